Context: an optimization exercise on an open-source flow, tuned for small area. The choices shown serve that exercise and are no tape-out recipe.
RTL that was checked went through simulation tests only; none was proved equivalent to the original.
The runs stand in the order in which they began. Some may have run side by side, so a run need not build on the results above it, and the first need not be the original design.
Some runs may be left out. An edit can pass the tests and still lose a function that they never use.
For runs 1, 2, 10 and 15, only the layout was checked, not whether the RTL still works.
The clock cells of runs 7 to 21 come from the design's own scripts or RTL, not from TritonCTS.
The flow treats the clock pin as an ideal source. Dropping or thinning the clock tree relies on that and would not hold on a real chip.
No activity file was given, so power comes from the tool's default toggle rates.

===== design/flow/run.sh =====
#!/bin/bash
# synth_recipe.tcl (not shown) runs the flow's synth.tcl, then flattens the netlist and writes it again
# the make line also repeats each setting of config.mk as NAME=value (left out here)
make -C /OpenROAD-flow-scripts/flow DESIGN_CONFIG=/design/flow/config.mk WORK_HOME=/design/flow/orfs CLKGATE_MAP_FILE= SYNTH_SCRIPT=/design/flow/synth_recipe.tcl finish

===== design/flow/config.mk =====
export PLATFORM = sky130hd
export DESIGN_NAME = top2
export DESIGN_NICKNAME = top2
export VERILOG_FILES = /design/flow/design.v
export SDC_FILE = /design/flow/constraint.sdc
export NUM_CORES = 4
export LEC_CHECK = 0
export CAP_MARGIN = 20
export CORE_MARGIN = 2
export CORE_UTILIZATION = 40
export SLEW_MARGIN = 20

===== design/flow/constraint.sdc =====
create_clock -name core_clock -period 10.0 [get_ports {clk}]
set_input_delay 2.0000 -clock core_clock [delete_from_list [all_inputs] [get_ports {clk}]]
set_output_delay 2.0000 -clock core_clock [all_outputs]
set_load 0.01 [all_outputs]

===== design/flow/design.v =====
module hc_sr042(input clk,
	input rst_n,
	input en,
	input echo2	,
	output reg trig2,
	output [8:0] dis
    );
reg [23:0]cnt;
reg [31:0] cnt_t;
parameter T=24'd15000000; 
parameter C=10'd600;
always@(posedge clk or negedge rst_n)
begin
	if(!rst_n)
		cnt<=0;
	else if(cnt==T-1)
		cnt<=0;
	else 
		cnt<=cnt+1;
end
always@(posedge clk or negedge rst_n)
begin
	if(!rst_n)
		trig2<=0;
	else if(cnt>=1&&cnt<=C)
		trig2<=1;
	else
		trig2<=0;
end
always@(posedge clk or negedge rst_n)
begin
	if(!rst_n)
		cnt_t<=0;	
	else if(echo2==1)
		cnt_t<=cnt_t+1;
	else if(cnt==T-1)
		cnt_t<=0;
	else 
		cnt_t<=cnt_t;
end
reg [31:0]distance ;
always@(posedge clk or negedge rst_n)
begin
	if(!rst_n)
		distance<=0;
	else if(cnt==T-2'd2)
		distance<=(cnt_t*11)>>15;
end
assign dis=distance;	
endmodule
module bcd2(input               clk,
     input               rst_n,
     input               tran_en,
     input       [15:0]  data_in,
     output   reg        tran_done,
     output      [15:0]  bcd
 );
 parameter       DATA_WIDTH  =   16;
 parameter       SHIFT_WIDTH =   5;
 parameter       SHIFT_DEPTH =   16;
 localparam  IDLE    =   3'b001;
 localparam   SHIFT   =   3'b010;
 localparam   DONE    =   3'b100;
 reg     [2:0]   pre_state;
 reg     [2:0]   next_state;
 reg     [SHIFT_DEPTH-1:0]   shift_cnt;
 reg     [DATA_WIDTH:0]  data_reg;
 reg     [3:0]   thou_reg;
 reg        [3:0]    hund_reg;
 reg        [3:0]    tens_reg;
 reg        [3:0]    unit_reg; 
 reg     [3:0]   thou_out;
 reg        [3:0]    hund_out;
 reg        [3:0]    tens_out;
 reg        [3:0]    unit_out; 
 wire    [3:0]   thou_tmp;
 wire    [3:0]    hund_tmp;
 wire    [3:0]    tens_tmp;
 wire    [3:0]    unit_tmp;
 always  @(posedge clk or negedge rst_n)begin
     if(rst_n == 1'b0)begin
         pre_state <= IDLE;
     end
     else begin
         pre_state <= next_state;
     end
 end
 always  @(*)begin
     case(pre_state)
     IDLE:begin
         if(tran_en == 1'b1)
             next_state = SHIFT;
         else 
             next_state = IDLE;
     end
     SHIFT:begin
         if(shift_cnt == SHIFT_DEPTH + 1)
             next_state = DONE;
         else 
             next_state = SHIFT;
     end
     DONE:begin
         next_state = IDLE;
     end
     default:next_state = IDLE;
     endcase
 end
 always  @(posedge clk or negedge rst_n)begin
     if(rst_n == 1'b0)begin
         thou_reg <= 4'b0; 
         hund_reg <= 4'b0; 
         tens_reg <= 4'b0; 
         unit_reg <= 4'b0; 
         tran_done <= 1'b0;
         shift_cnt <= 'd0; 
         data_reg <= 'd0;
     end
     else begin
         case(next_state)
         IDLE:begin
             thou_reg <= 4'b0; 
             hund_reg <= 4'b0; 
             tens_reg <= 4'b0; 
             unit_reg <= 4'b0; 
             tran_done <= 1'b0;
             shift_cnt <= 'd0; 
             data_reg <= data_in;
         end
         SHIFT:begin
             if(shift_cnt == SHIFT_DEPTH + 1)
                 shift_cnt <= 'd0;
             else begin
                 shift_cnt <= shift_cnt + 1'b1;
                 data_reg <= data_reg << 1;
                 unit_reg <= {unit_tmp[2:0], data_reg[16]};
                 tens_reg <= {tens_tmp[2:0], unit_tmp[3]};
                 hund_reg <= {hund_tmp[2:0], tens_tmp[3]};
                 thou_reg <= {thou_tmp[2:0], hund_tmp[3]};
             end
         end
         DONE:begin
             tran_done <= 1'b1;
         end
         default:begin
             thou_reg <= thou_reg; 
             hund_reg <= hund_reg; 
             tens_reg <= tens_reg; 
             unit_reg <= unit_reg; 
             tran_done <= tran_done;
             shift_cnt <= shift_cnt; 
         end
         endcase
     end
 end
 always  @(posedge clk or negedge rst_n)begin
     if(rst_n == 1'b0)begin
         thou_out <= 'd0;
         hund_out <= 'd0;
         tens_out <= 'd0;
         unit_out <= 'd0; 
     end
     else if(tran_done == 1'b1)begin
         thou_out <= thou_reg;
         hund_out <= hund_reg;
         tens_out <= tens_reg;
         unit_out <= unit_reg;
     end
     else begin
         thou_out <= thou_out;
         hund_out <= hund_out;
         tens_out <= tens_out;
         unit_out <= unit_out;
     end
 end
 assign  thou_tmp = (thou_reg > 4'd4)?  (thou_reg + 2'd3) : thou_reg;
 assign  hund_tmp = (hund_reg > 4'd4)?  (hund_reg + 2'd3) : hund_reg;
 assign  tens_tmp = (tens_reg > 4'd4)?  (tens_reg + 2'd3) : tens_reg; 
 assign  unit_tmp = (unit_reg > 4'd4)?  (unit_reg + 2'd3) : unit_reg; 
 assign bcd = {thou_out,hund_out,tens_out,unit_out};
endmodule
module smg2(input [9:0] x,
	  input clk,
	  input rst_n,
	  output reg led0,
	  output  [9:0]hz
    );
	 assign hz = x[3:0]*1 + x[7:4]*10 + x[9:8]*100;
	 always@(posedge clk or negedge  rst_n)
	 if(!rst_n)
	   led0 <= 0;
	 else if(hz <=40)
	   led0 <= 1;
	  else 
	   led0 <= 0;
endmodule
module top2(
input          clk     ,
		 input          rst_n   ,
		 input          echo2    ,
		 output         trig2,
		 output         led0,
		 output      [9:0]hz
    );   
	wire [8:0]  dis    ;
	wire        tran_en;
    hc_sr042 #(.T(24'd2500000)) HC_SR04_inst(
	          .clk    (clk   ),
	          .rst_n  (rst_n ),
	          .en     (1'b1  ),
	          .echo2	  (echo2	 ),
	          .trig2   (trig2  ),
	          .dis    (dis   )
    );
	reg  [ 8:0] dis_reg;
	wire [ 8:0] dis_wire;
	wire [15:0] bcd;
	always @(posedge clk or negedge rst_n) begin
	   if (!rst_n)
	      dis_reg <= 0;
	   else 
	      dis_reg <= dis;
	end
	assign dis_wire = dis_reg;
	assign tran_en = (dis_reg != dis)? 1'd1:1'd0;
	bcd2 bin_bcd_inst(
              .clk         (clk       ),
              .rst_n       (rst_n     ),
              .tran_en     (1'd1   ),
              .data_in     ({7'd0,dis_wire}),
              .tran_done   (          ),
              .bcd         (bcd       )
 );
    smg2 x7seg_msg_inst(
              .x         (bcd     ),
	          .clk       (clk     ),
	          .rst_n       (rst_n  ),
			  .led0 (led0),
			  .hz(hz)
    );
endmodule

==> results of run 1 <==
-- final cells by class --
cell class	count	area (um^2)	area share, %
repair buffers	17	163.9	1.802
flip-flops and latches	127	3179	34.96
multi-input cells	616	4392	48.29
inverters	110	412.9	4.540
clock buffers	17	425.4	4.677
clock inverters	15	183.9	2.022
well taps	270	337.8	3.714
-- power by group through the flow --
stage / sequential, uW / clock, uW / combinational (uW)
final: 529 / 645 / 66.6
after global routing: 530 / 683 / 80.0
after CTS: 529 / 657 / 68.8
after detailed placement: 538 / 0 / 68.3
after global placement: 538 / 0 / 67.1
after floorplan: 536 / 0 / 45.2
-- critical path: stages, from the launching register on --
cell and delay (ps):
dfrtp_1 420, ha_1 310, ha_1 230, fa_1 380, xor2_1 170, ha_1 310, ha_1 340, a31o_2 240
a21oi_1 170, xnor2_1 160, clkdlybuf4s50_1 570
-- metal layers --
layer  track usage [%]  up-vias  routed length [um]
li1                  -     3021                   -
met1             19.92     2811                7440
met2             25.38       63                7120
met3             3.375       23                 359
met4             5.388        0                 270
met5                 0        -                   0
-- Yosys cell counts, drive strengths merged, types with 9 or more instances --
| cell | instances | share of area (%) |
|---|---|---|
| o21ai | 52 | 3.2 |
| a21oi | 52 | 3.2 |
| nand2 | 94 | 4.4 |
| xnor2 | 25 | 2.7 |
| a21o | 13 | 1.2 |
| nand3 | 43 | 2.7 |
| xor2 | 25 | 2.7 |
| dfrtp | 126 | 39 |
| fa | 23 | 5.7 |
| inv | 110 | 5.1 |
| nor2 | 63 | 2.9 |
| clkbuf | 18 | 0.83 |
| a211oi | 9 | 0.83 |
| mux2i | 18 | 2.2 |
| nand4 | 18 | 1.4 |
| nor3 | 20 | 1.2 |
| ha | 69 | 11 |
-- worst paths after layout --
kind	slack, ps	to	depth (start not counted)
max	4260	hz[8]	10
min	370	dis_reg[3]$_DFF_PN0_	0
max reg2reg	6610	HC_SR04_inst.distance[8]$_DFFE_PN0N_	11
min reg2reg	370	dis_reg[3]$_DFF_PN0_	0
max in group asynchronous	7310	HC_SR04_inst.cnt_t[11]$_DFFE_PN0P_	2
min in group asynchronous	1600	bin_bcd_inst.shift_cnt[12]$_DFFE_PN0P_	1
-- logic make-up (layout without fill, tap and decap cells) --
| group | after synthesis | count (layout) | synth area share (%) |
|---|---|---|---|
| mux | 25 | 25 | 3.195 |
| buf+inv | 136 | 159 | 6.592 |
| fa+ha+maj | 92 | 92 | 16.33 |
| flops | 127 | 127 | 39.23 |
| compound gates | 159 | 159 | 11.78 |
| simple gates | 290 | 290 | 17.47 |
| xor+xnor | 50 | 50 | 5.403 |
-- through the flow --
stage / std cells / hold slack [ps] / power (uW)
final: 1172 / 373.4 / 1241
after global routing: 1172 / 381.1 / 1292
after CTS: 1172 / 377.7 / 1254
after detailed placement: 1140 / 364.5 / 606.6
after global placement: 1140 / 357.9 / 605.5
after floorplan: 879 / 353.5 / 580.9
==> notes.md, run 1 <==
CTS resizes -> 0
Status -> timing/DRC/antenna clean
Initial antenna violation count -> 0
ANT nets after route -> 0
Combinational power share -> 5.4%
Synthesized area -> 8105 um^2
Power Dens Cells -> 136.4 nW/um^2
Cell Area, Placed -> 8486 um^2
CP arrival -> 3740 ps
HP Class -> register to register
Post-Syn Instances -> 879
Hpwl dp -> 10,740 um
Die area -> 21,420 um^2
Layout cell share with drive strength beyond 1 -> 6.098%
Sequential fraction of the synthesis area -> 39.23%
Commonest cells after routing, fill and taps aside -> dfrtp_1 (126), inv_1 (110), nand2_1 (94)
Synth unique cells -> 56
Antenna diodes -> 0
Clk pin slew, worst setup/hold paths -> 60 ps
Initial DRC count -> 257
Placer Congestion -> 0.7681
Placement Setup Slack -> 4710 ps
Setup Viol. Count Final -> 0
Number of global-route vias before repair -> 5,792
Ports -> 15
Yosys Warn Count -> 5
Predominant post-synthesis flop cell -> dfrtp_1
Avg WL per Cell -> 12.96 um
Syn avg cell area -> 9.221 um^2
Final WS setup -> 4264 ps
Commonest non-fill, non-tap cell in the layout -> dfrtp_1
Layout area overhead -> 12.21%
Initial Util -> 40.45%
Worst VDD drop -> 0.0001043 V
Switching Power -> 298.5 uW
Setup TNS -> 0 ps
Drt pass-1 iters -> 5
Sink Count -> 127
Slew Limit Fails -> 0
Least-Margin Pin Slew -> 916.6 ps
P_leak -> 0.004469 uW
Share of synthesized registers carrying an async set or reset -> 100.0%
Critical path endpoint category -> primary output
Clk pwr share -> 52.0%
Min Clock Period, post-route -> 5736 ps
CP startpoint -> bin_bcd_inst.tens_out[1]$_DFFE_PN0P_
RSZ-0062 raised after global routing -> false
Post-synth EDFFs -> 0
Final Skew -> 10.07 ps
Die H -> 146.4 um
Final Net Count -> 984
Final hold viol count -> 0
Area of the core -> 20,040 um^2
Clk Latency, worst-skew pair -> 430 ps
Pin count of the biggest net entering global routing -> 81
Fillers -> 1,971
Setup CP Type -> register to primary output
Via count -> 5,918
CTS tree -> yes
Fmax -> 0.1743 GHz
DRC -> 0
Critical path launch point type -> register
Worst R2R Start -> HC_SR04_inst.cnt_t[6]$_DFFE_PN0P_
GRT Overall Usage -> 15.33%
Synth Register Bits -> 127
Max-cap violation count -> 0
Reg power frac -> 42.6%
Worst slew margin -> 38.67%
Worst Path Max Fanout -> 3
Finished layout cell area -> 9095 um^2
Max Root-Sink Buffers -> 2
CTS H-tree lvls -> 4
Post-CTS setup buffers -> 0
Drt via density -> 5.049
CTS Buf Count -> 17
Cell-internal power -> 942.3 uW
Data required, critical path -> 8000 ps
Global-route wire length before repair -> 27,210 um
Site Rows -> 52
Start point of the worst min-delay path -> HC_SR04_inst.distance[3]$_DFFE_PN0N_
IO buf count -> 14
Die Span X -> 146.4 um
Total wire length -> 15,190 um
Switch share -> 24.06%
Hold_buf cts -> 0
Total grt overflow -> 0
Clock root cell -> clkbuf_16
Post-layout util -> 45.39%
Period utilization -> 57.36%
==> run 2, diff against run 1 <==
==> design/flow/design.v (replaced) <==
module hc_sr042 #(parameter T = 2500000, parameter C = 600) (
    input            clk,
    input            rst_n,
    input            echo2,
    output           trig2,
    output           upd_win,    
    output reg [8:0] dis
);
    reg [21:0] cnt;
    reg [23:0] acc;
    wire last = (cnt == T - 1);
    always @(posedge clk or negedge rst_n)
        if (!rst_n)    cnt <= 22'd0;
        else if (last) cnt <= 22'd0;
        else           cnt <= cnt + 22'd1;
    assign trig2   = (cnt >= 2) && (cnt <= C + 1);
    assign upd_win = (cnt >= 19) && (cnt <= 37);
    always @(posedge clk or negedge rst_n)
        if (!rst_n)     acc <= 24'd0;
        else if (echo2) acc <= acc + 24'd11;
        else if (last)  acc <= 24'd0;
    wire [8:0] d    = acc[23:15];
    wire       ge   = d[8] & d[7] & (d[6] | d[5] | d[4]);    
    wire [8:0] fold = ge ? {2'b00, d[6:4] - 3'd1, d[3:0]} : d;
    always @(posedge clk or negedge rst_n)
        if (!rst_n)              dis <= 9'd0;
        else if (cnt == T - 2)   dis <= fold;
endmodule
module bcd2(
    input  clk,
    input  rst_n,
    output phase_end
);
    reg [4:0] ph;
    assign phase_end = (ph == 5'd18);
    always @(posedge clk or negedge rst_n)
        if (!rst_n)         ph <= 5'd0;
        else if (phase_end) ph <= 5'd0;
        else                ph <= ph + 5'd1;
endmodule
module smg2(
    input            clk,
    input            rst_n,
    input      [8:0] dis,
    input            load,
    output reg [8:0] disp,
    output reg       led0
);
    always @(posedge clk or negedge rst_n)
        if (!rst_n)    disp <= 9'd0;
        else if (load) disp <= dis;
    always @(posedge clk or negedge rst_n)
        if (!rst_n) led0 <= 1'b0;
        else        led0 <= (disp <= 9'd40);
endmodule
module top2(
    input        clk,
    input        rst_n,
    input        echo2,
    output       trig2,
    output       led0,
    output [9:0] hz
);
    wire       cap, upd_win, phase_end;
    wire [8:0] dis;
    wire [8:0] disp;
    hc_sr042 #(.T(2500000)) HC_SR04_inst(
        .clk(clk), .rst_n(rst_n), .echo2(echo2),
        .trig2(trig2), .upd_win(upd_win), .dis(dis));
    bcd2 bin_bcd_inst(
        .clk(clk), .rst_n(rst_n), .phase_end(phase_end));
    smg2 x7seg_msg_inst(
        .clk(clk), .rst_n(rst_n), .dis(dis), .load(upd_win & phase_end),
        .disp(disp), .led0(led0));
    assign hz = {1'b0, disp};
endmodule
==> run 2 against run 1 <==
  * Critical path depth is 5 lower
  * Routed wire length is 50% lower
  * Count of clock-buffer cells in the layout is 8 lower
  * Hold slack better by 84 ps
  * Critical endpoint is now trig2
  * Clock power is about 60% lower
  * Sequential cell count is 57 lower
  * Maximum frequency is 27% higher
  * Utilization hardly changed
  * Power is 49% lower
  * Area after synthesis is 54% lower
  * Register-to-register slack better by 890 ps
  * Via count is 53% lower
==> notes.md, run 2 <==
Status -> timing/DRC/antenna clean
Share of synthesized registers carrying an async set or reset -> 100.0% (unchanged)
Max-cap violation count -> 0 (unchanged)
Final hold viol count -> 0 (unchanged)
Global-route wire length before repair -> 13,070 um (-52%)
Total wire length -> 7547 um (-50%)
HP Class -> register to register
Predominant post-synthesis flop cell -> dfrtp_1
Fmax -> 0.2206 GHz (+27%)
Post-synth EDFFs -> 0 (unchanged)
Post-Syn Instances -> 363 (-59%)
Slowest-stage cell, CP -> nor3_1
Max Root-Sink Buffers -> 2 (unchanged)
RSZ-0062 raised after global routing -> false
Max FFs per register -> 24
Critical path launch point type -> register
Die H -> 100.2 um (-32%)
Layout area overhead -> 11.63%
Fillers -> 857 (-57%)
Antenna diodes -> 0 (unchanged)
ANT nets after route -> 0 (unchanged)
CTS tree -> yes
Drt via density -> 5.637 (+12%)
CTS resizes -> 0 (unchanged)
CP bufs+invs -> 1 (unchanged)
Cell Area, Placed -> 3909 um^2 (-54%)
Drt pass-1 iters -> 4 (-1)
Top cell type's share of synthesized area -> 47.35% (+8.4 points)
Number of global-route vias before repair -> 2,640 (-54%)
Worst VDD drop -> 0.00006120 V (-41%)
Pin count of the biggest net entering global routing -> 71 (-12%)
Biggest register -> HC_SR04_inst.acc
Yosys Warn Count -> 3 (-2)
Cell type with the highest aggregate area in the netlist -> dfrtp_1
Crit path cell chain -> nor3_1 > and4b_1 > o41ai_1 > a21oi_1 > clkdlybuf4s50_1
Via count -> 2,768 (-53%)
GRT Overall Usage -> 16.41% (+1.1 points)
Synthesized area -> 3700 um^2 (-54%)
WHS -> 457.8 ps (+84.34 ps)
Least-Margin Pin Slew -> 887.8 ps (-28.80 ps)
Family with the most delay on the worst path -> simple AND/OR/NAND/NOR gates
Clock root cell -> clkbuf_8
CTS H-tree lvls -> 3 (-1)
Die area -> 10,040 um^2 (-53%)
Worst slew margin -> 40.81% (+2.1 points)
Hold_buf cts -> 0 (unchanged)
Period utilization -> 45.34% (-12 points)
Area of the core -> 9109 um^2 (-55%)
Critical path endpoint category -> primary output
Synth top cells by count -> dfrtp_1 (70), inv_1 (21), nand2_1 (20), nor2_1 (19)
Initial DRC count -> 111 (-57%)
Placer Congestion -> 0.8217 (+7.0%)
Min Clock Period, post-route -> 4534 ps (-1202 ps)
Initial antenna violation count -> 0 (unchanged)
Avg WL per Cell -> 15.37 um (+19%)
Count leader, synth -> dfrtp_1
Setup Viol. Count Final -> 0 (unchanged)
Die Span X -> 100.2 um (-32%)
Finished layout cell area -> 4130 um^2 (-55%)
Clk pin slew, worst setup/hold paths -> 80 ps (+20 ps)
Sink Count -> 70 (-45%)
Post-CTS setup buffers -> 0 (unchanged)
Slew Limit Fails -> 0 (unchanged)
Ports -> 15 (unchanged)
Syn avg cell area -> 10.19 um^2 (+11%)
Commonest non-fill, non-tap cell in the layout -> dfrtp_1
Power Dens Cells -> 154.5 nW/um^2 (+13%)
Synth top area cells -> dfrtp_1 (47%), mux2_2 (4.9%), xnor2_1 (3.1%)
CP arrival -> 2530 ps (-1210 ps)
Final Net Count -> 387 (-61%)
Setup TNS -> 0 ps (unchanged)
DRC -> 0 (unchanged)
Data required, critical path -> 8000 ps (about the same)
Synth unique cells -> 58 (+3.6%)
Setup CP Type -> register to primary output
Synth Register Bits -> 70 (-45%)
Initial Util -> 40.62% (+0.17 points)
Worst Path Max Fanout -> 6 (+3)
Final Skew -> 8.555 ps (-1.514 ps)
Total grt overflow -> 0 (unchanged)
Clk Latency, worst-skew pair -> 350 ps (-80 ps)
Commonest cells after routing, fill and taps aside -> dfrtp_1 (70), inv_1 (21), nand2_1 (20)
P_leak -> 0.001714 uW (-62%)
Site Rows -> 35 (-33%)
Hpwl dp -> 5033 um (-53%)
Max stage delay on crit path -> 600 ps (+30 ps)
CTS Buf Count -> 9 (-8)
Layout cell share with drive strength beyond 1 -> 11.05% (+5.0 points)
IO buf count -> 13 (-1)
Sequential fraction of the synthesis area -> 47.35% (+8.1 points)
run 2: cell count changes in the layout (fill, tap and decap cells not counted), moves of 17 or more:
cell / delta
nand2_1: -74
clkbuf_16: -17
inv_1: -89
a21oi_1: -44
o21ai_0: -35
nor2_1: -44
fa_1: -23
ha_1: -60
xor2_1: -17
dfrtp_1: -56
nand3_1: -25
run 2: worst paths after layout:
kind,start,depth (start not counted),end,slack [ps]
setup reg to reg,bin_bcd_inst.ph[0]$_DFF_PN0_,6,x7seg_msg_inst.disp[2]$_DFFE_PN0P_,7500
hold reg to reg,x7seg_msg_inst.disp[8]$_DFFE_PN0P_,1,x7seg_msg_inst.led0$_DFF_PN0_,460
hold / removal,x7seg_msg_inst.disp[8]$_DFFE_PN0P_,1,x7seg_msg_inst.led0$_DFF_PN0_,460
max in group asynchronous,rst_n,2,HC_SR04_inst.cnt[18]$_DFF_PN0_,7580
setup / recovery,HC_SR04_inst.cnt[11]$_DFF_PN0_,5,trig2,5470
min in group asynchronous,rst_n,2,HC_SR04_inst.acc[7]$_DFFE_PN0P_,1850
run 2: where the power goes:
group	total [uW]	switching (uW)	leakage, uW	internal, uW
Combinational	57.2	36.8	0.000698	20.4
Clock	256	115	0.000106	141
Sequential	325	25.0	0.000910	300
Total	638	177	0.00171	461
run 2: routing by layer:
layer / share of wire (%) / vias to the layer above / track usage (%)
met5: 0 / - / 0
met3: 3.5 / 9 / 4.666
li1: - / 1362 / -
met4: 1.2 / 0 / 5.374
met2: 47 / 51 / 25.81
met1: 48 / 1346 / 21.92
run 2: kinds of logic after synthesis:
family	synth area share, %
AOI/OAI and AO/OA	13.46
xor gates and xnor gates	4.971
adders and majority gates	3.044
buffers and inverters	3.923
DFF	47.35
muxes	7.034
other	0.1014
and+or+nand+nor	20.12
run 2: layout make-up:
class                   instances  area [um^2]  area share, %
repair buffers                 14        132.6          3.211
well taps                     111        138.9          3.363
clock inverters                 7        97.59          2.363
clock buffers                   9        123.9          2.999
multi-input cells             258         1803          43.65
inverters                      22        82.58          1.999
flip-flops and latches         70         1752          42.41
run 2: stage by stage:
step	power (uW)	utilization [%]	worst slack, ps	instances
global placement	385.0	42.91	5861	475
finish	638.2	45.34	5466	491
CTS	647.5	45.34	5481	491
detailed placement	386.9	42.91	5881	475
floorplan	365.2	-	6669	363
global route	672.6	45.34	5347	491
==> run 3, diff against run 2 <==
==> design/flow/design.v (replaced) <==
module hc_sr042 #(
    parameter [21:0] S0   = 22'h337507,
    parameter [21:0] S1   = 22'h26ea0e,
    parameter [21:0] S601 = 22'h2431c5,
    parameter [21:0] STM2 = 22'h1cdd41
) (
    input            clk,
    input            rst_n,
    input            echo2,
    output reg       trig2,
    output reg       last,       
    output reg [8:0] dis
);
    reg [21:0] s;
    reg [23:0] acc;
    always @(posedge clk or negedge rst_n)
        if (!rst_n) s <= S0;
        else        s <= {s[20:0], s[21] ^ s[20] ^ last};
    always @(posedge clk or negedge rst_n)
        if (!rst_n) begin
            last  <= 1'b0;
            trig2 <= 1'b0;
        end else begin
            last  <= (s == STM2);
            trig2 <= (s == S1) | (trig2 & (s != S601));
        end
    wire [24:0] cy;
    wire [23:0] sum;
    assign sum[0] = acc[0] ^ echo2;
    assign cy[1]  = acc[0] & echo2;
    assign sum[1] = acc[1] ^ echo2 ^ cy[1];
    assign cy[2]  = (acc[1] & echo2) | (cy[1] & (acc[1] ^ echo2));
    assign sum[2] = acc[2] ^ cy[2];
    assign cy[3]  = acc[2] & cy[2];
    assign sum[3] = acc[3] ^ echo2 ^ cy[3];
    assign cy[4]  = (acc[3] & echo2) | (cy[3] & (acc[3] ^ echo2));
    genvar i;
    generate for (i = 4; i < 24; i = i + 1) begin : inc
        assign sum[i]  = acc[i] ^ cy[i];
        assign cy[i+1] = acc[i] & cy[i];
    end endgenerate
    always @(posedge clk or negedge rst_n)
        if (!rst_n)              acc <= 24'd0;
        else if (!echo2 && last) acc <= 24'd0;
        else                     acc <= sum;
    wire [8:0] d    = acc[23:15];
    wire       ge   = d[8] & d[7] & (d[6] | d[5] | d[4]);    
    wire [8:0] fold = ge ? {2'b00, d[6:4] - 3'd1, d[3:0]} : d;
    always @(posedge clk or negedge rst_n)
        if (!rst_n)           dis <= 9'd0;
        else if (s == STM2)   dis <= fold;
endmodule
module bcd2(
    input  clk,
    input  rst_n,
    output phase_end
);
    reg [4:0] p;
    assign phase_end = (p == 5'b10110);
    always @(posedge clk or negedge rst_n)
        if (!rst_n) p <= 5'b01101;
        else        p <= {p[3:0], p[4] ^ p[2] ^ phase_end};
endmodule
module smg2(
    input            clk,
    input            rst_n,
    input      [8:0] dis,
    input            load,
    output reg [8:0] disp,
    output reg       led0
);
    always @(posedge clk or negedge rst_n)
        if (!rst_n)    disp <= 9'd0;
        else if (load) disp <= dis;
    always @(posedge clk or negedge rst_n)
        if (!rst_n) led0 <= 1'b0;
        else        led0 <= (disp <= 9'd40);
endmodule
module top2(
    input        clk,
    input        rst_n,
    input        echo2,
    output       trig2,
    output       led0,
    output [9:0] hz
);
    wire       last, phase_end;
    wire [8:0] dis;
    wire [8:0] disp;
    reg        wait1, wait2;
    hc_sr042 HC_SR04_inst(
        .clk(clk), .rst_n(rst_n), .echo2(echo2),
        .trig2(trig2), .last(last), .dis(dis));
    bcd2 bin_bcd_inst(
        .clk(clk), .rst_n(rst_n), .phase_end(phase_end));
    always @(posedge clk or negedge rst_n)
        if (!rst_n) begin
            wait1 <= 1'b0;
            wait2 <= 1'b0;
        end else begin
            if (last)           wait1 <= 1'b1;
            else if (phase_end) wait1 <= 1'b0;
            if (phase_end)      wait2 <= wait1;
        end
    smg2 x7seg_msg_inst(
        .clk(clk), .rst_n(rst_n), .dis(dis), .load(phase_end & wait2),
        .disp(disp), .led0(led0));
    assign hz = {1'b0, disp};
endmodule
==> run 3 against run 2 <==
  * Final cell count shrank 34%
  * Synthesized cell count shrank 46%
  * First-iteration DRC count shrank 50%
  * Global-route usage shrank 4.3 points
  * Maximum frequency shrank 37%
  * Power shrank 4.3%
  * Largest cell class is now registers
  * Highest routed layer unchanged
==> notes.md, run 3 <==
Data required, critical path -> 10,240 ps (+2240 ps)
Critical path launch point type -> input pin
Setup CP Type -> input pin to register
Hpwl dp -> 2590 um (-49%)
Die Span X -> 89.59 um (-11%)
Routed length on met2 -> 1691 um (-53%)
Clock root cell -> clkbuf_8
Slowest-stage cell, CP -> clkdlybuf4s50_1
Worst slew margin -> 40.28% (-0.53 points)
Clk pwr share -> 39.1% (-1.1 points)
Initial DRC count -> 56 (-50%)
Drt pass-1 iters -> 4 (unchanged)
Die area -> 8026 um^2 (-20%)
Die H -> 89.59 um (-11%)
Sequential fraction of the synthesis area -> 63.83% (+16 points)
HP Class -> register to register
Worst Path Max Fanout -> 4 (-2)
Syn avg cell area -> 14.87 um^2 (+46%)
Hold path cells -> 0 (-1)
Worst R2R Start -> HC_SR04_inst.acc[0]$_DFF_PN0_
Min Clock Period, post-route -> 7193 ps (+2659 ps)
Cell type with the highest aggregate area in the netlist -> dfrtp_1
Synth top cells by count -> dfrtp_1 (59), and2_1 (24), ha_1 (24), dfstp_2 (15), mux2_2 (10)
Post-Syn Instances -> 197 (-46%)
Reg2reg path depth -> 25 (+19)
Reg2reg setup slack -> 4670 ps (-2830 ps)
Least-Margin Pin Slew -> 895.8 ps (+7.975 ps)
Setup TNS -> 0 ps (unchanged)
Status -> timing/DRC/antenna clean
P_leak -> 0.001665 uW (-2.9%)
Reg-to-Reg End -> HC_SR04_inst.acc[23]$_DFF_PN0_
CTS resizes -> 0 (unchanged)
Area of the core -> 7176 um^2 (-21%)
Global-route wire length before repair -> 7134 um (-45%)
Share of synthesized registers carrying an async set or reset -> 100.0% (unchanged)
Cell-internal power -> 464.8 uW (+0.81%)
Start point of the worst min-delay path -> HC_SR04_inst.s[16]$_DFF_PN1_
Clk Latency, worst-skew pair -> 350 ps (about the same)
Layout cell share with drive strength beyond 1 -> 23.32% (+12 points)
Finished layout cell area -> 3368 um^2 (-18%)
CTS Buf Count -> 9 (unchanged)
Final Net Count -> 247 (-36%)
ANT nets after route -> 0 (unchanged)
Switch share -> 23.91% (-3.8 points)
Initial antenna violation count -> 0 (unchanged)
Final hold viol count -> 0 (unchanged)
Slew Limit Fails -> 0 (unchanged)
Setup Viol. Count Final -> 0 (unchanged)
Commonest non-fill, non-tap cell in the layout -> dfrtp_1
Reg power frac -> 53.6% (+2.7 points)
Clk pin slew, worst setup/hold paths -> 80 ps (about the same)
Avg WL per Cell -> 12.51 um (-19%)
Commonest cells after routing, fill and taps aside -> dfrtp_1 (59), and2_1 (24), ha_1 (24)
Multi-input logic area -> 1007 um^2 (-44%)
Sink Count -> 74 (+5.7%)
Max FFs per register -> 24 (unchanged)
Count leader, synth -> dfrtp_1
Final Skew -> 6.465 ps (-2.090 ps)
Post-CTS setup buffers -> 0 (unchanged)
Max stage delay on crit path -> 510 ps (-90 ps)
Synth Register Bits -> 74 (+5.7%)
Yosys Warn Count -> 4 (+1)
Total wire length -> 4028 um (-47%)
Worst VDD drop -> 0.0001328 V (+120%)
Max Root-Sink Buffers -> 2 (unchanged)
Ports -> 15 (unchanged)
Combinational power share -> 7.3% (-1.7 points)
CTS tree -> yes
Fmax -> 0.1390 GHz (-37%)
Drt via density -> 4.593 (-19%)
Fillers -> 628 (-27%)
Cell Area, Placed -> 3161 um^2 (-19%)
Family with the most delay on the worst path -> adder cells
Biggest register -> HC_SR04_inst.acc
Antenna diodes -> 0 (unchanged)
Layout area overhead -> 14.94%
Post-synth EDFFs -> 0 (unchanged)
Placer Congestion -> 0.7290 (-11%)
Synthesized area -> 2930 um^2 (-21%)
CP arrival -> 7430 ps (+4900 ps)
Period utilization -> 71.93% (+27 points)
FF+latch area -> 1871 um^2 (+6.8%)
Predominant post-synthesis flop cell -> dfrtp_1
RSZ-0062 raised after global routing -> false
Via count -> 1,479 (-47%)
Number of global-route vias before repair -> 1,501 (-43%)
Max-cap violation count -> 0 (unchanged)
Total grt overflow -> 0 (unchanged)
Hold_buf cts -> 0 (unchanged)
GRT Overall Usage -> 12.14% (-4.3 points)
IO buf count -> 13 (unchanged)
Site Rows -> 31 (-11%)
Top Layer Used -> met4
CP bufs+invs -> 1 (unchanged)
Wire length on met3 -> 200 um (-25%)
DRC -> 0 (unchanged)
Power Dens Cells -> 181.4 nW/um^2 (+17%)
Switching Power -> 146.1 uW (-18%)
Synth unique cells -> 37 (-36%)
Pin count of the biggest net entering global routing -> 75 (+5.6%)
Initial Util -> 40.84% (+0.22 points)
CTS H-tree lvls -> 3 (unchanged)
Routed length on met1 -> 2059 um (-43%)
Top cell type's share of synthesized area -> 50.38% (+3.0 points)
Most frequent CP cell -> ha_1
WHS Endpoint -> HC_SR04_inst.s[17]$_DFF_PN1_
Synth top area cells -> dfrtp_1 (50%), dfstp_2 (13%), ha_1 (10%)
Critical path endpoint category -> register
==> run 3: changes by cell type in the layout (fill, tap and decap cells not counted), moves of 15 or more <==
cell	change
and2_1	+19
ha_1	+15
nor2_1	-18
dfstp_2	+15
==> run 3: power by group through the flow <==
stage                     combinational (uW)  sequential (uW)  clock (uW)
final                                   44.4              327         239
after CTS                               46.5              328         250
after detailed placement                46.0              333           0
after global routing                    57.4              329         264
after global placement                  44.5              333           0
after floorplan                         33.2              332           0
==> run 3: layout make-up <==
type / count / area share [%]
clock buffer: 9 / 3.678
tap: 99 / 3.678
timing repair buffer: 14 / 3.938
inverter: 7 / 0.7801
sequential: 74 / 55.53
clock inverter: 7 / 2.489
multi-input combinational: 112 / 29.90
==> run 3: how the worst max path moves through the flow <==
stage / startpoint / to / slack [ps] / cells after the start
4_1_cts: echo2 / HC_SR04_inst.acc[23]$_DFF_PN0_ / 2770 / 26
6_report: echo2 / HC_SR04_inst.acc[23]$_DFF_PN0_ / 2810 / 26
3_3_place_gp: echo2 / HC_SR04_inst.acc[23]$_DFF_PN0_ / 2410 / 26
2_1_floorplan: echo2 / HC_SR04_inst.acc[23]$_DFF_PN0_ / 3230 / 25
5_1_grt: echo2 / HC_SR04_inst.acc[23]$_DFF_PN0_ / 2550 / 26
3_5_place_dp: echo2 / HC_SR04_inst.acc[23]$_DFF_PN0_ / 2390 / 26
==> run 3: through the flow <==
step | hold WS (ps) | total power, uW | instances | util, % | setup slack, ps
after floorplan | 347.7 | 365.3 | 197 | - | 3226
after global placement | 351.2 | 377.7 | 306 | 44.05 | 2413
after detailed placement | 355.5 | 379.4 | 306 | 44.05 | 2389
after CTS | 375.8 | 624.3 | 322 | 46.94 | 2770
after global routing | 380.2 | 651.2 | 322 | 46.94 | 2547
final | 373.4 | 610.9 | 322 | 46.94 | 2807
==> run 3: cells by family (layout without fill, tap and decap cells) <==
family	count (synthesis)	count (layout)	synth area share [%]
xor+xnor	2	2	0.5979
other cells	1	1	0.1280
compound gates	11	11	2.520
simple gates	53	53	11.40
flops	74	74	63.83
buf+inv	11	37	1.794
fa+ha+maj	26	26	11.61
mux	19	19	8.113
==> run 3: per-layer routing <==
| metal | up-vias | GRT usage [%] |
|---|---|---|
| met5 | - | 0 |
| met4 | 0 | 4.478 |
| met3 | 7 | 6.033 |
| met2 | 26 | 16.78 |
| met1 | 727 | 16.45 |
| li1 | 719 | - |
==> run 4, diff against run 3 <==
--- a/design/flow/config.mk
+++ b/design/flow/config.mk
@@ -10,2 +10,4 @@
 export CORE_UTILIZATION = 40
+export CTS_CLUSTER_DIAMETER = 500
+export CTS_CLUSTER_SIZE = 100
 export SLEW_MARGIN = 20
==> run 4 against run 3 <==
  * Still clean on timing, DRC and antenna
  * Synthesized cell count stayed put
  * Die area unchanged
  * Critical path depth unchanged
  * Hold slack is the same
  * Area after synthesis stayed put
  * Power did not move
  * Global-route usage is the same
  * Worst setup slack unchanged
  * Final cell count stayed put
  * Maximum frequency is the same
  * Cell area stayed put
  * Critical endpoint unchanged
  * Largest power group unchanged
==> notes.md, run 4 <==
Sequential fraction of the synthesis area -> 63.83% (unchanged)
Predominant post-synthesis flop cell -> dfrtp_1
Layout cell share with drive strength beyond 1 -> 23.32% (unchanged)
Post-synthesis compound-gate area fraction -> 2.519% (unchanged)
Cell-internal power -> 464.8 uW (unchanged)
Reg power frac -> 53.6% (about the same)
Worst VDD drop -> 0.0001328 V (unchanged)
Status -> timing/DRC/antenna clean
Post-Synth Simple-Gate Area -> 11.40% (unchanged)
Layout area overhead -> 14.94% (unchanged)
Initial antenna violation count -> 0 (unchanged)
CTS tree -> yes
Slew Limit Fails -> 0 (unchanged)
Clk pin slew, worst setup/hold paths -> 80 ps (about the same)
Share of synthesized registers carrying an async set or reset -> 100.0% (unchanged)
CTS resizes -> 0 (unchanged)
Hold_buf cts -> 0 (unchanged)
P_leak -> 0.001665 uW (unchanged)
Drt pass-1 iters -> 4 (unchanged)
Cell type with the highest aggregate area in the netlist -> dfrtp_1
Largest family of logic cells by synthesized area -> adder cells
Power Dens Cells -> 181.4 nW/um^2 (unchanged)
Global-route wire length before repair -> 7134 um (unchanged)
Critical path launch point type -> input pin
Critical path endpoint category -> register
Initial Util -> 40.84% (unchanged)
Worst R2R Start -> HC_SR04_inst.acc[0]$_DFF_PN0_
Total grt overflow -> 0 (unchanged)
Synth top area cells -> dfrtp_1 (50%), dfstp_2 (13%), ha_1 (10%)
CP arrival -> 7430 ps (about the same)
Area of the core -> 7176 um^2 (unchanged)
Final Skew -> 6.465 ps (unchanged)
Start point of the worst min-delay path -> HC_SR04_inst.s[16]$_DFF_PN1_
Fillers -> 628 (unchanged)
Least-Margin Pin Slew -> 895.8 ps (unchanged)
GRT Overall Usage -> 12.14% (unchanged)
FF+latch area -> 1871 um^2 (unchanged)
Antenna diodes -> 0 (unchanged)
Synth unique cells -> 37 (unchanged)
Max Root-Sink Buffers -> 2 (unchanged)
Period utilization -> 71.93% (unchanged)
Total wire length -> 4028 um (unchanged)
Final Net Count -> 247 (unchanged)
Switching Power -> 146.1 uW (unchanged)
HP Class -> register to register
Min Clock Period, post-route -> 7193 ps (unchanged)
Commonest cells after routing, fill and taps aside -> dfrtp_1 (59), and2_1 (24), ha_1 (24)
Fmax -> 0.1390 GHz (unchanged)
Drt via density -> 4.593 (unchanged)
Site Rows -> 31 (unchanged)
Initial DRC count -> 56 (unchanged)
Biggest register -> HC_SR04_inst.acc
Post-CTS setup buffers -> 0 (unchanged)
Die Span X -> 89.59 um (unchanged)
Sink Count -> 74 (unchanged)
Clk pwr share -> 39.1% (about the same)
Worst Path Max Fanout -> 4 (unchanged)
Number of global-route vias before repair -> 1,501 (unchanged)
RSZ-0062 raised after global routing -> false
Count leader, synth -> dfrtp_1
Finished layout cell area -> 3368 um^2 (unchanged)
Setup Viol. Count Final -> 0 (unchanged)
CTS H-tree lvls -> 3 (unchanged)
Clk Latency, worst-skew pair -> 350 ps (about the same)
Setup TNS -> 0 ps (unchanged)
Ports -> 15 (unchanged)
Yosys Warn Count -> 4 (unchanged)
Commonest non-fill, non-tap cell in the layout -> dfrtp_1
Final hold viol count -> 0 (unchanged)
Clock root cell -> clkbuf_8
Worst slew margin -> 40.28% (unchanged)
Die area -> 8026 um^2 (unchanged)
Cell Area, Placed -> 3161 um^2 (unchanged)
Synth Register Bits -> 74 (unchanged)
IO buf count -> 13 (unchanged)
Hpwl dp -> 2590 um (unchanged)
Post-Syn Instances -> 197 (unchanged)
Multi-input logic area -> 1007 um^2 (unchanged)
Synth top cells by count -> dfrtp_1 (59), and2_1 (24), ha_1 (24), dfstp_2 (15), mux2_2 (10)
Placer Congestion -> 0.7290 (unchanged)
DRC -> 0 (unchanged)
Top cell type's share of synthesized area -> 50.38% (unchanged)
Syn avg cell area -> 14.87 um^2 (unchanged)
XOR/XNOR Fraction of Synth Area -> 0.5978% (unchanged)
CTS Buf Count -> 9 (unchanged)
Synthesized area -> 2930 um^2 (unchanged)
Pin count of the biggest net entering global routing -> 75 (unchanged)
Data required, critical path -> 10,240 ps (about the same)
Combinational power share -> 7.3% (about the same)
Synth Area in Adders -> 11.61% (unchanged)
Setup CP Type -> input pin to register
Max-cap violation count -> 0 (unchanged)
Max FFs per register -> 24 (unchanged)
CP startpoint -> echo2
Avg WL per Cell -> 12.51 um (unchanged)
Via count -> 1,479 (unchanged)
ANT nets after route -> 0 (unchanged)
Post-synthesis mux area share -> 8.113% (unchanged)
Switch share -> 23.91% (unchanged)
Post-synth EDFFs -> 0 (unchanged)
Die H -> 89.59 um (unchanged)
## run 4: cell counts in the layout (fill, tap and decap cells not counted)
Identical to the previous run, type by type.
## run 4: per-layer routing
metal | GRT usage [%] | wire length, um | share of wire [%]
met2 | 16.78 | 1691 | 42
met4 | 4.478 | 77 | 1.9
met1 | 16.45 | 2059 | 51
met5 | 0 | 0 | 0
met3 | 6.033 | 200 | 5.0
## run 4: power groups by stage
stage               Clock, uW  Combinational (uW)  Sequential [uW]
floorplan                   0                33.2              332
detailed placement          0                46.0              333
finish                    239                44.4              327
global route              264                57.4              329
global placement            0                44.5              333
CTS                       250                46.5              328
## run 4: final timing paths
kind                       cells past startpoint  slack (ps)                              to
hold / removal                                 0         370    HC_SR04_inst.s[17]$_DFF_PN1_
hold reg to reg                                0         370    HC_SR04_inst.s[17]$_DFF_PN1_
max in group asynchronous                      2        7560  HC_SR04_inst.acc[11]$_DFF_PN0_
setup reg to reg                              25        4670  HC_SR04_inst.acc[23]$_DFF_PN0_
setup / recovery                              26        2810  HC_SR04_inst.acc[23]$_DFF_PN0_
min in group asynchronous                      2        1860   x7seg_msg_inst.led0$_DFF_PN0_
## run 4: through the flow
stage | std cells | utilization, % | hold slack, ps | power (uW) | worst slack (ps)
final | 322 | 46.94 | 373.4 | 610.9 | 2807
after global routing | 322 | 46.94 | 380.2 | 651.2 | 2547
after CTS | 322 | 46.94 | 375.8 | 624.3 | 2770
after detailed placement | 306 | 44.05 | 355.5 | 379.4 | 2389
after global placement | 306 | 44.05 | 351.2 | 377.7 | 2413
after floorplan | 197 | - | 347.7 | 365.3 | 3226
## run 4: cell families after synthesis
group | count (synthesis)
XOR/XNOR | 2
AO/OA/AOI/OAI | 11
AND/OR/NAND/NOR | 53
flip-flops | 74
multiplexers | 19
other | 1
buffers and inverters | 11
adder cells (fa/ha/maj) | 26
## run 4: layout make-up
type	count	area share (%)
clock buffers	9	3.678
clock inverters	7	2.489
repair buffers	14	3.938
well taps	99	3.678
inverters	7	0.7801
flip-flops and latches	74	55.53
multi-input cells	112	29.90
## run 4: critical path, stage by stage
cell	delay, ps
clkdlybuf4s50_1	510
ha_1	260
fa_1	360
ha_1	200
fa_1	360
ha_1	190
ha_1	180
ha_1	180
ha_1	180
ha_1	180
ha_1	180
ha_1	180
ha_1	180
ha_1	180
ha_1	180
ha_1	180
ha_1	180
ha_1	180
ha_1	180
ha_1	190
ha_1	180
ha_1	180
ha_1	170
ha_1	180
xor2_1	150
and2_1	150
==> run 5, diff against run 4 <==
--- a/design/flow/config.mk
+++ b/design/flow/config.mk
@@ -10,2 +10,3 @@
 export CORE_UTILIZATION = 40
+export CTS_BUF_LIST = sky130_fd_sc_hd__clkbuf_16
 export CTS_CLUSTER_DIAMETER = 500
==> run 5 against run 4 <==
  * Critical path type unchanged
  * Routed wire length increased by 1.1%
  * Largest power group unchanged
  * Area after synthesis unchanged
  * Sequential share of layout area decreased by 1.6 points
  * Non-clock buffer count unchanged
==> notes.md, run 5 <==
CTS resizes -> 0 (unchanged)
Drt via density -> 4.643 (+1.1%)
Top cell type's share of synthesized area -> 50.38% (unchanged)
Total grt overflow -> 0 (unchanged)
Ports -> 15 (unchanged)
Hold_buf cts -> 0 (unchanged)
Cell Area, Placed -> 3161 um^2 (unchanged)
Share of synthesized registers carrying an async set or reset -> 100.0% (unchanged)
Post-CTS setup buffers -> 0 (unchanged)
Post-synth EDFFs -> 0 (unchanged)
Cell type with the highest aggregate area in the netlist -> dfrtp_1
Synth top area cells -> dfrtp_1 (50%), dfstp_2 (13%), ha_1 (10%)
Worst R2R Start -> HC_SR04_inst.acc[0]$_DFF_PN0_
Worst VDD drop -> 0.0001436 V (+8.1%)
Fillers -> 609 (-3.0%)
Layout area overhead -> 18.40%
Non-filler cells, final -> 322 (unchanged)
Synth unique cells -> 37 (unchanged)
Most frequent CP cell -> ha_1
Die H -> 89.59 um (unchanged)
Critical path launch point type -> input pin
Data required, critical path -> 10,220 ps (-20 ps)
Crit path to -> HC_SR04_inst.acc[23]$_DFF_PN0_
Global-route wire length before repair -> 7196 um (+0.87%)
Site Rows -> 31 (unchanged)
Synthesized area -> 2930 um^2 (unchanged)
CTS tree -> yes
Yosys Warn Count -> 4 (unchanged)
CTS Buf Count -> 9 (unchanged)
Setup CP Type -> input pin to register
Sequential fraction of the synthesis area -> 63.83% (unchanged)
Status -> timing/DRC/antenna clean
Via count -> 1,495 (+1.1%)
Max stage delay on crit path -> 510 ps (about the same)
IO buf count -> 13 (unchanged)
Post-Syn Instances -> 197 (unchanged)
Total wire length -> 4074 um (+1.1%)
WP depth -> 26 (unchanged)
Fmax -> 0.1386 GHz (-0.29%)
Slew Limit Fails -> 0 (unchanged)
Final Net Count -> 247 (unchanged)
Max Root-Sink Buffers -> 2 (unchanged)
Max FFs per register -> 24 (unchanged)
CP bufs+invs -> 1 (unchanged)
Avg WL per Cell -> 12.65 um (+1.1%)
GRT Overall Usage -> 12.12% (-0.015 points)
Clock root cell -> clkbuf_16
Die Span X -> 89.59 um (unchanged)
CTS H-tree lvls -> 3 (unchanged)
Worst Path Max Fanout -> 4 (unchanged)
Predominant post-synthesis flop cell -> dfrtp_1
Layout cell share with drive strength beyond 1 -> 23.32% (unchanged)
Commonest cells after routing, fill and taps aside -> dfrtp_1 (59), and2_1 (24), ha_1 (24)
Hpwl dp -> 2590 um (unchanged)
Final Skew -> 5.522 ps (-0.9426 ps)
Commonest non-fill, non-tap cell in the layout -> dfrtp_1
Min Clock Period, post-route -> 7214 ps (+20.95 ps)
Final WS setup -> 2786 ps (-20.95 ps)
Placement Setup Slack -> 2389 ps (unchanged)
Finished layout cell area -> 3470 um^2 (+3.0%)
Least-Margin Pin Slew -> 893.1 ps (-2.699 ps)
Antenna diodes -> 0 (unchanged)
Setup TNS -> 0 ps (unchanged)
Syn avg cell area -> 14.87 um^2 (unchanged)
Reg2reg path depth -> 25 (unchanged)
Count leader, synth -> dfrtp_1
HP Class -> register to register
Number of global-route vias before repair -> 1,518 (+1.1%)
Family with the most delay on the worst path -> adder cells
Area of the core -> 7176 um^2 (unchanged)
ANT nets after route -> 0 (unchanged)
WHS -> 370.1 ps (-3.323 ps)
Critical path endpoint category -> register
Post-Place Cells -> 306 (unchanged)
Power Dens Cells -> 201.7 nW/um^2 (+11%)
Slowest-stage cell, CP -> clkdlybuf4s50_1
CP startpoint -> echo2
Synth top cells by count -> dfrtp_1 (59), and2_1 (24), ha_1 (24), dfstp_2 (15), mux2_2 (10)
Setup Viol. Count Final -> 0 (unchanged)
Biggest register -> HC_SR04_inst.acc
Drt pass-1 iters -> 4 (unchanged)
P_leak -> 0.001711 uW (+2.8%)
Sink Count -> 74 (unchanged)
Worst slew margin -> 40.46% (+0.18 points)
CP arrival -> 7430 ps (about the same)
DRC -> 0 (unchanged)
Initial antenna violation count -> 0 (unchanged)
Pin count of the biggest net entering global routing -> 75 (unchanged)
Initial DRC count -> 47 (-16%)
Reg2reg setup slack -> 4680 ps (about the same)
Period utilization -> 72.14% (+0.21 points)
Clk Latency, worst-skew pair -> 330 ps (-20 ps)
Clk pin slew, worst setup/hold paths -> 60 ps (-20 ps)
RSZ-0062 raised after global routing -> false
Final hold viol count -> 0 (unchanged)
Max-cap violation count -> 0 (unchanged)
Die area -> 8026 um^2 (unchanged)
Reg-to-Reg End -> HC_SR04_inst.acc[23]$_DFF_PN0_
Synth Register Bits -> 74 (unchanged)
Initial Util -> 40.84% (unchanged)
Placer Congestion -> 0.7290 (unchanged)
[run 5: cell counts after synthesis]
No cell type changed its count.
[run 5: layout make-up]
type                    count  area, um^2  share of cell area, %
well taps                  99       123.9                  3.570
flip-flops and latches     74        1871                  53.91
repair buffers             14       132.6                  3.823
multi-input cells         112        1007                  29.03
clock buffers               9       225.2                  6.491
inverters                   7       26.28                 0.7573
clock inverters             7       83.83                  2.416
[run 5: power breakdown]
part	switching [uW]	internal (uW)
Combinational	20.3	24.1
Clock	129	198
Sequential	7.19	321
[run 5: cell families after synthesis]
kind of cell,share of synthesized area [%]
XOR/XNOR,0.5979
other,0.1280
AO/OA/AOI/OAI,2.520
multiplexers,8.113
buffers and inverters,1.794
adder cells (fa/ha/maj),11.61
AND/OR/NAND/NOR,11.40
flip-flops,63.83
[run 5: worst reg2reg max path, stage by stage (launching register included)]
cell     delay [ps]
dfrtp_1         360
ha_1            190
fa_1            360
ha_1            200
fa_1            360
ha_1            190
ha_1            180
ha_1            180
ha_1            180
ha_1            180
ha_1            180
ha_1            180
ha_1            180
ha_1            180
ha_1            180
ha_1            180
ha_1            180
ha_1            180
ha_1            180
ha_1            190
ha_1            180
ha_1            180
ha_1            170
ha_1            180
xor2_1          150
and2_1          150
[run 5: worst min-delay path by stage]
stage | start | to | slack, ps | cells after the start
floorplan | bin_bcd_inst.p[1]$_DFF_PN0_ | bin_bcd_inst.p[2]$_DFF_PN1_ | 350 | 0
global placement | bin_bcd_inst.p[1]$_DFF_PN0_ | bin_bcd_inst.p[2]$_DFF_PN1_ | 350 | 0
detailed placement | bin_bcd_inst.p[1]$_DFF_PN0_ | bin_bcd_inst.p[2]$_DFF_PN1_ | 360 | 0
CTS | bin_bcd_inst.p[1]$_DFF_PN0_ | bin_bcd_inst.p[2]$_DFF_PN1_ | 370 | 0
global route | bin_bcd_inst.p[1]$_DFF_PN0_ | bin_bcd_inst.p[2]$_DFF_PN1_ | 380 | 0
finish | bin_bcd_inst.p[1]$_DFF_PN0_ | bin_bcd_inst.p[2]$_DFF_PN1_ | 370 | 0
[run 5: through the flow]
stage / power (uW) / utilization (%)
after detailed placement: 379.4 / 44.05
final: 699.7 / 48.35
after floorplan: 365.3 / -
after global routing: 740.1 / 48.35
after global placement: 377.7 / 44.05
after CTS: 711.7 / 48.35
[run 5: routing by layer]
| metal | part of all wire [%] | GRT usage [%] | up-vias |
|---|---|---|---|
| met4 | 2.2 | 6.106 | 0 |
| met1 | 51 | 16.65 | 741 |
| met2 | 43 | 17.11 | 21 |
| met5 | 0 | 0 | - |
| li1 | - | - | 723 |
| met3 | 3.4 | 4.113 | 10 |
==> run 6, diff against run 5 <==
==> design/flow/flow/run.sh (new file) <==
#!/bin/bash
# Standard ORFS layout with a lighter clock tree (one level of large clock
# buffers, no dummy loads), minimum-size port buffers and a power-recovery
# pass that downsizes cells off the critical paths.
set -uo pipefail
bash standard.sh \
  "CTS_ARGS=-sink_clustering_enable -sink_clustering_size 100 -sink_clustering_max_diameter 500 -dont_use_dummy_load -root_buf sky130_fd_sc_hd__clkbuf_16 -buf_list sky130_fd_sc_hd__clkbuf_16 -repair_clock_nets" \
  "BUFFER_PORTS_ARGS=-buffer_cell sky130_fd_sc_hd__buf_1" \
  RECOVER_POWER=100 \
  finish > standard.log 2>&1
==> design/flow/standard.sh (new file) <==
#!/bin/bash
# synth_recipe.tcl (not shown) runs the flow's synth.tcl, then flattens the netlist and writes it again
# the make line also repeats each setting of config.mk as NAME=value (left out here)
make -C /OpenROAD-flow-scripts/flow DESIGN_CONFIG=/design/flow/config.mk WORK_HOME=/design/flow/orfs CLKGATE_MAP_FILE= SYNTH_SCRIPT=/design/flow/synth_recipe.tcl "${@:-finish}"
--- a/design/flow/config.mk
+++ b/design/flow/config.mk
@@ -10,5 +10,2 @@
 export CORE_UTILIZATION = 40
-export CTS_BUF_LIST = sky130_fd_sc_hd__clkbuf_16
-export CTS_CLUSTER_DIAMETER = 500
-export CTS_CLUSTER_SIZE = 100
 export SLEW_MARGIN = 20
removed: design/flow/run.sh
==> run 6 against run 5 <==
  * The layout now fails its checks (capacitance limit, slew limit)
  * Die area is the same
  * Routed wire length shrank 2.1%
  * Clock power shrank 21%
  * Critical path type unchanged
==> notes.md, run 6 <==
Status -> complete, but fails checks
Layout Check Fails -> capacitance limit, slew limit
Clock root cell -> clkbuf_16
Max-cap violation count -> 1 (+1)
Pin count of the biggest net entering global routing -> 75 (unchanged)
Site Rows -> 31 (unchanged)
Antenna diodes -> 0 (unchanged)
Total wire length -> 3989 um (-2.1%)
Initial antenna violation count -> 0 (unchanged)
Largest family of logic cells by synthesized area -> adder cells
Least-Margin Pin Slew -> 3777 ps (+2884 ps)
Placer Congestion -> 0.7170 (-1.6%)
IO buf count -> 13 (unchanged)
Worst Path Max Fanout -> 4 (unchanged)
Total grt overflow -> 0 (unchanged)
Max Root-Sink Buffers -> 2 (unchanged)
Worst slew margin -> -151.8% (-190 points)
Area of the core -> 7176 um^2 (unchanged)
Power Dens Cells -> 191.8 nW/um^2 (-4.9%)
Share of synthesized registers carrying an async set or reset -> 100.0% (unchanged)
Critical path launch point type -> input pin
Layout area overhead -> 11.83%
Drt pass-1 iters -> 4 (unchanged)
Data required, critical path -> 10,200 ps (-20 ps)
Synth unique cells -> 37 (unchanged)
Final Net Count -> 247 (unchanged)
Critical path endpoint category -> register
DRC -> 0 (unchanged)
Sequential fraction of the synthesis area -> 63.83% (unchanged)
Reg power frac -> 52.3% (+5.4 points)
Reg2reg setup slack -> 4710 ps (+30 ps)
Die H -> 89.59 um (unchanged)
Clk Latency, worst-skew pair -> 330 ps (about the same)
Post-Synth Simple-Gate Area -> 11.40% (unchanged)
RSZ-0062 raised after global routing -> false
Post-Syn Instances -> 197 (unchanged)
Initial Util -> 40.84% (unchanged)
Post-CTS setup buffers -> 0 (unchanged)
Sink Count -> 74 (unchanged)
Post-synthesis mux area share -> 8.113% (unchanged)
Switch share -> 20.41% (-1.9 points)
Fmax -> 0.1467 GHz (+5.8%)
GRT Overall Usage -> 12.07% (-0.056 points)
Synthesized area -> 2930 um^2 (unchanged)
Synth Register Bits -> 74 (unchanged)
Fillers -> 642 (+5.4%)
Drt via density -> 4.581 (-1.3%)
Setup CP Type -> input pin to register
P_leak -> 0.001611 uW (-5.8%)
Period utilization -> 68.17% (-4.0 points)
Hold_buf cts -> 0 (unchanged)
Max FFs per register -> 24 (unchanged)
Number of global-route vias before repair -> 1,486 (-2.1%)
XOR/XNOR Fraction of Synth Area -> 0.5978% (unchanged)
Die area -> 8026 um^2 (unchanged)
CTS tree -> yes
Hpwl dp -> 2500 um (-3.5%)
Clk pin slew, worst setup/hold paths -> 50 ps (about the same)
Cell-internal power -> 500.2 uW (-7.9%)
CP arrival -> 7020 ps (-410 ps)
Synth Area in Adders -> 11.61% (unchanged)
Setup Viol. Count Final -> 0 (unchanged)
Via count -> 1,443 (-3.5%)
Switching Power -> 128.3 uW (-18%)
Predominant post-synthesis flop cell -> dfrtp_1
ANT nets after route -> 0 (unchanged)
Initial DRC count -> 46 (-2.1%)
Min Clock Period, post-route -> 6817 ps (-397.5 ps)
Commonest cells after routing, fill and taps aside -> dfrtp_1 (59), ha_1 (24), and2_0 (16)
Avg WL per Cell -> 12.66 um (about the same)
Layout cell share with drive strength beyond 1 -> 10.19% (-13 points)
Worst VDD drop -> 0.0001154 V (-20%)
Cell type with the highest aggregate area in the netlist -> dfrtp_1
Post-synth EDFFs -> 0 (unchanged)
Setup TNS -> 0 ps (unchanged)
Final Skew -> 16.07 ps (+10.55 ps)
Global-route wire length before repair -> 7113 um (-1.2%)
CTS resizes -> 0 (unchanged)
Yosys Warn Count -> 4 (unchanged)
Slew Limit Fails -> 75 (+75)
Die Span X -> 89.59 um (unchanged)
Combinational power share -> 6.8% (+0.5 points)
Clk pwr share -> 40.9% (-5.9 points)
Syn avg cell area -> 14.87 um^2 (unchanged)
CTS H-tree lvls -> 3 (unchanged)
Count leader, synth -> dfrtp_1
Biggest register -> HC_SR04_inst.acc
Synth top cells by count -> dfrtp_1 (59), and2_1 (24), ha_1 (24), dfstp_2 (15), mux2_2 (10)
Final hold viol count -> 0 (unchanged)
Post-Place Cells -> 306 (unchanged)
Post-synthesis compound-gate area fraction -> 2.519% (unchanged)
Synth top area cells -> dfrtp_1 (50%), dfstp_2 (13%), ha_1 (10%)
Non-filler cells, final -> 315 (-2.2%)
HP Class -> register to register
Top cell type's share of synthesized area -> 50.38% (unchanged)
CTS Buf Count -> 9 (unchanged)
Commonest non-fill, non-tap cell in the layout -> dfrtp_1
Ports -> 15 (unchanged)
-- run 6: cell counts after synthesis --
No cell type changed its count.
-- run 6: cell families after synthesis --
kind of cell,Yosys count
buffers and inverters,11
DFF,74
other,1
xor gates and xnor gates,2
muxes,19
and+or+nand+nor,53
AOI/OAI and AO/OA,11
adders and majority gates,26
-- run 6: final timing paths --
path,to,cells after the start,startpoint
worst max-delay path,HC_SR04_inst.acc[23]$_DFF_PN0_,26,echo2
max in group asynchronous,HC_SR04_inst.acc[8]$_DFF_PN0_,2,rst_n
min in group asynchronous,x7seg_msg_inst.led0$_DFF_PN0_,2,rst_n
worst max register to register,HC_SR04_inst.acc[23]$_DFF_PN0_,25,HC_SR04_inst.acc[0]$_DFF_PN0_
worst min register to register,bin_bcd_inst.p[2]$_DFF_PN1_,0,bin_bcd_inst.p[1]$_DFF_PN0_
worst min-delay path,bin_bcd_inst.p[2]$_DFF_PN1_,0,bin_bcd_inst.p[1]$_DFF_PN0_
-- run 6: metal layers --
| layer | wire (um) | track usage, % | up-vias | part of all wire (%) |
|---|---|---|---|---|
| met2 | 1632 | 15.71 | 21 | 41 |
| met4 | 46 | 5.292 | 0 | 1.2 |
| met5 | 0 | 0 | - | 0 |
| met3 | 171 | 5.484 | 5 | 4.3 |
| li1 | - | - | 713 | - |
| met1 | 2139 | 17.19 | 704 | 54 |
-- run 6: critical path, stage by stage --
cell and delay (ps):
clkbuf_1 150, ha_1 240, fa_1 360, ha_1 200, fa_1 360, ha_1 190, ha_1 180, ha_1 180
ha_1 170, ha_1 170, ha_1 180, ha_1 180, ha_1 180, ha_1 180, ha_1 180, ha_1 180
ha_1 180, ha_1 180, ha_1 180, ha_1 190, ha_1 190, ha_1 180, ha_1 170, ha_1 180
xor2_1 150, and2_1 150
-- run 6: final cells by class --
cell class | count | area (um^2) | area share (%)
Timing Repair Buffer | 14 | 53.80 | 1.642
Sequential cell | 74 | 1871 | 57.08
Clock buffer | 9 | 225.2 | 6.873
Tap cell | 99 | 123.9 | 3.780
Inverter | 7 | 26.28 | 0.8018
Multi-Input combinational cell | 112 | 977.2 | 29.82
-- run 6: power by group through the flow --
stage | Clock (uW) | Sequential, uW | Combinational (uW)
global route | 279 | 330 | 55.7
global placement | 0 | 334 | 44.9
floorplan | 0 | 332 | 33.2
detailed placement | 0 | 333 | 45.8
CTS | 267 | 329 | 46.9
finish | 257 | 328 | 43.0
-- run 6: per-stage QoR --
step	utilization, %	hold slack (ps)	total power [uW]	setup WS, ps	instance area (um^2)
6_report	45.67	365.8	628.5	3183	3277
5_1_grt	45.67	370.8	665.0	2947	3277
4_1_cts	46.14	364.2	642.9	3137	3311
3_5_place_dp	43.00	353.0	379.3	2807	3085
3_3_place_gp	43.00	352.1	378.6	2851	3085
2_1_floorplan	-	347.7	365.3	3226	2930
==> run 7, diff against run 6 <==
==> design/flow/flow/run.sh (replaced) <==
#!/bin/bash
# Standard ORFS layout with: combinational cells downsized after synthesis
# (the flow's repair sizes up what timing needs), synthesis buffers removed,
# minimum-size port buffers, and a single clock buffer in place of the CTS
# H-tree. Logs: standard.log here and ORFS's per-step logs under orfs/logs.
set -uo pipefail
F=$(pwd)/flow
bash standard.sh \
  "PRE_FLOORPLAN_TCL=$F/pre_floorplan.tcl" \
  REMOVE_ABC_BUFFERS=1 \
  "BUFFER_PORTS_ARGS=-buffer_cell sky130_fd_sc_hd__buf_1" \
  "PRE_CTS_TCL=$F/pre_cts.tcl" \
  CLK_LEAF_BUF=${CLK_LEAF_BUF:-sky130_fd_sc_hd__clkbuf_8} CLK_NCLUSTERS=${CLK_NCLUSTERS:-4} \
  finish > standard.log 2>&1
==> design/flow/flow/pre_cts.tcl (new file) <==
# Clock distribution: the flip-flops are split into CLK_NCLUSTERS groups of equal
# size by position (balanced k-means); the clock port drives one clock buffer per group,
# placed at the group's centre, which drives the group's clock pins. This
# replaces TritonCTS's H-tree, which for this small design builds nine
# buffers and dummy loads.
set db [ord::get_db]
set block [ord::get_db_block]
set clknet [$block findNet clk]
set master [$db findMaster $::env(CLK_LEAF_BUF)]
set K $::env(CLK_NCLUSTERS)
set sinks {}
foreach it [$clknet getITerms] {
  set b [[$it getInst] getBBox]
  lappend sinks [list $it [expr {([$b xMin] + [$b xMax]) / 2.0}] [expr {([$b yMin] + [$b yMax]) / 2.0}]]
}
set ns [llength $sinks]
# k-means, seeded with sinks spread along x then y
set sorted [lsort -real -index 1 $sinks]
set cx {}; set cy {}
for {set k 0} {$k < $K} {incr k} {
  set s [lindex $sorted [expr {int(($k + 0.5) * $ns / $K)}]]
  lappend cx [lindex $s 1]; lappend cy [lindex $s 2]
}
# balanced k-means: each group holds at most ceil(ns/K) sinks
set cap [expr {($ns + $K - 1) / $K}]
for {set iter 0} {$iter < 30} {incr iter} {
  set pairs {}
  set i 0
  foreach s $sinks {
    for {set k 0} {$k < $K} {incr k} {
      lappend pairs [list [expr {abs([lindex $s 1] - [lindex $cx $k]) + abs([lindex $s 2] - [lindex $cy $k])}] $i $k]
    }
    incr i
  }
  set assign [lrepeat $ns -1]
  set cnt [lrepeat $K 0]
  foreach p [lsort -real -index 0 $pairs] {
    lassign $p d i k
    if {[lindex $assign $i] >= 0 || [lindex $cnt $k] >= $cap} { continue }
    lset assign $i $k
    lset cnt $k [expr {[lindex $cnt $k] + 1}]
  }
  set sumx [lrepeat $K 0.0]; set sumy [lrepeat $K 0.0]
  foreach s $sinks a $assign {
    lset sumx $a [expr {[lindex $sumx $a] + [lindex $s 1]}]
    lset sumy $a [expr {[lindex $sumy $a] + [lindex $s 2]}]
  }
  for {set k 0} {$k < $K} {incr k} {
    if {[lindex $cnt $k] > 0} {
      lset cx $k [expr {[lindex $sumx $k] / [lindex $cnt $k]}]
      lset cy $k [expr {[lindex $sumy $k] / [lindex $cnt $k]}]
    }
  }
}
for {set k 0} {$k < $K} {incr k} {
  if {[lindex $cnt $k] == 0} { continue }
  set inst [odb::dbInst_create $block $master clkbuf_leaf_$k]
  set net [odb::dbNet_create $block clknet_leaf_$k]
  $net setSigType CLOCK
  set i 0
  foreach s $sinks a $assign {
    if {$a == $k} { set it [lindex $s 0]; $it disconnect; $it connect $net }
  }
  [$inst findITerm A] connect $clknet
  [$inst findITerm X] connect $net
  $inst setLocation [expr {int([lindex $cx $k])}] [expr {int([lindex $cy $k])}]
  $inst setPlacementStatus PLACED
  puts "pre_cts: clock buffer $k ($::env(CLK_LEAF_BUF)) drives [lindex $cnt $k] sinks"
}
set_propagated_clock [all_clocks]
# TritonCTS is not run.
rename clock_tree_synthesis {}
proc clock_tree_synthesis {args} { puts "clock_tree_synthesis skipped" }
==> design/flow/flow/pre_floorplan.tcl (new file) <==
# Downsize every combinational cell that synthesis upsized to the smallest
# cell of the same family (same function and pins), and remove the buffers
# synthesis inserted. Timing is repaired afterwards by the standard flow,
# which sizes cells up again where a path needs it.
set db [ord::get_db]
set block [ord::get_db_block]
set n 0
foreach inst [$block getInsts] {
  set m [$inst getMaster]
  set name [$m getName]
  if {![regexp {^(sky130_fd_sc_hd__[a-z0-9]+)_([0-9]+)$} $name -> base drive]} { continue }
  # keep sequential cells as synthesis gave them
  if {[regexp {__(df|edf|sdf|dl|sedf|sdl)} $name]} { continue }
  if {[regexp {__(conb|tap|fill|decap|diode)} $name]} { continue }
  foreach d {0 1} {
    if {$d >= $drive} { break }
    set cand [$db findMaster ${base}_$d]
    if {$cand ne "NULL" && $cand ne ""} {
      if {[catch {replace_cell [$inst getName] ${base}_$d}] == 0} { incr n }
      break
    }
  }
}
puts "pre_floorplan: downsized $n cells"
--- a/design/flow/config.mk
+++ b/design/flow/config.mk
@@ -9,3 +9,3 @@
 export CORE_MARGIN = 2
-export CORE_UTILIZATION = 40
+export CORE_UTILIZATION = 65
 export SLEW_MARGIN = 20
==> run 7 against run 6 <==
  * Now clean on timing, DRC and antenna
  * Hold slack improved by 11 ps
  * Worst setup slack got worse by 140 ps
  * Final cell count decreased by 17%
  * Register-to-register slack got worse by 30 ps
  * Routed wire length decreased by 7.2%
  * Sequential cell count unchanged
  * Global-route usage increased by 3.7 points
  * Critical path depth unchanged
  * Die area decreased by 38%
  * Synthesized cell count unchanged
  * Via count decreased by 0.55%
  * Maximum frequency decreased by 2.1%
  * Largest power group unchanged
==> notes.md, run 7 <==
Die Span X -> 70.67 um (-21%)
Slowest-stage cell, CP -> fa_1
Drt pass-1 iters -> 4 (unchanged)
Total grt overflow -> 0 (unchanged)
Post-CTS setup buffers -> 0 (unchanged)
Final Net Count -> 242 (-2.0%)
Number of global-route vias before repair -> 1,448 (-2.6%)
Commonest non-fill, non-tap cell in the layout -> dfrtp_1
Worst slew margin -> 41.74% (+190 points)
CTS resizes -> 0 (unchanged)
Initial antenna violation count -> 0 (unchanged)
Commonest cells after routing, fill and taps aside -> dfrtp_1 (59), and2_0 (24), ha_1 (24)
Placer Congestion -> 0.7629 (+6.4%)
Power Dens Cells -> 156.4 nW/um^2 (-18%)
Area of the core -> 4324 um^2 (-40%)
Least-Margin Pin Slew -> 873.9 ps (-2903 ps)
Drt via density -> 5.456 (+19%)
Die H -> 70.67 um (-21%)
Final hold viol count -> 0 (unchanged)
RSZ-0062 raised after global routing -> false
Fmax -> 0.1437 GHz (-2.1%)
Setup TNS -> 0 ps (unchanged)
Avg WL per Cell -> 14.07 um (+11%)
Clk Latency, worst-skew pair -> 160 ps (-170 ps)
Layout cell share with drive strength beyond 1 -> 9.953% (-0.23 points)
Initial DRC count -> 33 (-28%)
Min Clock Period, post-route -> 6961 ps (+144.4 ps)
Setup Viol. Count Final -> 0 (unchanged)
Critical path launch point type -> input pin
Reg power frac -> 68.8% (+16 points)
Family with the most delay on the worst path -> adder cells
Data required, critical path -> 10,060 ps (-140 ps)
Post-Syn Instances -> 197 (unchanged)
Final WS setup -> 3039 ps (-144.4 ps)
Pin count of the biggest net entering global routing -> 75 (unchanged)
Max-cap violation count -> 0 (-1)
Hpwl dp -> 2598 um (+3.9%)
WHS -> 376.5 ps (+10.67 ps)
Hold path cells -> 0 (unchanged)
Clk pwr share -> 22.1% (-19 points)
Period utilization -> 69.61% (+1.4 points)
CP bufs+invs -> 1 (unchanged)
Slew Limit Fails -> 0 (-100%)
Global-route wire length before repair -> 6534 um (-8.1%)
Setup CP Type -> input pin to register
Switching Power -> 98.02 uW (-24%)
Cell-internal power -> 379.3 uW (-24%)
GRT Overall Usage -> 15.76% (+3.7 points)
CP arrival -> 7020 ps (about the same)
Via count -> 1,435 (-0.55%)
Max stage delay on crit path -> 360 ps (about the same)
Hold_buf cts -> 0 (unchanged)
Worst Path Max Fanout -> 4 (unchanged)
IO buf count -> 13 (unchanged)
Biggest register -> HC_SR04_inst.acc
Combinational power share -> 9.1% (+2.3 points)
Initial Util -> 66.81% (+26 points)
Ports -> 15 (unchanged)
Yosys Warn Count -> 4 (unchanged)
HP Class -> register to register
Die area -> 4994 um^2 (-38%)
Antenna diodes -> 0 (unchanged)
Site Rows -> 24 (-23%)
Clk pin slew, worst setup/hold paths -> 100 ps (+50 ps)
Worst VDD drop -> 0.0001214 V (+5.1%)
Total wire length -> 3701 um (-7.2%)
ANT nets after route -> 0 (unchanged)
Switch share -> 20.54% (+0.12 points)
P_leak -> 0.001530 uW (-5.0%)
DRC -> 0 (unchanged)
Tot Pwr -> 477.3 uW (-24%)
Critical path endpoint category -> register
Placement Setup Slack -> 2793 ps (-14.72 ps)
Most frequent CP cell -> ha_1
Max FFs per register -> 24 (unchanged)
Final Skew -> 4.579 ps (-11.49 ps)
Reg2reg path depth -> 25 (unchanged)
WP depth -> 26 (unchanged)
Status -> timing/DRC/antenna clean
## run 7: cell count changes in the layout (fill, tap and decap cells not counted), moves of 8 or more
cell	change
mux2_2	-10
and2_0	+8
dfstp_2	+14
mux2_1	+10
clkbuf_16	-9
and2_1	-8
dfstp_1	-14
## run 7: metrics by stage
stage                     utilization [%]  cells  cell area, um^2
after floorplan                         -    193             2874
after global placement              69.30    259             2997
after detailed placement            69.30    259             2997
after CTS                           70.57    263             3052
after global routing                70.57    263             3052
final                               70.57    263             3052
## run 7: cell type report
| type | count | area (um^2) |
|---|---|---|
| sequential | 74 | 1871 |
| tap | 52 | 65.06 |
| inverter | 7 | 26.28 |
| fill | 312 | 1272 |
| multi-input combinational | 112 | 977.2 |
| timing repair buffer | 14 | 57.56 |
| buffer | 4 | 55.05 |
## run 7: worst register-to-register path, stage by stage, from the launching register on
cell and delay (ps):
dfrtp_1 380, ha_1 190, fa_1 360, ha_1 200, fa_1 360, ha_1 190, ha_1 180, ha_1 180
ha_1 190, ha_1 180, ha_1 180, ha_1 180, ha_1 180, ha_1 180, ha_1 180, ha_1 180
ha_1 180, ha_1 170, ha_1 170, ha_1 180, ha_1 180, ha_1 180, ha_1 180, ha_1 180
xor2_1 150, and2_0 150
## run 7: path summary, 6_finish.rpt
check / start / endpoint / slack (ps)
setup / recovery: echo2 / HC_SR04_inst.acc[23]$_DFF_PN0_ / 3040
hold / removal: HC_SR04_inst.s[16]$_DFF_PN1_ / HC_SR04_inst.s[17]$_DFF_PN1_ / 380
setup reg to reg: HC_SR04_inst.acc[0]$_DFF_PN0_ / HC_SR04_inst.acc[23]$_DFF_PN0_ / 4680
hold reg to reg: HC_SR04_inst.s[16]$_DFF_PN1_ / HC_SR04_inst.s[17]$_DFF_PN1_ / 380
max in group asynchronous: rst_n / bin_bcd_inst.p[4]$_DFF_PN0_ / 7410
min in group asynchronous: rst_n / HC_SR04_inst.dis[7]$_DFFE_PN0P_ / 2030
## run 7: power groups by stage
stage / sequential, uW / combinational [uW] / clock [uW]
after floorplan: 332 / 31.0 / 0
after global placement: 333 / 40.9 / 0
after detailed placement: 334 / 44.6 / 0
after CTS: 329 / 45.1 / 109
after global routing: 331 / 58.2 / 119
final: 328 / 43.4 / 105
## run 7: per-layer routing
layer | vias up | track usage, % | wire [um]
li1 | 700 | - | -
met1 | 710 | 24.27 | 1885
met2 | 22 | 26.42 | 1675
met3 | 3 | 0.9972 | 107
met4 | 0 | 1.677 | 32
met5 | - | 0 | 0
==> run 8, diff against run 7 <==
--- a/design/flow/config.mk
+++ b/design/flow/config.mk
@@ -9,3 +9,3 @@
 export CORE_MARGIN = 2
-export CORE_UTILIZATION = 65
+export CORE_UTILIZATION = 40
 export SLEW_MARGIN = 20
==> run 8 against run 7 <==
  * Clock skew rose by 11 ps
  * Register-to-register slack improved by 20 ps
  * Sequential cell count did not move
  * Worst setup slack got worse by 3.1 ps
  * First-iteration DRC count fell by 3.0%
  * Utilization fell by 26 points
  * Sequential share of layout area fell by 1.1 points
  * Via count fell by 1.3%
  * Critical path type unchanged
==> notes.md, run 8 <==
Multi-input logic area -> 977.2 um^2 (unchanged)
Reg2reg path depth -> 25 (unchanged)
Clk Latency, worst-skew pair -> 170 ps (about the same)
FF+latch area -> 1871 um^2 (unchanged)
Hold_buf cts -> 0 (unchanged)
Reg2reg setup slack -> 4700 ps (+20 ps)
Setup TNS -> 0 ps (unchanged)
ANT nets after route -> 0 (unchanged)
CP arrival -> 7030 ps (about the same)
Start point of the worst min-delay path -> HC_SR04_inst.s[1]$_DFF_PN1_
Setup Viol. Count Final -> 0 (unchanged)
Initial Util -> 41.83% (-25 points)
Drt pass-1 iters -> 4 (unchanged)
Max FFs per register -> 24 (unchanged)
Slew Limit Fails -> 0 (unchanged)
WHS Endpoint -> HC_SR04_inst.s[2]$_DFF_PN1_
Tot Pwr -> 477.7 uW (about the same)
Pin count of the biggest net entering global routing -> 75 (unchanged)
Post-Syn Instances -> 197 (unchanged)
Initial DRC count -> 32 (-3.0%)
Post-CTS setup buffers -> 0 (unchanged)
DRC -> 0 (unchanged)
Min Clock Period, post-route -> 6964 ps (+3.120 ps)
Max-cap violation count -> 0 (unchanged)
Worst slew margin -> 41.22% (-0.52 points)
Layout cell share with drive strength beyond 1 -> 9.953% (unchanged)
Critical path endpoint category -> register
Fmax -> 0.1436 GHz (about the same)
Least-Margin Pin Slew -> 881.6 ps (+7.777 ps)
Die H -> 88.99 um (+26%)
Area of the core -> 6907 um^2 (+60%)
Biggest register -> HC_SR04_inst.acc
Critical path launch point type -> input pin
Commonest cells after routing, fill and taps aside -> dfrtp_1 (59), and2_0 (24), ha_1 (24)
Status -> timing/DRC/antenna clean
Total wire length -> 3802 um (+2.7%)
Yosys Warn Count -> 4 (unchanged)
Data required, critical path -> 10,070 ps (about the same)
Final Skew -> 15.54 ps (+10.96 ps)
Worst Path Max Fanout -> 4 (unchanged)
Avg WL per Cell -> 12.38 um (-12%)
Clk pin slew, worst setup/hold paths -> 110 ps (about the same)
Commonest non-fill, non-tap cell in the layout -> dfrtp_1
HP Class -> register to register
Non-filler cells, final -> 307 (+17%)
Final hold viol count -> 0 (unchanged)
Global-route wire length before repair -> 6561 um (+0.41%)
Die area -> 7918 um^2 (+59%)
Setup CP Type -> input pin to register
Hpwl dp -> 2537 um (-2.4%)
Die Span X -> 88.99 um (+26%)
Power Dens Cells -> 153.8 nW/um^2 (-1.7%)
Antenna diodes -> 0 (unchanged)
RSZ-0062 raised after global routing -> false
Site Rows -> 30 (+25%)
Fillers -> 641 (+110%)
GRT Overall Usage -> 10.12% (-5.6 points)
Drt via density -> 4.612 (-15%)
Reg-to-Reg End -> HC_SR04_inst.acc[23]$_DFF_PN0_
Initial antenna violation count -> 0 (unchanged)
Via count -> 1,416 (-1.3%)
Total grt overflow -> 0 (unchanged)
Post-Place Cells -> 303 (+17%)
CTS resizes -> 0 (unchanged)
Placer Congestion -> 0.7441 (-2.5%)
Ports -> 15 (unchanged)
IO buf count -> 13 (unchanged)
WHS -> 377.6 ps (+1.170 ps)
P_leak -> 0.001530 uW (unchanged)
Worst R2R Start -> HC_SR04_inst.acc[0]$_DFF_PN0_
Number of global-route vias before repair -> 1,360 (-6.1%)
Hold path cells -> 0 (unchanged)
Final Net Count -> 242 (unchanged)
Worst VDD drop -> 0.0001202 V (-0.94%)
Period utilization -> 69.64% (about the same)
[run 8: cell counts in the layout (fill, tap and decap cells not counted)]
Identical to the previous run, type by type.
[run 8: worst max-delay path by stage]
stage          start                              to  depth (start not counted)
2_1_floorplan  echo2  HC_SR04_inst.acc[23]$_DFF_PN0_                         25
3_3_place_gp   echo2  HC_SR04_inst.acc[23]$_DFF_PN0_                         26
3_5_place_dp   echo2  HC_SR04_inst.acc[23]$_DFF_PN0_                         26
4_1_cts        echo2  HC_SR04_inst.acc[23]$_DFF_PN0_                         26
5_1_grt        echo2  HC_SR04_inst.acc[23]$_DFF_PN0_                         26
6_report       echo2  HC_SR04_inst.acc[23]$_DFF_PN0_                         26
[run 8: per-stage QoR]
| step | area (um^2) | utilization [%] | setup WS, ps |
|---|---|---|---|
| 6_report | 3107 | 44.98 | 3036 |
| 3_5_place_dp | 3052 | 44.18 | 2785 |
| 4_1_cts | 3107 | 44.98 | 2984 |
| 5_1_grt | 3107 | 44.98 | 2773 |
| 2_1_floorplan | 2874 | - | 3227 |
| 3_3_place_gp | 3052 | 44.18 | 2826 |
[run 8: cell type report]
class,instances,area share [%]
Buffer,4,1.772
Inverter,7,0.8458
Multi-Input combinational cell,112,31.45
Sequential cell,74,60.21
Tap cell,96,3.866
Timing Repair Buffer,14,1.853
[run 8: where the power goes]
group          internal, uW  leakage (uW)  switching (uW)
Sequential              320      0.000954            7.30
Clock                  37.3     0.0000288            70.3
Combinational          21.5      0.000547            21.0
[run 8: worst max-delay path, cell delays in order]
cell and delay, ps:
buf_1 150, ha_1 240, fa_1 360, ha_1 200, fa_1 370, ha_1 190, ha_1 180, ha_1 180
ha_1 180, ha_1 180, ha_1 180, ha_1 180, ha_1 180, ha_1 180, ha_1 180, ha_1 180
ha_1 180, ha_1 170, ha_1 180, ha_1 180, ha_1 180, ha_1 180, ha_1 180, ha_1 180
xor2_1 150, and2_0 150
[run 8: per-layer routing]
layer	vias up	GRT usage [%]	share of wire (%)
met5	-	0	0
met4	0	0.8141	0.87
li1	699	-	-
met1	685	15.73	53
met2	28	15.74	42
met3	4	1.570	4.9
==> run 9, diff against run 8 <==
--- a/design/flow/flow/run.sh
+++ b/design/flow/flow/run.sh
@@ -3,3 +3,3 @@
 # (the flow's repair sizes up what timing needs), synthesis buffers removed,
-# minimum-size port buffers, and a single clock buffer in place of the CTS
+# minimum-size port buffers, and a few clock buffers (flow/pre_cts.tcl) in place of the CTS
 # H-tree. Logs: standard.log here and ORFS's per-step logs under orfs/logs.
--- a/design/flow/config.mk
+++ b/design/flow/config.mk
@@ -9,3 +9,3 @@
 export CORE_MARGIN = 2
-export CORE_UTILIZATION = 40
+export CORE_UTILIZATION = 65
 export SLEW_MARGIN = 20
==> run 9 against run 8 <==
  * Still clean
  * Final cell count down 14%
  * First-iteration DRC count rose by 3.1%
  * Die area decreased by 37%
  * Hold slack worse by 1.2 ps
  * Critical endpoint unchanged
  * Highest routed layer unchanged
==> notes.md, run 9 <==
Setup CP Type -> input pin to register
Final hold viol count -> 0 (unchanged)
Total grt overflow -> 0 (unchanged)
Yosys Warn Count -> 4 (unchanged)
Commonest cells after routing, fill and taps aside -> dfrtp_1 (59), and2_0 (24), ha_1 (24)
CTS resizes -> 0 (unchanged)
Power Dens Cells -> 156.4 nW/um^2 (+1.7%)
Avg WL per Cell -> 14.07 um (+14%)
Biggest register -> HC_SR04_inst.acc
Critical path launch point type -> input pin
Ports -> 15 (unchanged)
Final Net Count -> 242 (unchanged)
Initial Util -> 66.81% (+25 points)
WP depth -> 26 (unchanged)
HP Class -> register to register
DRC -> 0 (unchanged)
IO buf count -> 13 (unchanged)
Die Span X -> 70.67 um (-21%)
Drt via density -> 5.456 (+18%)
Pin count of the biggest net entering global routing -> 75 (unchanged)
Area of the core -> 4324 um^2 (-37%)
Fmax -> 0.1437 GHz (about the same)
Reg2reg path depth -> 25 (unchanged)
M3 GR Usage -> 0.9972% (-0.57 points)
GRT Overall Usage -> 15.76% (+5.6 points)
P_leak -> 0.001530 uW (unchanged)
Commonest non-fill, non-tap cell in the layout -> dfrtp_1
Number of global-route vias before repair -> 1,448 (+6.5%)
Post-CTS setup buffers -> 0 (unchanged)
Site Rows -> 24 (-20%)
Family with the most delay on the worst path -> adder cells
Max stage delay on crit path -> 360 ps (about the same)
Setup TNS -> 0 ps (unchanged)
Grt peak-use layer -> met2
Antenna diodes -> 0 (unchanged)
Final Skew -> 4.579 ps (-10.96 ps)
Met2 Use GR -> 26.42% (+11 points)
CP bufs+invs -> 1 (unchanged)
Layout cell share with drive strength beyond 1 -> 9.953% (unchanged)
Drt pass-1 iters -> 4 (unchanged)
Total wire length -> 3701 um (-2.7%)
Clk pin slew, worst setup/hold paths -> 100 ps (about the same)
Critical path endpoint category -> register
Hold path cells -> 0 (unchanged)
Max-cap violation count -> 0 (unchanged)
Clk Latency, worst-skew pair -> 160 ps (about the same)
Hold_buf cts -> 0 (unchanged)
Initial DRC count -> 33 (+3.1%)
Initial antenna violation count -> 0 (unchanged)
Die area -> 4994 um^2 (-37%)
Slowest-stage cell, CP -> fa_1
Global-route wire length before repair -> 6534 um (-0.41%)
CP arrival -> 7020 ps (about the same)
Most frequent CP cell -> ha_1
Min Clock Period, post-route -> 6961 ps (-3.120 ps)
Via count -> 1,435 (+1.3%)
Status -> timing/DRC/antenna clean
ANT nets after route -> 0 (unchanged)
Met1 Resource Use GR -> 24.27% (+8.5 points)
Max FFs per register -> 24 (unchanged)
Post-layout util -> 70.57% (+26 points)
Post-Syn Instances -> 197 (unchanged)
RSZ-0062 raised after global routing -> false
Least-Margin Pin Slew -> 873.9 ps (-7.777 ps)
Hpwl dp -> 2598 um (+2.4%)
Setup Viol. Count Final -> 0 (unchanged)
Data required, critical path -> 10,060 ps (about the same)
Placer Congestion -> 0.7629 (+2.5%)
Die H -> 70.67 um (-21%)
Worst slew margin -> 41.74% (+0.52 points)
Period utilization -> 69.61% (about the same)
Worst Path Max Fanout -> 4 (unchanged)
Worst VDD drop -> 0.0001214 V (+0.95%)
Slew Limit Fails -> 0 (unchanged)
[run 9: report_power, final]
group          internal (uW)  switching (uW)
Clock                   37.2            68.3
Combinational           21.6            21.7
Sequential               320            8.03
Total                    379            98.0
[run 9: through the flow]
step	setup slack, ps	power (uW)	cell area (um^2)	hold slack (ps)	cells
detailed placement	2793	378.6	2997	360.9	259
global placement	2901	374.2	2997	353.7	259
global route	2794	508.3	3052	382.3	263
floorplan	3227	363.0	2874	346.2	193
finish	3039	477.3	3052	376.5	263
CTS	2977	482.9	3052	376.0	263
[run 9: final cells by class]
type / instances / area (um^2)
buffer: 4 / 55.05
fill: 312 / 1272
inverter: 7 / 26.28
multi-input combinational: 112 / 977.2
sequential: 74 / 1871
tap: 52 / 65.06
timing repair buffer: 14 / 57.56
[run 9: path summary, 6_finish.rpt]
path | startpoint | to | slack [ps]
setup / recovery | echo2 | HC_SR04_inst.acc[23]$_DFF_PN0_ | 3040
hold / removal | HC_SR04_inst.s[16]$_DFF_PN1_ | HC_SR04_inst.s[17]$_DFF_PN1_ | 380
setup reg to reg | HC_SR04_inst.acc[0]$_DFF_PN0_ | HC_SR04_inst.acc[23]$_DFF_PN0_ | 4680
hold reg to reg | HC_SR04_inst.s[16]$_DFF_PN1_ | HC_SR04_inst.s[17]$_DFF_PN1_ | 380
max in group asynchronous | rst_n | bin_bcd_inst.p[4]$_DFF_PN0_ | 7410
min in group asynchronous | rst_n | HC_SR04_inst.dis[7]$_DFFE_PN0P_ | 2030
[run 9: routing by layer]
layer	wire length (um)	vias to the layer above	share of wire, %
li1	-	700	-
met1	1885	710	51
met2	1675	22	45
met3	107	3	2.9
met4	32	0	0.86
met5	0	-	0
==> run 10, diff against run 9 <==
--- a/design/flow/design.v
+++ b/design/flow/design.v
@@ -48,5 +48,4 @@
     wire [8:0] fold = ge ? {2'b00, d[6:4] - 3'd1, d[3:0]} : d;
-    always @(posedge clk or negedge rst_n)
-        if (!rst_n)           dis <= 9'd0;
-        else if (s == STM2)   dis <= fold;
+    always @(posedge clk)
+        if (s == STM2) dis <= fold;
 endmodule
==> run 10 against run 9 <==
  * Critical path depth did not move
  * Clock power barely moved
  * Utilization fell by 0.23 points
  * Sequential cell count did not move
  * Still clean on timing, DRC and antenna
  * Largest cell class unchanged
  * Critical path type unchanged
==> notes.md, run 10 <==
Period utilization -> 70.67% (+1.1 points)
Least-Margin Pin Slew -> 775.6 ps (-98.31 ps)
DRC -> 0 (unchanged)
Clk Latency, worst-skew pair -> 170 ps (about the same)
Cell Area, Placed -> 2965 um^2 (-1.0%)
Post-CTS setup buffers -> 0 (unchanged)
Critical path endpoint category -> register
Fmax -> 0.1415 GHz (-1.5%)
Via count -> 1,459 (+1.7%)
Placer Congestion -> 0.7888 (+3.4%)
Clk pin slew, worst setup/hold paths -> 100 ps (about the same)
Power Dens Cells -> 160.3 nW/um^2 (+2.5%)
Hold_buf cts -> 0 (unchanged)
Total grt overflow -> 0 (unchanged)
Worst slew margin -> 48.30% (+6.6 points)
Worst R2R Start -> HC_SR04_inst.acc[0]$_DFF_PN0_
Number of global-route vias before repair -> 1,544 (+6.6%)
Fillers -> 285 (-8.7%)
Setup Viol. Count Final -> 0 (unchanged)
ANT nets after route -> 0 (unchanged)
Max FFs per register -> 24 (unchanged)
CTS resizes -> 0 (unchanged)
RSZ-0062 raised after global routing -> false
Critical path launch point type -> input pin
Die H -> 70.26 um (-0.58%)
Min Clock Period, post-route -> 7067 ps (+106.3 ps)
Setup CP Type -> input pin to register
Area of the core -> 4294 um^2 (-0.69%)
Status -> timing/DRC/antenna clean
Global-route wire length before repair -> 7286 um (+12%)
Data required, critical path -> 10,050 ps (about the same)
Total wire length -> 3983 um (+7.6%)
Antenna diodes -> 0 (unchanged)
Post-Syn Instances -> 190 (-3.6%)
Final hold viol count -> 0 (unchanged)
Initial antenna violation count -> 0 (unchanged)
Initial Util -> 66.46% (-0.35 points)
HP Class -> register to register
Worst Path Max Fanout -> 4 (unchanged)
CP startpoint -> echo2
Pin count of the biggest net entering global routing -> 66 (-12%)
Hpwl dp -> 2781 um (+7.0%)
Initial DRC count -> 72 (+120%)
Biggest register -> HC_SR04_inst.acc
Yosys Warn Count -> 4 (unchanged)
Drt pass-1 iters -> 4 (unchanged)
Site Rows -> 24 (unchanged)
Commonest non-fill, non-tap cell in the layout -> dfrtp_1
Die area -> 4936 um^2 (-1.2%)
Commonest cells after routing, fill and taps aside -> dfrtp_1 (50), and2_0 (25), ha_1 (24)
Start point of the worst min-delay path -> HC_SR04_inst.s[0]$_DFF_PN1_
Finished layout cell area -> 3020 um^2 (-1.0%)
Slew Limit Fails -> 0 (unchanged)
Ports -> 15 (unchanged)
Post-layout util -> 70.34% (-0.23 points)
Worst VDD drop -> 0.0001112 V (-8.3%)
P_leak -> 0.001419 uW (-7.2%)
IO buf count -> 13 (unchanged)
Drt via density -> 5.699 (+4.5%)
Avg WL per Cell -> 15.56 um (+11%)
Max-cap violation count -> 0 (unchanged)
Final Skew -> 18.23 ps (+13.65 ps)
Die Span X -> 70.26 um (-0.58%)
CP arrival -> 7120 ps (+100 ps)
Final Net Count -> 235 (-2.9%)
Layout cell share with drive strength beyond 1 -> 10.78% (+0.83 points)
GRT Overall Usage -> 17.90% (+2.1 points)
Setup TNS -> 0 ps (unchanged)
==> run 10: area by class of cell <==
type / count / area, um^2 / share of cell area [%]
Tap cell: 52 / 65.06 / 2.154
Buffer: 4 / 55.05 / 1.823
Inverter: 4 / 15.01 / 0.4971
Multi-Input combinational cell: 107 / 904.6 / 29.95
Timing Repair Buffer: 15 / 65.06 / 2.154
Sequential cell: 74 / 1916 / 63.42
==> run 10: worst paths after layout <==
| kind | endpoint | slack [ps] | cells after the start |
|---|---|---|---|
| min in group asynchronous | x7seg_msg_inst.disp[7]$_DFFE_PN0P_ | 1950 | 2 |
| min | HC_SR04_inst.s[1]$_DFF_PN1_ | 380 | 0 |
| max | HC_SR04_inst.acc[23]$_DFF_PN0_ | 2930 | 26 |
| max in group asynchronous | HC_SR04_inst.acc[2]$_DFF_PN0_ | 7500 | 2 |
| min reg2reg | HC_SR04_inst.s[1]$_DFF_PN1_ | 380 | 0 |
| max reg2reg | HC_SR04_inst.acc[23]$_DFF_PN0_ | 4580 | 25 |
==> run 10: where the power goes <==
group	switching, uW	internal [uW]	leakage, uW	total [uW]
Sequential	7.82	325	0.000890	333
Clock	71.0	37.3	0.0000288	108
Combinational	21.4	21.7	0.000500	43.0
==> run 10: metrics by stage <==
step / setup WS [ps] / power (uW) / hold WS (ps) / instances
after detailed placement: 2715 / 382.7 / 365.4 / 252
after floorplan: 3223 / 367.6 / 354.4 / 185
after global routing: 2715 / 515.4 / 384.1 / 256
after CTS: 2893 / 490.4 / 379.7 / 256
final: 2933 / 484.1 / 380.6 / 256
after global placement: 2863 / 378.5 / 364.0 / 252
==> run 10: critical path: stages <==
cell,delay [ps]
buf_1,140
ha_1,230
fa_1,370
ha_1,200
fa_1,360
ha_1,190
ha_1,180
ha_1,180
ha_1,180
ha_1,180
ha_1,180
ha_1,190
ha_1,190
ha_1,180
ha_1,180
ha_1,180
ha_1,180
ha_1,190
ha_1,180
ha_1,200
ha_1,190
ha_1,180
ha_1,180
ha_1,190
xor2_1,150
and2_0,150
==> run 10: routing by layer <==
metal	vias to the layer above	wire length (um)	GRT usage, %
met1	732	1908	26.05
met2	35	1841	29.66
met5	-	0	0
li1	683	-	-
met3	9	143	1.443
met4	0	90	4.701
==> run 11, diff against run 10 <==
--- a/design/flow/design.v
+++ b/design/flow/design.v
@@ -13,15 +13,15 @@
 );
-    reg [21:0] s;
-    reg [23:0] acc;
+    localparam [21:0] INV = 22'h155555;
+    reg  [21:0] y;
+    wire [21:0] s = y ^ INV;
+    reg  [23:0] acc;
+    always @(posedge clk)
+        if (!rst_n) y <= S0 ^ INV;
+        else        y <= {s[20:0], s[21] ^ s[20] ^ last} ^ INV;
+    always @(posedge clk)
+        if (!rst_n) last <= 1'b0;
+        else        last <= (s == STM2);
     always @(posedge clk or negedge rst_n)
-        if (!rst_n) s <= S0;
-        else        s <= {s[20:0], s[21] ^ s[20] ^ last};
-    always @(posedge clk or negedge rst_n)
-        if (!rst_n) begin
-            last  <= 1'b0;
-            trig2 <= 1'b0;
-        end else begin
-            last  <= (s == STM2);
-            trig2 <= (s == S1) | (trig2 & (s != S601));
-        end
+        if (!rst_n) trig2 <= 1'b0;
+        else        trig2 <= (s == S1) | (trig2 & (s != S601));
     wire [24:0] cy;
@@ -41,6 +41,5 @@
     end endgenerate
-    always @(posedge clk or negedge rst_n)
-        if (!rst_n)              acc <= 24'd0;
-        else if (!echo2 && last) acc <= 24'd0;
-        else                     acc <= sum;
+    always @(posedge clk)
+        if (!rst_n || (!echo2 && last)) acc <= 24'd0;
+        else                            acc <= sum;
     wire [8:0] d    = acc[23:15];
@@ -56,7 +55,9 @@
 );
-    reg [4:0] p;
+    localparam [4:0] INV = 5'b10101;
+    reg  [4:0] q;
+    wire [4:0] p = q ^ INV;
     assign phase_end = (p == 5'b10110);
-    always @(posedge clk or negedge rst_n)
-        if (!rst_n) p <= 5'b01101;
-        else        p <= {p[3:0], p[4] ^ p[2] ^ phase_end};
+    always @(posedge clk)
+        if (!rst_n) q <= 5'b01101 ^ INV;
+        else        q <= {p[3:0], p[4] ^ p[2] ^ phase_end} ^ INV;
 endmodule
@@ -94,3 +95,3 @@
         .clk(clk), .rst_n(rst_n), .phase_end(phase_end));
-    always @(posedge clk or negedge rst_n)
+    always @(posedge clk)
         if (!rst_n) begin
==> run 11 against run 10 <==
  * Critical endpoint is now HC_SR04_inst.acc[23]$_SDFF_PP0_
  * Via count is 0.89% higher
  * Critical path depth stayed put
  * Still clean on timing, DRC and antenna
  * Hold slack better by 12 ps
==> notes.md, run 11 <==
Die H -> 68.39 um (-2.7%)
Max-cap violation count -> 0 (unchanged)
CTS resizes -> 0 (unchanged)
Cell-internal power -> 355.2 uW (-7.5%)
Drt via density -> 5.220 (-8.4%)
Max stage delay on crit path -> 360 ps (about the same)
Family with the most delay on the worst path -> adder cells
Power Dens Cells -> 154.2 nW/um^2 (-3.8%)
Worst Path Max Fanout -> 4 (unchanged)
Die area -> 4677 um^2 (-5.3%)
Setup CP Type -> input pin to register
Period utilization -> 69.40% (-1.3 points)
Commonest cells after routing, fill and taps aside -> dfxtp_1 (54), and2_0 (28), ha_1 (24)
Fillers -> 293 (+2.8%)
Area of the core -> 4000 um^2 (-6.8%)
WHS -> 392.2 ps (+11.64 ps)
Antenna diodes -> 0 (unchanged)
Biggest register -> HC_SR04_inst.acc
Data required, critical path -> 10,080 ps (+30 ps)
HP Class -> register to register
Pin count of the biggest net entering global routing -> 43 (-35%)
Commonest non-fill, non-tap cell in the layout -> dfxtp_1
Initial antenna violation count -> 0 (unchanged)
Die Span X -> 68.39 um (-2.7%)
Initial Util -> 67.38% (+0.91 points)
Via count -> 1,472 (+0.89%)
Switching Power -> 85.49 uW (-15%)
Worst VDD drop -> 0.00008537 V (-23%)
Final hold viol count -> 0 (unchanged)
Fmax -> 0.1441 GHz (+1.8%)
Post-layout util -> 71.44% (+1.1 points)
Drt pass-1 iters -> 4 (unchanged)
P_leak -> 0.001264 uW (-11%)
Hpwl dp -> 2777 um (-0.13%)
Total wire length -> 3673 um (-7.8%)
IO buf count -> 13 (unchanged)
Avg WL per Cell -> 13.02 um (-16%)
Placer Congestion -> 0.7120 (-9.7%)
Cell Area, Placed -> 2799 um^2 (-5.6%)
Reg power frac -> 71.9% (+3.2 points)
Total grt overflow -> 0 (unchanged)
Layout cell share with drive strength beyond 1 -> 3.017% (-7.8 points)
Ports -> 15 (unchanged)
Met1 Resource Use GR -> 24.71% (-1.3 points)
Least-Margin Pin Slew -> 853.3 ps (+77.75 ps)
Critical path launch point type -> input pin
Setup TNS -> 0 ps (unchanged)
ANT nets after route -> 0 (unchanged)
Final Skew -> 13.75 ps (-4.487 ps)
Worst slew margin -> 42.39% (-5.9 points)
Hold_buf cts -> 0 (unchanged)
Setup Viol. Count Final -> 0 (unchanged)
Yosys Warn Count -> 4 (unchanged)
Combinational power share -> 3.7% (-5.2 points)
Most frequent CP cell -> ha_1
Global-route wire length before repair -> 6437 um (-12%)
CP arrival -> 7020 ps (-100 ps)
CP bufs+invs -> 1 (unchanged)
Clk pin slew, worst setup/hold paths -> 120 ps (+20 ps)
Slowest-stage cell, CP -> fa_1
Max FFs per register -> 24 (unchanged)
Post-CTS setup buffers -> 0 (unchanged)
Status -> timing/DRC/antenna clean
Post-Syn Instances -> 219 (+15%)
Clk Latency, worst-skew pair -> 170 ps (about the same)
Grt peak-use layer -> met2
Switch share -> 19.40% (-1.3 points)
Critical path endpoint category -> register
Site Rows -> 23 (-4.2%)
DRC -> 0 (unchanged)
M3 GR Usage -> 1.809% (+0.37 points)
Initial DRC count -> 62 (-14%)
RSZ-0062 raised after global routing -> false
Tot Pwr -> 440.7 uW (-9.0%)
Min Clock Period, post-route -> 6940 ps (-127.3 ps)
Slew Limit Fails -> 0 (unchanged)
GRT Overall Usage -> 17.51% (-0.39 points)
Number of global-route vias before repair -> 1,433 (-7.2%)
Clk pwr share -> 24.4% (+2.0 points)
Finished layout cell area -> 2858 um^2 (-5.4%)
Final Net Count -> 263 (+12%)
Met2 Use GR -> 30.29% (+0.62 points)
run 11: path summary, 6_finish.rpt:
check	cells after the start	slack, ps	from	to
setup reg to reg	25	4790	HC_SR04_inst.acc[0]$_SDFF_PP0_	HC_SR04_inst.acc[23]$_SDFF_PP0_
min in group asynchronous	2	1810	rst_n	x7seg_msg_inst.disp[3]$_DFFE_PN0P_
max in group asynchronous	2	7910	rst_n	HC_SR04_inst.trig2$_DFF_PN0_
setup / recovery	26	3060	echo2	HC_SR04_inst.acc[23]$_SDFF_PP0_
hold / removal	1	390	HC_SR04_inst.y[16]$_SDFF_PN0_	HC_SR04_inst.y[17]$_SDFF_PN1_
hold reg to reg	1	390	HC_SR04_inst.y[16]$_SDFF_PN0_	HC_SR04_inst.y[17]$_SDFF_PN1_
run 11: power by group through the flow:
stage / clock, uW / sequential (uW) / combinational, uW
3_3_place_gp: 0 / 323 / 15.8
5_1_grt: 121 / 318 / 20.6
4_1_cts: 110 / 317 / 16.9
2_1_floorplan: 0 / 321 / 11.0
3_5_place_dp: 0 / 324 / 16.8
6_report: 108 / 317 / 16.4
run 11: layout make-up:
| class | instances | area, um^2 | share of cell area, % |
|---|---|---|---|
| plain buffers | 4 | 55.05 | 1.926 |
| inverters | 7 | 26.28 | 0.9194 |
| multi-input cells | 132 | 1023 | 35.81 |
| flip-flops and latches | 74 | 1627 | 56.92 |
| well taps | 50 | 62.56 | 2.189 |
| repair buffers | 15 | 63.81 | 2.233 |
run 11: worst reg2reg max path, delay by kind of cell, from the launching register on:
family | cells | cell delay (ps)
flops | 1 | 320
fa+ha+maj | 23 | 4540
simple gates | 1 | 140
xor+xnor | 1 | 140
run 11: per-layer routing:
metal  share of wire [%]  vias to the layer above
met5                   0                        -
met4                0.90                        0
met3                 3.2                        4
met2                  47                       18
met1                  49                      693
li1                    -                      757
run 11: per-stage QoR:
step,instances,setup slack [ps]
floorplan,213,3252
global placement,278,2928
detailed placement,278,2801
CTS,282,2987
global route,282,2757
finish,282,3060
==> run 12, diff against run 11 <==
==> design/flow/flow/run.sh (replaced) <==
#!/bin/bash
# Standard ORFS layout (standard.sh) with these changes:
# - synthesis maps logic with an area-oriented ABC script (flow/synth_area.tcl,
#   flow/area.abc); registers are the standard synthesis's;
# - combinational cells are downsized after synthesis and synthesis buffers
#   removed (flow/pre_floorplan.tcl); the flow's repair sizes up what timing
#   needs;
# - port buffers are minimum-size buffers;
# - the clock tree is a few clock buffers, each driving an equal share of
#   the flip-flops (flow/pre_cts.tcl), in place of TritonCTS's H-tree.
# Logs: standard.log here, and ORFS's per-step logs under orfs/logs.
set -uo pipefail
W=$(pwd)
F=$W/flow
bash standard.sh \
  "SYNTH_SCRIPT=$F/synth_area.tcl" \
  "FLOW_SYNTH_TCL=$W/synth_recipe.tcl" \
  "AREA_ABC_SCRIPT=$F/area.abc" \
  "PRE_FLOORPLAN_TCL=$F/pre_floorplan.tcl" \
  REMOVE_ABC_BUFFERS=1 \
  "BUFFER_PORTS_ARGS=-buffer_cell sky130_fd_sc_hd__buf_1" \
  "PRE_CTS_TCL=$F/pre_cts.tcl" \
  CLK_LEAF_BUF=${CLK_LEAF_BUF:-sky130_fd_sc_hd__clkbuf_8} CLK_NCLUSTERS=${CLK_NCLUSTERS:-4} \
  finish > standard.log 2>&1
==> design/flow/flow/area.abc (new file) <==
strash
dch
amap
topo
==> design/flow/flow/synth_area.tcl (new file) <==
# The standard flow's synthesis (synth_recipe.tcl, sourced below unchanged), with ABC's
# technology mapping run with an area-oriented script (AREA_ABC_SCRIPT) in
# place of ORFS's delay-oriented one, which with its 10 ps delay target
# upsizes most cells. Everything before ABC (and so every register, its
# name and its cell) is the standard synthesis; ABC maps only the logic
# between registers.
proc abc {args} {
  set i [lsearch -exact $args -script]
  if {$i >= 0} { lset args [expr {$i + 1}] $::env(AREA_ABC_SCRIPT) }
  set j [lsearch -exact $args -D]
  if {$j >= 0} { set args [lreplace $args $j [expr {$j + 1}]] }
  yosys abc {*}$args
}
source $::env(FLOW_SYNTH_TCL)
==> run 12 against run 11 <==
  * Largest cell class unchanged
  * Clock skew decreased by 1.2 ps
  * Clock power barely moved
  * Critical endpoint is now HC_SR04_inst.acc[22]$_SDFF_PP0_
  * Utilization fell by 0.16 points
  * Highest routed layer unchanged
  * Largest power group unchanged
  * Synthesized cell count is 4.1% higher
  * Register-to-register slack better by 30 ps
==> notes.md, run 12 <==
Status -> timing/DRC/antenna clean
Worst R2R Start -> HC_SR04_inst.acc[0]$_SDFF_PP0_
Power Dens Cells -> 157.1 nW/um^2 (+1.9%)
Non-filler cells, final -> 296 (+5.0%)
Via count -> 1,569 (+6.6%)
Share of synthesized registers carrying an async set or reset -> 14.86%
Data required, critical path -> 10,050 ps (-30 ps)
Synth top area cells -> dfxtp_1 (41%), ha_1 (11%), dfrtp_1 (10%)
Top cell type's share of synthesized area -> 41.01%
Synth Register Bits -> 74
Synthesized area -> 2633 um^2
GRT Overall Usage -> 17.50% (about the same)
Total wire length -> 3638 um (-0.95%)
HP Class -> register to register
Die H -> 67.64 um (-1.1%)
Reg-to-Reg End -> HC_SR04_inst.acc[22]$_SDFF_PP0_
Reg2reg setup slack -> 4820 ps (+30 ps)
Final hold viol count -> 0 (unchanged)
Hold_buf cts -> 0 (unchanged)
Syn avg cell area -> 11.55 um^2
Synth unique cells -> 30
Pin count of the biggest net entering global routing -> 25 (-42%)
WHS -> 397.6 ps (+5.380 ps)
Worst VDD drop -> 0.0001192 V (+40%)
Yosys Warn Count -> 4 (unchanged)
Ports -> 15 (unchanged)
Layout cell share with drive strength beyond 1 -> 2.439% (-0.58 points)
Clk pin slew, worst setup/hold paths -> 110 ps (about the same)
Setup CP Type -> input pin to register
Cell Area, Placed -> 2755 um^2 (-1.6%)
Post-Place Cells -> 292 (+5.0%)
Post-synth EDFFs -> 9
Area of the core -> 3943 um^2 (-1.4%)
Yosys Chip Area -> 2636 um^2
RSZ-0062 raised after global routing -> false
Cell type with the highest aggregate area in the netlist -> dfxtp_1
Predominant post-synthesis flop cell -> dfxtp_1
Fmax -> 0.1450 GHz (+0.60%)
Final Skew -> 12.57 ps (-1.174 ps)
Period utilization -> 68.98% (-0.42 points)
Least-Margin Pin Slew -> 636.1 ps (-217.3 ps)
CTS resizes -> 0 (unchanged)
Count leader, synth -> dfxtp_1
Final Net Count -> 277 (+5.3%)
P_leak -> 0.001205 uW (-4.7%)
CP arrival -> 6950 ps (-70 ps)
Commonest cells after routing, fill and taps aside -> dfxtp_1 (54), nor2_1 (26), nor2b_1 (25)
Max FFs per register -> 24 (unchanged)
IO buf count -> 13 (unchanged)
Min Clock Period, post-route -> 6898 ps (-41.68 ps)
Biggest register -> HC_SR04_inst.acc
Die area -> 4575 um^2 (-2.2%)
Hpwl dp -> 2673 um (-3.8%)
Setup Viol. Count Final -> 0 (unchanged)
ANT nets after route -> 0 (unchanged)
Reg2reg path depth -> 24 (-4.0%)
Layout area overhead -> 6.749%
Worst Path Max Fanout -> 4 (unchanged)
Global-route wire length before repair -> 6396 um (-0.64%)
Max-cap violation count -> 0 (unchanged)
Post-CTS setup buffers -> 0 (unchanged)
Post-Syn Instances -> 228 (+4.1%)
Initial Util -> 66.77% (-0.60 points)
Sequential fraction of the synthesis area -> 61.70%
Initial antenna violation count -> 0 (unchanged)
Finished layout cell area -> 2810 um^2 (-1.7%)
Antenna diodes -> 0 (unchanged)
Drt pass-1 iters -> 4 (unchanged)
Initial DRC count -> 112 (+81%)
Commonest non-fill, non-tap cell in the layout -> dfxtp_1
Critical path endpoint category -> register
Synth top cells by count -> dfxtp_1 (54), nor2_1 (26), nor2b_1 (25), ha_1 (24), nand2_1 (17)
CP startpoint -> echo2
Setup TNS -> 0 ps (unchanged)
DRC -> 0 (unchanged)
Crit path to -> HC_SR04_inst.acc[22]$_SDFF_PP0_
Placer Congestion -> 0.7982 (+12%)
Clk Latency, worst-skew pair -> 170 ps (about the same)
Number of global-route vias before repair -> 1,490 (+4.0%)
Die Span X -> 67.64 um (-1.1%)
Site Rows -> 23 (unchanged)
Total grt overflow -> 0 (unchanged)
Worst slew margin -> 57.06% (+15 points)
Slew Limit Fails -> 0 (unchanged)
Critical path launch point type -> input pin
Drt via density -> 5.301 (+1.5%)
Avg WL per Cell -> 12.29 um (-5.6%)
[run 12: cell types whose count changed in the layout (fill, tap and decap cells not counted), sizes merged, moves of 9 or more]
cell / before / now
nor2: 2 / 26
clkinv: 0 / 16
nor2b: 16 / 25
mux2: 9 / 0
and2: 28 / 0
[run 12: metal layers]
layer	track usage, %	part of all wire [%]	wire, um
met3	1.333	3.5	127
met4	3.316	1.9	69
met5	0	0	0
met1	23.88	47	1726
met2	30.76	47	1715
[run 12: report_power, final]
group          switching (uW)  total, uW  internal, uW
Clock                    69.8        107          37.3
Sequential               6.22        316           310
Combinational            10.5       18.2          7.63
Total                    86.6        441           355
[run 12: per-stage QoR]
step | power, uW | worst slack, ps | utilization (%)
6_report | 441.4 | 3102 | 71.28
2_1_floorplan | 333.4 | 3262 | -
4_1_cts | 445.4 | 3063 | 71.28
3_5_place_dp | 341.2 | 2882 | 69.88
5_1_grt | 459.4 | 2851 | 71.28
3_3_place_gp | 339.4 | 3005 | 69.88
[run 12: cell families after synthesis]
family	share of synthesized area (%)
other cells	0.1422
compound gates	5.695
simple gates	16.99
flops	61.70
buf+inv	2.563
fa+ha+maj	12.91
[run 12: worst min-delay path by stage]
stage	cells past startpoint	slack, ps	start	end
finish	1	400	HC_SR04_inst.y[16]$_SDFF_PN0_	HC_SR04_inst.y[17]$_SDFF_PN1_
global route	1	410	HC_SR04_inst.y[16]$_SDFF_PN0_	HC_SR04_inst.y[17]$_SDFF_PN1_
CTS	1	400	HC_SR04_inst.y[5]$_SDFF_PN0_	HC_SR04_inst.y[6]$_SDFF_PN1_
detailed placement	1	370	HC_SR04_inst.y[16]$_SDFF_PN0_	HC_SR04_inst.y[17]$_SDFF_PN1_
global placement	1	370	bin_bcd_inst.q[3]$_SDFF_PN1_	bin_bcd_inst.q[4]$_SDFF_PN1_
floorplan	1	360	bin_bcd_inst.q[3]$_SDFF_PN1_	bin_bcd_inst.q[4]$_SDFF_PN1_
[run 12: critical path, stage by stage]
cell and delay, ps:
buf_1 150, ha_1 240, fa_1 370, ha_1 200
fa_1 370, ha_1 190, ha_1 180, ha_1 180
ha_1 180, ha_1 180, ha_1 180, ha_1 180
ha_1 180, ha_1 180, ha_1 180, ha_1 180
ha_1 180, ha_1 180, ha_1 180, ha_1 180
ha_1 180, ha_1 180, ha_1 180, ha_1 260
nor2b_1 120
[run 12: layout make-up]
cell class / instances / area [um^2]
flip-flops and latches: 74 / 1627
fillers: 300 / 1132
multi-input cells: 137 / 942.2
repair buffers: 15 / 63.81
well taps: 50 / 62.56
inverters: 16 / 60.06
plain buffers: 4 / 55.05
==> run 13, diff against run 12 <==
--- a/design/flow/flow/run.sh
+++ b/design/flow/flow/run.sh
@@ -22,3 +22,3 @@
   "PRE_CTS_TCL=$F/pre_cts.tcl" \
-  CLK_LEAF_BUF=${CLK_LEAF_BUF:-sky130_fd_sc_hd__clkbuf_8} CLK_NCLUSTERS=${CLK_NCLUSTERS:-4} \
+  CLK_LEAF_BUF=${CLK_LEAF_BUF:-sky130_fd_sc_hd__clkbuf_16} CLK_NCLUSTERS=${CLK_NCLUSTERS:-2} \
   finish > standard.log 2>&1
==> run 13 against run 12 <==
  * Still clean on timing, DRC and antenna
  * Sequential cell count unchanged
  * First-iteration DRC count is 36% higher
  * Critical path depth unchanged
  * Via count decreased by 0.64%
  * Combinational power barely moved
  * Routed wire length increased by 0.14%
  * Sequential share of layout area is 0.10 points higher
  * Clock power barely moved
  * Critical path type unchanged
  * Largest cell class unchanged
==> notes.md, run 13 <==
Fmax -> 0.1457 GHz (+0.52%)
CP arrival -> 6950 ps (about the same)
Worst Path Max Fanout -> 4 (unchanged)
GRT Overall Usage -> 17.65% (+0.14 points)
Final WS setup -> 3137 ps (+35.71 ps)
Period utilization -> 68.63% (-0.36 points)
Top cell type's share of synthesized area -> 41.01% (unchanged)
Post-synth EDFFs -> 9 (unchanged)
CTS resizes -> 0 (unchanged)
Worst VDD drop -> 0.0001212 V (+1.7%)
Slew Limit Fails -> 0 (unchanged)
Total grt overflow -> 0 (unchanged)
Final hold viol count -> 0 (unchanged)
Syn avg cell area -> 11.55 um^2 (unchanged)
Area of the core -> 3943 um^2 (unchanged)
Cell type with the highest aggregate area in the netlist -> dfxtp_1
Die area -> 4575 um^2 (unchanged)
Biggest register -> HC_SR04_inst.acc
Setup Viol. Count Final -> 0 (unchanged)
DRC -> 0 (unchanged)
Least-Margin Pin Slew -> 628.9 ps (-7.130 ps)
Share of synthesized registers carrying an async set or reset -> 14.86% (unchanged)
Yosys Chip Area -> 2636 um^2 (unchanged)
Hpwl dp -> 2673 um (unchanged)
Synth top area cells -> dfxtp_1 (41%), ha_1 (11%), dfrtp_1 (10%)
Global-route wire length before repair -> 6465 um (+1.1%)
Hold_buf cts -> 0 (unchanged)
Count leader, synth -> dfxtp_1
Placement Setup Slack -> 2882 ps (unchanged)
Setup CP Type -> input pin to register
Synth top cells by count -> dfxtp_1 (54), nor2_1 (26), nor2b_1 (25), ha_1 (24), nand2_1 (17)
Final Net Count -> 275 (-0.72%)
Initial DRC count -> 152 (+36%)
Critical path endpoint category -> register
Data required, critical path -> 10,090 ps (+40 ps)
Number of global-route vias before repair -> 1,488 (-0.13%)
Min Clock Period, post-route -> 6863 ps (-35.71 ps)
Power Dens Cells -> 157.6 nW/um^2 (+0.33%)
Sequential fraction of the synthesis area -> 61.70% (unchanged)
Layout area overhead -> 6.559%
Synth Register Bits -> 74 (unchanged)
Commonest cells after routing, fill and taps aside -> dfxtp_1 (54), nor2_1 (26), nor2b_1 (25)
Tot Pwr -> 442.1 uW (+0.15%)
Worst slew margin -> 57.54% (+0.48 points)
Drt via density -> 5.303 (about the same)
Initial antenna violation count -> 0 (unchanged)
Commonest non-fill, non-tap cell in the layout -> dfxtp_1
HP Class -> register to register
Die H -> 67.64 um (unchanged)
Via count -> 1,559 (-0.64%)
Reg2reg setup slack -> 4830 ps (about the same)
Synthesized area -> 2633 um^2 (unchanged)
Antenna diodes -> 0 (unchanged)
Final Skew -> 11.75 ps (-0.8248 ps)
Ports -> 15 (unchanged)
Status -> timing/DRC/antenna clean
RSZ-0062 raised after global routing -> false
Drt pass-1 iters -> 4 (unchanged)
ANT nets after route -> 0 (unchanged)
Clk Latency, worst-skew pair -> 180 ps (about the same)
Predominant post-synthesis flop cell -> dfxtp_1
Post-Syn Instances -> 228 (unchanged)
Initial Util -> 66.77% (unchanged)
Total wire length -> 3643 um (+0.14%)
Site Rows -> 23 (unchanged)
Clk pin slew, worst setup/hold paths -> 130 ps (+20 ps)
Finished layout cell area -> 2805 um^2 (-0.18%)
Critical path launch point type -> input pin
Max-cap violation count -> 0 (unchanged)
P_leak -> 0.001200 uW (-0.34%)
Pin count of the biggest net entering global routing -> 38 (+52%)
Avg WL per Cell -> 12.39 um (+0.82%)
Synth unique cells -> 30 (unchanged)
Die Span X -> 67.64 um (unchanged)
Placer Congestion -> 0.7982 (unchanged)
IO buf count -> 13 (unchanged)
Max FFs per register -> 24 (unchanged)
Post-CTS setup buffers -> 0 (unchanged)
Layout cell share with drive strength beyond 1 -> 1.639% (-0.80 points)
Setup TNS -> 0 ps (unchanged)
Yosys Warn Count -> 4 (unchanged)
Cell Area, Placed -> 2755 um^2 (unchanged)
==> run 13: cell counts after synthesis <==
No cell type changed its count.
==> run 13: layout make-up <==
class	count	area [um^2]
Fill cell	296	1137
Tap cell	50	62.56
Sequential cell	74	1627
Multi-Input combinational cell	137	942.2
Buffer	2	50.05
Inverter	16	60.06
Timing Repair Buffer	15	63.81
==> run 13: cell families after synthesis <==
family | synth area share (%)
AOI/OAI and AO/OA | 5.695
adders and majority gates | 12.91
buffers and inverters | 2.563
DFF | 61.70
other | 0.1422
and+or+nand+nor | 16.99
==> run 13: metrics by stage <==
step | hold slack (ps) | cells | utilization, %
6_report | 401.9 | 294 | 71.15
5_1_grt | 411.4 | 294 | 71.15
4_1_cts | 402.8 | 294 | 71.15
3_5_place_dp | 373.7 | 292 | 69.88
3_3_place_gp | 368.7 | 292 | 69.88
2_1_floorplan | 359.7 | 227 | -
==> run 13: final timing paths <==
kind / start / end / depth (start not counted)
max: echo2 / HC_SR04_inst.acc[22]$_SDFF_PP0_ / 25
max reg2reg: HC_SR04_inst.acc[0]$_SDFF_PP0_ / HC_SR04_inst.acc[22]$_SDFF_PP0_ / 24
min in group asynchronous: rst_n / x7seg_msg_inst.led0$_DFF_PN0_ / 2
min: HC_SR04_inst.y[16]$_SDFF_PN0_ / HC_SR04_inst.y[17]$_SDFF_PN1_ / 1
min reg2reg: HC_SR04_inst.y[16]$_SDFF_PN0_ / HC_SR04_inst.y[17]$_SDFF_PN1_ / 1
max in group asynchronous: rst_n / x7seg_msg_inst.disp[5]$_DFFE_PN0P_ / 2
==> run 13: worst max-delay path: stages <==
cell and delay [ps]:
buf_1 150, ha_1 240, fa_1 370, ha_1 200
fa_1 370, ha_1 190, ha_1 180, ha_1 180
ha_1 180, ha_1 180, ha_1 180, ha_1 180
ha_1 180, ha_1 180, ha_1 180, ha_1 180
ha_1 180, ha_1 180, ha_1 180, ha_1 180
ha_1 180, ha_1 180, ha_1 180, ha_1 260
nor2b_1 120
==> run 13: power breakdown <==
part           leakage [uW]  internal (uW)  switching [uW]
Sequential         0.000654            310            6.22
Combinational      0.000522           7.67            10.6
Clock             0.0000246           37.6            69.9
==> run 13: metal layers <==
layer	GRT usage, %	wire length [um]
met1	24.97	1792
met2	30.76	1725
met3	1.000	85
met4	2.296	38
met5	0	0
==> run 14, diff against run 13 <==
--- a/design/flow/flow/run.sh
+++ b/design/flow/flow/run.sh
@@ -22,3 +22,3 @@
   "PRE_CTS_TCL=$F/pre_cts.tcl" \
-  CLK_LEAF_BUF=${CLK_LEAF_BUF:-sky130_fd_sc_hd__clkbuf_16} CLK_NCLUSTERS=${CLK_NCLUSTERS:-2} \
+  CLK_LEAF_BUF=${CLK_LEAF_BUF:-sky130_fd_sc_hd__clkbuf_8} CLK_NCLUSTERS=${CLK_NCLUSTERS:-4} \
   finish > standard.log 2>&1
--- a/design/flow/config.mk
+++ b/design/flow/config.mk
@@ -7,5 +7,5 @@
 export LEC_CHECK = 0
-export CAP_MARGIN = 20
+export CAP_MARGIN = 0
 export CORE_MARGIN = 2
 export CORE_UTILIZATION = 65
-export SLEW_MARGIN = 20
+export SLEW_MARGIN = 0
==> run 14 against run 13 <==
  * Still clean on timing, DRC and antenna
  * Via count rose by 0.64%
  * Sequential cell count did not move
  * Clock power barely moved
  * Power fell by 0.15%
  * Largest power group unchanged
==> notes.md, run 14 <==
Status -> timing/DRC/antenna clean
Syn avg cell area -> 11.55 um^2 (unchanged)
Max-cap violation count -> 0 (unchanged)
Layout area overhead -> 6.749%
Total wire length -> 3638 um (-0.14%)
CP arrival -> 6950 ps (about the same)
Critical path endpoint category -> register
Worst VDD drop -> 0.0001192 V (-1.6%)
Area of the core -> 3943 um^2 (unchanged)
Synth unique cells -> 30 (unchanged)
Post-Syn Instances -> 228 (unchanged)
P_leak -> 0.001205 uW (+0.34%)
Routed length on met2 -> 1715 um (-0.58%)
Count leader, synth -> dfxtp_1
Total grt overflow -> 0 (unchanged)
ANT nets after route -> 0 (unchanged)
Biggest register -> HC_SR04_inst.acc
Commonest cells after routing, fill and taps aside -> dfxtp_1 (54), nor2_1 (26), nor2b_1 (25)
Final Skew -> 12.57 ps (+0.8248 ps)
GRT Overall Usage -> 17.50% (-0.14 points)
Hold_buf cts -> 0 (unchanged)
Die H -> 67.64 um (unchanged)
Synth top area cells -> dfxtp_1 (41%), ha_1 (11%), dfrtp_1 (10%)
Hpwl dp -> 2673 um (unchanged)
Worst slew margin -> 57.06% (-0.48 points)
Non-filler cells, final -> 296 (+0.68%)
RSZ-0062 raised after global routing -> false
Sequential fraction of the synthesis area -> 61.70% (unchanged)
Fillers -> 300 (+1.4%)
Routed length on met1 -> 1726 um (-3.7%)
Final Net Count -> 277 (+0.73%)
Number of global-route vias before repair -> 1,490 (+0.13%)
Post-synth EDFFs -> 9 (unchanged)
Setup TNS -> 0 ps (unchanged)
Predominant post-synthesis flop cell -> dfxtp_1
Setup Viol. Count Final -> 0 (unchanged)
Initial Util -> 66.77% (unchanged)
Tot Pwr -> 441.4 uW (-0.15%)
DRC -> 0 (unchanged)
Critical path launch point type -> input pin
Synthesized area -> 2633 um^2 (unchanged)
Cell type with the highest aggregate area in the netlist -> dfxtp_1
CTS resizes -> 0 (unchanged)
Least-Margin Pin Slew -> 636.1 ps (+7.130 ps)
Initial antenna violation count -> 0 (unchanged)
Power Dens Cells -> 157.1 nW/um^2 (-0.33%)
Max FFs per register -> 24 (unchanged)
IO buf count -> 13 (unchanged)
Switching Power -> 86.59 uW (-0.15%)
Drt pass-1 iters -> 4 (unchanged)
Clk Latency, worst-skew pair -> 170 ps (about the same)
Initial DRC count -> 112 (-26%)
Wire length on met3 -> 127 um (+49%)
Post-CTS setup buffers -> 0 (unchanged)
Combinational power share -> 4.1% (about the same)
Layout cell share with drive strength beyond 1 -> 2.439% (+0.80 points)
Drt via density -> 5.301 (about the same)
Avg WL per Cell -> 12.29 um (-0.81%)
Worst Path Max Fanout -> 4 (unchanged)
Clk pwr share -> 24.3% (about the same)
Fmax -> 0.1450 GHz (-0.52%)
Reg power frac -> 71.6% (about the same)
Synth top cells by count -> dfxtp_1 (54), nor2_1 (26), nor2b_1 (25), ha_1 (24), nand2_1 (17)
Antenna diodes -> 0 (unchanged)
FF+latch area -> 1627 um^2 (unchanged)
Via count -> 1,569 (+0.64%)
HP Class -> register to register
Slew Limit Fails -> 0 (unchanged)
Top cell type's share of synthesized area -> 41.01% (unchanged)
Min Clock Period, post-route -> 6898 ps (+35.71 ps)
Yosys Chip Area -> 2636 um^2 (unchanged)
Multi-input logic area -> 942.2 um^2 (unchanged)
Placer Congestion -> 0.7982 (unchanged)
Top Layer Used -> met4
Post-Place Cells -> 292 (unchanged)
Clk pin slew, worst setup/hold paths -> 110 ps (-20 ps)
Commonest non-fill, non-tap cell in the layout -> dfxtp_1
WHS -> 397.6 ps (-4.329 ps)
Ports -> 15 (unchanged)
Data required, critical path -> 10,050 ps (-40 ps)
Synth Register Bits -> 74 (unchanged)
Share of synthesized registers carrying an async set or reset -> 14.86% (unchanged)
Yosys Warn Count -> 4 (unchanged)
Global-route wire length before repair -> 6396 um (-1.1%)
Period utilization -> 68.98% (+0.36 points)
Cell-internal power -> 354.8 uW (-0.15%)
Setup CP Type -> input pin to register
Die area -> 4575 um^2 (unchanged)
Switch share -> 19.62% (about the same)
Site Rows -> 23 (unchanged)
Final hold viol count -> 0 (unchanged)
Die Span X -> 67.64 um (unchanged)
Pin count of the biggest net entering global routing -> 25 (-34%)
-- run 14: cell types whose count changed in the layout (fill, tap and decap cells not counted), sizes merged --
cell,delta
clkbuf,+2
-- run 14: kinds of logic (layout without fill, tap and decap cells) --
| group | count (synthesis) | after routing | share of synthesized area, % |
|---|---|---|---|
| other cells | 1 | 1 | 0.1422 |
| buf+inv | 17 | 35 | 2.563 |
| simple gates | 89 | 89 | 16.99 |
| flops | 74 | 74 | 61.70 |
| compound gates | 21 | 21 | 5.695 |
| fa+ha+maj | 26 | 26 | 12.91 |
-- run 14: worst paths after layout --
path,from,to,slack [ps],depth (start not counted)
worst max-delay path,echo2,HC_SR04_inst.acc[22]$_SDFF_PP0_,3100,25
worst min-delay path,HC_SR04_inst.y[16]$_SDFF_PN0_,HC_SR04_inst.y[17]$_SDFF_PN1_,400,1
worst max register to register,HC_SR04_inst.acc[0]$_SDFF_PP0_,HC_SR04_inst.acc[22]$_SDFF_PP0_,4820,24
worst min register to register,HC_SR04_inst.y[16]$_SDFF_PN0_,HC_SR04_inst.y[17]$_SDFF_PN1_,400,1
max in group asynchronous,rst_n,x7seg_msg_inst.disp[6]$_DFFE_PN0P_,8010,2
min in group asynchronous,rst_n,x7seg_msg_inst.disp[5]$_DFFE_PN0P_,1770,2
-- run 14: critical path, stage by stage --
cell and delay [ps]:
buf_1 150, ha_1 240, fa_1 370, ha_1 200, fa_1 370, ha_1 190, ha_1 180, ha_1 180
ha_1 180, ha_1 180, ha_1 180, ha_1 180, ha_1 180, ha_1 180, ha_1 180, ha_1 180
ha_1 180, ha_1 180, ha_1 180, ha_1 180, ha_1 180, ha_1 180, ha_1 180, ha_1 260
nor2b_1 120
-- run 14: metal layers --
metal | up-vias | track usage [%]
met5 | - | 0
met2 | 20 | 30.76
met4 | 0 | 3.316
li1 | 809 | -
met3 | 6 | 1.333
met1 | 734 | 23.88
-- run 14: area by class of cell --
class                   instances  share of cell area [%]
flip-flops and latches         74                   57.88
plain buffers                   4                   1.959
repair buffers                 15                   2.271
well taps                      50                   2.226
inverters                      16                   2.137
multi-input cells             137                   33.53
-- run 14: metrics by stage --
stage                     cell area (um^2)  utilization (%)  setup WS [ps]
final                                 2810            71.28           3102
after global routing                  2810            71.28           2851
after CTS                             2810            71.28           3063
after detailed placement              2755            69.88           2882
after global placement                2755            69.88           3005
after floorplan                       2629                -           3262
-- run 14: power by group through the flow --
stage               clock, uW  combinational [uW]  sequential [uW]
floorplan                   0                12.3              321
detailed placement          0                18.4              323
CTS                       111                18.6              316
finish                    107                18.2              316
global placement            0                17.1              322
global route              120                21.7              317
==> run 15, diff against run 14 <==
--- a/design/flow/design.v
+++ b/design/flow/design.v
@@ -13,3 +13,3 @@
 );
-    localparam [21:0] INV = 22'h155555;
+    localparam [21:0] INV = 22'h2aaaaa;
     reg  [21:0] y;
--- a/design/flow/config.mk
+++ b/design/flow/config.mk
@@ -7,5 +7,5 @@
 export LEC_CHECK = 0
-export CAP_MARGIN = 0
+export CAP_MARGIN = 20
 export CORE_MARGIN = 2
 export CORE_UTILIZATION = 65
-export SLEW_MARGIN = 0
+export SLEW_MARGIN = 20
==> run 15 against run 14 <==
  * Highest routed layer unchanged
  * Still clean
  * Synthesized cell count shrank 1.3%
  * Sequential power is essentially flat
  * Worst setup slack lost 22 ps
  * Utilization shrank 0.095 points
  * Hold slack gained 3.6 ps
  * Area after synthesis shrank 0.14%
  * Power shrank 0.29%
  * Maximum frequency shrank 0.31%
  * Routed wire length grew 4.7%
  * Cell area shrank 0.13%
  * Critical path depth is the same
  * Via count shrank 0.32%
  * Largest power group unchanged
==> notes.md, run 15 <==
Final hold viol count -> 0 (unchanged)
Share of synthesized registers carrying an async set or reset -> 14.86% (unchanged)
Die H -> 67.60 um (about the same)
Biggest register -> HC_SR04_inst.acc
Die Span X -> 67.60 um (about the same)
Post-Syn Instances -> 225 (-1.3%)
Slowest-stage cell, CP -> fa_1
Fmax -> 0.1445 GHz (-0.31%)
Count leader, synth -> dfxtp_1
Yosys Chip Area -> 2633 um^2 (-0.14%)
WHS -> 401.2 ps (+3.636 ps)
ANT nets after route -> 0 (unchanged)
Post-CTS setup buffers -> 0 (unchanged)
Max FFs per register -> 24 (unchanged)
Status -> timing/DRC/antenna clean
Total wire length -> 3810 um (+4.7%)
Hold_buf cts -> 0 (unchanged)
Period utilization -> 69.20% (+0.22 points)
IO buf count -> 13 (unchanged)
Antenna diodes -> 0 (unchanged)
Commonest cells after routing, fill and taps aside -> dfxtp_1 (54), nor2b_1 (25), nand2_1 (24), ha_1 (24), nor2_1 (18)
Site Rows -> 23 (unchanged)
Synth top cells by count -> dfxtp_1 (54), nor2b_1 (25), ha_1 (24), nand2_1 (24), nor2_1 (18)
Total grt overflow -> 0 (unchanged)
Reg2reg path depth -> 24 (unchanged)
Layout cell share with drive strength beyond 1 -> 2.469% (+0.030 points)
Synthesized area -> 2629 um^2 (-0.14%)
Setup CP Type -> input pin to register
Setup Viol. Count Final -> 0 (unchanged)
Pin count of the biggest net entering global routing -> 30 (+20%)
Ports -> 15 (unchanged)
RSZ-0062 raised after global routing -> false
Number of global-route vias before repair -> 1,508 (+1.2%)
CP bufs+invs -> 1 (unchanged)
Placer Congestion -> 0.7972 (-0.13%)
Fillers -> 297 (-1.0%)
Commonest non-fill, non-tap cell in the layout -> dfxtp_1
Min Clock Period, post-route -> 6920 ps (+21.58 ps)
Synth top area cells -> dfxtp_1 (41%), ha_1 (11%), dfrtp_1 (10%)
Clk Latency, worst-skew pair -> 160 ps (about the same)
Yosys Warn Count -> 4 (unchanged)
CP arrival -> 6970 ps (+20 ps)
Max stage delay on crit path -> 370 ps (about the same)
Hold path cells -> 1 (unchanged)
HP Class -> register to register
Drt via density -> 5.338 (+0.70%)
Via count -> 1,564 (-0.32%)
Critical path endpoint category -> register
Worst VDD drop -> 0.0001287 V (+8.0%)
P_leak -> 0.001259 uW (+4.5%)
Cell type with the highest aggregate area in the netlist -> dfxtp_1
Avg WL per Cell -> 13.00 um (+5.8%)
Critical path launch point type -> input pin
Sequential fraction of the synthesis area -> 61.79% (+0.088 points)
Power Dens Cells -> 156.8 nW/um^2 (-0.15%)
WP depth -> 25 (unchanged)
Synth Register Bits -> 74 (unchanged)
Initial antenna violation count -> 0 (unchanged)
Worst slew margin -> 56.92% (-0.14 points)
Worst Path Max Fanout -> 4 (unchanged)
Syn avg cell area -> 11.68 um^2 (+1.2%)
Clk pin slew, worst setup/hold paths -> 110 ps (about the same)
Drt pass-1 iters -> 4 (unchanged)
DRC -> 0 (unchanged)
Predominant post-synthesis flop cell -> dfxtp_1
Least-Margin Pin Slew -> 643.9 ps (+7.844 ps)
Final Skew -> 9.607 ps (-2.965 ps)
Top cell type's share of synthesized area -> 41.06% (+0.058 points)
Slew Limit Fails -> 0 (unchanged)
CTS resizes -> 0 (unchanged)
Hpwl dp -> 2837 um (+6.1%)
Final Net Count -> 274 (-1.1%)
Data required, critical path -> 10,050 ps (about the same)
Family with the most delay on the worst path -> adder cells
Die area -> 4569 um^2 (-0.13%)
Area of the core -> 3943 um^2 (unchanged)
Most frequent CP cell -> ha_1
Post-synth EDFFs -> 9 (unchanged)
GRT Overall Usage -> 17.93% (+0.43 points)
Max-cap violation count -> 0 (unchanged)
Initial DRC count -> 110 (-1.8%)
Layout area overhead -> 6.759% (about the same)
Setup TNS -> 0 ps (unchanged)
Initial Util -> 66.68% (-0.095 points)
Synth unique cells -> 28 (-6.7%)
Global-route wire length before repair -> 6486 um (+1.4%)
==> run 15: cell types whose count changed after synthesis, sizes merged, moves of 2 or more <==
cell | previous run | this run
nor2 | 26 | 18
nand2 | 17 | 24
nand3 | 3 | 0
nand4b | 1 | 4
clkinv | 16 | 14
o21ai | 3 | 5
==> run 15: kinds of logic (layout without fill, tap and decap cells) <==
family	Yosys count	after routing	synth area share (%)
simple gates	87	87	17.21
flops	74	74	61.79
fa+ha+maj	26	26	12.93
compound gates	22	22	5.656
buf+inv	15	33	2.281
other cells	1	1	0.1424
==> run 15: area by class of cell <==
class / count / area [um^2] / share of cell area (%)
well taps: 50 / 62.56 / 2.229
inverters: 14 / 52.55 / 1.872
repair buffers: 15 / 63.81 / 2.274
plain buffers: 4 / 55.05 / 1.962
flip-flops and latches: 74 / 1627 / 57.96
multi-input cells: 136 / 945.9 / 33.70
==> run 15: per-layer routing <==
layer | part of all wire [%] | track usage, % | up-vias
li1 | - | - | 812
met1 | 47 | 23.84 | 729
met2 | 48 | 32.84 | 19
met3 | 3.7 | 1.833 | 4
met4 | 0.89 | 1.276 | 0
met5 | 0 | 0 | -
==> run 15: path summary, 6_finish.rpt <==
path                                                start                                 end  slack (ps)
max                                                 echo2     HC_SR04_inst.acc[22]$_SDFF_PP0_        3080
min                          bin_bcd_inst.q[3]$_SDFF_PN1_        bin_bcd_inst.q[4]$_SDFF_PN1_         400
max reg2reg                HC_SR04_inst.acc[0]$_SDFF_PP0_     HC_SR04_inst.acc[22]$_SDFF_PP0_        4800
min reg2reg                  bin_bcd_inst.q[3]$_SDFF_PN1_        bin_bcd_inst.q[4]$_SDFF_PN1_         400
max in group asynchronous                           rst_n  x7seg_msg_inst.disp[0]$_DFFE_PN0P_        7960
min in group asynchronous                           rst_n  x7seg_msg_inst.disp[2]$_DFFE_PN0P_        1810
==> run 15: per-stage QoR <==
stage               setup slack (ps)  instance area (um^2)  util (%)  std cells  total power (uW)
floorplan                       3262                  2625         -        224             332.8
CTS                             3027                  2806     71.18        293             442.9
global placement                3009                  2751     69.79        289             338.9
detailed placement              2859                  2751     69.79        289             341.0
finish                          3080                  2806     71.18        293             440.2
global route                    2821                  2806     71.18        293             459.8
==> run 15: power breakdown <==
part	switching, uW	internal (uW)	leakage [uW]
registers	6.20	310	0.000697
clock network	68.9	37.3	0.0000288
logic	10.2	7.64	0.000534
==> run 16, diff against run 15 <==
--- a/design/flow/design.v
+++ b/design/flow/design.v
@@ -13,3 +13,3 @@
 );
-    localparam [21:0] INV = 22'h2aaaaa;
+    localparam [21:0] INV = 22'h155555;
     reg  [21:0] y;
--- a/design/flow/config.mk
+++ b/design/flow/config.mk
@@ -10,2 +10,3 @@
 export CORE_UTILIZATION = 65
+export GPL_TIMING_DRIVEN = 0
 export SLEW_MARGIN = 20
==> run 16 against run 15 <==
  * First-iteration DRC count decreased by 10%
  * Sequential share of layout area decreased by 0.10 points
  * Clock skew decreased by 0.75 ps
  * Cell area increased by 0.18%
  * Critical path type unchanged
  * Largest cell class unchanged
  * Highest routed layer unchanged
==> notes.md, run 16 <==
Max FFs per register -> 24 (unchanged)
Hold_buf cts -> 0 (unchanged)
Max-cap violation count -> 0 (unchanged)
RSZ-0062 raised after global routing -> false
Met2 Use GR -> 34.31% (+1.5 points)
Synth top area cells -> dfxtp_1 (41%), ha_1 (11%), dfrtp_1 (10%)
Tot Pwr -> 442.3 uW (+0.48%)
Worst slew margin -> 57.88% (+0.96 points)
Clk pwr share -> 24.5% (+0.4 points)
Syn avg cell area -> 11.55 um^2 (-1.2%)
Avg WL per Cell -> 12.87 um (-1.0%)
Top cell type's share of synthesized area -> 41.01% (-0.058 points)
Global-route wire length before repair -> 6589 um (+1.6%)
Number of global-route vias before repair -> 1,575 (+4.4%)
Initial Util -> 66.77% (+0.095 points)
Post-layout util -> 71.31% (+0.13 points)
Predominant post-synthesis flop cell -> dfxtp_1
Combinational power share -> 4.1% (about the same)
Slew Limit Fails -> 0 (unchanged)
Via count -> 1,585 (+1.3%)
Fmax -> 0.1438 GHz (-0.47%)
Synth top cells by count -> dfxtp_1 (54), nor2_1 (26), nor2b_1 (25), ha_1 (24), nand2_1 (17)
Layout cell share with drive strength beyond 1 -> 2.857% (+0.39 points)
Reg2reg setup slack -> 4800 ps (about the same)
Post-CTS setup buffers -> 0 (unchanged)
Start point of the worst min-delay path -> HC_SR04_inst.y[5]$_SDFF_PN0_
Biggest register -> HC_SR04_inst.acc
Fillers -> 292 (-1.7%)
Synth unique cells -> 30 (+7.1%)
Reg power frac -> 71.5% (-0.3 points)
Die area -> 4575 um^2 (+0.13%)
Worst R2R Start -> HC_SR04_inst.acc[0]$_SDFF_PP0_
Critical path endpoint category -> register
Drt via density -> 5.373 (+0.66%)
Post-Syn Instances -> 228 (+1.3%)
CP arrival -> 7010 ps (+40 ps)
Sequential fraction of the synthesis area -> 61.70% (-0.088 points)
Area of the core -> 3943 um^2 (unchanged)
Total grt overflow -> 0 (unchanged)
Power Dens Cells -> 157.3 nW/um^2 (+0.30%)
Die Span X -> 67.64 um (about the same)
Cell type with the highest aggregate area in the netlist -> dfxtp_1
Layout area overhead -> 6.797% (about the same)
CTS resizes -> 0 (unchanged)
Setup Viol. Count Final -> 0 (unchanged)
P_leak -> 0.001205 uW (-4.3%)
Commonest cells after routing, fill and taps aside -> dfxtp_1 (54), nor2_1 (26), nor2b_1 (25)
Total wire length -> 3797 um (-0.34%)
DRC -> 0 (unchanged)
Period utilization -> 69.53% (+0.33 points)
Met1 Resource Use GR -> 23.13% (-0.71 points)
Worst Path Max Fanout -> 4 (unchanged)
Ports -> 15 (unchanged)
ANT nets after route -> 0 (unchanged)
Worst VDD drop -> 0.0001174 V (-8.8%)
Yosys Chip Area -> 2636 um^2 (+0.14%)
Data required, critical path -> 10,060 ps (about the same)
Count leader, synth -> dfxtp_1
Setup TNS -> 0 ps (unchanged)
Post-synth EDFFs -> 9 (unchanged)
Switch share -> 19.80% (+0.41 points)
Final hold viol count -> 0 (unchanged)
Placer Congestion -> 0.8879 (+11%)
Status -> timing/DRC/antenna clean
Setup CP Type -> input pin to register
Synth Register Bits -> 74 (unchanged)
Critical path launch point type -> input pin
Die H -> 67.64 um (about the same)
Antenna diodes -> 0 (unchanged)
Hpwl dp -> 2786 um (-1.8%)
Hold path cells -> 1 (unchanged)
Switching Power -> 87.58 uW (+2.6%)
Pin count of the biggest net entering global routing -> 23 (-23%)
Final Skew -> 8.859 ps (-0.7481 ps)
Synthesized area -> 2633 um^2 (+0.14%)
GRT Overall Usage -> 18.23% (+0.30 points)
IO buf count -> 13 (unchanged)
Final Net Count -> 276 (+0.73%)
WHS Endpoint -> HC_SR04_inst.y[6]$_SDFF_PN1_
Commonest non-fill, non-tap cell in the layout -> dfxtp_1
Initial DRC count -> 99 (-10%)
Clk Latency, worst-skew pair -> 160 ps (about the same)
HP Class -> register to register
Cell-internal power -> 354.7 uW (about the same)
Initial antenna violation count -> 0 (unchanged)
Reg2reg path depth -> 24 (unchanged)
Share of synthesized registers carrying an async set or reset -> 14.86% (unchanged)
Drt pass-1 iters -> 6 (+2)
Yosys Warn Count -> 4 (unchanged)
Grt peak-use layer -> met2
Min Clock Period, post-route -> 6953 ps (+32.85 ps)
Reg-to-Reg End -> HC_SR04_inst.acc[22]$_SDFF_PP0_
Site Rows -> 23 (unchanged)
M3 GR Usage -> 2.000% (+0.17 points)
Least-Margin Pin Slew -> 623.9 ps (-20.00 ps)
Clk pin slew, worst setup/hold paths -> 110 ps (about the same)
-- run 16: changes by cell type in the layout (fill, tap and decap cells not counted), moves of 2 or more --
cell      change
clkinv_1      +2
nand3_1       +3
buf_4         -2
nand2_1       -7
o21ai_0       -2
nor2_1        +8
nand4b_1      -3
-- run 16: worst max path at each step --
| stage | start | endpoint | slack, ps | depth (start not counted) |
|---|---|---|---|---|
| after global placement | echo2 | HC_SR04_inst.acc[22]$_SDFF_PP0_ | 2880 | 25 |
| after detailed placement | echo2 | HC_SR04_inst.acc[22]$_SDFF_PP0_ | 2810 | 25 |
| final | echo2 | HC_SR04_inst.acc[22]$_SDFF_PP0_ | 3050 | 25 |
| after global routing | echo2 | HC_SR04_inst.acc[23]$_SDFF_PP0_ | 2790 | 25 |
| after floorplan | echo2 | HC_SR04_inst.acc[22]$_SDFF_PP0_ | 3260 | 24 |
| after CTS | echo2 | HC_SR04_inst.acc[22]$_SDFF_PP0_ | 2990 | 25 |
-- run 16: worst max-delay path: stages --
cell and delay (ps):
buf_1 160, ha_1 250, fa_1 360, ha_1 200
fa_1 370, ha_1 200, ha_1 180, ha_1 180
ha_1 180, ha_1 190, ha_1 180, ha_1 180
ha_1 190, ha_1 180, ha_1 180, ha_1 170
ha_1 180, ha_1 180, ha_1 180, ha_1 190
ha_1 190, ha_1 190, ha_1 180, ha_1 260
nor2b_1 130
-- run 16: final cells by class --
type                       instances  area [um^2]  share of cell area [%]
sequential                        74         1627                   57.85
multi-input combinational        137        945.9                   33.64
tap                               50        62.56                   2.225
timing repair buffer              14        61.31                   2.181
inverter                          16        60.06                   2.136
buffer                             4        55.05                   1.958
-- run 16: metrics by stage --
step | setup slack, ps | hold slack, ps | cell area (um^2) | cells
3_3_place_gp | 2885 | 367.0 | 2740 | 290
5_1_grt | 2792 | 413.9 | 2811 | 295
2_1_floorplan | 3262 | 359.7 | 2629 | 227
6_report | 3047 | 396.1 | 2811 | 295
3_5_place_dp | 2809 | 368.1 | 2755 | 291
4_1_cts | 2991 | 395.9 | 2810 | 295
-- run 16: power groups by stage --
stage / Sequential (uW) / Combinational [uW] / Clock, uW
floorplan: 321 / 12.3 / 0
global placement: 322 / 16.4 / 0
global route: 318 / 21.7 / 121
CTS: 316 / 18.4 / 111
finish: 316 / 17.9 / 108
detailed placement: 323 / 18.1 / 0
-- run 16: cells by family after synthesis --
logic type | share of synthesized area (%)
compound gates | 5.695
fa+ha+maj | 12.91
buf+inv | 2.563
flops | 61.70
other cells | 0.1422
simple gates | 16.99
-- run 16: layer usage --
metal	part of all wire, %	vias to the layer above	wire [um]
met1	45	748	1723
li1	-	810	-
met2	50	22	1917
met4	1.1	0	40
met3	3.0	5	115
met5	0	-	0
==> run 17, diff against run 16 <==
--- a/design/flow/flow/run.sh
+++ b/design/flow/flow/run.sh
@@ -2,3 +2,4 @@
 # Standard ORFS layout (standard.sh) with these changes:
-# - synthesis maps logic with an area-oriented ABC script (flow/synth_area.tcl,
+# - synthesis maps logic with an area-oriented ABC script and without
+#   fixed adder cells (flow/synth_area.tcl,
 #   flow/area.abc); registers are the standard synthesis's;
==> design/flow/flow/area.abc (replaced) <==
strash
dc2
dch
amap
topo
==> design/flow/flow/synth_area.tcl (replaced) <==
# The standard flow's synthesis (synth_recipe.tcl, sourced below unchanged) with two
# changes to how the logic between registers is mapped to cells:
# - ABC runs an area-oriented script (AREA_ABC_SCRIPT) in place of ORFS's
#   delay-oriented one, which with its 10 ps delay target upsizes most
#   cells;
# - Yosys's extract_fa is skipped, so ABC maps the counters' adder logic
#   together with the logic around it instead of as fixed half/full-adder
#   cells.
# Every register, its name and its cell are those of the standard
# synthesis: both changes only affect combinational logic.
proc abc {args} {
  set i [lsearch -exact $args -script]
  if {$i >= 0} { lset args [expr {$i + 1}] $::env(AREA_ABC_SCRIPT) }
  set j [lsearch -exact $args -D]
  if {$j >= 0} { set args [lreplace $args $j [expr {$j + 1}]] }
  yosys abc {*}$args
}
proc extract_fa {args} { puts "extract_fa skipped" }
source $::env(FLOW_SYNTH_TCL)
--- a/design/flow/config.mk
+++ b/design/flow/config.mk
@@ -10,3 +10,2 @@
 export CORE_UTILIZATION = 65
-export GPL_TIMING_DRIVEN = 0
 export SLEW_MARGIN = 20
==> run 17 against run 16 <==
  * Still clean
  * Sequential cell count unchanged
  * Power down 1.7%
  * Cell area down 4.7%
  * Combinational power down about 10%
  * Via count up 8.0%
  * Hold slack worse by 3.4 ps
  * Routed wire length up 3.8%
  * Global-route usage up 1.2 points
  * Clock power down 4%
==> notes.md, run 17 <==
Data required, critical path -> 10,070 ps (about the same)
Share of synthesized registers carrying an async set or reset -> 14.86% (unchanged)
HP Class -> register to register
Number of global-route vias before repair -> 1,569 (-0.38%)
Commonest non-fill, non-tap cell in the layout -> dfxtp_1
Drt pass-1 iters -> 4 (-2)
Hpwl dp -> 2830 um (+1.6%)
Syn avg cell area -> 10.27 um^2 (-11%)
Hold path cells -> 1 (unchanged)
Antenna diodes -> 0 (unchanged)
Period utilization -> 49.24% (-20 points)
Clk pin slew, worst setup/hold paths -> 100 ps (about the same)
Final Net Count -> 267 (-3.3%)
Max-cap violation count -> 0 (unchanged)
Global-route wire length before repair -> 6817 um (+3.5%)
Predominant post-synthesis flop cell -> dfxtp_1
Yosys Chip Area -> 2500 um^2 (-5.2%)
Power Dens Cells -> 162.3 nW/um^2 (+3.2%)
Final Skew -> 8.711 ps (-0.1471 ps)
Avg WL per Cell -> 12.71 um (-1.2%)
Synth top cells by count -> dfxtp_1 (54), nor2_1 (53), nor3_1 (18), nand2_1 (17), clkinv_1 (13)
Via count -> 1,712 (+8.0%)
Layout area overhead -> 7.318%
DRC -> 0 (unchanged)
Site Rows -> 22 (-4.3%)
Synth unique cells -> 32 (+6.7%)
Die H -> 65.97 um (-2.5%)
Die area -> 4352 um^2 (-4.9%)
Synth top area cells -> dfxtp_1 (43%), dfrtp_1 (11%), edfxtp_1 (11%)
Reg2reg path depth -> 17 (-29%)
Fmax -> 0.2031 GHz (+41%)
Setup CP Type -> input pin to register
Die Span X -> 65.97 um (-2.5%)
Total wire length -> 3941 um (+3.8%)
Layout cell share with drive strength beyond 1 -> 2.672% (-0.19 points)
Clk Latency, worst-skew pair -> 160 ps (about the same)
Setup Viol. Count Final -> 0 (unchanged)
Cell type with the highest aggregate area in the netlist -> dfxtp_1
Slew Limit Fails -> 0 (unchanged)
Biggest register -> HC_SR04_inst.acc
Worst VDD drop -> 0.00009744 V (-17%)
Synth Register Bits -> 74 (unchanged)
Post-synth EDFFs -> 9 (unchanged)
Sequential fraction of the synthesis area -> 65.07% (+3.4 points)
ANT nets after route -> 0 (unchanged)
IO buf count -> 13 (unchanged)
Hold_buf cts -> 0 (unchanged)
Post-Syn Instances -> 243 (+6.6%)
Critical path launch point type -> input pin
Yosys Warn Count -> 4 (unchanged)
Post-CTS setup buffers -> 0 (unchanged)
RSZ-0062 raised after global routing -> false
Min Clock Period, post-route -> 4924 ps (-2029 ps)
P_leak -> 0.001033 uW (-14%)
Final hold viol count -> 0 (unchanged)
Fillers -> 279 (-4.5%)
Max FFs per register -> 24 (unchanged)
Worst slew margin -> 63.24% (+5.4 points)
GRT Overall Usage -> 19.41% (+1.2 points)
Commonest cells after routing, fill and taps aside -> dfxtp_1 (54), nor2_1 (53), nor3_1 (18)
CP arrival -> 5000 ps (-2010 ps)
Initial DRC count -> 119 (+20%)
Status -> timing/DRC/antenna clean
Ports -> 15 (unchanged)
Placer Congestion -> 0.8357 (-5.9%)
CTS resizes -> 0 (unchanged)
Pin count of the biggest net entering global routing -> 25 (+8.7%)
Drt via density -> 5.523 (+2.8%)
Top cell type's share of synthesized area -> 43.24% (+2.2 points)
Critical path endpoint category -> register
Final WS setup -> 5076 ps (+2029 ps)
Area of the core -> 3689 um^2 (-6.4%)
Placement Setup Slack -> 4942 ps (+2133 ps)
Count leader, synth -> dfxtp_1
Setup TNS -> 0 ps (unchanged)
Synthesized area -> 2496 um^2 (-5.2%)
Initial antenna violation count -> 0 (unchanged)
Least-Margin Pin Slew -> 548.1 ps (-75.83 ps)
Worst Path Max Fanout -> 4 (unchanged)
Total grt overflow -> 0 (unchanged)
Initial Util -> 67.67% (+0.90 points)
Tot Pwr -> 434.8 uW (-1.7%)
run 17: per-stage QoR:
stage | area [um^2] | cells | hold slack (ps) | util (%)
after floorplan | 2492 | 242 | 352.7 | -
after global placement | 2624 | 306 | 362.8 | 71.13
after detailed placement | 2624 | 306 | 370.1 | 71.13
after CTS | 2679 | 310 | 395.7 | 72.63
after global routing | 2679 | 310 | 419.3 | 72.63
final | 2679 | 310 | 392.7 | 72.63
run 17: path summary, 6_finish.rpt:
path                                           startpoint  slack, ps                                  to
max                                                 echo2       5080     HC_SR04_inst.acc[23]$_SDFF_PP0_
min                          bin_bcd_inst.q[3]$_SDFF_PN1_        390        bin_bcd_inst.q[4]$_SDFF_PN1_
max reg2reg                HC_SR04_inst.acc[0]$_SDFF_PP0_       6760     HC_SR04_inst.acc[23]$_SDFF_PP0_
min reg2reg                  bin_bcd_inst.q[3]$_SDFF_PN1_        390        bin_bcd_inst.q[4]$_SDFF_PN1_
max in group asynchronous                           rst_n       8000  x7seg_msg_inst.disp[1]$_DFFE_PN0P_
min in group asynchronous                           rst_n       1780  x7seg_msg_inst.disp[4]$_DFFE_PN0P_
run 17: final cells by class:
cell class	instances	area (um^2)	share of cell area, %
buffer	4	55.05	2.055
sequential	74	1627	60.72
tap	48	60.06	2.242
multi-input combinational	155	817.0	30.50
inverter	13	48.80	1.822
timing repair buffer	16	71.32	2.662
run 17: where the power goes:
group	total, uW	internal (uW)	switching [uW]
registers	315	309	5.94
logic	16.1	5.70	10.4
clock network	104	37.2	66.9
total	435	352	83.2
run 17: metal layers:
layer  vias to the layer above  track usage, %  part of all wire (%)
met4                         0           1.786                  0.96
met5                         -               0                     0
li1                        887               -                     -
met3                         4           1.874                   3.7
met1                       795           26.26                    46
met2                        26           35.35                    49
run 17: kinds of logic after synthesis:
kind of cell    count (synthesis)  synth area share (%)
simple gates                  124                 23.72
flops                          74                 65.07
compound gates                 30                 8.810
buf+inv                        14                 2.252
other cells                     1                0.1500
run 17: critical path, cell delays in order:
cell and delay [ps]:
buf_1 110, clkinv_1 120, nor2_1 160, nand2_1 80, o21ai_0 140, and3_1 250, and3_1 200, and3_1 200
and3_1 200, and3_1 200, and3_1 220, and3_1 210, nand2_1 90, nor2_1 170, nand2_1 110, nor2_1 180
nand2_1 100, a221oi_1 270
==> run 18, diff against run 17 <==
--- a/design/flow/config.mk
+++ b/design/flow/config.mk
@@ -10,2 +10,3 @@
 export CORE_UTILIZATION = 65
+export GPL_TIMING_DRIVEN = 0
 export SLEW_MARGIN = 20
==> run 18 against run 17 <==
  * Synthesized cell count is the same
  * Combinational power is essentially flat
  * Register-to-register slack is essentially flat
  * Area after synthesis is the same
  * Critical endpoint unchanged
  * Critical path type unchanged
==> notes.md, run 18 <==
Status -> timing/DRC/antenna clean
Worst slew margin -> 52.43% (-11 points)
Hpwl dp -> 2734 um (-3.4%)
Critical path endpoint category -> register
Synth top area cells -> dfxtp_1 (43%), dfrtp_1 (11%), edfxtp_1 (11%)
Period utilization -> 49.97% (+0.73 points)
Setup TNS -> 0 ps (unchanged)
Min Clock Period, post-route -> 4997 ps (+72.88 ps)
Initial antenna violation count -> 0 (unchanged)
Least-Margin Pin Slew -> 709.7 ps (+161.7 ps)
Count leader, synth -> dfxtp_1
CTS resizes -> 0 (unchanged)
Multi-input logic area -> 825.8 um^2 (+1.1%)
Pin count of the biggest net entering global routing -> 24 (-4.0%)
Max-cap violation count -> 0 (unchanged)
Setup Viol. Count Final -> 0 (unchanged)
RSZ-0062 raised after global routing -> false
Non-filler cells, final -> 308 (-0.65%)
Site Rows -> 22 (unchanged)
Final Net Count -> 265 (-0.75%)
Worst R2R Start -> HC_SR04_inst.acc[0]$_SDFF_PP0_
Total wire length -> 3860 um (-2.1%)
Die H -> 65.97 um (unchanged)
Final hold viol count -> 0 (unchanged)
Yosys Warn Count -> 4 (unchanged)
Sequential fraction of the synthesis area -> 65.07% (unchanged)
Synth top cells by count -> dfxtp_1 (54), nor2_1 (53), nor3_1 (18), nand2_1 (17), clkinv_1 (13)
Ports -> 15 (unchanged)
Worst VDD drop -> 0.0001083 V (+11%)
Worst Path Max Fanout -> 4 (unchanged)
Die Span X -> 65.97 um (unchanged)
Power Dens Cells -> 163.4 nW/um^2 (+0.66%)
Initial DRC count -> 101 (-15%)
Top cell type's share of synthesized area -> 43.24% (unchanged)
Total grt overflow -> 0 (unchanged)
Predominant post-synthesis flop cell -> dfxtp_1
Start point of the worst min-delay path -> bin_bcd_inst.q[3]$_SDFF_PN1_
Max FFs per register -> 24 (unchanged)
Initial Util -> 67.67% (unchanged)
FF+latch area -> 1627 um^2 (unchanged)
CP startpoint -> echo2
Post-CTS setup buffers -> 0 (unchanged)
Drt pass-1 iters -> 4 (unchanged)
Antenna diodes -> 0 (unchanged)
Setup CP Type -> input pin to register
Cell type with the highest aggregate area in the netlist -> dfxtp_1
Synth unique cells -> 32 (unchanged)
Syn avg cell area -> 10.27 um^2 (unchanged)
ANT nets after route -> 0 (unchanged)
Commonest non-fill, non-tap cell in the layout -> dfxtp_1
Placer Congestion -> 0.7968 (-4.7%)
Synthesized area -> 2496 um^2 (unchanged)
Biggest register -> HC_SR04_inst.acc
Final WS setup -> 5003 ps (-72.88 ps)
Die area -> 4352 um^2 (unchanged)
Post-synth EDFFs -> 9 (unchanged)
IO buf count -> 13 (unchanged)
Final Skew -> 14.12 ps (+5.412 ps)
Layout area overhead -> 7.418% (about the same)
Area of the core -> 3689 um^2 (unchanged)
Synth Register Bits -> 74 (unchanged)
Post-Place Cells -> 304 (-0.65%)
P_leak -> 0.001029 uW (-0.32%)
Clk pin slew, worst setup/hold paths -> 110 ps (about the same)
Fmax -> 0.2001 GHz (-1.5%)
Fillers -> 277 (-0.72%)
Avg WL per Cell -> 12.53 um (-1.4%)
Slew Limit Fails -> 0 (unchanged)
Post-Syn Instances -> 243 (unchanged)
Hold_buf cts -> 0 (unchanged)
Drt via density -> 5.380 (-2.6%)
HP Class -> register to register
Placement Setup Slack -> 4868 ps (-73.66 ps)
Commonest cells after routing, fill and taps aside -> dfxtp_1 (54), nor2_1 (53), nand2_1 (17), nor3_1 (17), clkinv_1 (13)
Critical path launch point type -> input pin
Global-route wire length before repair -> 6686 um (-1.9%)
Via count -> 1,657 (-3.2%)
Data required, critical path -> 10,080 ps (about the same)
Clk Latency, worst-skew pair -> 170 ps (about the same)
Layout cell share with drive strength beyond 1 -> 3.077% (+0.41 points)
GRT Overall Usage -> 18.92% (-0.49 points)
DRC -> 0 (unchanged)
Share of synthesized registers carrying an async set or reset -> 14.86% (unchanged)
CP arrival -> 5070 ps (+70 ps)
Number of global-route vias before repair -> 1,568 (-0.064%)
Yosys Chip Area -> 2500 um^2 (unchanged)
## run 18: cell counts after synthesis
Identical to the previous run, type by type.
## run 18: routing by layer
metal / wire, um / part of all wire, % / track usage, %
met5: 0 / 0 / 0
met4: 81 / 2.1 / 4.082
met3: 84 / 2.2 / 1.533
met2: 1804 / 47 / 34.34
met1: 1889 / 49 / 24.80
## run 18: final cells by class
| cell class | instances | share of cell area [%] |
|---|---|---|
| multi-input cells | 155 | 30.80 |
| plain buffers | 4 | 2.053 |
| inverters | 13 | 1.820 |
| repair buffers | 14 | 2.427 |
| flip-flops and latches | 74 | 60.66 |
| well taps | 48 | 2.240 |
## run 18: report_power, final
group	internal [uW]	leakage [uW]	total, uW	switching, uW
registers	309	0.000687	314	5.72
clock network	37.3	0.0000288	108	70.4
logic	5.81	0.000313	16.0	10.1
total	352	0.00103	438	86.3
## run 18: path summary, 6_finish.rpt
check	to	slack [ps]	cells after the start
hold reg to reg	bin_bcd_inst.q[4]$_SDFF_PN1_	380	1
min in group asynchronous	x7seg_msg_inst.disp[1]$_DFFE_PN0P_	1780	1
setup / recovery	HC_SR04_inst.acc[23]$_SDFF_PP0_	5000	18
setup reg to reg	HC_SR04_inst.acc[23]$_SDFF_PP0_	6750	17
hold / removal	bin_bcd_inst.q[4]$_SDFF_PN1_	380	1
max in group asynchronous	x7seg_msg_inst.disp[0]$_DFFE_PN0P_	7880	1
## run 18: worst max-delay path: stages
cell	delay [ps]
buf_1	140
clkinv_1	140
nor2_1	160
nand2_1	70
o21ai_0	130
and3_1	250
and3_1	200
and3_1	200
and3_1	220
and3_1	210
and3_1	220
and3_1	210
nand2_1	90
nor2_1	160
nand2_1	100
nor2_1	180
nand2_1	100
a221oi_1	270
## run 18: per-stage QoR
stage	hold WS, ps	instance area (um^2)	utilization (%)	total power [uW]
after global placement	362.8	2601	70.52	335.9
after floorplan	352.7	2492	-	330.4
after global routing	399.1	2681	72.69	454.8
after detailed placement	365.2	2625	71.17	337.2
final	379.1	2681	72.69	438.1
after CTS	379.9	2680	72.66	441.3
## run 18: logic make-up after synthesis
family,count (synthesis),share of synthesized area (%)
AOI/OAI and AO/OA,30,8.810
buffers and inverters,14,2.252
DFF,74,65.07
other,1,0.1500
and+or+nand+nor,124,23.72
==> run 19, diff against run 18 <==
--- a/design/flow/config.mk
+++ b/design/flow/config.mk
@@ -7,3 +7,3 @@
 export LEC_CHECK = 0
-export CAP_MARGIN = 20
+export CAP_MARGIN = 0
 export CORE_MARGIN = 2
@@ -11,2 +11,2 @@
 export GPL_TIMING_DRIVEN = 0
-export SLEW_MARGIN = 20
+export SLEW_MARGIN = 0
==> run 19 against run 18 <==
  * Combinational power is 4% lower
  * Area after synthesis unchanged
  * Highest routed layer unchanged
  * Maximum frequency hardly changed
  * Largest cell class unchanged
  * Global-route usage decreased by 0.19 points
  * Critical endpoint unchanged
  * Register-to-register slack lost 20 ps
  * Still clean
==> notes.md, run 19 <==
Antenna diodes -> 0 (unchanged)
Synth top cells by count -> dfxtp_1 (54), nor2_1 (53), nor3_1 (18), nand2_1 (17), clkinv_1 (13)
Die area -> 4352 um^2 (unchanged)
Clk Latency, worst-skew pair -> 160 ps (about the same)
Post-CTS setup buffers -> 0 (unchanged)
Post-synth EDFFs -> 9 (unchanged)
Sequential fraction of the synthesis area -> 65.07% (unchanged)
Final hold viol count -> 0 (unchanged)
Max-cap violation count -> 0 (unchanged)
Commonest cells after routing, fill and taps aside -> dfxtp_1 (54), nor2_1 (53), nand2_1 (17), nor3_1 (17)
Site Rows -> 22 (unchanged)
Synth top area cells -> dfxtp_1 (43%), dfrtp_1 (11%), edfxtp_1 (11%)
Drt pass-1 iters -> 4 (unchanged)
Die Span X -> 65.97 um (unchanged)
Least-Margin Pin Slew -> 1110 ps (+400.4 ps)
HP Class -> register to register
Initial antenna violation count -> 0 (unchanged)
Yosys Warn Count -> 4 (unchanged)
Setup CP Type -> input pin to register
Avg WL per Cell -> 12.64 um (+0.82%)
Worst Path Max Fanout -> 4 (unchanged)
Status -> timing/DRC/antenna clean
Initial Util -> 67.67% (unchanged)
Number of global-route vias before repair -> 1,527 (-2.6%)
Ports -> 15 (unchanged)
GRT Overall Usage -> 18.73% (-0.19 points)
ANT nets after route -> 0 (unchanged)
Synth Register Bits -> 74 (unchanged)
Biggest register -> HC_SR04_inst.acc
Synth unique cells -> 32 (unchanged)
Setup Viol. Count Final -> 0 (unchanged)
Layout area overhead -> 6.767%
Initial DRC count -> 124 (+23%)
Setup TNS -> 0 ps (unchanged)
Final Skew -> 7.186 ps (-6.938 ps)
Min Clock Period, post-route -> 4998 ps (+1.930 ps)
Post-Syn Instances -> 243 (unchanged)
Synthesized area -> 2496 um^2 (unchanged)
Layout cell share with drive strength beyond 1 -> 2.317% (-0.76 points)
Clk pin slew, worst setup/hold paths -> 100 ps (about the same)
IO buf count -> 13 (unchanged)
Top cell type's share of synthesized area -> 43.24% (unchanged)
Total wire length -> 3879 um (+0.49%)
Hold_buf cts -> 0 (unchanged)
Drt via density -> 5.420 (+0.75%)
Placer Congestion -> 0.7968 (unchanged)
Syn avg cell area -> 10.27 um^2 (unchanged)
CTS resizes -> 0 (unchanged)
Area of the core -> 3689 um^2 (unchanged)
WHS -> 391.1 ps (+12.03 ps)
CP arrival -> 5070 ps (about the same)
Commonest non-fill, non-tap cell in the layout -> dfxtp_1
Max FFs per register -> 24 (unchanged)
Hpwl dp -> 2713 um (-0.77%)
Post-layout util -> 72.25% (-0.44 points)
Count leader, synth -> dfxtp_1
Critical path launch point type -> input pin
Worst slew margin -> 25.99% (-26 points)
Critical path endpoint category -> register
Fmax -> 0.2001 GHz (about the same)
RSZ-0062 raised after global routing -> false
Yosys Chip Area -> 2500 um^2 (unchanged)
Power Dens Cells -> 164.2 nW/um^2 (+0.50%)
Data required, critical path -> 10,070 ps (about the same)
Share of synthesized registers carrying an async set or reset -> 14.86% (unchanged)
Total grt overflow -> 0 (unchanged)
Worst VDD drop -> 0.0001239 V (+14%)
Global-route wire length before repair -> 6603 um (-1.2%)
DRC -> 0 (unchanged)
Pin count of the biggest net entering global routing -> 25 (+4.2%)
P_leak -> 0.001019 uW (-1.0%)
Cell type with the highest aggregate area in the netlist -> dfxtp_1
Final Net Count -> 264 (-0.38%)
Predominant post-synthesis flop cell -> dfxtp_1
Die H -> 65.97 um (unchanged)
Slew Limit Fails -> 0 (unchanged)
Period utilization -> 49.98% (about the same)
Via count -> 1,664 (+0.42%)
[run 19: cell counts after synthesis]
No cell type changed its count.
[run 19: logic make-up after synthesis]
group / after synthesis / share of synthesized area [%]
flops: 74 / 65.07
compound gates: 30 / 8.810
other cells: 1 / 0.1500
buf+inv: 14 / 2.252
simple gates: 124 / 23.72
[run 19: critical path, cell delays in order]
cell,delay [ps]
buf_1,140
clkinv_1,130
nor2_1,150
nand2_1,70
o21ai_0,130
and3_1,250
and3_1,210
and3_1,200
and3_1,220
and3_1,200
and3_1,220
and3_1,220
nand2_1,90
nor2_1,170
nand2_1,110
nor2_1,180
nand2_1,100
a221oi_1,270
[run 19: cell type report]
cell class / instances / area, um^2
inverters: 13 / 48.80
fillers: 280 / 1023
multi-input cells: 155 / 825.8
well taps: 48 / 60.06
repair buffers: 13 / 48.80
flip-flops and latches: 74 / 1627
plain buffers: 4 / 55.05
[run 19: per-layer routing]
layer	track usage (%)	share of wire (%)	up-vias
met5	0	0	-
met4	2.551	1.7	0
met3	1.193	2.1	5
met2	34.60	47	13
met1	24.89	49	771
li1	-	-	875
[run 19: path summary, 6_finish.rpt]
kind | startpoint | to | slack (ps) | cells after the start
min in group asynchronous | rst_n | x7seg_msg_inst.disp[1]$_DFFE_PN0P_ | 2020 | 1
max | echo2 | HC_SR04_inst.acc[23]$_SDFF_PP0_ | 5000 | 18
min | HC_SR04_inst.y[5]$_SDFF_PN0_ | HC_SR04_inst.y[6]$_SDFF_PN1_ | 390 | 1
max in group asynchronous | rst_n | x7seg_msg_inst.disp[8]$_DFFE_PN0P_ | 7320 | 1
min reg2reg | HC_SR04_inst.y[5]$_SDFF_PN0_ | HC_SR04_inst.y[6]$_SDFF_PN1_ | 390 | 1
max reg2reg | HC_SR04_inst.acc[0]$_SDFF_PP0_ | HC_SR04_inst.acc[23]$_SDFF_PP0_ | 6730 | 17
[run 19: through the flow]
step | cell area, um^2 | instances | setup WS (ps) | power (uW)
after floorplan | 2492 | 242 | 5399 | 330.4
after global placement | 2601 | 303 | 4916 | 335.9
after detailed placement | 2605 | 303 | 4844 | 336.5
after CTS | 2660 | 307 | 4996 | 441.1
after global routing | 2665 | 307 | 4610 | 454.9
final | 2665 | 307 | 5002 | 437.6
[run 19: report_power, final]
| group | total, uW | internal, uW | switching (uW) |
|---|---|---|---|
| sequential | 314 | 309 | 5.72 |
| clock | 108 | 37.3 | 70.6 |
| combinational | 15.3 | 5.24 | 10.0 |
==> run 20, diff against run 19 <==
--- a/design/flow/config.mk
+++ b/design/flow/config.mk
@@ -9,3 +9,3 @@
 export CORE_MARGIN = 2
-export CORE_UTILIZATION = 65
+export CORE_UTILIZATION = 50
 export GPL_TIMING_DRIVEN = 0
==> run 20 against run 19 <==
  * Still clean
  * Register-to-register slack about the same
  * Power increased by 0.58%
  * Clock skew increased by 2.1 ps
  * Clock power hardly changed
  * Sequential power hardly changed
  * Worst setup slack better by 9.6 ps
  * Utilization fell by 15 points
  * Via count is 1.8% higher
  * Sequential share of layout area fell by 0.76 points
  * Die area up 28%
  * Hold slack gained 3.6 ps
  * Routed wire length is 3.5% higher
  * Highest routed layer unchanged
==> notes.md, run 20 <==
Site Rows -> 25 (+14%)
Fillers -> 441 (+57%)
Top cell type's share of synthesized area -> 43.24% (unchanged)
Count leader, synth -> dfxtp_1
Least-Margin Pin Slew -> 1209 ps (+98.86 ps)
Fmax -> 0.2004 GHz (+0.19%)
Start point of the worst min-delay path -> bin_bcd_inst.q[3]$_SDFF_PN1_
Die Span X -> 74.66 um (+13%)
Syn avg cell area -> 10.27 um^2 (unchanged)
Post-Syn Instances -> 243 (unchanged)
Data required, critical path -> 10,080 ps (about the same)
Number of global-route vias before repair -> 1,639 (+7.3%)
Final Net Count -> 265 (+0.38%)
Initial DRC count -> 89 (-28%)
Worst slew margin -> 18.78% (-7.2 points)
Ports -> 15 (unchanged)
Total wire length -> 4014 um (+3.5%)
Synth unique cells -> 32 (unchanged)
Reg2reg setup slack -> 6730 ps (about the same)
HP Class -> register to register
Synth top cells by count -> dfxtp_1 (54), nor2_1 (53), nor3_1 (18), nand2_1 (17), clkinv_1 (13)
Final Skew -> 9.294 ps (+2.109 ps)
Synth Register Bits -> 74 (unchanged)
Die H -> 74.66 um (+13%)
Multi-input logic area -> 820.8 um^2 (-0.61%)
Status -> timing/DRC/antenna clean
Hpwl dp -> 2815 um (+3.8%)
Global-route wire length before repair -> 7058 um (+6.9%)
Clk Latency, worst-skew pair -> 170 ps (about the same)
Setup TNS -> 0 ps (unchanged)
Max FFs per register -> 24 (unchanged)
Via count -> 1,694 (+1.8%)
Critical path endpoint category -> register
Area of the core -> 4755 um^2 (+29%)
Placement Setup Slack -> 4805 ps (-38.96 ps)
Worst R2R Start -> HC_SR04_inst.acc[1]$_SDFF_PP0_
DRC -> 0 (unchanged)
CP arrival -> 5070 ps (about the same)
CTS resizes -> 0 (unchanged)
Reg-to-Reg End -> HC_SR04_inst.acc[23]$_SDFF_PP0_
Slew Limit Fails -> 0 (unchanged)
ANT nets after route -> 0 (unchanged)
Min Clock Period, post-route -> 4989 ps (-9.580 ps)
GRT Overall Usage -> 15.48% (-3.2 points)
Commonest cells after routing, fill and taps aside -> dfxtp_1 (54), nor2_1 (53), nor3_1 (18)
Reg2reg path depth -> 17 (unchanged)
RSZ-0062 raised after global routing -> false
Hold_buf cts -> 0 (unchanged)
Predominant post-synthesis flop cell -> dfxtp_1
Yosys Chip Area -> 2500 um^2 (unchanged)
Yosys Warn Count -> 4 (unchanged)
Die area -> 5573 um^2 (+28%)
Worst VDD drop -> 0.0001550 V (+25%)
Initial antenna violation count -> 0 (unchanged)
P_leak -> 0.001026 uW (+0.72%)
Setup Viol. Count Final -> 0 (unchanged)
Total grt overflow -> 0 (unchanged)
Sequential fraction of the synthesis area -> 65.07% (unchanged)
Finished layout cell area -> 2699 um^2 (+1.3%)
Max-cap violation count -> 0 (unchanged)
Tot Pwr -> 440.1 uW (+0.58%)
Period utilization -> 49.89% (-0.096 points)
Post-Place Cells -> 323 (+6.6%)
Final hold viol count -> 0 (unchanged)
Synth top area cells -> dfxtp_1 (43%), dfrtp_1 (11%), edfxtp_1 (11%)
Share of synthesized registers carrying an async set or reset -> 14.86% (unchanged)
Drt via density -> 5.180 (-4.4%)
Layout area overhead -> 8.120%
IO buf count -> 13 (unchanged)
Drt pass-1 iters -> 4 (unchanged)
Final WS setup -> 5011 ps (+9.580 ps)
Pin count of the biggest net entering global routing -> 24 (-4.0%)
Cell type with the highest aggregate area in the netlist -> dfxtp_1
Power Dens Cells -> 163.1 nW/um^2 (-0.68%)
Non-filler cells, final -> 327 (+6.5%)
Synthesized area -> 2496 um^2 (unchanged)
FF+latch area -> 1627 um^2 (unchanged)
Avg WL per Cell -> 12.28 um (-2.8%)
Cell Area, Placed -> 2644 um^2 (+1.5%)
Post-CTS setup buffers -> 0 (unchanged)
Placer Congestion -> 0.8366 (+5.0%)
Hold path cells -> 1 (unchanged)
Setup CP Type -> input pin to register
Biggest register -> HC_SR04_inst.acc
Clk pin slew, worst setup/hold paths -> 110 ps (about the same)
Post-synth EDFFs -> 9 (unchanged)
Antenna diodes -> 0 (unchanged)
Layout cell share with drive strength beyond 1 -> 2.308% (-0.0089 points)
Initial Util -> 52.50% (-15 points)
WHS Endpoint -> bin_bcd_inst.q[4]$_SDFF_PN1_
Commonest non-fill, non-tap cell in the layout -> dfxtp_1
Worst Path Max Fanout -> 4 (unchanged)
Critical path launch point type -> input pin
-- run 20: final cells by class --
cell class                      instances  area share (%)
Inverter                               13           1.808
Buffer                                  4           2.040
Timing Repair Buffer                   14           2.364
Tap cell                               67           3.106
Multi-Input combinational cell        155           30.41
Sequential cell                        74           60.27
-- run 20: worst max-delay path, stage by stage --
cell	delay [ps]
buf_1	140
clkinv_1	130
nor2_1	150
nand2_1	80
o21ai_0	130
and3_1	250
and3_1	210
and3_1	210
and3_1	210
and3_1	210
and3_1	220
and3_1	220
nand2_1	90
nor2_1	160
nand2_1	110
nor2_1	180
nand2_1	100
a221oi_1	270
-- run 20: per-stage QoR --
step	hold WS (ps)	util (%)
2_1_floorplan	352.7	-
3_3_place_gp	362.3	55.21
3_5_place_dp	366.9	55.61
4_1_cts	392.3	56.76
5_1_grt	420.0	56.76
6_report	394.7	56.76
-- run 20: routing by layer --
metal / up-vias / wire length, um / track usage [%]
li1: 883 / - / -
met1: 779 / 1873 / 21.33
met2: 25 / 1980 / 27.53
met3: 7 / 107 / 0.9371
met4: 0 / 53 / 2.778
met5: - / 0 / 0
-- run 20: cells by family after synthesis --
group | synth area share, %
simple gates | 23.72
compound gates | 8.810
buf+inv | 2.252
flops | 65.07
other cells | 0.1500
-- run 20: power breakdown --
part           internal, uW  switching (uW)
clock                  37.3            72.0
combinational          5.80            10.4
sequential              309            5.82
-- run 20: worst max path at each step --
stage / startpoint / end / cells past startpoint / slack (ps)
after floorplan: echo2 / HC_SR04_inst.acc[23]$_SDFF_PP0_ / 17 / 5400
after global placement: echo2 / HC_SR04_inst.acc[23]$_SDFF_PP0_ / 18 / 4840
after detailed placement: echo2 / HC_SR04_inst.acc[23]$_SDFF_PP0_ / 18 / 4800
after CTS: echo2 / HC_SR04_inst.acc[23]$_SDFF_PP0_ / 18 / 4970
after global routing: echo2 / HC_SR04_inst.acc[23]$_SDFF_PP0_ / 18 / 4670
final: echo2 / HC_SR04_inst.acc[23]$_SDFF_PP0_ / 18 / 5010
==> run 21, diff against run 20 <==
--- a/design/flow/config.mk
+++ b/design/flow/config.mk
@@ -9,3 +9,3 @@
 export CORE_MARGIN = 2
-export CORE_UTILIZATION = 50
+export CORE_UTILIZATION = 80
 export GPL_TIMING_DRIVEN = 0
==> run 21 against run 20 <==
  * Final cell count shrank 11%
  * Maximum frequency down 6.1%
  * Critical path depth is the same
  * Clock skew rose by 6.8 ps
  * Critical endpoint unchanged
  * Largest cell class unchanged
  * Largest power group unchanged
==> notes.md, run 21 <==
Min Clock Period, post-route -> 5315 ps (+326.2 ps)
Cell type with the highest aggregate area in the netlist -> dfxtp_1
Total wire length -> 4353 um (+8.4%)
Reg power frac -> 71.9% (+0.4 points)
Switching Power -> 87.03 uW (-1.4%)
P_leak -> 0.001019 uW (-0.72%)
Antenna diodes -> 0 (unchanged)
HP Class -> register to register
Synthesized area -> 2496 um^2 (unchanged)
Ports -> 15 (unchanged)
Number of global-route vias before repair -> 1,657 (+1.1%)
Final WS setup -> 4685 ps (-326.2 ps)
Layout area overhead -> 5.814%
Predominant post-synthesis flop cell -> dfxtp_1
Final Net Count -> 264 (-0.38%)
Via count -> 1,772 (+4.6%)
Period utilization -> 53.15% (+3.3 points)
WHS -> 399.6 ps (+4.816 ps)
Synth top cells by count -> dfxtp_1 (54), nor2_1 (53), nor3_1 (18), nand2_1 (17), clkinv_1 (13)
Setup CP Type -> input pin to register
Max-cap violation count -> 0 (unchanged)
Commonest cells after routing, fill and taps aside -> dfxtp_1 (54), nor2_1 (53), nor3_1 (18)
Critical path endpoint category -> register
Top cell type's share of synthesized area -> 43.24% (unchanged)
Layout cell share with drive strength beyond 1 -> 1.931% (-0.38 points)
Avg WL per Cell -> 14.91 um (+21%)
Worst VDD drop -> 0.0001559 V (+0.56%)
CTS resizes -> 0 (unchanged)
CP arrival -> 5360 ps (+290 ps)
Final Skew -> 16.13 ps (+6.831 ps)
IO buf count -> 13 (unchanged)
Share of synthesized registers carrying an async set or reset -> 14.86% (unchanged)
Synth unique cells -> 32 (unchanged)
Data required, critical path -> 10,040 ps (-40 ps)
Initial Util -> 83.13% (+31 points)
Die Span X -> 59.86 um (-20%)
DRC -> 0 (unchanged)
Sequential fraction of the synthesis area -> 65.07% (unchanged)
Clk pin slew, worst setup/hold paths -> 110 ps (about the same)
Status -> timing/DRC/antenna clean
Yosys Warn Count -> 4 (unchanged)
Initial antenna violation count -> 0 (unchanged)
Fmax -> 0.1881 GHz (-6.1%)
Post-Syn Instances -> 243 (unchanged)
Fillers -> 145 (-67%)
Post-synth EDFFs -> 9 (unchanged)
RSZ-0062 raised after global routing -> false
Setup Viol. Count Final -> 0 (unchanged)
Clk pwr share -> 24.6% (-0.2 points)
Commonest non-fill, non-tap cell in the layout -> dfxtp_1
Worst slew margin -> 14.63% (-4.2 points)
Final hold viol count -> 0 (unchanged)
Clk Latency, worst-skew pair -> 160 ps (about the same)
Hpwl dp -> 3083 um (+9.5%)
Combinational power share -> 3.6% (about the same)
Total grt overflow -> 0 (unchanged)
Die H -> 59.86 um (-20%)
Placement Setup Slack -> 4665 ps (-140.1 ps)
Biggest register -> HC_SR04_inst.acc
Worst Path Max Fanout -> 4 (unchanged)
Post-CTS setup buffers -> 0 (unchanged)
Post-layout util -> 87.96% (+31 points)
Synth top area cells -> dfxtp_1 (43%), dfrtp_1 (11%), edfxtp_1 (11%)
Slew Limit Fails -> 0 (unchanged)
Yosys Chip Area -> 2500 um^2 (unchanged)
Critical path launch point type -> input pin
Area of the core -> 3003 um^2 (-37%)
Global-route wire length before repair -> 7224 um (+2.4%)
Hold_buf cts -> 0 (unchanged)
Count leader, synth -> dfxtp_1
Drt via density -> 6.068 (+17%)
Switch share -> 19.86% (-0.19 points)
Site Rows -> 20 (-20%)
Initial DRC count -> 229 (+160%)
Synth Register Bits -> 74 (unchanged)
Max FFs per register -> 24 (unchanged)
Setup TNS -> 0 ps (unchanged)
Syn avg cell area -> 10.27 um^2 (unchanged)
Die area -> 3583 um^2 (-36%)
Least-Margin Pin Slew -> 1271 ps (+61.78 ps)
Placer Congestion -> 0.8858 (+5.9%)
Pin count of the biggest net entering global routing -> 25 (+4.2%)
ANT nets after route -> 0 (unchanged)
Cell-internal power -> 351.2 uW (-0.18%)
Drt pass-1 iters -> 4 (unchanged)
GRT Overall Usage -> 25.53% (+10 points)
Power Dens Cells -> 165.9 nW/um^2 (+1.8%)
run 21: cell counts after synthesis:
No cell type changed its count.
run 21: critical path, stage by stage:
cell	delay (ps)
buf_1	160
clkinv_1	150
nor2_1	150
nand2_1	80
o21ai_0	120
and3_1	250
and3_1	210
and3_1	210
and3_1	210
and3_1	220
and3_1	240
and3_1	230
nand2_1	120
nor2_1	250
nand2_1	140
nor2_1	180
nand2_1	110
a221oi_1	330
run 21: metrics by stage:
step | cells | cell area [um^2] | total power [uW]
2_1_floorplan | 242 | 2492 | 330.4
3_3_place_gp | 288 | 2582 | 335.5
3_5_place_dp | 288 | 2586 | 337.0
4_1_cts | 292 | 2641 | 438.0
5_1_grt | 292 | 2641 | 453.4
6_report | 292 | 2641 | 438.3
run 21: worst paths after layout:
kind | startpoint | end | slack (ps) | cells after the start
max in group asynchronous | rst_n | x7seg_msg_inst.disp[1]$_DFFE_PN0P_ | 7340 | 1
max | echo2 | HC_SR04_inst.acc[23]$_SDFF_PP0_ | 4680 | 18
max reg2reg | HC_SR04_inst.acc[0]$_SDFF_PP0_ | HC_SR04_inst.acc[23]$_SDFF_PP0_ | 6440 | 17
min | bin_bcd_inst.q[3]$_SDFF_PN1_ | bin_bcd_inst.q[4]$_SDFF_PN1_ | 400 | 1
min in group asynchronous | rst_n | x7seg_msg_inst.led0$_DFF_PN0_ | 2010 | 1
min reg2reg | bin_bcd_inst.q[3]$_SDFF_PN1_ | bin_bcd_inst.q[4]$_SDFF_PN1_ | 400 | 1
run 21: layer usage:
layer	up-vias	GRT usage, %	share of wire (%)
met4	0	5.714	1.7
met2	43	44.10	51
met1	842	35.45	44
li1	877	-	-
met5	-	0	0
met3	10	1.732	3.4
run 21: cell families (layout without fill, tap and decap cells):
kind of cell    Yosys count  count (layout)  share of synthesized area [%]
simple gates            124             124                          23.72
compound gates           30              30                          8.810
other cells               1               1                         0.1500
flops                    74              74                          65.07
buf+inv                  14              30                          2.252
run 21: power groups by stage:
stage	clock, uW	sequential [uW]	combinational, uW
after global routing	119	316	17.8
after global placement	0	321	14.6
after detailed placement	0	321	15.6
final	108	315	15.6
after CTS	107	315	15.7
after floorplan	0	320	10.8
run 21: final cells by class:
class	count	area, um^2	share of cell area, %
Inverter	13	48.80	1.847
Timing Repair Buffer	13	48.80	1.847
Multi-Input combinational cell	155	820.8	31.08
Tap cell	33	41.29	1.563
Buffer	4	55.05	2.084
Sequential cell	74	1627	61.58

==> static timing again, ports no longer ideal <==
The results above use ideal ports. As a check the final layouts listed here were re-extracted and re-timed, cells and wires unchanged. Step 1: set_driving_cell puts a clkbuf_16 on clk and a buf_2 on each other input, an assumption about the parent block. Step 2, shift: input delay + t, output delay - t, t = (earliest + latest rising clock arrival at the registers) / 2. This alone moves slack from input paths to output paths. a / b / c = ideal ports / drivers / drivers and shift; a / b = the first two.
run | t, ns | setup slack, ns | clock arrival spread, ns | pins driven straight from the clock port
run 1 | 0.464 | 4.264 / 4.223 / 4.686 | 0.011 / 0.011 | 1
run 2 | 0.378 | 5.466 / 5.436 / 5.814 | 0.009 / 0.009 | 1
run 3 | 0.372 | 2.807 / 2.814 / 2.442 | 0.007 / 0.006 | 1
run 4 | 0.372 | 2.807 / 2.814 / 2.442 | 0.007 / 0.006 | 1
run 5 | 0.359 | 2.786 / 2.799 / 2.440 | 0.006 / 0.006 | 1
run 6 | 0.353 | 3.183 / 3.194 / 2.841 | 0.020 / 0.021 | 1
run 7 | 0.210 | 3.039 / 3.073 / 2.863 | 0.005 / 0.005 | 4
run 8 | 0.217 | 3.036 / 3.074 / 2.857 | 0.015 / 0.015 | 4
run 9 | 0.210 | 3.039 / 3.073 / 2.863 | 0.005 / 0.005 | 4
run 10 | 0.219 | 2.933 / 2.967 / 2.748 | 0.018 / 0.018 | 4
run 11 | 0.215 | 3.060 / 3.090 / 2.875 | 0.015 / 0.014 | 4
run 12 | 0.213 | 3.102 / 3.135 / 2.921 | 0.013 / 0.013 | 4
run 13 | 0.224 | 3.137 / 3.163 / 2.939 | 0.014 / 0.014 | 2
run 14 | 0.213 | 3.102 / 3.135 / 2.921 | 0.013 / 0.013 | 4
run 15 | 0.210 | 3.080 / 3.108 / 2.898 | 0.009 / 0.010 | 4
run 16 | 0.211 | 3.047 / 3.077 / 2.865 | 0.009 / 0.009 | 4
run 17 | 0.210 | 5.076 / 5.105 / 4.894 | 0.009 / 0.009 | 4
run 18 | 0.217 | 5.003 / 5.039 / 4.821 | 0.014 / 0.015 | 4
run 19 | 0.216 | 5.002 / 5.033 / 4.817 | 0.008 / 0.008 | 4
run 20 | 0.212 | 5.011 / 5.037 / 4.825 | 0.010 / 0.010 | 4
run 21 | 0.205 | 4.685 / 4.712 / 4.507 | 0.016 / 0.016 | 4
